From an optimization exercise on the open Yosys and OpenROAD flow, aimed at a short achievable clock period and few clock cycles; shortcuts taken in it are not production practice.
At most, simulation tests tie the RTL to the original design; equivalence was not proved.
Runs are listed by start time; runs that overlapped did not see each other's results, and the first one shown may already differ from the original design.
Not every run is shown, and edits may drop behaviour that the tests do not exercise.
Function not checked in runs 4, 6, 7, 10 to 16, 20 and 21: the RTL went through the layout flow alone.
No driver is modelled on the clock port, so clocking that relies on it looks cheaper here than on a real chip.
Power and IR drop assume default switching activity.

File: design/flow/run.sh
#!/bin/bash
# synth_recipe.tcl (not shown) runs the flow's synth.tcl, then flattens the netlist and writes it again
# the make line also repeats each setting of config.mk as NAME=value (left out here)
make -C /OpenROAD-flow-scripts/flow DESIGN_CONFIG=/design/flow/config.mk WORK_HOME=/design/flow/orfs CLKGATE_MAP_FILE= SYNTH_SCRIPT=/design/flow/synth_recipe.tcl finish
File: design/flow/config.mk
export PLATFORM = sky130hd
export DESIGN_NAME = jericalla_evolucion
export DESIGN_NICKNAME = jericalla_evolucion
export VERILOG_FILES = /design/flow/design.v
export SDC_FILE = /design/flow/constraint.sdc
export NUM_CORES = 4
export LEC_CHECK = 0
export CAP_MARGIN = 20
export CORE_MARGIN = 2
export CORE_UTILIZATION = 40
export SLEW_MARGIN = 20
File: design/flow/constraint.sdc
create_clock -name core_clock -period 10.0 [get_ports {clk}]
set_input_delay 2.0000 -clock core_clock [delete_from_list [all_inputs] [get_ports {clk}]]
set_output_delay 2.0000 -clock core_clock [all_outputs]
set_load 0.01 [all_outputs]
File: design/flow/design.v
module contador_de_programa(
    input  wire       clk,
    input  wire       reset,
    input  wire [6:0] cantidad_instrucciones,
    output reg  [1:0] fase,
    output reg  [6:0] o_contador,
    output reg        done
);
wire [6:0] siguiente = o_contador + 7'd1;
always @(posedge clk) begin
    if (reset) begin
        fase       <= 2'd0;
        o_contador <= 7'd0;
        done       <= (cantidad_instrucciones == 7'd0);
    end else if (!done) begin
        if (fase == 2'd2) begin
            fase       <= 2'd0;
            o_contador <= siguiente;
            if (siguiente == cantidad_instrucciones)
                done <= 1'b1;
        end else begin
            fase <= fase + 2'd1;
        end
    end
end
endmodule
module unidad_control
(
    input  [3:0] instruction,
    output reg       write_enable_RB,
    output reg       read_ram,
    output reg       write_ram,
    output reg [3:0] alu_opcode,
    output reg       valido
);
always @* begin
    write_enable_RB = 1'b0;
    read_ram        = 1'b0;
    write_ram       = 1'b0;
    alu_opcode      = 4'b0000;
    valido          = 1'b1;
    case (instruction)
        4'b0000: begin write_enable_RB = 1'b1; alu_opcode = 4'b0000; end  
        4'b0001: begin write_enable_RB = 1'b1; alu_opcode = 4'b0001; end  
        4'b0010: begin write_enable_RB = 1'b1; alu_opcode = 4'b0010; end  
        4'b0011: begin write_enable_RB = 1'b1; alu_opcode = 4'b0110; end  
        4'b0100: begin write_enable_RB = 1'b1; alu_opcode = 4'b0111; end  
        4'b0101: begin write_enable_RB = 1'b1; alu_opcode = 4'b1100; end  
        4'b0110: write_ram = 1'b1;                                         
        4'b0111: read_ram  = 1'b1;                                         
        default: valido = 1'b0;                                            
    endcase
end
endmodule
module alu(
    input  [3:0]      op,
    input  [31:0]     din1_alu,
    input  [31:0]     din2_alu,
    output reg [31:0] result_alu
);
always @* begin
    case (op)
        4'b0000: result_alu = din1_alu & din2_alu;
        4'b0001: result_alu = din1_alu | din2_alu;
        4'b0010: result_alu = din1_alu + din2_alu;
        4'b0110: result_alu = din1_alu - din2_alu;
        4'b0111: result_alu = (din1_alu < din2_alu) ? 32'd1 : 32'd0;
        4'b1100: result_alu = ~(din1_alu | din2_alu);
        default: result_alu = 32'd0;
    endcase
end
endmodule
module banco_de_registros(
    input  wire        clk,
    input  wire        reset,
    input  wire [4:0]  read_address_1,
    input  wire [4:0]  read_address_2,
    input  wire [4:0]  write_address,
    input  wire [31:0] data_write,
    input  wire        write_enable,
    output wire [31:0] data_register_1,
    output wire [31:0] data_register_2
);
reg [31:0] mem [0:31];
function [31:0] valor_inicial(input [4:0] r);
    case (r)
        5'd0:  valor_inicial = 32'h000000DE;
        5'd1:  valor_inicial = 32'h0000006F;
        5'd2:  valor_inicial = 32'h00000064;
        5'd3:  valor_inicial = 32'h000000C8;
        5'd7:  valor_inicial = 32'h00000014;
        5'd8:  valor_inicial = 32'h00000015;
        5'd9:  valor_inicial = 32'h00000016;
        5'd10: valor_inicial = 32'h00000052;
        5'd11: valor_inicial = 32'h0000001B;
        5'd12: valor_inicial = 32'h7FFFFFF3;
        5'd16: valor_inicial = 32'h00000017;
        5'd17: valor_inicial = 32'h00000018;
        5'd18: valor_inicial = 32'h00000019;
        default: valor_inicial = 32'h00000000;
    endcase
endfunction
integer i;
always @(posedge clk) begin
    if (reset) begin
        for (i = 0; i < 32; i = i + 1)
            mem[i] <= valor_inicial(i[4:0]);
    end else if (write_enable) begin
        mem[write_address] <= data_write;
    end
end
assign data_register_1 = mem[read_address_1];
assign data_register_2 = mem[read_address_2];
endmodule
module ram(
    input  wire        clk,
    input  wire [31:0] address,
    input  wire [31:0] din,
    input  wire        write_enable,
    output wire [31:0] dout
);
reg [31:0] mem [0:31];
always @(posedge clk) begin
    if (write_enable)
        mem[address[4:0]] <= din;
end
assign dout = mem[address[4:0]];
endmodule
module jericalla_evolucion(
    input  wire        clk,
    input  wire        reset,
    input  wire [6:0]  cantidad_instrucciones,
    output wire [6:0]  imem_addr,
    input  wire [18:0] imem_data,
    output reg  [31:0] data_out,
    output reg         zf,
    output reg         valid,
    output wire        done
);
wire [1:0] fase;
wire [6:0] pc;
contador_de_programa contador_de_programa_inst(
    .clk(clk),
    .reset(reset),
    .cantidad_instrucciones(cantidad_instrucciones),
    .fase(fase),
    .o_contador(pc),
    .done(done)
);
assign imem_addr = pc;
wire       cu_we_rb, cu_read_ram, cu_write_ram, cu_valido;
wire [3:0] cu_alu_opcode;
unidad_control unidad_control_inst(
    .instruction(imem_data[18:15]),
    .write_enable_RB(cu_we_rb),
    .read_ram(cu_read_ram),
    .write_ram(cu_write_ram),
    .alu_opcode(cu_alu_opcode),
    .valido(cu_valido)
);
wire [31:0] rb_dr1, rb_dr2;
reg  [31:0] resultado;
reg        b1_we_rb, b1_read_ram, b1_write_ram, b1_valido;
reg [3:0]  b1_alu_opcode;
reg [4:0]  b1_rd;
reg [31:0] b1_dr1, b1_dr2;
reg        b2_we_rb, b2_valido;
reg [4:0]  b2_rd;
wire activo = !done;
banco_de_registros banco_de_registros_inst(
    .clk(clk),
    .reset(reset),
    .read_address_1(imem_data[9:5]),
    .read_address_2(imem_data[4:0]),
    .write_address(b2_rd),
    .data_write(resultado),
    .write_enable(activo && fase == 2'd2 && b2_we_rb),
    .data_register_1(rb_dr1),
    .data_register_2(rb_dr2)
);
wire [31:0] alu_result;
alu alu_inst(
    .op(b1_alu_opcode),
    .din1_alu(b1_dr1),
    .din2_alu(b1_dr2),
    .result_alu(alu_result)
);
wire [31:0] ram_dout;
ram ram_inst(
    .clk(clk),
    .address(b1_dr1),
    .din(b1_dr2),
    .write_enable(activo && fase == 2'd1 && b1_write_ram),
    .dout(ram_dout)
);
always @(posedge clk) begin
    if (reset) begin
        b1_we_rb  <= 1'b0;
        b1_read_ram <= 1'b0;
        b1_write_ram <= 1'b0;
        b1_valido <= 1'b0;
        b2_we_rb  <= 1'b0;
        b2_valido <= 1'b0;
        valid     <= 1'b0;
        zf        <= 1'b0;
    end else begin
        valid <= 1'b0;
        if (activo) begin
            case (fase)
                2'd0: begin
                    b1_we_rb      <= cu_we_rb;
                    b1_read_ram   <= cu_read_ram;
                    b1_write_ram  <= cu_write_ram;
                    b1_valido     <= cu_valido;
                    b1_alu_opcode <= cu_alu_opcode;
                    b1_rd         <= imem_data[14:10];
                    b1_dr1        <= rb_dr1;
                    b1_dr2        <= rb_dr2;
                end
                2'd1: begin
                    b2_we_rb  <= b1_we_rb;
                    b2_valido <= b1_valido;
                    b2_rd     <= b1_rd;
                    if (b1_read_ram)
                        resultado <= ram_dout;
                    else if (b1_write_ram)
                        resultado <= b1_dr2;
                    else
                        resultado <= alu_result;
                end
                default: begin
                    valid    <= b2_valido;
                    data_out <= resultado;
                    if (b2_we_rb)
                        zf <= (resultado == 32'd0);
                end
            endcase
        end
    end
end
endmodule
==> results_dict.tcl, run 1 <==
set metrics [dict create \
    status "timing/DRC/antenna clean" \
    synth_cell_types 86 \
    synth-main-ff-cell "edfxtp_1" \
    final_layout_size_suffix_gt1_frac 0.2677 \
    via_per_inst 6.115 \
    via_count 58960 \
    avgSynthCellArea_um2 17.19 \
    cts_root_buf "clkbuf_16" \
    gp_congestion 0.8550 \
    max_slew_margin 0.2122 \
    num_rows 187 \
    cp_max_fo 63 \
    overflow 0 \
    worstSetupPathType "input port to register" \
    drt_iter0_drc 7319 \
    fin_cells 9642 \
    yosys.area.top_type "edfxtp_1" \
    die_area_um2 263700 \
    slew_viol_final 0 \
    post-route-min-period_ns 5.481 \
    grt_usage 0.2440 \
    dr.pass1.iters 5 \
    crit_path_start_kind "input port" \
    grt_pass1_wl_um 456100 \
    setup_viol 0 \
    cts_resized 0 \
    vdd_drop_max_v 0.0001939 \
    wire_per_inst_um 33.65 \
    cts.htree.levels 4 \
    top_level_ports 70 \
    cts_tree "yes" \
    leakage_nw 38.22 \
    clk_latency_ns 0.91 \
    cts.path.max_buffers 3 \
    ys_seq_area_frac 0.6367 \
    worstPathArrival_ns 5.95 \
    postRouteAntennaNets 0 \
    hold_viol_final 0 \
    portBuffers 69 \
    cp-end-kind "register" \
    die_h_um 513.6 \
    antenna_found_initial 26 \
    grt_pass1_vias 60360 \
    finalCritPeriodShare 0.5481 \
    r2r_setup_slack_ns 5.09 \
    dp_hpwl_um 189500 \
    clkSlewWorstSetupHoldPaths_ns 0.06 \
    syn_nets 6177 \
    synthesis.area_um2 103900 \
    worstMarginPinSlew_ns 1.182 \
    start_util 0.4010 \
    synthCells 6042 \
    setup-tns-final_ns 0 \
    drc 0 \
    power_density_nw_per_um2 183.5 \
    cts_setup_buffers 0 \
    core_area_um2 259000 \
    cts_buffers 229 \
    syn_to_final_growth_pct 12.08 \
    clock.fmax_mhz 182.5 \
    async_flop_share 0 \
    worstPathRequired_ns 10.47 \
    synth-edff-count 2190 \
    finClkSkew_ns 0.06382 \
    cts_num_sinks 2208 \
    grt_setup_unrepaired "no" \
    synth.area.top_cells "edfxtp_1 63%, mux4_2 20%, and2_1 5.3%, clkbuf_1 1.4%, ha_1 1.3%" \
    ys_ff_latch 2208 \
    cap_violations 0 \
    hp-class "register to register" \
    ys_warn_count 6 \
    yosysMostFrequentCell "edfxtp_1" \
    synth_top_cell_area_share 0.6332 \
    die_w_um 513.6 \
    dp.cells 9207 \
    yosys-top-cells-count "2190 x edfxtp_1, 906 x mux4_2, 874 x and2_1, 386 x clkbuf_1, 202 x nor2_1" \
    holdBufCountCts 0 \
    wirelength_um 324400 \
    grt_max_degree 129 \
    fillers 22070 \
    fin_nets 6177 \
]
==> cells by family after synthesis <==
group                    share of synthesized area
adder cells (fa/ha/maj)                    0.01303
flip-flops                                  0.6367
AND/OR/NAND/NOR                            0.08597
buffers and inverters                      0.02446
XOR/XNOR                                  0.002614
AO/OA/AOI/OAI                              0.03164
multiplexers                                0.2056
==> area by class of cell <==
type                            instances  area, um^2  share of cell area
Sequential cell                      2208       66130              0.5681
Clock buffer                          279        5918             0.05084
Multi-Input combinational cell       3214       35740              0.3070
Inverter                               97       364.1            0.003128
Timing Repair Buffer                  292        2507             0.02154
Clock inverter                        141        1475             0.01267
Antenna cell                            9       22.52           0.0001935
Tap cell                             3402        4257             0.03657
==> metal layers <==
metal,vias up,wire length [um],track usage
met3,632,25840,0.04158
met5,-,12,0
met2,2776,162600,0.4180
li1,24060,-,-
met1,31490,123000,0.3113
met4,2,12950,0.08973
==> cells in the final DEF, fill, tap and decap left out, drive strengths merged, types with 111 or more instances in the layout <==
master / netlist / layout
edfxtp: 2190 / 2190
mux4: 906 / 906
and2: 874 / 874
clkbuf: 386 / 279
buf: 137 / 234
nor2: 203 / 203
nand2: 176 / 176
a21oi: 162 / 162
nor3: 111 / 111
==> per-stage QoR <==
step                power (W)  hold WS, ns    util  instance area [um^2]  setup WS, ns
finish                0.02136       0.4197  0.4494                116400         4.519
detailed placement    0.01304       0.4135  0.4204                108900         3.628
floorplan             0.01219       0.4003       -                103900         4.046
global placement      0.01301       0.4117  0.4203                108900         3.711
CTS                   0.02146       0.4248  0.4489                116300         4.543
global route          0.02195       0.4355  0.4494                116400         4.577
==> critical path, stage by stage <==
cell,delay [ns]
buf_2,0.10
buf_4,0.20
nand3b_1,0.61
or3_4,0.96
nor2_4,0.96
or2_2,1.01
==> registers in the layout, summed over array words and instances (netlist names), 2 cells and up <==
| name | cells |
|---|---|
| ram_inst.mem | 1024 |
| b1_dr1 | 32 |
| contador_de_programa_inst.fase | 2 |
| b1_dr2 | 32 |
| b1_rd | 5 |
| banco_de_registros_inst.mem | 1024 |
| b2_rd | 5 |
| resultado | 32 |
| contador_de_programa_inst.o_contador | 7 |
| data_out | 32 |
| b1_alu_opcode | 4 |
==> report_power, final <==
group          switching [W]  internal, W  total [W]  leakage [nW]
registers           0.000130       0.0104     0.0106          21.0
clock network        0.00377      0.00472    0.00850          3.58
logic                0.00142     0.000886    0.00230          13.6
==> final timing paths <==
path	from	to	depth (start not counted)
worst max-delay path	reset	banco_de_registros_inst.mem[28][8]$_SDFFCE_PN0P_	6
worst min-delay path	b1_rd[3]$_DFFE_PP_	b2_rd[3]$_DFFE_PP_	0
worst max register to register	contador_de_programa_inst.done$_DFF_P_	banco_de_registros_inst.mem[28][8]$_SDFFCE_PN0P_	6
worst min register to register	b1_rd[3]$_DFFE_PP_	b2_rd[3]$_DFFE_PP_	0
Testbench counts, summed over its fixed seeds: cycles 15,903.
==> inputs of run 2 (changes only) <==
==> design/flow/design.v (replaced) <==
module contador_de_programa(
    input  wire       clk,
    input  wire       reset,
    input  wire [6:0] cantidad_instrucciones,
    output reg  [6:0] o_contador,    
    output reg  [6:0] n_r,           
    output reg        f_valido,      
    output reg        f_ultimo       
);
reg  [6:0] pc;
wire       activo    = (pc != n_r);
wire [6:0] siguiente = pc + 7'd1;
always @(posedge clk) begin
    if (reset) begin
        pc         <= 7'd0;
        o_contador <= 7'd0;
        n_r        <= cantidad_instrucciones;
    end else if (activo) begin
        pc         <= siguiente;
        o_contador <= siguiente;
    end
end
always @(posedge clk) begin
    f_valido <= activo;
    f_ultimo <= (siguiente == n_r);
end
endmodule
module unidad_control
(
    input  [3:0] instruction,
    output       op_and,
    output       op_or,
    output       op_add,
    output       op_sub,
    output       op_slt,
    output       op_nor,
    output       op_sw,
    output       op_lw,
    output       write_enable_RB,
    output       valido
);
assign op_and = (instruction == 4'd0);
assign op_or  = (instruction == 4'd1);
assign op_add = (instruction == 4'd2);
assign op_sub = (instruction == 4'd3);
assign op_slt = (instruction == 4'd4);
assign op_nor = (instruction == 4'd5);
assign op_sw  = (instruction == 4'd6);
assign op_lw  = (instruction == 4'd7);
assign write_enable_RB = (instruction <= 4'd5);
assign valido = !instruction[3];
endmodule
module alu(
    input         op_and,
    input         op_or,
    input         op_add,
    input         op_sub,
    input         op_slt,
    input         op_nor,
    input  [31:0] din1_alu,
    input  [31:0] din2_alu,
    output [31:0] result_alu,
    output        zero_alu
);
wire [31:0] a = din1_alu;
wire [31:0] b = din2_alu;
wire [31:0] r_and = a & b;
wire [31:0] r_or  = a | b;
wire [31:0] r_add = a + b;
wire [31:0] r_sub = a - b;
wire        lt    = (a < b);
assign result_alu = ({32{op_and}} & r_and)
                  | ({32{op_or}}  & r_or)
                  | ({32{op_nor}} & ~r_or)
                  | ({32{op_add}} & r_add)
                  | ({32{op_sub}} & r_sub)
                  | {31'd0, op_slt & lt};
wire [31:0] t = a ^ b;
wire        z_add = (t == {r_or[30:0], 1'b0});
assign zero_alu = (op_and & ~|r_and)
                | (op_or  & ~|r_or)
                | (op_nor & &r_or)
                | (op_add & z_add)
                | (op_sub & (a == b))
                | (op_slt & ~lt);
endmodule
module banco_de_registros(
    input  wire        clk,
    input  wire        reset,
    input  wire [4:0]  read_address_1,
    input  wire [4:0]  read_address_2,
    input  wire [4:0]  write_address,
    input  wire [31:0] data_write,
    input  wire        write_enable,
    output wire [31:0] data_register_1,
    output wire [31:0] data_register_2
);
reg [31:0] mem [0:31];
function [31:0] valor_inicial(input [4:0] r);
    case (r)
        5'd0:  valor_inicial = 32'h000000DE;
        5'd1:  valor_inicial = 32'h0000006F;
        5'd2:  valor_inicial = 32'h00000064;
        5'd3:  valor_inicial = 32'h000000C8;
        5'd7:  valor_inicial = 32'h00000014;
        5'd8:  valor_inicial = 32'h00000015;
        5'd9:  valor_inicial = 32'h00000016;
        5'd10: valor_inicial = 32'h00000052;
        5'd11: valor_inicial = 32'h0000001B;
        5'd12: valor_inicial = 32'h7FFFFFF3;
        5'd16: valor_inicial = 32'h00000017;
        5'd17: valor_inicial = 32'h00000018;
        5'd18: valor_inicial = 32'h00000019;
        default: valor_inicial = 32'h00000000;
    endcase
endfunction
integer i;
always @(posedge clk) begin
    if (reset) begin
        for (i = 0; i < 32; i = i + 1)
            mem[i] <= valor_inicial(i[4:0]);
    end else if (write_enable) begin
        mem[write_address] <= data_write;
    end
end
assign data_register_1 = mem[read_address_1];
assign data_register_2 = mem[read_address_2];
endmodule
module ram(
    input  wire        clk,
    input  wire [4:0]  address,
    input  wire [31:0] din,
    input  wire        write_enable,
    output wire [31:0] dout
);
reg [31:0] mem [0:31];
always @(posedge clk) begin
    if (write_enable)
        mem[address] <= din;
end
assign dout = mem[address];
endmodule
module jericalla_evolucion(
    input  wire        clk,
    input  wire        reset,
    input  wire [6:0]  cantidad_instrucciones,
    output wire [6:0]  imem_addr,
    input  wire [18:0] imem_data,
    output reg  [31:0] data_out,
    output reg         zf,
    output reg         valid,
    output reg         done
);
reg rst_r;
always @(posedge clk) rst_r <= reset;
wire [6:0] n_r;
wire       f_v, f_last;
contador_de_programa contador_de_programa_inst(
    .clk(clk),
    .reset(reset),
    .cantidad_instrucciones(cantidad_instrucciones),
    .o_contador(imem_addr),
    .n_r(n_r),
    .f_valido(f_v),
    .f_ultimo(f_last)
);
reg [18:0] ir;
always @(posedge clk) ir <= imem_data;
wire d_and, d_or, d_add, d_sub, d_slt, d_nor, d_sw, d_lw, d_we, d_res;
unidad_control unidad_control_inst(
    .instruction(ir[18:15]),
    .op_and(d_and), .op_or(d_or), .op_add(d_add), .op_sub(d_sub),
    .op_slt(d_slt), .op_nor(d_nor), .op_sw(d_sw), .op_lw(d_lw),
    .write_enable_RB(d_we),
    .valido(d_res)
);
wire [4:0] rs1 = ir[9:5];
wire [4:0] rs2 = ir[4:0];
reg        x_v, x_last, x_res, x_we;
reg        x_and, x_or, x_add, x_sub, x_slt, x_nor, x_sw, x_lw;
reg [4:0]  x_rd;
reg [31:0] x_a, x_b;
reg        w_we;
reg [4:0]  w_rd;
reg [31:0] w_val;
wire [31:0] rf_a, rf_b, alu_result;
wire        alu_zero;
banco_de_registros banco_de_registros_inst(
    .clk(clk),
    .reset(rst_r),
    .read_address_1(rs1),
    .read_address_2(rs2),
    .write_address(w_rd),
    .data_write(w_val),
    .write_enable(w_we),
    .data_register_1(rf_a),
    .data_register_2(rf_b)
);
wire fe_a = x_v && x_we && (x_rd == rs1);
wire fw_a = w_we && (w_rd == rs1);
wire fe_b = x_v && x_we && (x_rd == rs2);
wire fw_b = w_we && (w_rd == rs2);
wire [31:0] d_a = fe_a ? alu_result : fw_a ? w_val : rf_a;
wire [31:0] d_b = fe_b ? alu_result : fw_b ? w_val : rf_b;
always @(posedge clk) begin
    x_v    <= !rst_r && f_v;
    x_last <= f_last;
    x_res  <= d_res;
    x_we   <= d_we;
    x_and  <= d_and;
    x_or   <= d_or;
    x_add  <= d_add;
    x_sub  <= d_sub;
    x_slt  <= d_slt;
    x_nor  <= d_nor;
    x_sw   <= d_sw;
    x_lw   <= d_lw;
    x_rd   <= ir[14:10];
    x_a    <= d_a;
    x_b    <= d_b;
end
alu alu_inst(
    .op_and(x_and), .op_or(x_or), .op_add(x_add), .op_sub(x_sub),
    .op_slt(x_slt), .op_nor(x_nor),
    .din1_alu(x_a),
    .din2_alu(x_b),
    .result_alu(alu_result),
    .zero_alu(alu_zero)
);
wire [31:0] ram_dout;
ram ram_inst(
    .clk(clk),
    .address(x_a[4:0]),
    .din(x_b),
    .write_enable(!rst_r && x_v && x_sw),
    .dout(ram_dout)
);
always @(posedge clk) begin
    data_out <= x_lw ? ram_dout : x_sw ? x_b : alu_result;
    w_val    <= alu_result;
    w_rd     <= x_rd;
    if (rst_r) begin
        valid <= 1'b0;
        zf    <= 1'b0;
        done  <= (n_r == 7'd0);
        w_we  <= 1'b0;
    end else begin
        valid <= x_v && x_res;
        if (x_v && x_we)
            zf <= alu_zero;
        if (x_v && x_last)
            done <= 1'b1;
        w_we  <= x_v && x_we;
    end
end
endmodule
==> results_dict.tcl, run 2 <==
set metrics [dict create \
    fillers 22670 \
    grt_busiest_layer "met2" \
    max_slew_margin 0.2738 \
    die_area_um2 267500 \
    seq_area_um2 65460 \
    multi_input_area_um2 37780 \
    slew_viol_final 0 \
    yosysMostFrequentCell "edfxtp_1" \
    grt_max_degree 138 \
    leakage_nw 39.32 \
    portBuffers 69 \
    crit_path_start_kind "register" \
    synth_top_family_by_area "multiplexers" \
    use_met2 0.4253 \
    die_h_um 517.2 \
    layout_common_cells "2056 x edfxtp_1, 959 x and2_1, 897 x mux4_2, 226 x clkbuf_16, 219 x nand2_1" \
    reg.largest.list "banco_de_registros_inst.mem (1024), ram_inst.mem (1024)" \
    synth_top_cell_area_share 0.5860 \
    syn_to_final_growth_pct 11.70 \
    via_count 61910 \
    num_rows 188 \
    async_flop_share 0 \
    core_area_um2 262300 \
    ys_seq_area_frac 0.6206 \
    start_util 0.4017 \
    worstPathArrival_ns 5.68 \
    fin_nets 6508 \
    top_level_ports 70 \
    setup_viol 0 \
    dr.pass1.iters 6 \
    hold_path.startpoint "ir[10]$_DFF_P_" \
    cts.htree.levels 4 \
    worstSetupPathType "register to register" \
    synthCells 6402 \
    dp_hpwl_um 197000 \
    cts_resized 0 \
    p_total_w 0.02287 \
    final_layout_size_suffix_gt1_frac 0.2476 \
    overflow 0 \
    clock.fmax_mhz 201.3 \
    use_met3 0.04416 \
    worstMarginPinSlew_ns 1.089 \
    hold_viol_final 0 \
    wirelength_um 341900 \
    wire_per_inst_um 33.92 \
    antenna_found_initial 30 \
    yosys.area_share.simple 0.08969 \
    clk_latency_ns 0.91 \
    fin_util 0.4487 \
    synth-edff-count 2056 \
    synth-main-ff-cell "edfxtp_1" \
    cap_violations 0 \
    post-route-min-period_ns 4.967 \
    cts_num_sinks 2238 \
    synth_compound_area_frac 0.04007 \
    mostFrequentLayoutCell "edfxtp_1" \
    grt_usage 0.2558 \
    vdd_drop_max_v 0.0002097 \
    setup-tns-final_ns 0 \
    finalCritPeriodShare 0.4967 \
    grtUsageMet1 0.3368 \
    timing.rr.start "x_a[4]$_DFF_P_" \
    yosys.area.top_type "edfxtp_1" \
    postRouteAntennaNets 0 \
    drt_iter0_drc 8393 \
    gp_congestion 0.9270 \
    status "timing/DRC/antenna clean" \
    cts.path.max_buffers 3 \
    drc 0 \
    worstPathRequired_ns 10.71 \
    yosys-top-cells-count "2056 x edfxtp_1, 959 x and2_1, 897 x mux4_2, 393 x clkbuf_1, 220 x nand2_1" \
    power_density_nw_per_um2 194.3 \
    grt_pass1_wl_um 481300 \
    cts_tree "yes" \
    startpoint "x_a[4]$_DFF_P_" \
    cts_buffers 224 \
    synth_xor_area_frac 0.007150 \
    cp-end-kind "register" \
    hp-class "register to register" \
    synth.area.top_cells "edfxtp_1 59%, mux4_2 19%, and2_1 5.7%, dfxtp_1 3.5%, ha_1 1.4%" \
    avgSynthCellArea_um2 16.46 \
    synth.mux.area_fraction 0.2019 \
    finClkSkew_ns 0.04884 \
    synthesis.area_um2 105400 \
    clkSlewWorstSetupHoldPaths_ns 0.06 \
    cts_setup_buffers 0 \
    synthAdderAreaFrac 0.01463 \
    cp_max_fo 18 \
    grt_setup_unrepaired "no" \
    die_w_um 517.2 \
    grt_pass1_vias 62430 \
    holdBufCountCts 0 \
    syn_nets 6552 \
    cts_root_buf "clkbuf_16" \
    ys_warn_count 4 \
    synth_cell_types 95 \
    ys_ff_latch 2238 \
    via_per_inst 6.143 \
]
==> run 2: cell types whose count changed in the layout (fill, tap and decap cells not counted), moves of 45 or more <==
cell      before   now
mux2_2        66    10
and2_1       874   959
mux2i_1       21    96
a22oi_1       42    90
dfxtp_1       16   145
nor3_1       106    30
a21oi_1      161    83
nand2_1      174   219
o21ai_0       41   162
edfxtp_1    2190  2056
==> run 2: area by class of cell <==
type                            instances  share of cell area
Antenna cell                           13           0.0002764
Clock buffer                          303             0.05164
Clock inverter                        115            0.009091
Inverter                              137            0.004370
Multi-Input combinational cell       3485              0.3210
Sequential cell                      2238              0.5563
Tap cell                             3515             0.03737
Timing Repair Buffer                  272             0.01993
==> run 2: cells by family (layout without fill, tap and decap cells) <==
logic type	after synthesis	in the layout
buffers and inverters	679	827
muxes	1003	1003
xor gates and xnor gates	86	86
AOI/OAI and AO/OA	601	601
DFF	2238	2238
other	0	13
adders and majority gates	122	122
and+or+nand+nor	1673	1673
==> run 2: where the power goes <==
part           switching (W)  internal [W]  leakage [nW]  total [W]
Combinational        0.00216       0.00131          14.6    0.00347
Clock                0.00371       0.00460          3.47    0.00831
Sequential          0.000466        0.0106          21.2     0.0111
Total                0.00633        0.0165          39.3     0.0229
==> run 2: worst paths after layout <==
kind                           to  slack (ns)  cells after the start
setup / recovery  x_a[24]$_DFF_P_        5.03                     12
hold / removal    x_rd[0]$_DFF_P_        0.33                      0
setup reg to reg  x_a[24]$_DFF_P_        5.03                     12
hold reg to reg   x_rd[0]$_DFF_P_        0.33                      0
==> run 2: through the flow <==
| step | cells | cell area, um^2 | hold slack (ns) | setup WS, ns |
|---|---|---|---|---|
| final | 10080 | 117700 | 0.3294 | 5.033 |
| after global routing | 10070 | 117700 | 0.3401 | 4.575 |
| after CTS | 10060 | 117600 | 0.3311 | 4.976 |
| after detailed placement | 9645 | 110400 | 0.3132 | 4.987 |
| after global placement | 9643 | 110400 | 0.3116 | 5.155 |
| after floorplan | 6402 | 105400 | 0.3096 | 5.886 |
==> run 2: critical path, stage by stage (launching register included) <==
cell,delay (ns)
dfxtp_1,0.81
clkinv_1,0.47
ha_1,0.64
nor2_2,0.14
a2111oi_2,0.44
o21ai_2,0.17
a31oi_2,0.33
o21ai_0,0.20
nor2_1,0.19
o21ai_0,0.13
xnor2_1,0.17
a221oi_1,0.87
o21ai_0,0.24
==> run 2: per-layer routing <==
layer | share of wire | routed length (um)
met1 | 0.38 | 131200
met2 | 0.49 | 167400
met3 | 0.087 | 29770
met4 | 0.040 | 13520
met5 | 0.000038 | 13
Testbench counts for the RTL of run 2, summed over its fixed seeds: cycles 5,397.
==> inputs of run 3 (changes only) <==
==> design/flow/flow/run.sh (new file) <==
#!/bin/bash
# Standard ORFS layout (standard.sh, standard synthesis unchanged),
# with repair_timing aiming for a setup slack margin, so that the resizer
# works on paths well below the 10 ns clock. The SDC is not changed.
set -euo pipefail
MARGIN=${MARGIN:-7}
bash standard.sh SETUP_SLACK_MARGIN=$MARGIN finish > standard_make.log 2>&1
==> design/flow/standard.sh (new file) <==
#!/bin/bash
# synth_recipe.tcl (not shown) runs the flow's synth.tcl, then flattens the netlist and writes it again
# the make line also repeats each setting of config.mk as NAME=value (left out here)
make -C /OpenROAD-flow-scripts/flow DESIGN_CONFIG=/design/flow/config.mk WORK_HOME=/design/flow/orfs CLKGATE_MAP_FILE= SYNTH_SCRIPT=/design/flow/synth_recipe.tcl "${@:-finish}"
removed: design/flow/run.sh
==> results_dict.tcl, run 3 <==
set metrics [dict create \
    status "timing/DRC/antenna clean" \
    dp.cells 9611 \
    wirelength_um 373300 \
    grt_setup_unrepaired "yes" \
    worstPathArrival_ns 1.45 \
    worstMarginPinSlew_ns 1.242 \
    worst_path_max_delay_cell "dfxtp_4" \
    ys_warn_count 4 \
    die_area_um2 267500 \
    fin_nets 6820 \
    drt_iter0_drc 9408 \
    synth-main-ff-cell "edfxtp_1" \
    cp_slowest_stage_delay_ns 0.44 \
    async_flop_share 0 \
    cts_tree "yes" \
    antenna_found_initial 32 \
    portBuffers 69 \
    core_area_um2 262300 \
    synth_top_cell_area_share 0.5860 \
    slew_viol_final 0 \
    layout_common_cells "2056 x edfxtp_1, 956 x and2_1, 897 x mux4_2, 274 x buf_4, 243 x clkbuf_16" \
    vdd_drop_max_v 0.0001963 \
    crit_family "flip-flops" \
    grt_pass1_wl_um 516600 \
    grt_max_degree 72 \
    finClkSkew_ns 0.07039 \
    overflow 0 \
    clock.fmax_mhz 290.1 \
    post-route-min-period_ns 3.447 \
    holdBufCountCts 0 \
    synthCells 6402 \
    clkSlewWorstSetupHoldPaths_ns 0.06 \
    power_density_nw_per_um2 194.9 \
    cp-end-kind "output pin" \
    dp_hpwl_um 195600 \
    seq_area_um2 65710 \
    postRouteAntennaNets 0 \
    dr.pass1.iters 6 \
    grt_usage 0.2771 \
    cts_num_sinks 2238 \
    via_per_inst 6.278 \
    top_level_ports 70 \
    final_layout_size_suffix_gt1_frac 0.3441 \
    syn_nets 6552 \
    yosysMostFrequentCell "edfxtp_1" \
    start_util 0.4017 \
    syn_to_final_growth_pct 18.59 \
    via_count 65290 \
    gp_congestion 0.9059 \
    cap_violations 0 \
    path_cells "buf_6" \
    synth-edff-count 2056 \
    ys_ff_latch 2238 \
    hp-class "register to register" \
    fillers 21950 \
    yosys.area.top_type "edfxtp_1" \
    cts.htree.levels 4 \
    cts.path.max_buffers 3 \
    grt_pass1_vias 65040 \
    cts_buffers 232 \
    die_h_um 517.2 \
    setup_viol 0 \
    synth.area.top_cells "edfxtp_1 59%, mux4_2 19%, and2_1 5.7%, dfxtp_1 3.5%, ha_1 1.4%" \
    crit_buf_inv 1 \
    crit_path_start_kind "register" \
    worstSetupPathType "register to output pin" \
    leakage_nw 42.19 \
    die_w_um 517.2 \
    reg.largest.list "banco_de_registros_inst.mem (1024), ram_inst.mem (1024)" \
    yosys-top-cells-count "2056 x edfxtp_1, 959 x and2_1, 897 x mux4_2, 393 x clkbuf_1, 220 x nand2_1" \
    finalCritPeriodShare 0.3447 \
    max_slew_margin 0.1712 \
    drc 0 \
    multi_input_area_um2 40060 \
    ys_seq_area_frac 0.6206 \
    avgSynthCellArea_um2 16.46 \
    cp_max_fo 1 \
    synthesis.area_um2 105400 \
    setup-tns-final_ns 0 \
    fin_cells 10400 \
    synth_cell_types 95 \
    mostFrequentLayoutCell "edfxtp_1" \
    hold_viol_final 0 \
    num_rows 188 \
    wire_per_inst_um 35.89 \
    worstPathRequired_ns 8.00 \
    clk_latency_ns 0.90 \
    cts_root_buf "clkbuf_16" \
]
## run 3: cell counts after synthesis
Identical to the previous run, type by type.
## run 3: final cells by class
class / count / share of cell area
timing repair buffer: 562 / 0.05361
timing repair inverter: 1 / 0.00007010
clock buffer: 286 / 0.04907
sequential: 2238 / 0.5259
tap: 3515 / 0.03520
antenna: 12 / 0.0002404
multi-input combinational: 3498 / 0.3206
clock inverter: 151 / 0.01060
inverter: 137 / 0.004647
## run 3: logic make-up (layout without fill, tap and decap cells)
family          count (synthesis)  in the layout  synth area share
flops                        2238           2238            0.6206
simple gates                 1673           1686           0.08969
mux                          1003           1003            0.2019
buf+inv                       679           1137           0.02589
compound gates                601            601           0.04007
fa+ha+maj                     122            122           0.01463
xor+xnor                       86             86          0.007150
other cells                     0             12                 0
## run 3: worst reg2reg max path: stages (launching register included)
cell       delay [ns]
dfxtp_4          0.35
buf_12           0.13
buf_8            0.13
fa_2             0.41
o21bai_4         0.17
a2111oi_4        0.11
o21ai_4          0.26
a31oi_4          0.19
o211ai_4         0.28
a41oi_2          0.18
xnor2_2          0.17
a221oi_2         0.36
inv_2            0.10
o21ai_4          0.29
nand2_1          0.10
## run 3: timing repair
item | in CTS | in global routing
pin swaps | 115 | 131
setup buffers | 232 | 60
gates resized for setup | 760 | 283
setup endpoints to repair | 1600 | 538
gates cloned | 38 | 10
## run 3: through the flow
stage	power, W	hold WS (ns)	instance area, um^2	utilization	setup slack (ns)
floorplan	0.01334	0.3096	105700	-	6.821
global placement	0.01473	0.3139	110300	0.4207	4.998
detailed placement	0.01476	0.3138	110300	0.4207	4.967
CTS	0.02404	0.3282	123200	0.4696	6.485
global route	0.02501	0.3355	124900	0.4763	6.495
finish	0.02436	0.3258	124900	0.4764	6.553
## run 3: path summary, 6_finish.rpt
check	start	to	slack, ns	depth (start not counted)
max	data_out[20]$_DFF_P_	data_out[20]	6.55	1
min	contador_de_programa_inst.f_ultimo$_DFF_P_	x_last$_DFF_P_	0.33	0
max reg2reg	x_b[1]$_DFF_P_	data_out[28]$_DFF_P_	6.66	14
min reg2reg	contador_de_programa_inst.f_ultimo$_DFF_P_	x_last$_DFF_P_	0.33	0
## run 3: report_power, final
part	total, W	internal [W]	leakage (nW)	switching [W]
Clock	0.00863	0.00482	3.66	0.00381
Sequential	0.0111	0.0106	21.3	0.000464
Combinational	0.00462	0.00194	17.3	0.00269
## run 3: metal layers
layer | up-vias | track usage | wire length, um
li1 | 25760 | - | -
met1 | 34360 | 0.3697 | 140600
met2 | 4247 | 0.4389 | 174100
met3 | 925 | 0.05810 | 39490
met4 | 6 | 0.1206 | 19000
met5 | - | 0 | 41
==> inputs of run 4 (changes only) <==
--- a/design/flow/design.v
+++ b/design/flow/design.v
@@ -3,13 +3,14 @@
     input  wire       reset,
     input  wire [6:0] cantidad_instrucciones,
     output reg  [6:0] o_contador,    
-    output reg  [6:0] n_r,           
-    output reg        f_valido,      
-    output reg        f_ultimo       
+    output wire       activo,        
+    output wire       ultimo         
 );
 reg  [6:0] pc;
-wire       activo    = (pc != n_r);
+reg  [6:0] n_r;                      
 wire [6:0] siguiente = pc + 7'd1;
+assign activo = (pc != n_r);
+assign ultimo = (siguiente == n_r);
 always @(posedge clk) begin
     if (reset) begin
         pc         <= 7'd0;
@@ -19,10 +20,6 @@
         pc         <= siguiente;
         o_contador <= siguiente;
     end
-end
-always @(posedge clk) begin
-    f_valido <= activo;
-    f_ultimo <= (siguiente == n_r);
 end
 endmodule
 module unidad_control
@@ -151,31 +148,25 @@
     output reg         valid,
     output reg         done
 );
-reg rst_r;
-always @(posedge clk) rst_r <= reset;
-wire [6:0] n_r;
-wire       f_v, f_last;
+wire f_v, f_last;
 contador_de_programa contador_de_programa_inst(
     .clk(clk),
     .reset(reset),
     .cantidad_instrucciones(cantidad_instrucciones),
     .o_contador(imem_addr),
-    .n_r(n_r),
-    .f_valido(f_v),
-    .f_ultimo(f_last)
-);
-reg [18:0] ir;
-always @(posedge clk) ir <= imem_data;
-wire d_and, d_or, d_add, d_sub, d_slt, d_nor, d_sw, d_lw, d_we, d_res;
+    .activo(f_v),
+    .ultimo(f_last)
+);
+wire f_and, f_or, f_add, f_sub, f_slt, f_nor, f_sw, f_lw, f_we, f_res;
 unidad_control unidad_control_inst(
-    .instruction(ir[18:15]),
-    .op_and(d_and), .op_or(d_or), .op_add(d_add), .op_sub(d_sub),
-    .op_slt(d_slt), .op_nor(d_nor), .op_sw(d_sw), .op_lw(d_lw),
-    .write_enable_RB(d_we),
-    .valido(d_res)
-);
-wire [4:0] rs1 = ir[9:5];
-wire [4:0] rs2 = ir[4:0];
+    .instruction(imem_data[18:15]),
+    .op_and(f_and), .op_or(f_or), .op_add(f_add), .op_sub(f_sub),
+    .op_slt(f_slt), .op_nor(f_nor), .op_sw(f_sw), .op_lw(f_lw),
+    .write_enable_RB(f_we),
+    .valido(f_res)
+);
+wire [4:0] rs1 = imem_data[9:5];
+wire [4:0] rs2 = imem_data[4:0];
 reg        x_v, x_last, x_res, x_we;
 reg        x_and, x_or, x_add, x_sub, x_slt, x_nor, x_sw, x_lw;
 reg [4:0]  x_rd;
@@ -187,7 +178,7 @@
 wire        alu_zero;
 banco_de_registros banco_de_registros_inst(
     .clk(clk),
-    .reset(rst_r),
+    .reset(reset),
     .read_address_1(rs1),
     .read_address_2(rs2),
     .write_address(w_rd),
@@ -200,24 +191,24 @@
 wire fw_a = w_we && (w_rd == rs1);
 wire fe_b = x_v && x_we && (x_rd == rs2);
 wire fw_b = w_we && (w_rd == rs2);
-wire [31:0] d_a = fe_a ? alu_result : fw_a ? w_val : rf_a;
-wire [31:0] d_b = fe_b ? alu_result : fw_b ? w_val : rf_b;
-always @(posedge clk) begin
-    x_v    <= !rst_r && f_v;
+wire [31:0] f_a = fe_a ? alu_result : fw_a ? w_val : rf_a;
+wire [31:0] f_b = fe_b ? alu_result : fw_b ? w_val : rf_b;
+always @(posedge clk) begin
+    x_v    <= !reset && f_v;
     x_last <= f_last;
-    x_res  <= d_res;
-    x_we   <= d_we;
-    x_and  <= d_and;
-    x_or   <= d_or;
-    x_add  <= d_add;
-    x_sub  <= d_sub;
-    x_slt  <= d_slt;
-    x_nor  <= d_nor;
-    x_sw   <= d_sw;
-    x_lw   <= d_lw;
-    x_rd   <= ir[14:10];
-    x_a    <= d_a;
-    x_b    <= d_b;
+    x_res  <= f_res;
+    x_we   <= f_we;
+    x_and  <= f_and;
+    x_or   <= f_or;
+    x_add  <= f_add;
+    x_sub  <= f_sub;
+    x_slt  <= f_slt;
+    x_nor  <= f_nor;
+    x_sw   <= f_sw;
+    x_lw   <= f_lw;
+    x_rd   <= imem_data[14:10];
+    x_a    <= f_a;
+    x_b    <= f_b;
 end
 alu alu_inst(
     .op_and(x_and), .op_or(x_or), .op_add(x_add), .op_sub(x_sub),
@@ -232,17 +223,17 @@
     .clk(clk),
     .address(x_a[4:0]),
     .din(x_b),
-    .write_enable(!rst_r && x_v && x_sw),
+    .write_enable(!reset && x_v && x_sw),
     .dout(ram_dout)
 );
 always @(posedge clk) begin
     data_out <= x_lw ? ram_dout : x_sw ? x_b : alu_result;
     w_val    <= alu_result;
     w_rd     <= x_rd;
-    if (rst_r) begin
+    if (reset) begin
         valid <= 1'b0;
         zf    <= 1'b0;
-        done  <= (n_r == 7'd0);
+        done  <= (cantidad_instrucciones == 7'd0);
         w_we  <= 1'b0;
     end else begin
         valid <= x_v && x_res;
==> results_dict.tcl, run 4 <==
set metrics [dict create \
    cap_violations 0 \
    die_w_um 515.2 \
    cp-end-kind "register" \
    crit_path_start_kind "input port" \
    fin_cells 10620 \
    gp_congestion 0.9194 \
    hp-class "register to register" \
    cts_num_sinks 2216 \
    portBuffers 69 \
    switchingPower_w 0.007028 \
    setup_viol 0 \
    die_area_um2 265400 \
    layout_common_cells "2056 x edfxtp_1, 903 x and2_1, 896 x mux4_2, 282 x buf_4, 276 x clkbuf_16" \
    die_h_um 515.2 \
    drc 0 \
    fillers 20660 \
    cp_max_fo 6 \
    avgSynthCellArea_um2 16.49 \
    start_util 0.4025 \
    max_slew_margin 0.1857 \
    reg.largest.list "banco_de_registros_inst.mem (1024), ram_inst.mem (1024)" \
    final_layout_size_suffix_gt1_frac 0.3832 \
    leakage_nw 45.74 \
    synth.area.top_cells "edfxtp_1 59%, mux4_2 19%, and2_1 5.8%, dfxtp_1 3.1%, clkbuf_1 1.5%" \
    synth_xor_area_frac 0.006871 \
    finClkSkew_ns 0.05275 \
    finalCritPeriodShare 0.3642 \
    cts_root_buf "clkbuf_16" \
    clkSlewWorstSetupHoldPaths_ns 0.07 \
    synth_top_cell_area_share 0.5907 \
    yosys.area_share.simple 0.09044 \
    grt_pass1_vias 66660 \
    synth_cell_types 82 \
    fin_ws_ns 6.358 \
    ys_ff_latch 2216 \
    clock.fmax_mhz 274.6 \
    switching_share 0.2872 \
    yosys.area.top_type "edfxtp_1" \
    worstPathArrival_ns 4.41 \
    grt_max_degree 65 \
    p_seq_frac 0.452 \
    comb_power_share 0.192 \
    drt_iter0_drc 9985 \
    yosys-top-cells-count "2056 x edfxtp_1, 964 x and2_1, 896 x mux4_2, 426 x clkbuf_1, 201 x nand2_1" \
    postRouteAntennaNets 0 \
    top_level_ports 70 \
    synthesis.area_um2 104500 \
    dr.pass1.iters 6 \
    mostFrequentLayoutCell "edfxtp_1" \
    clk_latency_ns 0.92 \
    synth_top_family_by_area "multiplexers" \
    synth-edff-count 2056 \
    synth_compound_area_frac 0.04020 \
    wirelength_um 408700 \
    hold_viol_final 0 \
    overflow 0 \
    holdBufCountCts 0 \
    holdWs_ns 0.4214 \
    grt_pass1_wl_um 535800 \
    status "timing/DRC/antenna clean" \
    synth-main-ff-cell "edfxtp_1" \
    p_total_w 0.02447 \
    antenna_found_initial 27 \
    yosysMostFrequentCell "edfxtp_1" \
    power_density_nw_per_um2 185.1 \
    wire_per_inst_um 38.50 \
    slew_viol_final 0 \
    worstSetupPathType "input port to register" \
    dp_slack_ns 4.449 \
    core_area_um2 259700 \
    cts.path.max_buffers 3 \
    internal_power_w 0.01744 \
    async_flop_share 0 \
    fin_nets 7129 \
    vdd_drop_max_v 0.0001755 \
    grt_usage 0.2908 \
    ys_warn_count 4 \
    syn_to_final_growth_pct 26.48 \
    post-route-min-period_ns 3.642 \
    worstPathRequired_ns 10.77 \
    ys_seq_area_frac 0.6213 \
    dp_hpwl_um 186900 \
    worstMarginPinSlew_ns 1.220 \
    grt_setup_unrepaired "yes" \
    num_rows 187 \
    synthAdderAreaFrac 0.01475 \
    via_count 68570 \
    setup-tns-final_ns 0 \
    syn_nets 6488 \
    cts_buffers 233 \
    dp.cells 9416 \
    synthCells 6338 \
    via_per_inst 6.460 \
    cts.htree.levels 4 \
    cts_tree "yes" \
    synth.mux.area_fraction 0.2018 \
    pwr-share-clk 0.356 \
]
[run 4: critical path, cell delays in order]
cell and delay (ns):
buf_16 0.16, buf_16 0.18, buf_4 0.14, buf_16 0.12
mux4_2 0.50, mux4_2 0.54, mux2i_2 0.21, nand2_1 0.13
o211ai_1 0.26, o21ai_1 0.12
[run 4: metrics by stage]
step           instance area [um^2]  utilization
2_1_floorplan                106700            -
3_3_place_gp                 109500       0.4216
3_5_place_dp                 109500       0.4217
4_1_cts                      128000       0.4929
5_1_grt                      132200       0.5089
6_report                     132200       0.5090
[run 4: final timing paths]
check / from / to / slack [ns] / depth (start not counted)
max: imem_data[5] / x_a[8]$_DFF_P_ / 6.36 / 10
min: x_rd[4]$_DFF_P_ / w_rd[4]$_DFF_P_ / 0.42 / 0
max reg2reg: x_a[3]$_DFF_P_ / data_out[25]$_DFF_P_ / 6.57 / 13
min reg2reg: x_rd[4]$_DFF_P_ / w_rd[4]$_DFF_P_ / 0.42 / 0
[run 4: area by class of cell]
| class | count | area, um^2 | area share |
|---|---|---|---|
| multi-input cells | 3480 | 40150 | 0.3037 |
| repair buffers | 920 | 14410 | 0.1090 |
| inverters | 128 | 503.0 | 0.003805 |
| well taps | 3402 | 4257 | 0.03220 |
| diodes | 23 | 57.56 | 0.0004354 |
| clock inverters | 145 | 1368 | 0.01034 |
| clock buffers | 301 | 6287 | 0.04756 |
| flip-flops and latches | 2216 | 65180 | 0.4930 |
[run 4: logic make-up after synthesis]
group	Yosys count
adders and majority gates	122
buffers and inverters	674
and+or+nand+nor	1656
AOI/OAI and AO/OA	602
DFF	2216
xor gates and xnor gates	82
muxes	986
[run 4: power by group through the flow]
stage	Combinational (W)	Clock (W)	Sequential (W)
floorplan	0.00228	0	0.0110
global placement	0.00319	0	0.0113
detailed placement	0.00320	0	0.0113
CTS	0.00437	0.00876	0.0110
global route	0.00485	0.00910	0.0111
finish	0.00470	0.00871	0.0111
[run 4: per-layer routing]
layer	GRT usage	vias to the layer above	part of all wire
met4	0.1687	14	0.082
met3	0.06978	1382	0.11
met1	0.3618	35800	0.35
met2	0.4640	4922	0.46
li1	-	26450	-
met5	0	-	0.00021
[run 4: timing repair]
action,4_1_cts,5_1_grt
pin swaps,161,134
setup buffers,374,163
setup endpoints to repair,3162,1717
gates resized for setup,997,349
cloned,142,51
==> inputs of run 5 (changes only) <==
==> design/flow/design.v: back to that of run 2 <==
--- a/design/flow/config.mk
+++ b/design/flow/config.mk
@@ -7,5 +7,6 @@
 export LEC_CHECK = 0
 export CAP_MARGIN = 20
 export CORE_MARGIN = 2
-export CORE_UTILIZATION = 40
+export CORE_UTILIZATION = 65
+export PLACE_DENSITY = 0.75
 export SLEW_MARGIN = 20
==> results_dict.tcl, run 5 <==
set metrics [dict create \
    finalCritPeriodShare 0.3452 \
    fin_nets 6735 \
    switchingPower_w 0.006736 \
    cp.depth 1 \
    synth.mux.area_fraction 0.2019 \
    grt_usage 0.4408 \
    cp_slowest_stage_delay_ns 0.38 \
    syn_nets 6552 \
    slew_viol_final 0 \
    synth_cell_types 95 \
    holdWs_ns 0.3286 \
    yosys.area.top_type "edfxtp_1" \
    worst_path_max_delay_cell "dfxtp_4" \
    cts.path.max_buffers 3 \
    synth-edff-count 2056 \
    die_h_um 406.6 \
    hp-class "register to register" \
    post-route-min-period_ns 3.452 \
    clkSlewWorstSetupHoldPaths_ns 0.08 \
    synthAdderAreaFrac 0.01463 \
    pwr-share-clk 0.346 \
    dr.pass1.iters 6 \
    die_w_um 406.6 \
    die_area_um2 165300 \
    synthesis.area_um2 105400 \
    wirelength_um 361900 \
    crit_path_start_kind "register" \
    clock.fmax_mhz 289.7 \
    dp_hpwl_um 179000 \
    comb_power_share 0.184 \
    grt_setup_unrepaired "yes" \
    hold_viol_final 0 \
    cts.htree.levels 4 \
    worstPathRequired_ns 8.00 \
    fillers 9314 \
    core_area_um2 160800 \
    avgSynthCellArea_um2 16.46 \
    synth_xor_area_frac 0.007150 \
    num_rows 147 \
    cp_max_fo 1 \
    synth_top_cell_area_share 0.5860 \
    p_seq_frac 0.470 \
    final_layout_size_suffix_gt1_frac 0.3267 \
    top_level_ports 70 \
    fin_cells 8949 \
    worstPathArrival_ns 1.45 \
    yosys-top-cells-count "2056 x edfxtp_1, 959 x and2_1, 897 x mux4_2, 393 x clkbuf_1, 220 x nand2_1" \
    mostFrequentLayoutCell "edfxtp_1" \
    crit_path_end "data_out[22]" \
    ys_ff_latch 2238 \
    synth_top_family_by_area "multiplexers" \
    dp_slack_ns 5.101 \
    timing.rr.start "x_b[7]$_DFF_P_" \
    status "timing/DRC/antenna clean" \
    setup-tns-final_ns 0 \
    via_per_inst 7.496 \
    postRouteAntennaNets 0 \
    ys_warn_count 4 \
    max_slew_margin 0.1311 \
    cp-end-kind "output pin" \
    syn_to_final_growth_pct 14.99 \
    grt_max_degree 131 \
    gp_congestion 0.9781 \
    switching_share 0.2839 \
    async_flop_share 0 \
    portBuffers 69 \
    wire_per_inst_um 40.44 \
    setup_viol 0 \
    worstSetupPathType "register to output pin" \
    reg.largest.list "banco_de_registros_inst.mem (1024), ram_inst.mem (1024)" \
    cts_num_sinks 2238 \
    synth.area.top_cells "edfxtp_1 59%, mux4_2 19%, and2_1 5.7%, dfxtp_1 3.5%, ha_1 1.4%" \
    path_cells "buf_8" \
    leakage_nw 41.34 \
    synth_compound_area_frac 0.04007 \
    final_area_um2 121100 \
    crit_family "flip-flops" \
    finClkSkew_ns 0.04955 \
    place_area_um2 108600 \
    dp.cells 8242 \
    yosys.area_share.simple 0.08969 \
    grt_pass1_vias 66320 \
    start_util 0.6554 \
    clk_latency_ns 0.94 \
    cts_tree "yes" \
    worstMarginPinSlew_ns 1.299 \
    power_density_nw_per_um2 195.8 \
    drc 0 \
    grt_pass1_wl_um 498200 \
    cap_violations 0 \
    r2r_setup_slack_ns 6.58 \
    layout_common_cells "2056 x edfxtp_1, 956 x and2_1, 897 x mux4_2, 260 x buf_4, 225 x clkbuf_16" \
    startpoint "data_out[22]$_DFF_P_" \
    fin_ws_ns 6.549 \
    internal_power_w 0.01699 \
    ys_seq_area_frac 0.6206 \
    reg2reg_to "data_out[26]$_DFF_P_" \
    synthCells 6402 \
    cts_root_buf "clkbuf_16" \
    cts_buffers 217 \
    via_count 67080 \
    overflow 0 \
    worstRegToRegCells 16 \
    synth-main-ff-cell "edfxtp_1" \
    vdd_drop_max_v 0.0002135 \
    yosysMostFrequentCell "edfxtp_1" \
    antenna_found_initial 18 \
    drt_iter0_drc 11840 \
    crit_buf_inv 1 \
]
[run 5: per-layer routing]
metal,track usage,vias up,part of all wire
met5,0,-,0.00015
met4,0.2851,8,0.081
met3,0.1226,1522,0.14
met2,0.6776,6236,0.46
met1,0.5577,33770,0.32
li1,-,25550,-
[run 5: layout make-up]
class | instances | area (um^2) | share of cell area
Timing Repair inverter | 2 | 13.76 | 0.0001136
Clock buffer | 286 | 5883 | 0.04856
Multi-Input combinational cell | 3495 | 39530 | 0.3263
Sequential cell | 2238 | 65680 | 0.5422
Timing Repair Buffer | 494 | 5599 | 0.04622
Antenna cell | 16 | 40.04 | 0.0003305
Inverter | 137 | 584.3 | 0.004823
Tap cell | 2160 | 2703 | 0.02231
Clock inverter | 121 | 1110 | 0.009161
[run 5: repair_timing]
item | 4_1_cts | 5_1_grt
hold buffers | 0 | 0
pin swaps | 94 | 98
resized for setup | 691 | 190
buffers inserted | 199 | 47
gates cloned | 31 | 6
setup endpoints to repair | 1700 | 726
[run 5: how the worst min path moves through the flow]
stage	cells past startpoint	to	start
final	0	x_rd[1]$_DFF_P_	ir[11]$_DFF_P_
after global routing	0	x_last$_DFF_P_	contador_de_programa_inst.f_ultimo$_DFF_P_
after CTS	0	x_rd[1]$_DFF_P_	ir[11]$_DFF_P_
after detailed placement	0	x_rd[1]$_DFF_P_	ir[11]$_DFF_P_
after global placement	0	x_last$_DFF_P_	contador_de_programa_inst.f_ultimo$_DFF_P_
after floorplan	0	x_last$_DFF_P_	contador_de_programa_inst.f_ultimo$_DFF_P_
[run 5: power groups by stage]
stage          clock network [W]  logic, W  registers [W]
2_1_floorplan                  0   0.00228         0.0111
3_3_place_gp                   0   0.00312         0.0115
3_5_place_dp                   0   0.00312         0.0115
4_1_cts                  0.00816   0.00400         0.0111
5_1_grt                  0.00851   0.00450         0.0112
6_report                 0.00820   0.00437         0.0111
[run 5: cell families (layout without fill, tap and decap cells)]
family                     count (synthesis)  in the layout
AOI/OAI and AO/OA                        601            601
xor gates and xnor gates                  86             86
adders and majority gates                122            122
buffers and inverters                    679           1040
DFF                                     2238           2238
muxes                                   1003           1003
other                                      0             16
and+or+nand+nor                         1673           1683
[run 5: per-stage QoR]
step	util	power, W
detailed placement	0.6753	0.01461
global route	0.7534	0.02419
global placement	0.6753	0.01457
CTS	0.7457	0.02329
finish	0.7536	0.02372
floorplan	-	0.01334
Testbench counts for the RTL of run 5, summed over its fixed seeds: cycles 5,397.
==> inputs of run 6 (changes only) <==
--- a/design/flow/design.v
+++ b/design/flow/design.v
@@ -3,13 +3,14 @@
     input  wire       reset,
     input  wire [6:0] cantidad_instrucciones,
     output reg  [6:0] o_contador,    
-    output reg  [6:0] n_r,           
-    output reg        f_valido,      
-    output reg        f_ultimo       
+    output wire       activo,        
+    output wire       ultimo         
 );
 reg  [6:0] pc;
-wire       activo    = (pc != n_r);
+reg  [6:0] n_r;                      
 wire [6:0] siguiente = pc + 7'd1;
+assign activo = (pc != n_r);
+assign ultimo = (siguiente == n_r);
 always @(posedge clk) begin
     if (reset) begin
         pc         <= 7'd0;
@@ -19,10 +20,6 @@
         pc         <= siguiente;
         o_contador <= siguiente;
     end
-end
-always @(posedge clk) begin
-    f_valido <= activo;
-    f_ultimo <= (siguiente == n_r);
 end
 endmodule
 module unidad_control
@@ -123,8 +120,20 @@
         mem[write_address] <= data_write;
     end
 end
-assign data_register_1 = mem[read_address_1];
-assign data_register_2 = mem[read_address_2];
+wire [31:0] sel_1 = 32'd1 << read_address_1;
+wire [31:0] sel_2 = 32'd1 << read_address_2;
+reg [31:0] rd_1, rd_2;
+integer k;
+always @* begin
+    rd_1 = 32'd0;
+    rd_2 = 32'd0;
+    for (k = 0; k < 32; k = k + 1) begin
+        rd_1 = rd_1 | ({32{sel_1[k]}} & mem[k]);
+        rd_2 = rd_2 | ({32{sel_2[k]}} & mem[k]);
+    end
+end
+assign data_register_1 = rd_1;
+assign data_register_2 = rd_2;
 endmodule
 module ram(
     input  wire        clk,
@@ -151,31 +160,25 @@
     output reg         valid,
     output reg         done
 );
-reg rst_r;
-always @(posedge clk) rst_r <= reset;
-wire [6:0] n_r;
-wire       f_v, f_last;
+wire f_v, f_last;
 contador_de_programa contador_de_programa_inst(
     .clk(clk),
     .reset(reset),
     .cantidad_instrucciones(cantidad_instrucciones),
     .o_contador(imem_addr),
-    .n_r(n_r),
-    .f_valido(f_v),
-    .f_ultimo(f_last)
-);
-reg [18:0] ir;
-always @(posedge clk) ir <= imem_data;
-wire d_and, d_or, d_add, d_sub, d_slt, d_nor, d_sw, d_lw, d_we, d_res;
+    .activo(f_v),
+    .ultimo(f_last)
+);
+wire f_and, f_or, f_add, f_sub, f_slt, f_nor, f_sw, f_lw, f_we, f_res;
 unidad_control unidad_control_inst(
-    .instruction(ir[18:15]),
-    .op_and(d_and), .op_or(d_or), .op_add(d_add), .op_sub(d_sub),
-    .op_slt(d_slt), .op_nor(d_nor), .op_sw(d_sw), .op_lw(d_lw),
-    .write_enable_RB(d_we),
-    .valido(d_res)
-);
-wire [4:0] rs1 = ir[9:5];
-wire [4:0] rs2 = ir[4:0];
+    .instruction(imem_data[18:15]),
+    .op_and(f_and), .op_or(f_or), .op_add(f_add), .op_sub(f_sub),
+    .op_slt(f_slt), .op_nor(f_nor), .op_sw(f_sw), .op_lw(f_lw),
+    .write_enable_RB(f_we),
+    .valido(f_res)
+);
+wire [4:0] rs1 = imem_data[9:5];
+wire [4:0] rs2 = imem_data[4:0];
 reg        x_v, x_last, x_res, x_we;
 reg        x_and, x_or, x_add, x_sub, x_slt, x_nor, x_sw, x_lw;
 reg [4:0]  x_rd;
@@ -187,7 +190,7 @@
 wire        alu_zero;
 banco_de_registros banco_de_registros_inst(
     .clk(clk),
-    .reset(rst_r),
+    .reset(reset),
     .read_address_1(rs1),
     .read_address_2(rs2),
     .write_address(w_rd),
@@ -200,24 +203,28 @@
 wire fw_a = w_we && (w_rd == rs1);
 wire fe_b = x_v && x_we && (x_rd == rs2);
 wire fw_b = w_we && (w_rd == rs2);
-wire [31:0] d_a = fe_a ? alu_result : fw_a ? w_val : rf_a;
-wire [31:0] d_b = fe_b ? alu_result : fw_b ? w_val : rf_b;
-always @(posedge clk) begin
-    x_v    <= !rst_r && f_v;
+wire [31:0] f_a = ({32{fe_a}} & alu_result)
+                | ({32{!fe_a && fw_a}} & w_val)
+                | ({32{!fe_a && !fw_a}} & rf_a);
+wire [31:0] f_b = ({32{fe_b}} & alu_result)
+                | ({32{!fe_b && fw_b}} & w_val)
+                | ({32{!fe_b && !fw_b}} & rf_b);
+always @(posedge clk) begin
+    x_v    <= !reset && f_v;
     x_last <= f_last;
-    x_res  <= d_res;
-    x_we   <= d_we;
-    x_and  <= d_and;
-    x_or   <= d_or;
-    x_add  <= d_add;
-    x_sub  <= d_sub;
-    x_slt  <= d_slt;
-    x_nor  <= d_nor;
-    x_sw   <= d_sw;
-    x_lw   <= d_lw;
-    x_rd   <= ir[14:10];
-    x_a    <= d_a;
-    x_b    <= d_b;
+    x_res  <= f_res;
+    x_we   <= f_we;
+    x_and  <= f_and;
+    x_or   <= f_or;
+    x_add  <= f_add;
+    x_sub  <= f_sub;
+    x_slt  <= f_slt;
+    x_nor  <= f_nor;
+    x_sw   <= f_sw;
+    x_lw   <= f_lw;
+    x_rd   <= imem_data[14:10];
+    x_a    <= f_a;
+    x_b    <= f_b;
 end
 alu alu_inst(
     .op_and(x_and), .op_or(x_or), .op_add(x_add), .op_sub(x_sub),
@@ -232,17 +239,17 @@
     .clk(clk),
     .address(x_a[4:0]),
     .din(x_b),
-    .write_enable(!rst_r && x_v && x_sw),
+    .write_enable(!reset && x_v && x_sw),
     .dout(ram_dout)
 );
 always @(posedge clk) begin
-    data_out <= x_lw ? ram_dout : x_sw ? x_b : alu_result;
+    data_out <= ({32{x_lw}} & ram_dout) | ({32{x_sw}} & x_b) | alu_result;
     w_val    <= alu_result;
     w_rd     <= x_rd;
-    if (rst_r) begin
+    if (reset) begin
         valid <= 1'b0;
         zf    <= 1'b0;
-        done  <= (n_r == 7'd0);
+        done  <= (cantidad_instrucciones == 7'd0);
         w_we  <= 1'b0;
     end else begin
         valid <= x_v && x_res;
--- a/design/flow/config.mk
+++ b/design/flow/config.mk
@@ -8,5 +8,7 @@
 export CAP_MARGIN = 20
 export CORE_MARGIN = 2
 export CORE_UTILIZATION = 65
+export CTS_CLUSTER_DIAMETER = 150
+export CTS_CLUSTER_SIZE = 24
 export PLACE_DENSITY = 0.75
 export SLEW_MARGIN = 20
==> results_dict.tcl, run 6 <==
set metrics [dict create \
    die_w_um 395.3 \
    avgSynthCellArea_um2 14.33 \
    cts.htree.levels 3 \
    grt_pass1_vias 88120 \
    overflow 140 \
    run.stop_error "[ERROR GRT-0116] Global routing finished with congestion. Check the congestion regions in the DRC Viewer." \
    num_rows 143 \
    start_util 0.6546 \
    place_area_um2 104100 \
    dp_hpwl_um 237400 \
    cts.path.max_buffers 3 \
    die_h_um 395.3 \
    cts_num_sinks 2216 \
    status "aborted with a tool error" \
    yosys-top-cells-count "2056 x edfxtp_1, 955 x and2_1, 663 x a22oi_1, 469 x clkbuf_1, 271 x a221oi_1" \
    ys_ff_latch 2216 \
    yosys.area.top_type "edfxtp_1" \
    synthCells 6948 \
    syn_nets 7075 \
    synth-edff-count 2056 \
    ys_seq_area_frac 0.6524 \
    async_flop_share 0 \
    synth.area.top_cells "edfxtp_1 62%, and2_1 6.0%, mux4_2 5.8%, a22oi_1 5.0%, dfxtp_1 3.2%" \
    synthesis.area_um2 99550 \
    grt_usage 0.7661 \
    synth_cell_types 95 \
    cts_buffers 102 \
    stop_stage "global routing (5_1_grt)" \
    yosysMostFrequentCell "edfxtp_1" \
    holdBufCountCts 0 \
    grt_max_degree 117 \
    grt_pass1_wl_um 801200 \
    gp_congestion 1.076 \
    synth_top_cell_area_share 0.6202 \
    cts_root_buf "clkbuf_16" \
    synth-main-ff-cell "edfxtp_1" \
    ys_warn_count 4 \
    top_level_ports 70 \
    portBuffers 69 \
]
-- run 6: cell types whose count changed after synthesis, moves of 49 or more --
cell      before  now
nand2_1      220  144
a221oi_1      25  271
mux4_2       897  256
o21ai_0      162   82
a22oi_1       90  663
nor3_1        34   87
nand4_1       42  222
a22o_1        11  251
mux2i_1       96   12
nor2_1       171  220
clkbuf_1     393  469
-- run 6: kinds of logic after synthesis --
group / synth area share
simple gates: 0.1127
flops: 0.6524
compound gates: 0.1245
fa+ha+maj: 0.01259
mux: 0.06097
buf+inv: 0.02866
xor+xnor: 0.008182
-- run 6: worst max path at each step --
stage               slack (ns)             endpoint
floorplan                 6.34      x_b[11]$_DFF_P_
global placement          4.20      x_a[19]$_DFF_P_
detailed placement        4.19      x_b[10]$_DFF_P_
CTS                       6.62  data_out[0]$_DFF_P_
-- run 6: routing by layer --
metal	overflow	global-route usage
met4	49	0.6936
met3	12	0.6614
met5	1	0.4791
met1	23	0.7890
met2	55	0.8836
-- run 6: through the flow --
step | hold slack (ns) | worst slack (ns) | instances
floorplan | 0.3734 | 6.338 | 6948
global placement | 0.4381 | 4.203 | 8659
detailed placement | 0.4175 | 4.187 | 8660
CTS | 0.4265 | 6.618 | 9612
-- run 6: timing repair --
item	CTS
buffers inserted	659
gates resized for setup	1367
cloned	102
setup endpoints to repair	3133
pin swaps	313
-- run 6: power groups by stage --
stage | Combinational, W | Clock, W | Sequential, W
after detailed placement | 0.00287 | 0 | 0.0113
after CTS | 0.00403 | 0.00492 | 0.0110
after floorplan | 0.00193 | 0 | 0.0110
after global placement | 0.00284 | 0 | 0.0113
==> inputs of run 7 (changes only) <==
--- a/design/flow/config.mk
+++ b/design/flow/config.mk
@@ -7,8 +7,8 @@
 export LEC_CHECK = 0
 export CAP_MARGIN = 20
 export CORE_MARGIN = 2
-export CORE_UTILIZATION = 65
+export CORE_UTILIZATION = 45
 export CTS_CLUSTER_DIAMETER = 150
 export CTS_CLUSTER_SIZE = 24
-export PLACE_DENSITY = 0.75
+export PLACE_DENSITY = 0.65
 export SLEW_MARGIN = 20
==> results_dict.tcl, run 7 <==
set metrics [dict create \
    status "aborted with a tool error" \
    stop_stage "global routing (5_1_grt)" \
    run.stop_error "[ERROR GRT-0232] Routing congestion too high. Check the congestion heatmap in the GUI." \
    die_w_um 474.3 \
    synth.area.top_cells "edfxtp_1 62%, and2_1 6.0%, mux4_2 5.8%, a22oi_1 5.0%, dfxtp_1 3.2%" \
    synth_cell_types 95 \
    gp_congestion 1.026 \
    top_level_ports 70 \
    synth_top_cell_area_share 0.6202 \
    portBuffers 69 \
    die_h_um 474.3 \
    yosysMostFrequentCell "edfxtp_1" \
    cts_buffers 103 \
    ys_ff_latch 2216 \
    cts_num_sinks 2216 \
    yosys.area.top_type "edfxtp_1" \
    grt_max_degree 62 \
    avgSynthCellArea_um2 14.33 \
    ys_seq_area_frac 0.6524 \
    cts.path.max_buffers 3 \
    yosys-top-cells-count "2056 x edfxtp_1, 955 x and2_1, 663 x a22oi_1, 469 x clkbuf_1, 271 x a221oi_1" \
    cts.htree.levels 3 \
    dp_slack_ns 4.179 \
    num_rows 172 \
    grt_usage 0.5906 \
    cts_root_buf "clkbuf_16" \
    overflow 228 \
    dp_hpwl_um 242400 \
    synth-edff-count 2056 \
    synthCells 6948 \
    synth-main-ff-cell "edfxtp_1" \
    async_flop_share 0 \
    start_util 0.4530 \
    ys_warn_count 4 \
    synthesis.area_um2 99550 \
    syn_nets 7075 \
]
==> run 7: metal layers <==
| metal | GRT overflow | GRT usage |
|---|---|---|
| met1 | 30 | 0.6207 |
| met2 | 103 | 0.6905 |
| met3 | 20 | 0.5016 |
| met4 | 70 | 0.4977 |
| met5 | 5 | 0.3558 |
==> run 7: worst min path at each step <==
| stage | start | end | slack [ns] |
|---|---|---|---|
| after global placement | x_rd[3]$_DFF_P_ | w_rd[3]$_DFF_P_ | 0.39 |
| after floorplan | x_rd[1]$_DFF_P_ | w_rd[1]$_DFF_P_ | 0.37 |
| after detailed placement | x_rd[2]$_DFF_P_ | w_rd[2]$_DFF_P_ | 0.39 |
| after CTS | x_rd[2]$_DFF_P_ | w_rd[2]$_DFF_P_ | 0.40 |
==> run 7: power groups by stage <==
stage	combinational [W]	clock (W)	sequential (W)
floorplan	0.00193	0	0.0110
global placement	0.00304	0	0.0113
detailed placement	0.00307	0	0.0113
CTS	0.00437	0.00507	0.0110
==> run 7: kinds of logic after synthesis <==
| logic type | share of synthesized area |
|---|---|
| flops | 0.6524 |
| compound gates | 0.1245 |
| buf+inv | 0.02866 |
| xor+xnor | 0.008182 |
| fa+ha+maj | 0.01259 |
| simple gates | 0.1127 |
| mux | 0.06097 |
==> run 7: timing repair <==
item	4_1_cts
pin swaps	413
cloned	165
endpoints found under the setup margin	3203
hold buffers	0
setup buffers	744
gates resized for setup	1664
==> run 7: stage by stage <==
step / area, um^2 / hold slack [ns] / cells / total power, W
2_1_floorplan: 102600 / 0.3734 / 6948 / 0.01290
4_1_cts: 126800 / 0.3956 / 10730 / 0.02044
3_5_place_dp: 105500 / 0.3908 / 9624 / 0.01434
3_3_place_gp: 105500 / 0.3864 / 9622 / 0.01431
==> inputs of run 8 (changes only) <==
--- a/design/flow/design.v
+++ b/design/flow/design.v
@@ -3,14 +3,13 @@
     input  wire       reset,
     input  wire [6:0] cantidad_instrucciones,
     output reg  [6:0] o_contador,    
-    output wire       activo,        
-    output wire       ultimo         
+    output reg  [6:0] n_r,           
+    output reg        f_valido,      
+    output reg        f_ultimo       
 );
 reg  [6:0] pc;
-reg  [6:0] n_r;                      
+wire       activo    = (pc != n_r);
 wire [6:0] siguiente = pc + 7'd1;
-assign activo = (pc != n_r);
-assign ultimo = (siguiente == n_r);
 always @(posedge clk) begin
     if (reset) begin
         pc         <= 7'd0;
@@ -20,6 +19,10 @@
         pc         <= siguiente;
         o_contador <= siguiente;
     end
+end
+always @(posedge clk) begin
+    f_valido <= activo;
+    f_ultimo <= (siguiente == n_r);
 end
 endmodule
 module unidad_control
@@ -47,6 +50,31 @@
 assign write_enable_RB = (instruction <= 4'd5);
 assign valido = !instruction[3];
 endmodule
+module ks_add(input [31:0] a, input [31:0] b, input cin, output [31:0] s, output cout);
+wire [31:0] p0 = a ^ b;
+wire [31:0] g0 = a & b;
+wire [31:0] G [0:5];
+wire [31:0] P [0:5];
+assign G[0] = {g0[31:1], g0[0] | (p0[0] & cin)};
+assign P[0] = p0;
+genvar l, i;
+generate
+  for (l = 0; l < 5; l = l + 1) begin : lv
+    for (i = 0; i < 32; i = i + 1) begin : bt
+      if (i >= (1 << l)) begin : c
+        assign G[l+1][i] = G[l][i] | (P[l][i] & G[l][i - (1 << l)]);
+        assign P[l+1][i] = P[l][i] & P[l][i - (1 << l)];
+      end else begin : n
+        assign G[l+1][i] = G[l][i];
+        assign P[l+1][i] = P[l][i];
+      end
+    end
+  end
+endgenerate
+wire [31:0] c = {G[5][30:0], cin};
+assign s = p0 ^ c;
+assign cout = G[5][31];
+endmodule
 module alu(
     input         op_and,
     input         op_or,
@@ -63,9 +91,11 @@
 wire [31:0] b = din2_alu;
 wire [31:0] r_and = a & b;
 wire [31:0] r_or  = a | b;
-wire [31:0] r_add = a + b;
-wire [31:0] r_sub = a - b;
-wire        lt    = (a < b);
+wire [31:0] r_add, r_sub;
+wire        c_add, c_sub;
+ks_add u_add(.a(a), .b(b),  .cin(1'b0), .s(r_add), .cout(c_add));
+ks_add u_sub(.a(a), .b(~b), .cin(1'b1), .s(r_sub), .cout(c_sub));
+wire lt = ~c_sub;
 assign result_alu = ({32{op_and}} & r_and)
                   | ({32{op_or}}  & r_or)
                   | ({32{op_nor}} & ~r_or)
@@ -120,20 +150,8 @@
         mem[write_address] <= data_write;
     end
 end
-wire [31:0] sel_1 = 32'd1 << read_address_1;
-wire [31:0] sel_2 = 32'd1 << read_address_2;
-reg [31:0] rd_1, rd_2;
-integer k;
-always @* begin
-    rd_1 = 32'd0;
-    rd_2 = 32'd0;
-    for (k = 0; k < 32; k = k + 1) begin
-        rd_1 = rd_1 | ({32{sel_1[k]}} & mem[k]);
-        rd_2 = rd_2 | ({32{sel_2[k]}} & mem[k]);
-    end
-end
-assign data_register_1 = rd_1;
-assign data_register_2 = rd_2;
+assign data_register_1 = mem[read_address_1];
+assign data_register_2 = mem[read_address_2];
 endmodule
 module ram(
     input  wire        clk,
@@ -160,25 +178,31 @@
     output reg         valid,
     output reg         done
 );
-wire f_v, f_last;
+reg rst_r;
+always @(posedge clk) rst_r <= reset;
+wire [6:0] n_r;
+wire       f_v, f_last;
 contador_de_programa contador_de_programa_inst(
     .clk(clk),
     .reset(reset),
     .cantidad_instrucciones(cantidad_instrucciones),
     .o_contador(imem_addr),
-    .activo(f_v),
-    .ultimo(f_last)
-);
-wire f_and, f_or, f_add, f_sub, f_slt, f_nor, f_sw, f_lw, f_we, f_res;
+    .n_r(n_r),
+    .f_valido(f_v),
+    .f_ultimo(f_last)
+);
+reg [18:0] ir;
+always @(posedge clk) ir <= imem_data;
+wire d_and, d_or, d_add, d_sub, d_slt, d_nor, d_sw, d_lw, d_we, d_res;
 unidad_control unidad_control_inst(
-    .instruction(imem_data[18:15]),
-    .op_and(f_and), .op_or(f_or), .op_add(f_add), .op_sub(f_sub),
-    .op_slt(f_slt), .op_nor(f_nor), .op_sw(f_sw), .op_lw(f_lw),
-    .write_enable_RB(f_we),
-    .valido(f_res)
-);
-wire [4:0] rs1 = imem_data[9:5];
-wire [4:0] rs2 = imem_data[4:0];
+    .instruction(ir[18:15]),
+    .op_and(d_and), .op_or(d_or), .op_add(d_add), .op_sub(d_sub),
+    .op_slt(d_slt), .op_nor(d_nor), .op_sw(d_sw), .op_lw(d_lw),
+    .write_enable_RB(d_we),
+    .valido(d_res)
+);
+wire [4:0] rs1 = ir[9:5];
+wire [4:0] rs2 = ir[4:0];
 reg        x_v, x_last, x_res, x_we;
 reg        x_and, x_or, x_add, x_sub, x_slt, x_nor, x_sw, x_lw;
 reg [4:0]  x_rd;
@@ -190,7 +214,7 @@
 wire        alu_zero;
 banco_de_registros banco_de_registros_inst(
     .clk(clk),
-    .reset(reset),
+    .reset(rst_r),
     .read_address_1(rs1),
     .read_address_2(rs2),
     .write_address(w_rd),
@@ -203,28 +227,24 @@
 wire fw_a = w_we && (w_rd == rs1);
 wire fe_b = x_v && x_we && (x_rd == rs2);
 wire fw_b = w_we && (w_rd == rs2);
-wire [31:0] f_a = ({32{fe_a}} & alu_result)
-                | ({32{!fe_a && fw_a}} & w_val)
-                | ({32{!fe_a && !fw_a}} & rf_a);
-wire [31:0] f_b = ({32{fe_b}} & alu_result)
-                | ({32{!fe_b && fw_b}} & w_val)
-                | ({32{!fe_b && !fw_b}} & rf_b);
-always @(posedge clk) begin
-    x_v    <= !reset && f_v;
+wire [31:0] d_a = fe_a ? alu_result : fw_a ? w_val : rf_a;
+wire [31:0] d_b = fe_b ? alu_result : fw_b ? w_val : rf_b;
+always @(posedge clk) begin
+    x_v    <= !rst_r && f_v;
     x_last <= f_last;
-    x_res  <= f_res;
-    x_we   <= f_we;
-    x_and  <= f_and;
-    x_or   <= f_or;
-    x_add  <= f_add;
-    x_sub  <= f_sub;
-    x_slt  <= f_slt;
-    x_nor  <= f_nor;
-    x_sw   <= f_sw;
-    x_lw   <= f_lw;
-    x_rd   <= imem_data[14:10];
-    x_a    <= f_a;
-    x_b    <= f_b;
+    x_res  <= d_res;
+    x_we   <= d_we;
+    x_and  <= d_and;
+    x_or   <= d_or;
+    x_add  <= d_add;
+    x_sub  <= d_sub;
+    x_slt  <= d_slt;
+    x_nor  <= d_nor;
+    x_sw   <= d_sw;
+    x_lw   <= d_lw;
+    x_rd   <= ir[14:10];
+    x_a    <= d_a;
+    x_b    <= d_b;
 end
 alu alu_inst(
     .op_and(x_and), .op_or(x_or), .op_add(x_add), .op_sub(x_sub),
@@ -239,17 +259,17 @@
     .clk(clk),
     .address(x_a[4:0]),
     .din(x_b),
-    .write_enable(!reset && x_v && x_sw),
+    .write_enable(!rst_r && x_v && x_sw),
     .dout(ram_dout)
 );
 always @(posedge clk) begin
-    data_out <= ({32{x_lw}} & ram_dout) | ({32{x_sw}} & x_b) | alu_result;
+    data_out <= x_lw ? ram_dout : x_sw ? x_b : alu_result;
     w_val    <= alu_result;
     w_rd     <= x_rd;
-    if (reset) begin
+    if (rst_r) begin
         valid <= 1'b0;
         zf    <= 1'b0;
-        done  <= (cantidad_instrucciones == 7'd0);
+        done  <= (n_r == 7'd0);
         w_we  <= 1'b0;
     end else begin
         valid <= x_v && x_res;
==> design/flow/flow/run.sh (replaced) <==
#!/bin/bash
# Standard ORFS layout (standard.sh, standard synthesis unchanged),
# with repair_timing aiming for a setup slack margin, so that the resizer
# works on paths well below the 10 ns clock (the SDC is not changed), and a
# placement step before CTS that moves each output port's flip-flop next to
# its output buffer (flow/move_out.tcl).
set -euo pipefail
MARGIN=${MARGIN:-7}
HERE=$(pwd)
bash standard.sh SETUP_SLACK_MARGIN=$MARGIN PRE_CTS_TCL=$HERE/flow/move_out.tcl finish > standard_make.log 2>&1
==> design/flow/flow/move_out.tcl (new file) <==
# Move each flip-flop that drives an output port's buffer next to that
# buffer (which sits at the port), then legalize. Shortens the wire between
# the flip-flop and the output buffer; the clock tree is built afterwards.
set block [ord::get_db_block]
set moved 0
foreach bterm [$block getBTerms] {
  if {[$bterm getIoType] != "OUTPUT"} { continue }
  set net [$bterm getNet]
  if {$net == "NULL"} { continue }
  set buf ""
  foreach it [$net getITerms] {
    if {[$it isOutputSignal]} { set buf [$it getInst] }
  }
  if {$buf == ""} { continue }
  set innet ""
  foreach it [$buf getITerms] {
    if {[$it isInputSignal]} { set innet [$it getNet] }
  }
  if {$innet == "" || $innet == "NULL"} { continue }
  set drv ""
  foreach it [$innet getITerms] {
    if {[$it isOutputSignal]} { set drv [$it getInst] }
  }
  if {$drv == ""} { continue }
  set mname [[$drv getMaster] getName]
  if {![string match "*df*" $mname]} { continue }
  lassign [$buf getLocation] x y
  $drv setLocation $x $y
  incr moved
}
puts "move_out: moved $moved flip-flops next to their output buffers"
detailed_placement
--- a/design/flow/config.mk
+++ b/design/flow/config.mk
@@ -7,8 +7,8 @@
 export LEC_CHECK = 0
 export CAP_MARGIN = 20
 export CORE_MARGIN = 2
-export CORE_UTILIZATION = 45
+export CORE_UTILIZATION = 65
 export CTS_CLUSTER_DIAMETER = 150
 export CTS_CLUSTER_SIZE = 24
-export PLACE_DENSITY = 0.65
+export PLACE_DENSITY = 0.75
 export SLEW_MARGIN = 20
==> results_dict.tcl, run 8 <==
set metrics [dict create \
    switchingPower_w 0.006119 \
    gp_congestion 0.9910 \
    synth_top_family_by_area "multiplexers" \
    holdBufCountCts 0 \
    synth.mux.area_fraction 0.2008 \
    reg.largest.list "banco_de_registros_inst.mem (1024), ram_inst.mem (1024)" \
    worstPathRequired_ns 10.58 \
    post-route-min-period_ns 3.399 \
    die_area_um2 165200 \
    yosysMostFrequentCell "edfxtp_1" \
    pwr-share-clk 0.240 \
    cts_num_sinks 2238 \
    hp-class "register to register" \
    synth_xor_area_frac 0.007321 \
    num_rows 147 \
    hold_depth 0 \
    cts_buffers 103 \
    ys_ff_latch 2238 \
    overflow 0 \
    avgSynthCellArea_um2 16.51 \
    synth_cell_types 90 \
    dr.pass1.iters 15 \
    cap_violations 0 \
    internal_power_w 0.01461 \
    synth_compound_area_frac 0.04183 \
    setup-tns-final_ns 0 \
    cp_slowest_stage_delay_ns 0.70 \
    vdd_drop_max_v 0.0002255 \
    yosys.area.top_type "edfxtp_1" \
    switching_share 0.2951 \
    fin_nets 6632 \
    die_w_um 406.5 \
    leakage_nw 39.85 \
    wire_per_inst_um 39.26 \
    p_seq_frac 0.535 \
    cp_max_fo 13 \
    seq_area_um2 65670 \
    power_density_nw_per_um2 175.6 \
    yosys.area_share.simple 0.08911 \
    synth-main-ff-cell "edfxtp_1" \
    start_util 0.6549 \
    yosys-top-cells-count "2056 x edfxtp_1, 959 x and2_1, 897 x mux4_2, 403 x clkbuf_1, 185 x nand2_1" \
    finClkSkew_ns 0.05270 \
    crit_path_start_kind "register" \
    wirelength_um 343000 \
    status "timing/DRC/antenna clean" \
    synthesis.area_um2 105300 \
    multi_input_area_um2 39770 \
    worstSetupPathType "register to register" \
    via_per_inst 7.432 \
    path_cells "buf_4 -> nand2_2 -> nor2_4 -> buf_16 -> a22oi_1 -> nand3_1 -> a221oi_2 -> o21bai_1 -> o41ai_4" \
    synthCells 6375 \
    clk_latency_ns 0.79 \
    cts_tree "yes" \
    grt_pass1_vias 64050 \
    die_h_um 406.5 \
    setup_viol 0 \
    core_area_um2 160800 \
    holdWs_ns 0.3394 \
    dp_hpwl_um 185400 \
    postRouteAntennaNets 0 \
    syn_nets 6524 \
    layout_common_cells "2056 x edfxtp_1, 958 x and2_1, 897 x mux4_2, 294 x buf_4, 172 x nand2_1" \
    clkSlewWorstSetupHoldPaths_ns 0.10 \
    comb_power_share 0.225 \
    synth.area.top_cells "edfxtp_1 59%, mux4_2 19%, and2_1 5.7%, dfxtp_1 3.5%, clkbuf_1 1.4%" \
    place_area_um2 108500 \
    cp-end-kind "register" \
    ys_seq_area_frac 0.6210 \
    final_layout_size_suffix_gt1_frac 0.3156 \
    slew_viol_final 0 \
    grt_max_degree 74 \
    fillers 9603 \
    worstMarginPinSlew_ns 1.125 \
    drt_iter0_drc 10800 \
    grt_pass1_wl_um 475400 \
    top_level_ports 70 \
    hold_viol_final 0 \
    ys_warn_count 5 \
    via_count 64930 \
    finalCritPeriodShare 0.3399 \
    synth-edff-count 2056 \
    max_slew_margin 0.2488 \
    clock.fmax_mhz 294.2 \
    final_area_um2 118000 \
    mostFrequentLayoutCell "edfxtp_1" \
    portBuffers 69 \
    worstPathArrival_ns 3.98 \
    drc 0 \
    worst_path_max_delay_cell "a221oi_2" \
    grt_usage 0.4164 \
    syn_to_final_growth_pct 12.12 \
    worstRegToRegCells 9 \
    synth_top_cell_area_share 0.5864 \
    synthAdderAreaFrac 0.01445 \
    antenna_found_initial 7 \
    async_flop_share 0 \
    grt_setup_unrepaired "yes" \
]
run 8: cell count changes after synthesis, moves of 66 or more:
cell	delta
a221oi_1	-236
a22o_1	-235
a22oi_1	-578
clkbuf_1	-66
mux2i_1	+74
mux4_2	+641
nand4_1	-189
run 8: final cells by class:
type,instances,area share
repair inverters,1,0.0001378
diodes,5,0.0001060
well taps,2160,0.02290
inverters,129,0.004738
repair buffers,545,0.05273
flip-flops and latches,2238,0.5564
multi-input cells,3465,0.3370
clock buffers,186,0.02465
clock inverters,8,0.001420
run 8: worst paths after layout:
kind / startpoint / end / slack, ns
setup / recovery: x_a[4]$_DFF_P_ / data_out[31]$_DFF_P_ / 6.60
hold / removal: ir[14]$_DFF_P_ / x_rd[4]$_DFF_P_ / 0.34
setup reg to reg: x_a[4]$_DFF_P_ / data_out[31]$_DFF_P_ / 6.60
hold reg to reg: ir[14]$_DFF_P_ / x_rd[4]$_DFF_P_ / 0.34
run 8: power groups by stage:
stage	Sequential (W)	Combinational [W]	Clock, W
3_5_place_dp	0.0115	0.00321	0
6_report	0.0111	0.00467	0.00497
4_1_cts	0.0111	0.00427	0.00496
3_3_place_gp	0.0115	0.00320	0
5_1_grt	0.0111	0.00481	0.00524
2_1_floorplan	0.0111	0.00230	0
run 8: critical path: cells and delay by family, from the launching register on:
family	cells	cell delay, ns
flops	1	0.37
compound gates	4	1.48
buf+inv	2	0.43
simple gates	3	0.90
run 8: through the flow:
| step | instances | power [W] | utilization | setup slack (ns) |
|---|---|---|---|---|
| after floorplan | 6375 | 0.01336 | - | 6.947 |
| after global placement | 8232 | 0.01467 | 0.6750 | 5.311 |
| after detailed placement | 8233 | 0.01472 | 0.6752 | 5.282 |
| after CTS | 8665 | 0.02030 | 0.7243 | 6.665 |
| after global routing | 8732 | 0.02118 | 0.7342 | 6.660 |
| final | 8737 | 0.02073 | 0.7343 | 6.601 |
run 8: timing repair:
item	in CTS	in global routing
endpoints found under the setup margin	1287	345
pin swaps	93	95
gates cloned	25	11
resized for setup	704	208
setup buffers	213	56
run 8: kinds of logic (layout without fill, tap and decap cells):
group | Yosys count | after routing
AO/OA/AOI/OAI | 628 | 628
XOR/XNOR | 88 | 88
adder cells (fa/ha/maj) | 121 | 121
buffers and inverters | 674 | 869
flip-flops | 2238 | 2238
multiplexers | 990 | 990
other | 0 | 5
AND/OR/NAND/NOR | 1636 | 1638
run 8: metal layers:
layer | wire length [um] | GRT usage | up-vias
met5 | 10 | 0 | -
met4 | 19170 | 0.2001 | 2
met3 | 45330 | 0.08995 | 994
met2 | 164100 | 0.6628 | 5265
met1 | 114300 | 0.5550 | 33440
li1 | - | - | 25240
Testbench counts for the RTL of run 8, summed over its fixed seeds: cycles 5,397.
==> inputs of run 9 (changes only) <==
==> design/flow/flow/run.sh (replaced) <==
#!/bin/bash
# Standard ORFS layout (standard.sh, standard synthesis unchanged),
# with repair_timing aiming for a setup slack margin, so that the resizer
# works on paths well below the 10 ns clock. The SDC is not changed.
set -euo pipefail
MARGIN=${MARGIN:-7}
bash standard.sh SETUP_SLACK_MARGIN=$MARGIN finish > standard_make.log 2>&1
removed: design/flow/flow/move_out.tcl
==> results_dict.tcl, run 9 <==
set metrics [dict create \
    hold_viol_final 0 \
    worstPathArrival_ns 1.35 \
    reg.largest.list "banco_de_registros_inst.mem (1024), ram_inst.mem (1024)" \
    core_area_um2 160800 \
    internal_power_w 0.01452 \
    worst_path_max_delay_cell "dfxtp_4" \
    comb_power_share 0.218 \
    cts.htree.levels 3 \
    crit_family "flip-flops" \
    crit_buf_inv 1 \
    dp_slack_ns 5.282 \
    fin_nets 6623 \
    die_area_um2 165200 \
    grt_max_degree 75 \
    top_level_ports 70 \
    slew_viol_final 0 \
    vdd_drop_max_v 0.0001506 \
    cts_num_sinks 2238 \
    cp_max_fo 1 \
    drt_iter0_drc 10620 \
    start_util 0.6549 \
    worstPathRequired_ns 8.00 \
    layout_common_cells "2056 x edfxtp_1, 958 x and2_1, 897 x mux4_2, 305 x buf_4, 176 x nand2_1" \
    place_area_um2 108500 \
    die_h_um 406.5 \
    worstMarginPinSlew_ns 1.158 \
    crit_path_start_kind "register" \
    post-route-min-period_ns 3.353 \
    grt_pass1_wl_um 472100 \
    cts_root_buf "clkbuf_16" \
    cts_tree "yes" \
    switching_share 0.2926 \
    grt_usage 0.4128 \
    synth-edff-count 2056 \
    worstRegToRegCells 14 \
    antenna_found_initial 9 \
    synthesis.area_um2 105300 \
    setup_viol 0 \
    die_w_um 406.5 \
    gp_congestion 0.9910 \
    dp_hpwl_um 185400 \
    async_flop_share 0 \
    final_layout_size_suffix_gt1_frac 0.3061 \
    grt_setup_unrepaired "yes" \
    overflow 0 \
    grt_pass1_vias 63480 \
    clk_latency_ns 0.78 \
    status "timing/DRC/antenna clean" \
    cp_slowest_stage_delay_ns 0.46 \
    cts.path.max_buffers 3 \
    synth-main-ff-cell "edfxtp_1" \
    clock.fmax_mhz 298.2 \
    wirelength_um 340000 \
    via_count 64630 \
    num_rows 147 \
    switchingPower_w 0.006006 \
    syn_nets 6524 \
    wire_per_inst_um 38.97 \
    yosys.area.top_type "edfxtp_1" \
    synth_cell_types 90 \
    syn_to_final_growth_pct 11.42 \
    finalCritPeriodShare 0.3353 \
    leakage_nw 39.61 \
    synth.area.top_cells "edfxtp_1 59%, mux4_2 19%, and2_1 5.7%, dfxtp_1 3.5%, clkbuf_1 1.4%" \
    path_cells "buf_6" \
    clkSlewWorstSetupHoldPaths_ns 0.10 \
    portBuffers 69 \
    setup-tns-final_ns 0 \
    yosysMostFrequentCell "edfxtp_1" \
    cap_violations 0 \
    yosys-top-cells-count "2056 x edfxtp_1, 959 x and2_1, 897 x mux4_2, 403 x clkbuf_1, 185 x nand2_1" \
    fillers 9754 \
    multi_input_area_um2 39390 \
    hp-class "register to register" \
    seq_area_um2 65700 \
    p_seq_frac 0.543 \
    finClkSkew_ns 0.03914 \
    synth_top_cell_area_share 0.5864 \
    mostFrequentLayoutCell "edfxtp_1" \
    holdBufCountCts 0 \
    cp.depth 1 \
    ys_ff_latch 2238 \
    cp-end-kind "output pin" \
    ys_warn_count 5 \
    final_area_um2 117300 \
    fin_ws_ns 6.647 \
    ys_seq_area_frac 0.6210 \
    pwr-share-clk 0.239 \
    drc 0 \
    avgSynthCellArea_um2 16.51 \
    hold_depth 0 \
    dr.pass1.iters 6 \
    synthCells 6375 \
    postRouteAntennaNets 0 \
    cts_buffers 103 \
    max_slew_margin 0.2267 \
    power_density_nw_per_um2 175.0 \
    worstSetupPathType "register to output pin" \
    p_total_w 0.02053 \
    via_per_inst 7.407 \
]
[run 9: cell counts after synthesis]
No cell type changed its count.
[run 9: layout make-up]
| cell class | count | share of cell area |
|---|---|---|
| Antenna cell | 5 | 0.0001067 |
| Clock buffer | 182 | 0.02450 |
| Clock inverter | 10 | 0.001035 |
| Inverter | 129 | 0.004587 |
| Multi-Input combinational cell | 3466 | 0.3358 |
| Sequential cell | 2238 | 0.5601 |
| Tap cell | 2160 | 0.02304 |
| Timing Repair Buffer | 535 | 0.05069 |
| Timing Repair inverter | 1 | 0.0001387 |
[run 9: power by group through the flow]
stage	sequential, W	combinational [W]	clock, W
after floorplan	0.0111	0.00230	0
after global placement	0.0115	0.00320	0
after detailed placement	0.0115	0.00321	0
after CTS	0.0111	0.00406	0.00489
after global routing	0.0112	0.00462	0.00518
final	0.0111	0.00448	0.00491
[run 9: path summary, 6_finish.rpt]
kind	from	slack, ns	endpoint
min reg2reg	ir[10]$_DFF_P_	0.34	x_rd[0]$_DFF_P_
max	data_out[7]$_DFF_P_	6.65	data_out[7]
min	ir[10]$_DFF_P_	0.34	x_rd[0]$_DFF_P_
max reg2reg	x_a[2]$_DFF_P_	6.90	x_b[25]$_DFF_P_
[run 9: logic make-up after synthesis]
group           count (synthesis)  synth area share
simple gates                 1636           0.08911
xor+xnor                       88          0.007321
mux                           990            0.2008
flops                        2238            0.6210
fa+ha+maj                     121           0.01445
compound gates                628           0.04183
buf+inv                       674           0.02544
[run 9: layer usage]
layer / vias up / GRT usage / wire [um]
met2: 5043 / 0.6568 / 161600
met3: 999 / 0.08642 / 43810
met1: 33360 / 0.5527 / 114800
met5: - / 0 / 22
li1: 25230 / - / -
met4: 4 / 0.1975 / 19750
[run 9: repair_timing]
item / 4_1_cts / 5_1_grt
setup buffers: 166 / 96
gates cloned: 23 / 10
gates resized for setup: 659 / 156
setup endpoints to repair: 1287 / 526
pin swaps: 65 / 81
[run 9: metrics by stage]
stage               utilization  std cells  hold WS, ns
floorplan                     -       6375       0.3096
global placement         0.6750       8232       0.3110
detailed placement       0.6752       8233       0.3121
CTS                      0.7191       8614       0.3340
global route             0.7296       8721       0.3422
finish                   0.7297       8726       0.3356
==> inputs of run 10 (changes only) <==
--- a/design/flow/design.v
+++ b/design/flow/design.v
@@ -155,17 +155,18 @@
 endmodule
 module ram(
     input  wire        clk,
-    input  wire [4:0]  address,
+    input  wire [4:0]  write_address,
     input  wire [31:0] din,
     input  wire        write_enable,
+    input  wire [4:0]  read_address,
     output wire [31:0] dout
 );
 reg [31:0] mem [0:31];
 always @(posedge clk) begin
     if (write_enable)
-        mem[address] <= din;
-end
-assign dout = mem[address];
+        mem[write_address] <= din;
+end
+assign dout = mem[read_address];
 endmodule
 module jericalla_evolucion(
     input  wire        clk,
@@ -203,10 +204,11 @@
 );
 wire [4:0] rs1 = ir[9:5];
 wire [4:0] rs2 = ir[4:0];
-reg        x_v, x_last, x_res, x_we;
+reg        x_vres, x_vwe, x_vsw, x_fin;   
 reg        x_and, x_or, x_add, x_sub, x_slt, x_nor, x_sw, x_lw;
 reg [4:0]  x_rd;
 reg [31:0] x_a, x_b;
+reg [31:0] x_m;                          
 reg        w_we;
 reg [4:0]  w_rd;
 reg [31:0] w_val;
@@ -223,17 +225,28 @@
     .data_register_1(rf_a),
     .data_register_2(rf_b)
 );
-wire fe_a = x_v && x_we && (x_rd == rs1);
+wire fe_a = x_vwe && (x_rd == rs1);
 wire fw_a = w_we && (w_rd == rs1);
-wire fe_b = x_v && x_we && (x_rd == rs2);
+wire fe_b = x_vwe && (x_rd == rs2);
 wire fw_b = w_we && (w_rd == rs2);
 wire [31:0] d_a = fe_a ? alu_result : fw_a ? w_val : rf_a;
 wire [31:0] d_b = fe_b ? alu_result : fw_b ? w_val : rf_b;
-always @(posedge clk) begin
-    x_v    <= !rst_r && f_v;
-    x_last <= f_last;
-    x_res  <= d_res;
-    x_we   <= d_we;
+wire [31:0] ram_dout;
+ram ram_inst(
+    .clk(clk),
+    .write_address(x_a[4:0]),
+    .din(x_b),
+    .write_enable(x_vsw),
+    .read_address(d_a[4:0]),
+    .dout(ram_dout)
+);
+wire fm = x_vsw && (x_a[4:0] == d_a[4:0]);
+wire d_go = !rst_r && f_v;
+always @(posedge clk) begin
+    x_vres <= d_go && d_res;
+    x_vwe  <= d_go && d_we;
+    x_vsw  <= d_go && d_sw;
+    x_fin  <= d_go && f_last;
     x_and  <= d_and;
     x_or   <= d_or;
     x_add  <= d_add;
@@ -245,6 +258,7 @@
     x_rd   <= ir[14:10];
     x_a    <= d_a;
     x_b    <= d_b;
+    x_m    <= fm ? x_b : ram_dout;
 end
 alu alu_inst(
     .op_and(x_and), .op_or(x_or), .op_add(x_add), .op_sub(x_sub),
@@ -254,16 +268,8 @@
     .result_alu(alu_result),
     .zero_alu(alu_zero)
 );
-wire [31:0] ram_dout;
-ram ram_inst(
-    .clk(clk),
-    .address(x_a[4:0]),
-    .din(x_b),
-    .write_enable(!rst_r && x_v && x_sw),
-    .dout(ram_dout)
-);
-always @(posedge clk) begin
-    data_out <= x_lw ? ram_dout : x_sw ? x_b : alu_result;
+always @(posedge clk) begin
+    data_out <= x_lw ? x_m : x_sw ? x_b : alu_result;
     w_val    <= alu_result;
     w_rd     <= x_rd;
     if (rst_r) begin
@@ -272,12 +278,12 @@
         done  <= (n_r == 7'd0);
         w_we  <= 1'b0;
     end else begin
-        valid <= x_v && x_res;
-        if (x_v && x_we)
+        valid <= x_vres;
+        if (x_vwe)
             zf <= alu_zero;
-        if (x_v && x_last)
+        if (x_fin)
             done <= 1'b1;
-        w_we  <= x_v && x_we;
-    end
-end
-endmodule
+        w_we  <= x_vwe;
+    end
+end
+endmodule
==> results_dict.tcl, run 10 <==
set metrics [dict create \
    status "timing/DRC/antenna clean" \
    gp_congestion 1.020 \
    grt_max_degree 69 \
    postRouteAntennaNets 0 \
    crit_path_end "done" \
    synth.mux.area_fraction 0.2035 \
    wirelength_um 348500 \
    crit_family "flip-flops" \
    grt_pass1_vias 63870 \
    fin_nets 6563 \
    finClkSkew_ns 0.03625 \
    die_h_um 406.3 \
    start_util 0.6552 \
    worstSetupPathType "register to output pin" \
    finalCritPeriodShare 0.3374 \
    die_area_um2 165100 \
    grt_usage 0.4236 \
    cts_num_sinks 2238 \
    worstPathRequired_ns 8.00 \
    synthesis.area_um2 105200 \
    cts.htree.levels 3 \
    vdd_drop_max_v 0.0001845 \
    ys_warn_count 5 \
    synth_compound_area_frac 0.03925 \
    yosysMostFrequentCell "edfxtp_1" \
    num_rows 147 \
    fillers 9609 \
    reg2reg_to "x_b[2]$_DFF_P_" \
    worstRegToRegCells 8 \
    portBuffers 69 \
    cts.path.max_buffers 3 \
    core_area_um2 160600 \
    synth_top_cell_area_share 0.5869 \
    path_cells "buf_2" \
    cts_root_buf "clkbuf_16" \
    clock.fmax_mhz 296.4 \
    layout_common_cells "2056 x edfxtp_1, 953 x and2_1, 897 x mux4_2, 257 x buf_4, 160 x nand2_1" \
    setup_viol 0 \
    reg.largest.list "banco_de_registros_inst.mem (1024), ram_inst.mem (1024)" \
    syn_to_final_growth_pct 10.96 \
    top_level_ports 70 \
    via_count 65770 \
    hold_viol_final 0 \
    synth-main-ff-cell "edfxtp_1" \
    slew_viol_final 0 \
    die_w_um 406.3 \
    multi_input_area_um2 39330 \
    post-route-min-period_ns 3.374 \
    seq_area_um2 65690 \
    holdWs_ns 0.3404 \
    synthAdderAreaFrac 0.01446 \
    antenna_found_initial 25 \
    synth_top_family_by_area "multiplexers" \
    synth-edff-count 2056 \
    dp_hpwl_um 178000 \
    cp_max_fo 1 \
    synth_xor_area_frac 0.007493 \
    yosys-top-cells-count "2056 x edfxtp_1, 953 x and2_1, 897 x mux4_2, 401 x clkbuf_1, 211 x nor2_1" \
    crit_buf_inv 1 \
    dp_slack_ns 5.701 \
    synthCells 6362 \
    cp.depth 1 \
    yosys.area_share.simple 0.08872 \
    fin_util 0.7270 \
    yosys.area.top_type "edfxtp_1" \
    worstMarginPinSlew_ns 1.135 \
    timing.rr.start "ir[0]$_DFF_P_" \
    fin_ws_ns 6.626 \
    cts_tree "yes" \
    async_flop_share 0 \
    synth_cell_types 92 \
    holdBufCountCts 0 \
    synth.area.top_cells "edfxtp_1 59%, mux4_2 19%, and2_1 5.7%, dfxtp_1 3.5%, clkbuf_1 1.4%" \
    avgSynthCellArea_um2 16.54 \
    crit_path_start_kind "register" \
    cp-end-kind "output pin" \
    syn_nets 6511 \
    cap_violations 0 \
    grt_pass1_wl_um 481200 \
    startpoint "done$_SDFFCE_PN1P_" \
    drc 0 \
    dr.pass1.iters 8 \
    cp_slowest_stage_delay_ns 0.41 \
    worstPathArrival_ns 1.37 \
    hp-class "register to register" \
    clkSlewWorstSetupHoldPaths_ns 0.10 \
    ys_seq_area_frac 0.6215 \
    final_layout_size_suffix_gt1_frac 0.2952 \
    ys_ff_latch 2238 \
    clk_latency_ns 0.82 \
    via_per_inst 7.580 \
    power_density_nw_per_um2 173.7 \
    leakage_nw 39.05 \
    r2r_setup_slack_ns 6.90 \
    max_slew_margin 0.2420 \
    overflow 0 \
    grt_setup_unrepaired "yes" \
    worst_path_max_delay_cell "edfxtp_1" \
    wire_per_inst_um 40.17 \
    drt_iter0_drc 11850 \
    setup-tns-final_ns 0 \
    mostFrequentLayoutCell "edfxtp_1" \
    cts_buffers 103 \
]
-- run 10: metal layers --
metal / GRT usage / wire length [um]
met1: 0.5556 / 111000
met4: 0.2382 / 25510
met3: 0.1140 / 51920
met2: 0.6496 / 160000
met5: 0 / 105
-- run 10: worst min path at each step --
stage                         from              end  slack [ns]  cells past startpoint
finish              ir[11]$_DFF_P_  x_rd[1]$_DFF_P_        0.34                      0
global route        ir[10]$_DFF_P_  x_rd[0]$_DFF_P_        0.34                      0
CTS                 ir[10]$_DFF_P_  x_rd[0]$_DFF_P_        0.34                      0
detailed placement  ir[12]$_DFF_P_  x_rd[2]$_DFF_P_        0.32                      0
global placement    ir[10]$_DFF_P_  x_rd[0]$_DFF_P_        0.31                      0
floorplan           ir[10]$_DFF_P_  x_rd[0]$_DFF_P_        0.31                      0
-- run 10: area by class of cell --
cell class / instances / area share
Tap cell: 2160 / 0.02315
Multi-Input combinational cell: 3476 / 0.3369
Sequential cell: 2238 / 0.5628
Clock inverter: 8 / 0.001393
Timing Repair Buffer: 474 / 0.04627
Antenna cell: 14 / 0.0003001
Clock buffer: 186 / 0.02475
Inverter: 120 / 0.004395
Timing Repair inverter: 1 / 0.00004288
-- run 10: cell families after synthesis --
| family | after synthesis |
|---|---|
| DFF | 2238 |
| adders and majority gates | 121 |
| xor gates and xnor gates | 90 |
| and+or+nand+nor | 1642 |
| buffers and inverters | 659 |
| muxes | 1017 |
| AOI/OAI and AO/OA | 595 |
-- run 10: timing repair --
action	in CTS	in global routing
pin swaps	55	76
cloned	27	9
setup buffers	157	70
endpoints found under the setup margin	943	384
resized for setup	592	171
-- run 10: where the power goes --
group / switching, W / total [W] / internal (W)
Sequential: 0.000545 / 0.0112 / 0.0106
Combinational: 0.00237 / 0.00411 / 0.00174
Clock: 0.00299 / 0.00499 / 0.00200
-- run 10: metrics by stage --
stage,power [W],area [um^2],std cells
3_5_place_dp,0.01454,108400,8206
5_1_grt,0.02070,116700,8664
6_report,0.02028,116700,8677
4_1_cts,0.01979,115100,8584
2_1_floorplan,0.01331,105400,6362
3_3_place_gp,0.01450,108400,8206
==> inputs of run 11 (changes only) <==
==> design/flow/flow/run.sh (replaced) <==
#!/bin/bash
# Standard ORFS layout (standard.sh, standard synthesis unchanged),
# with repair_timing aiming for a setup slack margin, so that the resizer
# works on paths well below the 10 ns clock (the SDC is not changed), and a
# placement step before CTS that moves each output port's flip-flop next to
# its output buffer (flow/move_out.tcl).
set -euo pipefail
MARGIN=${MARGIN:-7}
HERE=$(pwd)
bash standard.sh SETUP_SLACK_MARGIN=$MARGIN PRE_CTS_TCL=$HERE/flow/move_out.tcl finish > standard_make.log 2>&1
==> design/flow/flow/move_out.tcl (new file) <==
# Move each flip-flop that drives an output port's buffer next to that
# buffer (which sits at the port), then legalize. Shortens the wire between
# the flip-flop and the output buffer; the clock tree is built afterwards.
set block [ord::get_db_block]
set moved 0
foreach bterm [$block getBTerms] {
  if {[$bterm getIoType] != "OUTPUT"} { continue }
  set net [$bterm getNet]
  if {$net == "NULL"} { continue }
  set buf ""
  foreach it [$net getITerms] {
    if {[$it isOutputSignal]} { set buf [$it getInst] }
  }
  if {$buf == ""} { continue }
  set innet ""
  foreach it [$buf getITerms] {
    if {[$it isInputSignal]} { set innet [$it getNet] }
  }
  if {$innet == "" || $innet == "NULL"} { continue }
  set drv ""
  foreach it [$innet getITerms] {
    if {[$it isOutputSignal]} { set drv [$it getInst] }
  }
  if {$drv == ""} { continue }
  set mname [[$drv getMaster] getName]
  if {![string match "*df*" $mname]} { continue }
  lassign [$buf getLocation] x y
  $drv setLocation $x $y
  incr moved
}
puts "move_out: moved $moved flip-flops next to their output buffers"
detailed_placement
==> results_dict.tcl, run 11 <==
set metrics [dict create \
    holdBufCountCts 0 \
    worstRegToRegCells 12 \
    grt_pass1_wl_um 487100 \
    synth.area.top_cells "edfxtp_1 59%, mux4_2 19%, and2_1 5.7%, dfxtp_1 3.5%, clkbuf_1 1.4%" \
    synth-edff-count 2056 \
    worst_path_max_delay_cell "edfxtp_1" \
    syn_nets 6511 \
    crit_family "flip-flops" \
    num_rows 147 \
    mostFrequentLayoutCell "edfxtp_1" \
    crit_buf_inv 1 \
    fin_cells 8681 \
    post-route-min-period_ns 3.329 \
    hold_viol_final 0 \
    crit_path_start_kind "register" \
    finalCritPeriodShare 0.3329 \
    final_layout_size_suffix_gt1_frac 0.3029 \
    gp_congestion 1.020 \
    ys_seq_area_frac 0.6215 \
    place_area_um2 108400 \
    grt_pass1_vias 64440 \
    synthesis.area_um2 105200 \
    synth_top_cell_area_share 0.5869 \
    worstMarginPinSlew_ns 1.181 \
    r2r_setup_slack_ns 6.80 \
    grt_setup_unrepaired "yes" \
    final_area_um2 117100 \
    setup_viol 0 \
    worstPathArrival_ns 1.33 \
    vdd_drop_max_v 0.0001558 \
    cp_slowest_stage_delay_ns 0.38 \
    ys_ff_latch 2238 \
    avgSynthCellArea_um2 16.54 \
    antenna_found_initial 26 \
    die_w_um 406.3 \
    max_slew_margin 0.2117 \
    holdWs_ns 0.3385 \
    synthCells 6362 \
    p_total_w 0.02034 \
    ys_warn_count 5 \
    grt_usage 0.4289 \
    yosys.area.top_type "edfxtp_1" \
    cts_num_sinks 2238 \
    syn_to_final_growth_pct 11.28 \
    portBuffers 69 \
    drt_iter0_drc 12330 \
    core_area_um2 160600 \
    yosys-top-cells-count "2056 x edfxtp_1, 953 x and2_1, 897 x mux4_2, 401 x clkbuf_1, 211 x nor2_1" \
    top_level_ports 70 \
    overflow 0 \
    hp-class "register to register" \
    power_density_nw_per_um2 173.7 \
    layout_common_cells "2056 x edfxtp_1, 953 x and2_1, 897 x mux4_2, 263 x buf_4, 156 x nand2_1" \
    finClkSkew_ns 0.03785 \
    hold_depth 0 \
    worstPathRequired_ns 8.00 \
    start_util 0.6552 \
    clkSlewWorstSetupHoldPaths_ns 0.09 \
    cts_buffers 103 \
    leakage_nw 39.17 \
    fin_nets 6575 \
    wire_per_inst_um 40.69 \
    dr.pass1.iters 7 \
    status "timing/DRC/antenna clean" \
    dp_hpwl_um 178000 \
    postRouteAntennaNets 0 \
    hold_end "x_rd[1]$_DFF_P_" \
    clock.fmax_mhz 300.4 \
    cp-end-kind "output pin" \
    reg2reg_to "data_out[28]$_DFF_P_" \
    die_h_um 406.3 \
    cap_violations 0 \
    timing.rr.start "x_a[11]$_DFF_P_" \
    synth-main-ff-cell "edfxtp_1" \
    grt_max_degree 69 \
    die_area_um2 165100 \
    drc 0 \
    dp.cells 8206 \
    slew_viol_final 0 \
    async_flop_share 0 \
    via_per_inst 7.635 \
    worstSetupPathType "register to output pin" \
    wirelength_um 353200 \
    clk_latency_ns 0.81 \
    startpoint "done$_SDFFCE_PN1P_" \
    yosysMostFrequentCell "edfxtp_1" \
    path_cells "buf_2" \
    setup-tns-final_ns 0 \
    cts_tree "yes" \
    hold_path.startpoint "ir[11]$_DFF_P_" \
    cp_max_fo 1 \
    reg.largest.list "banco_de_registros_inst.mem (1024), ram_inst.mem (1024)" \
    synth_cell_types 92 \
    via_count 66280 \
]
[run 11: cell types whose count changed in the layout (fill, tap and decap cells not counted), sizes merged]
| cell | delta |
|---|---|
| clkbuf | -12 |
| clkinv | +3 |
| inv | -4 |
| clkinvlp | +1 |
| buf | +10 |
| diode | +6 |
[run 11: kinds of logic (layout without fill, tap and decap cells)]
group / after synthesis / count (layout) / synth area share
compound gates: 595 / 595 / 0.03925
xor+xnor: 90 / 90 / 0.007493
fa+ha+maj: 121 / 121 / 0.01446
buf+inv: 659 / 787 / 0.02506
flops: 2238 / 2238 / 0.6215
mux: 1017 / 1017 / 0.2035
other cells: 0 / 20 / 0
simple gates: 1642 / 1653 / 0.08872
[run 11: metal layers]
layer	wire length (um)	GRT usage	vias to the layer above
met1	109700	0.5536	33230
met4	27750	0.2541	20
met5	146	0	-
met2	161500	0.6580	6418
met3	54080	0.1196	1566
li1	-	-	25050
[run 11: metrics by stage]
step | setup slack (ns) | util
after floorplan | 6.884 | -
after global placement | 5.692 | 0.6749
after detailed placement | 5.701 | 0.6749
after CTS | 6.638 | 0.7188
after global routing | 6.637 | 0.7287
final | 6.671 | 0.7290
[run 11: layout make-up]
class                      instances  area, um^2
multi-input combinational       3476       39550
tap                             2160        2703
antenna                           20       50.05
timing repair inverter             1       5.005
clock buffer                     172        2836
timing repair buffer             486        5567
clock inverter                     8       171.4
sequential                      2238       65660
inverter                         120       511.7
fill                            9517       43510
[run 11: worst max-delay path by stage]
stage / cells past startpoint / to
floorplan: 16 / x_a[30]$_DFF_P_
global placement: 8 / x_b[4]$_DFF_P_
detailed placement: 10 / data_out[28]$_DFF_P_
CTS: 1 / done
global route: 1 / done
finish: 1 / done
[run 11: report_power, final]
group	switching [W]	total, W	internal [W]	leakage (nW)
Combinational	0.00248	0.00427	0.00178	16.5
Sequential	0.000503	0.0111	0.0106	21.3
Clock	0.00297	0.00495	0.00198	1.42
[run 11: repair_timing]
item                       in CTS  in global routing
gates cloned                   26                 10
setup buffers                 177                 61
setup endpoints to repair     933                473
pin swaps                      66                 89
resized for setup             621                195
==> inputs of run 12 (changes only) <==
--- a/design/flow/design.v
+++ b/design/flow/design.v
@@ -272,18 +272,9 @@
     data_out <= x_lw ? x_m : x_sw ? x_b : alu_result;
     w_val    <= alu_result;
     w_rd     <= x_rd;
-    if (rst_r) begin
-        valid <= 1'b0;
-        zf    <= 1'b0;
-        done  <= (n_r == 7'd0);
-        w_we  <= 1'b0;
-    end else begin
-        valid <= x_vres;
-        if (x_vwe)
-            zf <= alu_zero;
-        if (x_fin)
-            done <= 1'b1;
-        w_we  <= x_vwe;
-    end
-end
-endmodule
+    valid <= !rst_r && x_vres;
+    zf    <= !rst_r && ((x_vwe && alu_zero) || (!x_vwe && zf));
+    done  <= rst_r ? (n_r == 7'd0) : (done || x_fin);
+    w_we  <= !rst_r && x_vwe;
+end
+endmodule
==> design/flow/flow/run.sh (replaced) <==
#!/bin/bash
# Standard ORFS layout (standard.sh, standard synthesis unchanged),
# with repair_timing aiming for a setup slack margin, so that the resizer
# works on paths well below the 10 ns clock. The SDC is not changed.
set -euo pipefail
MARGIN=${MARGIN:-7}
bash standard.sh SETUP_SLACK_MARGIN=$MARGIN finish > standard_make.log 2>&1
removed: design/flow/flow/move_out.tcl
==> results_dict.tcl, run 12 <==
set metrics [dict create \
    route.met3.wl_um 45640 \
    hold_end "x_rd[2]$_DFF_P_" \
    grt_pass1_vias 64030 \
    p_seq_frac 0.531 \
    power_density_nw_per_um2 176.6 \
    status "timing/DRC/antenna clean" \
    switching_share 0.2979 \
    max_slew_margin 0.1912 \
    cp-end-kind "output pin" \
    dr.pass1.iters 8 \
    crit_buf_inv 1 \
    r2r_setup_slack_ns 6.66 \
    hold_viol_final 0 \
    antenna_found_initial 15 \
    synth-edff-count 2055 \
    setup_viol 0 \
    path_cells "buf_6" \
    cap_violations 0 \
    timing.rr.start "x_a[3]$_DFF_P_" \
    worstMarginPinSlew_ns 1.211 \
    pwr-share-clk 0.239 \
    worstRegToRegCells 13 \
    mostFrequentLayoutCell "edfxtp_1" \
    layout_common_cells "2055 x edfxtp_1, 958 x and2_1, 898 x mux4_2, 308 x buf_4, 170 x nor2_1" \
    num_rows 147 \
    dp_hpwl_um 195100 \
    top_level_ports 70 \
    grt_max_degree 67 \
    cts_num_sinks 2238 \
    wirelength_um 354400 \
    drc 0 \
    fin_cells 8711 \
    avgSynthCellArea_um2 16.48 \
    async_flop_share 0 \
    overflow 0 \
    holdBufCountCts 0 \
    ys_ff_latch 2238 \
    comb_power_share 0.230 \
    die_h_um 405.8 \
    wire_per_inst_um 40.68 \
    start_util 0.6542 \
    hold_depth 0 \
    switchingPower_w 0.006153 \
    route.met2.wl_um 164300 \
    via_count 65080 \
    gp_congestion 1.027 \
    crit_path_start_kind "register" \
    clock.fmax_mhz 297.3 \
    reg.largest.list "banco_de_registros_inst.mem (1024), ram_inst.mem (1024)" \
    drt_iter0_drc 11150 \
    slew_viol_final 0 \
    hold_path.startpoint "ir[12]$_DFF_P_" \
    ys_warn_count 5 \
    syn_nets 6498 \
    post-route-min-period_ns 3.364 \
    postRouteAntennaNets 0 \
    finalCritPeriodShare 0.3364 \
    synthesis.area_um2 104900 \
    syn_to_final_growth_pct 11.47 \
    portBuffers 69 \
    internal_power_w 0.01450 \
    yosysMostFrequentCell "edfxtp_1" \
    ys_seq_area_frac 0.6230 \
    yosys.area.top_type "edfxtp_1" \
    synth_top_cell_area_share 0.5881 \
    die_area_um2 164700 \
    reg2reg_to "data_out[31]$_DFF_P_" \
    final_layout_size_suffix_gt1_frac 0.3069 \
    clkSlewWorstSetupHoldPaths_ns 0.10 \
    via_per_inst 7.471 \
    seq_area_um2 65670 \
    cp_max_fo 1 \
    worstSetupPathType "register to output pin" \
    worstPathRequired_ns 8.00 \
    cts_root_buf "clkbuf_16" \
    synthCells 6366 \
    grt_pass1_wl_um 489100 \
    setup-tns-final_ns 0 \
    grt_setup_unrepaired "yes" \
    worstPathArrival_ns 1.36 \
    cts_buffers 103 \
    core_area_um2 160400 \
    grt_usage 0.4332 \
    highest_layer "met5" \
    leakage_nw 39.19 \
    cp_slowest_stage_delay_ns 0.45 \
    holdWs_ns 0.3380 \
    die_w_um 405.8 \
    wl_met1_um 113900 \
    cts_tree "yes" \
    hp-class "register to register" \
    cts.path.max_buffers 3 \
    finClkSkew_ns 0.03793 \
    synth.area.top_cells "edfxtp_1 59%, mux4_2 19%, and2_1 5.7%, dfxtp_1 3.5%, clkbuf_1 1.5%" \
    synth_cell_types 84 \
    clk_latency_ns 0.82 \
    fillers 9804 \
    dp.cells 8258 \
    crit_family "flip-flops" \
    vdd_drop_max_v 0.0001662 \
    cts.htree.levels 3 \
    fin_nets 6599 \
    multi_input_area_um2 39210 \
    synth-main-ff-cell "edfxtp_1" \
    worst_path_max_delay_cell "dfxtp_4" \
    yosys-top-cells-count "2055 x edfxtp_1, 960 x and2_1, 898 x mux4_2, 433 x clkbuf_1, 243 x nor2_1" \
]
## run 12: cell count changes after synthesis, moves of 17 or more
cell      delta
clkbuf_1    +32
buf_1       +64
ha_1        -17
buf_2       -95
a21oi_1     +30
nor2_1      +32
nand2_1     -29
a21o_1      -18
## run 12: worst max-delay path by stage
stage               cells after the start                  from              endpoint  slack, ns
floorplan                              16        x_a[1]$_DFF_P_  data_out[31]$_DFF_P_       6.41
detailed placement                     11       x_b[21]$_DFF_P_        x_a[0]$_DFF_P_       5.04
global route                           15        x_b[4]$_DFF_P_  data_out[31]$_DFF_P_       6.59
global placement                       11       x_b[22]$_DFF_P_        x_b[0]$_DFF_P_       5.12
CTS                                     1  data_out[21]$_DFF_P_          data_out[21]       6.61
finish                                  1  data_out[19]$_DFF_P_          data_out[19]       6.64
## run 12: kinds of logic after synthesis
group / after synthesis / synth area share
multiplexers: 1024 / 0.2049
XOR/XNOR: 85 / 0.007095
adder cells (fa/ha/maj): 104 / 0.01247
AO/OA/AOI/OAI: 579 / 0.03754
AND/OR/NAND/NOR: 1679 / 0.09114
flip-flops: 2238 / 0.6230
buffers and inverters: 657 / 0.02382
## run 12: area by class of cell
class                      count  share of cell area
tap                         2160             0.02311
antenna                        2          0.00004279
inverter                     119            0.004204
timing repair buffer         534             0.05017
multi-input combinational   3471              0.3352
clock inverter                 8            0.001369
clock buffer                 179             0.02447
sequential                  2238              0.5615
## run 12: power groups by stage
stage / clock, W / sequential (W) / combinational (W)
6_report: 0.00494 / 0.0110 / 0.00475
5_1_grt: 0.00522 / 0.0110 / 0.00485
4_1_cts: 0.00492 / 0.0109 / 0.00439
3_5_place_dp: 0 / 0.0113 / 0.00354
3_3_place_gp: 0 / 0.0113 / 0.00352
2_1_floorplan: 0 / 0.0111 / 0.00229
## run 12: per-stage QoR
| stage | utilization | cell area (um^2) | total power, W | worst slack [ns] |
|---|---|---|---|---|
| detailed placement | 0.6769 | 108600 | 0.01486 | 5.040 |
| global route | 0.7293 | 117000 | 0.02104 | 6.591 |
| floorplan | - | 105400 | 0.01335 | 6.411 |
| finish | 0.7293 | 117000 | 0.02065 | 6.636 |
| CTS | 0.7214 | 115700 | 0.02026 | 6.611 |
| global placement | 0.6769 | 108600 | 0.01481 | 5.123 |
## run 12: metal layers
| metal | up-vias | track usage |
|---|---|---|
| met2 | 5431 | 0.6730 |
| met1 | 33230 | 0.5543 |
| met4 | 6 | 0.2857 |
| li1 | 25150 | - |
| met5 | - | 0 |
| met3 | 1268 | 0.09978 |
## run 12: timing repair
action,CTS,global route
resized for setup,702,152
cloned,12,9
pin swaps,66,63
endpoints found under the setup margin,1369,345
setup buffers,195,48
==> inputs of run 13 (changes only) <==
==> design/flow/flow/run.sh (replaced) <==
#!/bin/bash
# Standard ORFS layout (standard.sh, standard synthesis unchanged),
# with repair_timing aiming for a setup slack margin, so that the resizer
# works on paths well below the 10 ns clock (the SDC is not changed), and a
# placement step before CTS that moves each output port's flip-flop next to
# its output buffer (flow/move_out.tcl).
set -euo pipefail
MARGIN=${MARGIN:-7}
HERE=$(pwd)
bash standard.sh SETUP_SLACK_MARGIN=$MARGIN PRE_CTS_TCL=$HERE/flow/move_out.tcl finish > standard_make.log 2>&1
==> design/flow/flow/move_out.tcl (new file) <==
# Move each flip-flop that drives an output port's buffer next to that
# buffer (which sits at the port), then legalize. Shortens the wire between
# the flip-flop and the output buffer; the clock tree is built afterwards.
set block [ord::get_db_block]
set moved 0
foreach bterm [$block getBTerms] {
  if {[$bterm getIoType] != "OUTPUT"} { continue }
  set net [$bterm getNet]
  if {$net == "NULL"} { continue }
  set buf ""
  foreach it [$net getITerms] {
    if {[$it isOutputSignal]} { set buf [$it getInst] }
  }
  if {$buf == ""} { continue }
  set innet ""
  foreach it [$buf getITerms] {
    if {[$it isInputSignal]} { set innet [$it getNet] }
  }
  if {$innet == "" || $innet == "NULL"} { continue }
  set drv ""
  foreach it [$innet getITerms] {
    if {[$it isOutputSignal]} { set drv [$it getInst] }
  }
  if {$drv == ""} { continue }
  set mname [[$drv getMaster] getName]
  if {![string match "*df*" $mname]} { continue }
  lassign [$buf getLocation] x y
  $drv setLocation $x $y
  incr moved
}
puts "move_out: moved $moved flip-flops next to their output buffers"
detailed_placement
==> results_dict.tcl, run 13 <==
set metrics [dict create \
    status "timing/DRC/antenna clean" \
    dr.pass1.iters 7 \
    yosysMostFrequentCell "edfxtp_1" \
    portBuffers 69 \
    cp_common_cell "buf_4" \
    power_density_nw_per_um2 176.9 \
    yosys.area.top_type "edfxtp_1" \
    cp_slowest_stage_delay_ns 0.57 \
    max_slew_margin 0.3441 \
    cap_violations 0 \
    synth_top_cell_area_share 0.5881 \
    cp_max_fo 5 \
    leakage_nw 39.31 \
    die_w_um 405.8 \
    reg.largest.list "banco_de_registros_inst.mem (1024), ram_inst.mem (1024)" \
    crit_path_start_kind "register" \
    postRouteAntennaNets 0 \
    grt_pass1_wl_um 491500 \
    core_area_um2 160400 \
    hold_viol_final 0 \
    dp_hpwl_um 195100 \
    worst_path_max_delay_cell "o41ai_4" \
    grt_max_degree 66 \
    multi_input_area_um2 39340 \
    synth-main-ff-cell "edfxtp_1" \
    synthCells 6366 \
    synth_cell_types 84 \
    fin_util 0.7304 \
    die_area_um2 164700 \
    top_level_ports 70 \
    gp_congestion 1.027 \
    worstSetupPathType "register to register" \
    avgSynthCellArea_um2 16.48 \
    place_area_um2 108600 \
    syn_nets 6498 \
    fin_nets 6602 \
    seq_area_um2 65620 \
    setup_viol 0 \
    p_total_w 0.02072 \
    wire_per_inst_um 40.83 \
    final_area_um2 117100 \
    post-route-min-period_ns 3.664 \
    drt_iter0_drc 11110 \
    mostFrequentLayoutCell "edfxtp_1" \
    grt_pass1_vias 64090 \
    finalCritPeriodShare 0.3664 \
    synth-edff-count 2055 \
    overflow 0 \
    drc 0 \
    ys_warn_count 5 \
    clk_latency_ns 0.80 \
    finClkSkew_ns 0.04991 \
    synthesis.area_um2 104900 \
    ys_ff_latch 2238 \
    setup-tns-final_ns 0 \
    grt_setup_unrepaired "yes" \
    yosys-top-cells-count "2055 x edfxtp_1, 960 x and2_1, 898 x mux4_2, 433 x clkbuf_1, 243 x nor2_1" \
    worstPathRequired_ns 10.61 \
    synth.area.top_cells "edfxtp_1 59%, mux4_2 19%, and2_1 5.7%, dfxtp_1 3.5%, clkbuf_1 1.5%" \
    cts_num_sinks 2238 \
    worstMarginPinSlew_ns 0.9838 \
    grt_usage 0.4352 \
    clock.fmax_mhz 272.9 \
    holdWs_ns 0.3363 \
    via_count 65200 \
    via_per_inst 7.472 \
    cts_tree "yes" \
    cp-end-kind "register" \
    ys_seq_area_frac 0.6230 \
    layout_common_cells "2055 x edfxtp_1, 959 x and2_1, 898 x mux4_2, 318 x buf_4, 168 x nor2_1" \
    path_cells "inv_4 -> ha_4 -> buf_4 -> nor3b_2 -> o31ai_4 -> a2111oi_4 -> o41ai_4 -> a31oi_4 -> nor4_2 -> a2111oi_2 -> buf_4 -> and3_4 -> a311oi_4" \
    clkSlewWorstSetupHoldPaths_ns 0.10 \
    antenna_found_initial 10 \
    final_layout_size_suffix_gt1_frac 0.3063 \
    num_rows 147 \
    worstPathArrival_ns 4.27 \
    async_flop_share 0 \
    fillers 9773 \
    slew_viol_final 0 \
    vdd_drop_max_v 0.0001873 \
    syn_to_final_growth_pct 11.64 \
    hp-class "register to register" \
    cts_buffers 103 \
    die_h_um 405.8 \
    holdBufCountCts 0 \
    wirelength_um 356400 \
    start_util 0.6542 \
]
==> run 13: area by class of cell <==
class | instances | share of cell area
antenna | 7 | 0.0001495
timing repair buffer | 537 | 0.05068
clock inverter | 9 | 0.001196
clock buffer | 186 | 0.02466
inverter | 119 | 0.004219
multi-input combinational | 3471 | 0.3358
tap | 2160 | 0.02307
sequential | 2238 | 0.5602
==> run 13: cells by family (layout without fill, tap and decap cells) <==
| logic type | count (synthesis) | after routing | share of synthesized area |
|---|---|---|---|
| AO/OA/AOI/OAI | 579 | 579 | 0.03754 |
| XOR/XNOR | 85 | 85 | 0.007095 |
| adder cells (fa/ha/maj) | 104 | 104 | 0.01247 |
| buffers and inverters | 657 | 851 | 0.02382 |
| flip-flops | 2238 | 2238 | 0.6230 |
| multiplexers | 1024 | 1024 | 0.2049 |
| other | 0 | 7 | 0 |
| AND/OR/NAND/NOR | 1679 | 1679 | 0.09114 |
==> run 13: final timing paths <==
kind,from,to,cells past startpoint,slack [ns]
max,x_b[4]$_DFF_P_,data_out[31]$_DFF_P_,13,6.34
min,ir[11]$_DFF_P_,x_rd[1]$_DFF_P_,0,0.34
max reg2reg,x_b[4]$_DFF_P_,data_out[31]$_DFF_P_,13,6.34
min reg2reg,ir[11]$_DFF_P_,x_rd[1]$_DFF_P_,0,0.34
==> run 13: timing repair <==
action / 4_1_cts / 5_1_grt
pin swaps: 76 / 53
endpoints found under the hold margin: 0 / 0
setup endpoints to repair: 1319 / 498
gates resized for setup: 700 / 122
buffers inserted: 199 / 43
cloned: 19 / 6
==> run 13: where the power goes <==
| part | leakage [nW] | internal, W | switching (W) |
|---|---|---|---|
| registers | 21.3 | 0.0106 | 0.000286 |
| logic | 16.6 | 0.00192 | 0.00294 |
| clock network | 1.43 | 0.00202 | 0.00294 |
| total | 39.3 | 0.0146 | 0.00617 |
==> run 13: stage by stage <==
step           instances  setup slack [ns]
6_report            8727             6.336
3_5_place_dp        8258             5.040
4_1_cts             8671             6.355
3_3_place_gp        8258             5.123
2_1_floorplan       6366             6.411
5_1_grt             8721             6.381
==> run 13: worst max-delay path, delay by kind of cell (launching register included) <==
family	cells	cell delay, ns
buffers and inverters	3	0.34
flip-flops	1	0.42
AND/OR/NAND/NOR	3	0.60
AO/OA/AOI/OAI	6	1.81
adder cells (fa/ha/maj)	1	0.31
==> run 13: routing by layer <==
layer | vias up | wire length (um) | share of wire | GRT usage
met4 | 8 | 31660 | 0.089 | 0.2983
met1 | 33390 | 115000 | 0.32 | 0.5576
met5 | - | 47 | 0.00013 | 0
li1 | 25190 | - | - | -
met2 | 5407 | 164100 | 0.46 | 0.6707
met3 | 1209 | 45560 | 0.13 | 0.09982
==> inputs of run 14 (changes only) <==
--- a/design/flow/design.v
+++ b/design/flow/design.v
@@ -84,24 +84,23 @@
     input         op_nor,
     input  [31:0] din1_alu,
     input  [31:0] din2_alu,
-    output [31:0] result_alu,
+    output [31:0] r_add,
+    output [31:0] r_sub,
+    output [31:0] r_logic,
+    output        lt,
     output        zero_alu
 );
 wire [31:0] a = din1_alu;
 wire [31:0] b = din2_alu;
 wire [31:0] r_and = a & b;
 wire [31:0] r_or  = a | b;
-wire [31:0] r_add, r_sub;
 wire        c_add, c_sub;
 ks_add u_add(.a(a), .b(b),  .cin(1'b0), .s(r_add), .cout(c_add));
 ks_add u_sub(.a(a), .b(~b), .cin(1'b1), .s(r_sub), .cout(c_sub));
-wire lt = ~c_sub;
-assign result_alu = ({32{op_and}} & r_and)
-                  | ({32{op_or}}  & r_or)
-                  | ({32{op_nor}} & ~r_or)
-                  | ({32{op_add}} & r_add)
-                  | ({32{op_sub}} & r_sub)
-                  | {31'd0, op_slt & lt};
+assign lt = ~c_sub;
+assign r_logic = ({32{op_and}} & r_and)
+               | ({32{op_or}}  & r_or)
+               | ({32{op_nor}} & ~r_or);
 wire [31:0] t = a ^ b;
 wire        z_add = (t == {r_or[30:0], 1'b0});
 assign zero_alu = (op_and & ~|r_and)
@@ -204,16 +203,18 @@
 );
 wire [4:0] rs1 = ir[9:5];
 wire [4:0] rs2 = ir[4:0];
-reg        x_vres, x_vwe, x_vsw, x_fin;   
-reg        x_and, x_or, x_add, x_sub, x_slt, x_nor, x_sw, x_lw;
+reg        x_vres, x_vwe, x_vsw;         
+reg        x_and, x_or, x_add, x_sub, x_slt, x_nor, x_lg, x_sw, x_lw;
 reg [4:0]  x_rd;
 reg [31:0] x_a, x_b;
+reg [31:0] x_bs;                         
 reg [31:0] x_m;                          
 reg        w_we;
 reg [4:0]  w_rd;
 reg [31:0] w_val;
-wire [31:0] rf_a, rf_b, alu_result;
-wire        alu_zero;
+wire [31:0] rf_a, rf_b;
+wire [31:0] r_add, r_sub, r_logic;
+wire        r_lt, alu_zero;
 banco_de_registros banco_de_registros_inst(
     .clk(clk),
     .reset(rst_r),
@@ -226,55 +227,79 @@
     .data_register_2(rf_b)
 );
 wire fe_a = x_vwe && (x_rd == rs1);
-wire fw_a = w_we && (w_rd == rs1);
+wire fw_a = !fe_a && w_we && (w_rd == rs1);
+wire fr_a = !fe_a && !fw_a;
 wire fe_b = x_vwe && (x_rd == rs2);
-wire fw_b = w_we && (w_rd == rs2);
-wire [31:0] d_a = fe_a ? alu_result : fw_a ? w_val : rf_a;
-wire [31:0] d_b = fe_b ? alu_result : fw_b ? w_val : rf_b;
+wire fw_b = !fe_b && w_we && (w_rd == rs2);
+wire fr_b = !fe_b && !fw_b;
+wire [31:0] d_a = ({32{fe_a && x_add}} & r_add)
+                | ({32{fe_a && x_sub}} & r_sub)
+                | ({32{fe_a && x_lg}}  & r_logic)
+                | {31'd0, fe_a && x_slt && r_lt}
+                | ({32{fw_a}} & w_val)
+                | ({32{fr_a}} & rf_a);
+wire [31:0] d_b = ({32{fe_b && x_add}} & r_add)
+                | ({32{fe_b && x_sub}} & r_sub)
+                | ({32{fe_b && x_lg}}  & r_logic)
+                | {31'd0, fe_b && x_slt && r_lt}
+                | ({32{fw_b}} & w_val)
+                | ({32{fr_b}} & rf_b);
 wire [31:0] ram_dout;
 ram ram_inst(
     .clk(clk),
     .write_address(x_a[4:0]),
-    .din(x_b),
+    .din(x_bs),
     .write_enable(x_vsw),
     .read_address(d_a[4:0]),
     .dout(ram_dout)
 );
 wire fm = x_vsw && (x_a[4:0] == d_a[4:0]);
 wire d_go = !rst_r && f_v;
+reg done_pre;
+always @(posedge clk)
+    done_pre <= rst_r ? (n_r == 7'd0) : (done_pre || (f_v && f_last));
 always @(posedge clk) begin
     x_vres <= d_go && d_res;
     x_vwe  <= d_go && d_we;
     x_vsw  <= d_go && d_sw;
-    x_fin  <= d_go && f_last;
     x_and  <= d_and;
     x_or   <= d_or;
     x_add  <= d_add;
     x_sub  <= d_sub;
     x_slt  <= d_slt;
     x_nor  <= d_nor;
+    x_lg   <= d_and || d_or || d_nor;
     x_sw   <= d_sw;
     x_lw   <= d_lw;
     x_rd   <= ir[14:10];
     x_a    <= d_a;
     x_b    <= d_b;
-    x_m    <= fm ? x_b : ram_dout;
+    if (d_sw)
+        x_bs <= d_b;
+    x_m    <= fm ? x_bs : ram_dout;
 end
 alu alu_inst(
     .op_and(x_and), .op_or(x_or), .op_add(x_add), .op_sub(x_sub),
     .op_slt(x_slt), .op_nor(x_nor),
     .din1_alu(x_a),
     .din2_alu(x_b),
-    .result_alu(alu_result),
+    .r_add(r_add),
+    .r_sub(r_sub),
+    .r_logic(r_logic),
+    .lt(r_lt),
     .zero_alu(alu_zero)
 );
-always @(posedge clk) begin
-    data_out <= x_lw ? x_m : x_sw ? x_b : alu_result;
+wire [31:0] alu_result = ({32{x_add}} & r_add)
+                       | ({32{x_sub}} & r_sub)
+                       | ({32{x_lg}}  & r_logic)
+                       | {31'd0, x_slt && r_lt};
+always @(posedge clk) begin
+    data_out <= ({32{x_lw}} & x_m) | ({32{x_sw}} & x_bs) | alu_result;
     w_val    <= alu_result;
     w_rd     <= x_rd;
-    valid <= !rst_r && x_vres;
-    zf    <= !rst_r && ((x_vwe && alu_zero) || (!x_vwe && zf));
-    done  <= rst_r ? (n_r == 7'd0) : (done || x_fin);
-    w_we  <= !rst_r && x_vwe;
-end
-endmodule
+    valid    <= !rst_r && x_vres;
+    zf       <= !rst_r && ((x_vwe && alu_zero) || (!x_vwe && zf));
+    done     <= rst_r ? (n_r == 7'd0) : done_pre;
+    w_we     <= !rst_r && x_vwe;
+end
+endmodule
==> design/flow/flow/run.sh (replaced) <==
#!/bin/bash
# Standard ORFS layout (standard.sh, standard synthesis unchanged),
# with repair_timing aiming for a setup slack margin, so that the resizer
# works on paths well below the 10 ns clock. The SDC is not changed.
set -euo pipefail
MARGIN=${MARGIN:-7}
bash standard.sh SETUP_SLACK_MARGIN=$MARGIN finish > standard_make.log 2>&1
removed: design/flow/flow/move_out.tcl
==> results_dict.tcl, run 14 <==
set metrics [dict create \
    grt_setup_unrepaired "yes" \
    max_slew_margin 0.1872 \
    clk_latency_ns 0.81 \
    cts_num_sinks 2271 \
    cts_root_buf "clkbuf_16" \
    die_area_um2 166700 \
    top_level_ports 70 \
    yosys-top-cells-count "2087 x edfxtp_1, 963 x and2_1, 896 x mux4_2, 410 x clkbuf_1, 203 x nor2_1" \
    synth-main-ff-cell "edfxtp_1" \
    cts_tree "yes" \
    final_area_um2 119600 \
    grt_max_degree 77 \
    synth_top_cell_area_share 0.5900 \
    timing.rr.start "x_a[3]$_DFF_P_" \
    ys_warn_count 5 \
    core_area_um2 162600 \
    cts_buffers 104 \
    vdd_drop_max_v 0.0001639 \
    leakage_nw 40.03 \
    antenna_found_initial 28 \
    post-route-min-period_ns 3.384 \
    start_util 0.6533 \
    cts.path.max_buffers 3 \
    ys_seq_area_frac 0.6247 \
    pwr-share-clk 0.231 \
    fin_nets 6691 \
    syn_nets 6560 \
    async_flop_share 0 \
    cp-end-kind "register" \
    drt_iter0_drc 12820 \
    finClkSkew_ns 0.03220 \
    reg2reg_to "x_bs[25]$_DFFE_PP_" \
    hp-class "register to register" \
    synth_cell_types 88 \
    portBuffers 69 \
    r2r_setup_slack_ns 6.62 \
    mostFrequentLayoutCell "edfxtp_1" \
    hold_path.startpoint "ir[13]$_DFF_P_" \
    worstRegToRegCells 12 \
    clkSlewWorstSetupHoldPaths_ns 0.11 \
    avgSynthCellArea_um2 16.51 \
    setup-tns-final_ns 0 \
    ys_ff_latch 2271 \
    cap_violations 0 \
    fin_util 0.7355 \
    synth.area.top_cells "edfxtp_1 59%, mux4_2 19%, and2_1 5.7%, dfxtp_1 3.5%, clkbuf_1 1.4%" \
    grt_pass1_wl_um 492700 \
    seq_area_um2 66530 \
    place_area_um2 110000 \
    cts.htree.levels 3 \
    num_rows 148 \
    final_layout_size_suffix_gt1_frac 0.3104 \
    fillers 9721 \
    gp_congestion 1.019 \
    yosysMostFrequentCell "edfxtp_1" \
    switching_share 0.3090 \
    syn_to_final_growth_pct 12.58 \
    p_total_w 0.02183 \
    via_per_inst 7.654 \
    cp_max_fo 5 \
    dp_hpwl_um 196200 \
    wire_per_inst_um 40.65 \
    multi_input_area_um2 40330 \
    reg.largest.list "banco_de_registros_inst.mem (1024), ram_inst.mem (1024)" \
    setup_viol 0 \
    switchingPower_w 0.006746 \
    postRouteAntennaNets 0 \
    crit_path_start_kind "register" \
    hold_depth 0 \
    synthesis.area_um2 106200 \
    status "timing/DRC/antenna clean" \
    power_density_nw_per_um2 182.6 \
    grt_usage 0.4254 \
    p_seq_frac 0.509 \
    wirelength_um 359200 \
    worstSetupPathType "register to register" \
    comb_power_share 0.260 \
    yosys.area.top_type "edfxtp_1" \
    worstMarginPinSlew_ns 1.219 \
    clock.fmax_mhz 295.5 \
    synthCells 6432 \
    dr.pass1.iters 7 \
    die_w_um 408.2 \
    internal_power_w 0.01509 \
    overflow 0 \
    drc 0 \
    via_count 67640 \
    slew_viol_final 0 \
    synth-edff-count 2087 \
    die_h_um 408.2 \
    worstPathRequired_ns 10.53 \
    worstPathArrival_ns 3.91 \
    grt_pass1_vias 65340 \
    hold_viol_final 0 \
    finalCritPeriodShare 0.3384 \
    hold_end "x_rd[3]$_DFF_P_" \
    layout_common_cells "2087 x edfxtp_1, 961 x and2_1, 896 x mux4_2, 338 x buf_4, 142 x a22oi_1" \
]
==> run 14: cell count changes in the layout (fill, tap and decap cells not counted), moves of 20 or more <==
cell	before	now
nor2_1	168	116
nor2_4	57	78
or2_2	25	4
a21oi_1	139	91
buf_4	318	338
o21ai_4	5	37
dfxtp_4	52	27
a221o_1	16	53
edfxtp_1	2055	2087
nand3_1	17	41
mux2i_1	99	48
a22oi_1	103	142
==> run 14: cells by family after synthesis <==
family | after synthesis | synth area share
simple gates | 1663 | 0.08928
fa+ha+maj | 100 | 0.01185
mux | 981 | 0.1980
flops | 2271 | 0.6247
xor+xnor | 104 | 0.008575
buf+inv | 669 | 0.02457
compound gates | 644 | 0.04299
==> run 14: per-layer routing <==
layer	track usage	share of wire	vias up
met4	0.2114	0.064	20
met1	0.5932	0.33	34400
met5	0	0.00046	-
met3	0.1297	0.16	1244
li1	-	-	25620
met2	0.6186	0.44	6352
==> run 14: worst max-delay path by stage <==
stage	end	start	cells past startpoint	slack [ns]
2_1_floorplan	banco_de_registros_inst.mem[20][0]$_SDFFCE_PN0P_	w_rd[0]$_DFF_P_	4	6.17
3_3_place_gp	x_bs[18]$_DFFE_PP_	x_a[3]$_DFF_P_	11	5.16
3_5_place_dp	x_a[22]$_DFF_P_	ir[5]$_DFF_P_	11	5.35
4_1_cts	zf	zf$_DFF_P_	1	6.65
5_1_grt	x_bs[29]$_DFFE_PP_	x_a[3]$_DFF_P_	12	6.67
6_report	x_bs[25]$_DFFE_PP_	x_a[3]$_DFF_P_	12	6.62
==> run 14: critical path: stages, from the launching register on <==
cell and delay [ns]:
dfxtp_4 0.49, clkinvlp_4 0.18, ha_4 0.27, a211o_1 0.28, a21oi_2 0.20, o221a_4 0.28
o21ai_4 0.07, a2111o_2 0.53, a41oi_2 0.23, xnor2_1 0.11, a21oi_2 0.16, buf_6 0.15
o221ai_2 0.12
==> run 14: metrics by stage <==
stage,hold slack [ns],std cells,setup slack [ns]
floorplan,0.3096,6432,6.172
detailed placement,0.3165,8302,5.351
CTS,0.3389,8722,6.649
global route,0.3518,8828,6.667
finish,0.3378,8837,6.616
global placement,0.3113,8301,5.160
==> run 14: layout make-up <==
type | instances | area share
Multi-Input combinational cell | 3492 | 0.3372
Clock buffer | 187 | 0.02437
Antenna cell | 10 | 0.0002093
Tap cell | 2175 | 0.02276
Inverter | 123 | 0.004311
Clock inverter | 8 | 0.001444
Sequential cell | 2271 | 0.5564
Timing Repair Buffer | 571 | 0.05330
==> run 14: power groups by stage <==
stage                     logic (W)  registers [W]  clock network [W]
after global placement      0.00415         0.0113                  0
after CTS                   0.00507         0.0111            0.00502
after global routing        0.00582         0.0112            0.00532
final                       0.00567         0.0111            0.00504
after floorplan             0.00289         0.0110                  0
after detailed placement    0.00417         0.0113                  0
==> run 14: timing repair <==
action,in CTS,in global routing
gates resized for setup,630,212
gates cloned,30,19
setup buffers,195,74
endpoints found under the hold margin,0,0
pin swaps,105,85
setup endpoints to repair,1456,434
hold buffers,0,0
==> inputs of run 15 (changes only) <==
==> design/flow/flow/run.sh (replaced) <==
#!/bin/bash
# Standard ORFS layout (standard.sh, standard synthesis unchanged),
# with repair_timing aiming for a setup slack margin, so that the resizer
# works on paths well below the 10 ns clock (the SDC is not changed), and a
# placement step before CTS that moves each output port's flip-flop next to
# its output buffer (flow/move_out.tcl).
set -euo pipefail
MARGIN=${MARGIN:-7}
HERE=$(pwd)
bash standard.sh SETUP_SLACK_MARGIN=$MARGIN PRE_CTS_TCL=$HERE/flow/move_out.tcl finish > standard_make.log 2>&1
==> design/flow/flow/move_out.tcl (new file) <==
# Move each flip-flop that drives an output port's buffer next to that
# buffer (which sits at the port), then legalize. Shortens the wire between
# the flip-flop and the output buffer; the clock tree is built afterwards.
set block [ord::get_db_block]
set moved 0
foreach bterm [$block getBTerms] {
  if {[$bterm getIoType] != "OUTPUT"} { continue }
  set net [$bterm getNet]
  if {$net == "NULL"} { continue }
  set buf ""
  foreach it [$net getITerms] {
    if {[$it isOutputSignal]} { set buf [$it getInst] }
  }
  if {$buf == ""} { continue }
  set innet ""
  foreach it [$buf getITerms] {
    if {[$it isInputSignal]} { set innet [$it getNet] }
  }
  if {$innet == "" || $innet == "NULL"} { continue }
  set drv ""
  foreach it [$innet getITerms] {
    if {[$it isOutputSignal]} { set drv [$it getInst] }
  }
  if {$drv == ""} { continue }
  set mname [[$drv getMaster] getName]
  if {![string match "*df*" $mname]} { continue }
  lassign [$buf getLocation] x y
  $drv setLocation $x $y
  incr moved
}
puts "move_out: moved $moved flip-flops next to their output buffers"
detailed_placement
==> results_dict.tcl, run 15 <==
set metrics [dict create \
    status "timing/DRC/antenna clean" \
    grt_pass1_wl_um 494100 \
    portBuffers 69 \
    die_w_um 408.2 \
    yosys-top-cells-count "2087 x edfxtp_1, 963 x and2_1, 896 x mux4_2, 410 x clkbuf_1, 203 x nor2_1" \
    layout_common_cells "2087 x edfxtp_1, 960 x and2_1, 896 x mux4_2, 385 x buf_4, 142 x a22oi_1" \
    holdBufCountCts 0 \
    grt_pass1_vias 65570 \
    syn_to_final_growth_pct 13.90 \
    leakage_nw 40.64 \
    drt_iter0_drc 13130 \
    setup-tns-final_ns 0 \
    clkSlewWorstSetupHoldPaths_ns 0.10 \
    synthesis.area_um2 106200 \
    clk_latency_ns 0.81 \
    worstPathArrival_ns 3.97 \
    cts_num_sinks 2271 \
    synth-main-ff-cell "edfxtp_1" \
    hold_depth 0 \
    crit_buf_inv 2 \
    crit_path_start_kind "register" \
    async_flop_share 0 \
    antenna_found_initial 24 \
    grt_usage 0.4269 \
    finalCritPeriodShare 0.3450 \
    vdd_drop_max_v 0.0001856 \
    crit_family "compound AO/OA/AOI/OAI gates" \
    post-route-min-period_ns 3.450 \
    ys_ff_latch 2271 \
    worstRegToRegCells 12 \
    cp_max_fo 5 \
    reg.largest.list "banco_de_registros_inst.mem (1024), ram_inst.mem (1024)" \
    via_per_inst 7.643 \
    cts_buffers 104 \
    synth.area.top_cells "edfxtp_1 59%, mux4_2 19%, and2_1 5.7%, dfxtp_1 3.5%, clkbuf_1 1.4%" \
    ys_seq_area_frac 0.6247 \
    holdWs_ns 0.3367 \
    power_density_nw_per_um2 182.5 \
    path_cells "clkinvlp_4 -> ha_4 -> a211o_1 -> a21oi_2 -> o221a_4 -> o21ai_4 -> a2111o_2 -> a41oi_2 -> xnor2_1 -> a21oi_2 -> buf_6 -> o221ai_2" \
    slew_viol_final 0 \
    mostFrequentLayoutCell "edfxtp_1" \
    postRouteAntennaNets 0 \
    gp_congestion 1.019 \
    cp-end-kind "register" \
    fin_nets 6779 \
    grt_setup_unrepaired "yes" \
    worstSetupPathType "register to register" \
    ys_warn_count 5 \
    core_area_um2 162600 \
    wire_per_inst_um 40.43 \
    hp-class "register to register" \
    max_slew_margin 0.1846 \
    start_util 0.6533 \
    overflow 0 \
    setup_viol 0 \
    wirelength_um 361200 \
    synth-edff-count 2087 \
    cp_common_cell "a21oi_2" \
    grt_max_degree 77 \
    cp.depth 12 \
    finClkSkew_ns 0.07826 \
    p_total_w 0.02208 \
    drc 0 \
    worst_path_max_delay_cell "a2111o_2" \
    hold_viol_final 0 \
    clock.fmax_mhz 289.8 \
    die_h_um 408.2 \
    dp_hpwl_um 196200 \
    dr.pass1.iters 9 \
    fin_cells 8934 \
    die_area_um2 166700 \
    via_count 68280 \
    worstMarginPinSlew_ns 1.221 \
    syn_nets 6560 \
    yosysMostFrequentCell "edfxtp_1" \
    worstPathRequired_ns 10.52 \
    cts_tree "yes" \
    dp.cells 8302 \
    final_layout_size_suffix_gt1_frac 0.3237 \
    yosys.area.top_type "edfxtp_1" \
    top_level_ports 70 \
    synth_cell_types 88 \
    synth_top_cell_area_share 0.5900 \
    cp_slowest_stage_delay_ns 0.53 \
    num_rows 148 \
    avgSynthCellArea_um2 16.51 \
    synthCells 6432 \
    cap_violations 0 \
]
## run 15: cell count changes in the layout (fill, tap and decap cells not counted), sizes merged
| cell | before | now |
|---|---|---|
| buf | 520 | 606 |
| clkbuf | 201 | 208 |
| diode | 10 | 16 |
| inv | 120 | 116 |
| clkinv | 6 | 8 |
| clkinvlp | 4 | 6 |
| bufbuf | 10 | 9 |
| bufinv | 1 | 0 |
## run 15: cell type report
cell class | count | area (um^2)
fill | 9583 | 41600
antenna | 16 | 40.04
clock inverter | 7 | 188.9
multi-input combinational | 3492 | 40560
tap | 2175 | 2721
inverter | 123 | 520.5
timing repair buffer | 659 | 7467
sequential | 2271 | 66540
clock buffer | 191 | 2950
## run 15: power by group
group          internal [W]  switching [W]
registers            0.0106       0.000478
logic               0.00258        0.00335
clock network       0.00204        0.00299
total                0.0153        0.00682
## run 15: path summary, 6_finish.rpt
check,startpoint,to,slack [ns]
worst min register to register,ir[13]$_DFF_P_,x_rd[3]$_DFF_P_,0.34
worst max register to register,x_a[3]$_DFF_P_,x_bs[25]$_DFFE_PP_,6.55
worst max-delay path,x_a[3]$_DFF_P_,x_bs[25]$_DFFE_PP_,6.55
worst min-delay path,ir[13]$_DFF_P_,x_rd[3]$_DFF_P_,0.34
## run 15: metal layers
layer  vias up  track usage  part of all wire
met5         -            0           0.00017
li1      25810            -                 -
met2      6601       0.6199              0.44
met3      1287       0.1252              0.16
met4         2       0.2154             0.064
met1     34580       0.5984              0.33
## run 15: per-stage QoR
| stage | worst slack (ns) | utilization | cell area, um^2 |
|---|---|---|---|
| floorplan | 6.172 | - | 106600 |
| global placement | 5.160 | 0.6767 | 110000 |
| detailed placement | 5.351 | 0.6768 | 110000 |
| CTS | 6.681 | 0.7250 | 117900 |
| global route | 6.632 | 0.7440 | 121000 |
| finish | 6.550 | 0.7441 | 121000 |
## run 15: cells by family after synthesis
group | count (synthesis) | synth area share
adders and majority gates | 100 | 0.01185
buffers and inverters | 669 | 0.02457
DFF | 2271 | 0.6247
and+or+nand+nor | 1663 | 0.08928
xor gates and xnor gates | 104 | 0.008575
AOI/OAI and AO/OA | 644 | 0.04299
muxes | 981 | 0.1980
## run 15: timing repair
item,in CTS,in global routing
pin swaps,101,79
resized for setup,661,279
buffers inserted,204,152
endpoints found under the hold margin,0,0
setup endpoints to repair,1472,398
gates cloned,33,17
==> inputs of run 16 (changes only) <==
--- a/design/flow/design.v
+++ b/design/flow/design.v
@@ -274,8 +274,7 @@
     x_rd   <= ir[14:10];
     x_a    <= d_a;
     x_b    <= d_b;
-    if (d_sw)
-        x_bs <= d_b;
+    x_bs   <= {32{d_sw}} & d_b;
     x_m    <= fm ? x_bs : ram_dout;
 end
 alu alu_inst(
==> design/flow/flow/run.sh (replaced) <==
#!/bin/bash
# Standard ORFS layout (standard.sh, standard synthesis unchanged),
# with repair_timing aiming for a setup slack margin, so that the resizer
# works on paths well below the 10 ns clock. The SDC is not changed.
set -euo pipefail
MARGIN=${MARGIN:-7}
bash standard.sh SETUP_SLACK_MARGIN=$MARGIN finish > standard_make.log 2>&1
removed: design/flow/flow/move_out.tcl
==> results_dict.tcl, run 16 <==
set metrics [dict create \
    portBuffers 69 \
    ys_seq_area_frac 0.6233 \
    grt_max_degree 71 \
    finalCritPeriodShare 0.3335 \
    crit_buf_inv 1 \
    layout_common_cells "2055 x edfxtp_1, 920 x and2_1, 894 x mux4_2, 364 x buf_4, 138 x a22oi_1" \
    ys_ff_latch 2271 \
    grt_pass1_wl_um 484700 \
    top_level_ports 70 \
    yosys.area.top_type "edfxtp_1" \
    gp_congestion 0.9707 \
    worst_path_max_delay_cell "dfxtp_4" \
    dr.pass1.iters 8 \
    worstPathRequired_ns 8.00 \
    place_area_um2 109600 \
    syn_nets 6534 \
    syn_to_final_growth_pct 12.18 \
    cts.htree.levels 3 \
    cts_root_buf "clkbuf_16" \
    start_util 0.6524 \
    hp-class "register to register" \
    slew_viol_final 0 \
    max_slew_margin 0.2364 \
    async_flop_share 0 \
    worstPathArrival_ns 1.34 \
    setup-tns-final_ns 0 \
    dp_hpwl_um 191800 \
    worstMarginPinSlew_ns 1.144 \
    setup_viol 0 \
    via_per_inst 7.614 \
    mostFrequentLayoutCell "edfxtp_1" \
    vdd_drop_max_v 0.0001804 \
    clk_latency_ns 0.82 \
    crit_path_start_kind "register" \
    grt_setup_unrepaired "yes" \
    final_layout_size_suffix_gt1_frac 0.3117 \
    power_density_nw_per_um2 171.4 \
    clock.fmax_mhz 299.8 \
    cts.path.max_buffers 3 \
    post-route-min-period_ns 3.335 \
    wirelength_um 350300 \
    synth-edff-count 2055 \
    grt_usage 0.4175 \
    drt_iter0_drc 12210 \
    synthesis.area_um2 105900 \
    drc 0 \
    yosysMostFrequentCell "edfxtp_1" \
    avgSynthCellArea_um2 16.54 \
    final_area_um2 118900 \
    wire_per_inst_um 39.76 \
    hold_viol_final 0 \
    cp_max_fo 2 \
    cp_slowest_stage_delay_ns 0.42 \
    worstSetupPathType "register to output pin" \
    die_w_um 407.7 \
    synth_top_cell_area_share 0.5825 \
    cts_tree "yes" \
    grtUsageMet1 0.5897 \
    holdWs_ns 0.3422 \
    use_met3 0.1222 \
    overflow 0 \
    fin_nets 6666 \
    die_h_um 407.7 \
    cp-end-kind "output pin" \
    path_cells "buf_6" \
    postRouteAntennaNets 0 \
    num_rows 148 \
    cts_num_sinks 2271 \
    core_area_um2 162400 \
    leakage_nw 40.64 \
    clkSlewWorstSetupHoldPaths_ns 0.10 \
    status "timing/DRC/antenna clean" \
    synth.area.top_cells "edfxtp_1 58%, mux4_2 19%, and2_1 5.4%, dfxtp_1 4.1%, clkbuf_1 1.4%" \
    ys_warn_count 5 \
    cts_buffers 104 \
    grt_pass1_vias 64730 \
    finClkSkew_ns 0.05041 \
    synthCells 6405 \
    reg.largest.list "banco_de_registros_inst.mem (1024), ram_inst.mem (1024)" \
    use_met2 0.6051 \
    synth-main-ff-cell "edfxtp_1" \
    antenna_found_initial 10 \
    die_area_um2 166200 \
    yosys-top-cells-count "2055 x edfxtp_1, 921 x and2_1, 894 x mux4_2, 399 x clkbuf_1, 216 x dfxtp_1" \
    grt_busiest_layer "met2" \
    via_count 67080 \
    crit_family "flip-flops" \
    cap_violations 0 \
    p_total_w 0.02038 \
    synth_cell_types 89 \
]
==> run 16: cell count changes in the layout (fill, tap and decap cells not counted), moves of 25 or more <==
cell      previous run  this run
mux2i_4             26         1
mux2i_1             42        81
o211ai_1             7        35
nor3_1              19        85
edfxtp_1          2087      2055
buf_6              111        81
and2_1             960       920
==> run 16: stage by stage <==
stage                       util  setup slack (ns)  instances
after floorplan                -             6.137       6405
after global placement    0.6742             4.795       8275
after detailed placement  0.6746             4.812       8279
after CTS                 0.7175             6.518       8661
after global routing      0.7317             6.650       8801
final                     0.7318             6.665       8811
==> run 16: cell type report <==
class / count / area, um^2
clock inverter: 8 / 183.9
antenna: 10 / 25.02
timing repair buffer: 575 / 6339
clock buffer: 187 / 2914
sequential: 2271 / 66260
inverter: 131 / 569.3
tap: 2175 / 2721
fill: 9810 / 43550
multi-input combinational: 3454 / 39840
==> run 16: repair_timing <==
item | in CTS | in global routing
setup endpoints to repair | 2043 | 343
buffers inserted | 166 | 125
gates resized for setup | 596 | 249
pin swaps | 91 | 105
cloned | 21 | 15
hold buffers | 0 | 0
==> run 16: worst register-to-register path: stages, from the launching register on <==
cell and delay [ns]:
dfxtp_4 0.41, inv_8 0.04, ha_4 0.16, fa_2 0.38, nor2_4 0.14, o221ai_4 0.14
a211oi_4 0.32, buf_4 0.17, o21bai_4 0.11, a2111oi_4 0.55, nor3b_2 0.09, nand3b_4 0.19
a21o_4 0.22, a221o_1 0.28
==> run 16: cells by family after synthesis <==
| group | Yosys count | synth area share |
|---|---|---|
| buffers and inverters | 681 | 0.02573 |
| adders and majority gates | 101 | 0.01207 |
| DFF | 2271 | 0.6233 |
| xor gates and xnor gates | 89 | 0.007358 |
| and+or+nand+nor | 1620 | 0.08726 |
| muxes | 992 | 0.1994 |
| AOI/OAI and AO/OA | 651 | 0.04493 |
==> run 16: layer usage <==
metal | wire length, um | vias up
met1 | 117900 | 34160
met3 | 56360 | 1109
met2 | 154400 | 6248
met4 | 21580 | 8
met5 | 90 | -
li1 | - | 25560
==> run 16: power by group <==
| part | leakage, nW | switching, W | internal (W) | total [W] |
|---|---|---|---|---|
| clock network | 1.45 | 0.00301 | 0.00202 | 0.00502 |
| registers | 22.5 | 0.000415 | 0.0106 | 0.0110 |
| logic | 16.7 | 0.00248 | 0.00190 | 0.00438 |
| total | 40.6 | 0.00590 | 0.0145 | 0.0204 |
==> run 16: worst paths after layout <==
path	start	end	slack, ns	depth (start not counted)
hold / removal	ir[13]$_DFF_P_	x_rd[3]$_DFF_P_	0.34	0
setup / recovery	zf$_DFF_P_	zf	6.66	1
hold reg to reg	ir[13]$_DFF_P_	x_rd[3]$_DFF_P_	0.34	0
setup reg to reg	x_a[0]$_DFF_P_	data_out[28]$_DFF_P_	6.68	13
==> inputs of run 17 (changes only) <==
==> design/flow/design.v: back to that of run 8 <==
==> design/flow/flow/run.sh (replaced) <==
#!/bin/bash
# Standard ORFS layout (standard.sh, standard synthesis unchanged),
# with repair_timing aiming for a setup slack margin, so that the resizer
# works on paths well below the 10 ns clock. The SDC is not changed.
set -euo pipefail
MARGIN=${MARGIN:-6.8}
bash standard.sh SETUP_SLACK_MARGIN=$MARGIN finish > standard_make.log 2>&1
==> results_dict.tcl, run 17 <==
set metrics [dict create \
    synth_cell_types 90 \
    fin_nets 6524 \
    worstMarginPinSlew_ns 1.092 \
    synth.area.top_cells "edfxtp_1 59%, mux4_2 19%, and2_1 5.7%, dfxtp_1 3.5%, clkbuf_1 1.4%" \
    synth_top_cell_area_share 0.5864 \
    ys_ff_latch 2238 \
    die_area_um2 165200 \
    worstSetupPathType "register to output pin" \
    cp_max_fo 1 \
    clk_latency_ns 0.81 \
    clock.fmax_mhz 296.1 \
    start_util 0.6549 \
    synth_compound_area_frac 0.04183 \
    synth.mux.area_fraction 0.2008 \
    worstRegToRegCells 6 \
    synth-edff-count 2056 \
    via_per_inst 7.417 \
    cts_num_sinks 2238 \
    ys_warn_count 5 \
    num_rows 147 \
    worstPathArrival_ns 1.38 \
    grt_setup_unrepaired "yes" \
    cts_tree "yes" \
    drt_iter0_drc 9964 \
    wire_per_inst_um 38.26 \
    syn_nets 6524 \
    hold_depth 0 \
    r2r_setup_slack_ns 6.72 \
    postRouteAntennaNets 0 \
    dr.pass1.iters 8 \
    clkSlewWorstSetupHoldPaths_ns 0.12 \
    yosys.area_share.simple 0.08911 \
    final_layout_size_suffix_gt1_frac 0.2770 \
    post-route-min-period_ns 3.377 \
    cts_root_buf "clkbuf_16" \
    hold_viol_final 0 \
    async_flop_share 0 \
    grt_pass1_wl_um 459800 \
    dp_hpwl_um 183200 \
    finClkSkew_ns 0.04644 \
    cts.path.max_buffers 3 \
    drc 0 \
    portBuffers 69 \
    cp.depth 1 \
    slew_viol_final 0 \
    yosys.area.top_type "edfxtp_1" \
    vdd_drop_max_v 0.0001471 \
    setup_viol 0 \
    p_total_w 0.02025 \
    leakage_nw 38.89 \
    power_density_nw_per_um2 175.4 \
    synth-main-ff-cell "edfxtp_1" \
    crit_family "flip-flops" \
    synthesis.area_um2 105300 \
    path_cells "buf_6" \
    grt_max_degree 117 \
    cts_buffers 103 \
    die_h_um 406.5 \
    worstPathRequired_ns 8.00 \
    avgSynthCellArea_um2 16.51 \
    via_count 63930 \
    worst_path_max_delay_cell "dfxtp_4" \
    cap_violations 0 \
    mostFrequentLayoutCell "edfxtp_1" \
    ys_seq_area_frac 0.6210 \
    synthAdderAreaFrac 0.01445 \
    gp_congestion 1.033 \
    cp_slowest_stage_delay_ns 0.44 \
    wirelength_um 329800 \
    cts.htree.levels 3 \
    setup-tns-final_ns 0 \
    max_slew_margin 0.2721 \
    overflow 0 \
    synthCells 6375 \
    hp-class "register to register" \
    core_area_um2 160800 \
    fillers 9924 \
    synth_xor_area_frac 0.007321 \
    yosysMostFrequentCell "edfxtp_1" \
    die_w_um 406.5 \
    synth_top_family_by_area "multiplexers" \
    cp-end-kind "output pin" \
    layout_common_cells "2056 x edfxtp_1, 959 x and2_1, 897 x mux4_2, 257 x buf_4, 179 x nand2_1" \
    antenna_found_initial 10 \
    grt_pass1_vias 62900 \
    grt_usage 0.3990 \
    finalCritPeriodShare 0.3377 \
    reg.largest.list "banco_de_registros_inst.mem (1024), ram_inst.mem (1024)" \
    syn_to_final_growth_pct 9.677 \
    status "timing/DRC/antenna clean" \
    yosys-top-cells-count "2056 x edfxtp_1, 959 x and2_1, 897 x mux4_2, 403 x clkbuf_1, 185 x nand2_1" \
    crit_path_start_kind "register" \
    crit_buf_inv 1 \
    top_level_ports 70 \
]
[run 17: timing repair]
item	CTS	global route
setup endpoints to repair	1303	407
cloned	13	15
gates resized for setup	536	124
setup buffers	70	81
pin swaps	35	41
hold buffers	0	0
[run 17: path summary, 6_finish.rpt]
kind                   startpoint               to
max          data_out[18]$_DFF_P_     data_out[18]
min reg2reg        ir[12]$_DFF_P_  x_rd[2]$_DFF_P_
min                ir[12]$_DFF_P_  x_rd[2]$_DFF_P_
max reg2reg         ir[9]$_DFF_P_  x_a[12]$_DFF_P_
[run 17: stage by stage]
step / instance area (um^2) / hold WS (ns) / setup WS [ns] / utilization / std cells
floorplan: 105300 / 0.3096 / 6.801 / - / 6375
global placement: 108600 / 0.3116 / 5.017 / 0.6754 / 8250
detailed placement: 108600 / 0.3121 / 5.182 / 0.6756 / 8251
CTS: 114000 / 0.3338 / 6.588 / 0.7090 / 8519
global route: 115500 / 0.3344 / 6.617 / 0.7183 / 8616
finish: 115500 / 0.3340 / 6.623 / 0.7183 / 8619
[run 17: cell families (layout without fill, tap and decap cells)]
kind of cell    after synthesis  in the layout
flops                      2238           2238
simple gates               1636           1637
mux                         990            990
buf+inv                     674            753
compound gates              628            628
fa+ha+maj                   121            121
xor+xnor                     88             88
other cells                   0              4
[run 17: metal layers]
layer  global-route usage  share of wire
met5                    0       0.000039
met4               0.1968          0.063
met3              0.08171           0.12
met2               0.6435           0.48
met1               0.5249           0.33
[run 17: power by group]
group	internal [W]	switching (W)	leakage [nW]
Clock	0.00199	0.00295	1.43
Combinational	0.00176	0.00239	16.2
Sequential	0.0106	0.000538	21.3
[run 17: layout make-up]
cell class                 count  area, um^2  area share
sequential                  2238       65650      0.5685
multi-input combinational   3464       38790      0.3360
tap                         2160        2703     0.02341
clock inverter                 8       160.2    0.001387
clock buffer                 177        2855     0.02473
timing repair buffer         439        4800     0.04157
inverter                     129       501.7    0.004345
antenna                        4       10.01  0.00008669
Testbench counts for the RTL of run 17, summed over its fixed seeds: cycles 5,397.
==> inputs of run 18 (changes only) <==
==> design/flow/flow/run.sh (replaced) <==
#!/bin/bash
# Standard ORFS layout (standard.sh, standard synthesis unchanged),
# with repair_timing aiming for a setup slack margin, so that the resizer
# works on paths well below the 10 ns clock. The SDC is not changed.
set -euo pipefail
MARGIN=${MARGIN:-7.3}
bash standard.sh SETUP_SLACK_MARGIN=$MARGIN finish > standard_make.log 2>&1
==> results_dict.tcl, run 18 <==
set metrics [dict create \
    grt_setup_unrepaired "yes" \
    synthesis.area_um2 105300 \
    finalCritPeriodShare 0.3369 \
    num_rows 147 \
    setup-tns-final_ns 0 \
    worst_path_max_delay_cell "dfxtp_4" \
    worstMarginPinSlew_ns 1.135 \
    crit_buf_inv 1 \
    clock.fmax_mhz 296.9 \
    synth_top_cell_area_share 0.5864 \
    die_area_um2 165200 \
    leakage_nw 41.13 \
    cts_tree "yes" \
    top_level_ports 70 \
    die_w_um 406.5 \
    yosys.area.top_type "edfxtp_1" \
    cp_max_fo 1 \
    fillers 9256 \
    wire_per_inst_um 40.25 \
    clkSlewWorstSetupHoldPaths_ns 0.11 \
    final_layout_size_suffix_gt1_frac 0.3395 \
    worstPathArrival_ns 1.37 \
    status "timing/DRC/antenna clean" \
    synth-edff-count 2056 \
    hp-class "register to register" \
    core_area_um2 160800 \
    dr.pass1.iters 9 \
    start_util 0.6549 \
    setup_viol 0 \
    grt_pass1_wl_um 489100 \
    crit_family "flip-flops" \
    ys_warn_count 5 \
    cts_buffers 103 \
    mostFrequentLayoutCell "edfxtp_1" \
    grt_max_degree 68 \
    portBuffers 69 \
    cts_root_buf "clkbuf_16" \
    cp_slowest_stage_delay_ns 0.44 \
    vdd_drop_max_v 0.0001853 \
    avgSynthCellArea_um2 16.51 \
    crit_path_start_kind "register" \
    grt_usage 0.4299 \
    cp-end-kind "output pin" \
    gp_congestion 1.013 \
    cts.htree.levels 3 \
    overflow 0 \
    synth_cell_types 90 \
    cap_violations 0 \
    finClkSkew_ns 0.03035 \
    ys_seq_area_frac 0.6210 \
    synthCells 6375 \
    dp_hpwl_um 180700 \
    holdBufCountCts 0 \
    yosys-top-cells-count "2056 x edfxtp_1, 959 x and2_1, 897 x mux4_2, 403 x clkbuf_1, 185 x nand2_1" \
    holdWs_ns 0.3356 \
    power_density_nw_per_um2 174.4 \
    hold_viol_final 0 \
    synth.area.top_cells "edfxtp_1 59%, mux4_2 19%, and2_1 5.7%, dfxtp_1 3.5%, clkbuf_1 1.4%" \
    post-route-min-period_ns 3.369 \
    seq_area_um2 65710 \
    fin_nets 6781 \
    cts_num_sinks 2238 \
    antenna_found_initial 5 \
    postRouteAntennaNets 0 \
    worstPathRequired_ns 8.00 \
    max_slew_margin 0.2436 \
    synth-main-ff-cell "edfxtp_1" \
    worstSetupPathType "register to output pin" \
    drt_iter0_drc 11590 \
    slew_viol_final 0 \
    grt_pass1_vias 65180 \
    clk_latency_ns 0.82 \
    async_flop_share 0 \
    multi_input_area_um2 40190 \
    ys_ff_latch 2238 \
    reg.largest.list "banco_de_registros_inst.mem (1024), ram_inst.mem (1024)" \
    fin_util 0.7524 \
    via_count 67150 \
    via_per_inst 7.556 \
    syn_nets 6524 \
    wirelength_um 357700 \
    die_h_um 406.5 \
    syn_to_final_growth_pct 14.88 \
    drc 0 \
    layout_common_cells "2056 x edfxtp_1, 957 x and2_1, 897 x mux4_2, 320 x buf_4, 178 x nand2_1" \
    cts.path.max_buffers 3 \
    path_cells "buf_6" \
    yosysMostFrequentCell "edfxtp_1" \
]
[run 18: stage by stage]
stage               cell area (um^2)  total power [W]  std cells  setup WS (ns)
floorplan                     105700          0.01339       6375          6.974
global placement              108600          0.01466       8218          5.555
detailed placement            108600          0.01470       8218          5.515
CTS                           118700          0.02047       8765          6.624
global route                  120900          0.02148       8879          6.613
finish                        120900          0.02109       8887          6.631
[run 18: cell families after synthesis]
kind of cell / count (synthesis) / share of synthesized area
AOI/OAI and AO/OA: 628 / 0.04183
xor gates and xnor gates: 88 / 0.007321
adders and majority gates: 121 / 0.01445
buffers and inverters: 674 / 0.02544
DFF: 2238 / 0.6210
muxes: 990 / 0.2008
and+or+nand+nor: 1636 / 0.08911
[run 18: routing by layer]
layer	global-route usage	wire, um	vias to the layer above
met2	0.6685	166400	6036
met3	0.1125	49370	1408
met5	0	64	-
met1	0.5559	114800	34100
li1	-	-	25600
met4	0.2481	27060	6
[run 18: final timing paths]
check | cells past startpoint | from | end | slack [ns]
max reg2reg | 12 | x_b[1]$_DFF_P_ | data_out[22]$_DFF_P_ | 6.91
min reg2reg | 0 | contador_de_programa_inst.f_ultimo$_DFF_P_ | x_last$_DFF_P_ | 0.34
max | 1 | data_out[26]$_DFF_P_ | data_out[26] | 6.63
min | 0 | contador_de_programa_inst.f_ultimo$_DFF_P_ | x_last$_DFF_P_ | 0.34
[run 18: timing repair]
item / 4_1_cts / 5_1_grt
buffers inserted: 294 / 98
gates cloned: 61 / 16
resized for setup: 902 / 257
pin swaps: 113 / 143
setup endpoints to repair: 2245 / 703
[run 18: area by class of cell]
class,instances,area share
Tap cell,2160,0.02235
Clock buffer,184,0.02382
Sequential cell,2238,0.5433
Inverter,129,0.004624
Timing Repair inverter,1,0.0001345
Multi-Input combinational cell,3471,0.3323
Clock inverter,8,0.001386
Antenna cell,8,0.0001655
Timing Repair Buffer,688,0.07188
[run 18: worst reg2reg max path: stages, from the launching register on]
cell      delay (ns)
dfxtp_4         0.47
inv_2           0.09
ha_4            0.27
a211oi_4        0.36
o21ai_4         0.15
and4_4          0.21
o31a_1          0.33
a21o_1          0.24
buf_6           0.13
a211oi_4        0.24
mux2i_1         0.12
a21oi_2         0.23
a21oi_1         0.10
[run 18: power breakdown]
group          internal, W  leakage, nW  switching [W]
clock              0.00200         1.44        0.00299
combinational      0.00215         18.4        0.00281
sequential          0.0106         21.3       0.000505
==> inputs of run 19 (changes only) <==
==> design/flow/flow/run.sh (replaced) <==
#!/bin/bash
# Standard ORFS layout (standard.sh, standard synthesis unchanged),
# with repair_timing aiming for a setup slack margin, so that the resizer
# works on paths well below the 10 ns clock (the SDC is not changed), and a
# placement step before CTS that moves each output port's flip-flop halfway towards
# its output buffer (flow/move_out.tcl).
set -euo pipefail
MARGIN=${MARGIN:-7}
HERE=$(pwd)
bash standard.sh SETUP_SLACK_MARGIN=$MARGIN PRE_CTS_TCL=$HERE/flow/move_out.tcl finish > standard_make.log 2>&1
==> design/flow/flow/move_out.tcl (new file) <==
# Move each flip-flop that drives an output port's buffer halfway towards
# that buffer (which sits at the port), then legalize. Shortens the wire between
# the flip-flop and the output buffer; the clock tree is built afterwards.
set block [ord::get_db_block]
set moved 0
foreach bterm [$block getBTerms] {
  if {[$bterm getIoType] != "OUTPUT"} { continue }
  set net [$bterm getNet]
  if {$net == "NULL"} { continue }
  set buf ""
  foreach it [$net getITerms] {
    if {[$it isOutputSignal]} { set buf [$it getInst] }
  }
  if {$buf == ""} { continue }
  set innet ""
  foreach it [$buf getITerms] {
    if {[$it isInputSignal]} { set innet [$it getNet] }
  }
  if {$innet == "" || $innet == "NULL"} { continue }
  set drv ""
  foreach it [$innet getITerms] {
    if {[$it isOutputSignal]} { set drv [$it getInst] }
  }
  if {$drv == ""} { continue }
  set mname [[$drv getMaster] getName]
  if {![string match "*df*" $mname]} { continue }
  lassign [$buf getLocation] bx by
  lassign [$drv getLocation] fx fy
  $drv setLocation [expr {($bx + $fx) / 2}] [expr {($by + $fy) / 2}]
  incr moved
}
puts "move_out: moved $moved flip-flops towards their output buffers"
detailed_placement
==> results_dict.tcl, run 19 <==
set metrics [dict create \
    status "timing/DRC/antenna clean" \
    holdBufCountCts 0 \
    async_flop_share 0 \
    worstPathRequired_ns 8.00 \
    setup_viol 0 \
    internal_power_w 0.01462 \
    ys_seq_area_frac 0.6210 \
    die_h_um 406.5 \
    slew_viol_final 0 \
    wire_per_inst_um 39.24 \
    top_level_ports 70 \
    wirelength_um 343100 \
    avgSynthCellArea_um2 16.51 \
    synth_cell_types 90 \
    crit_buf_inv 1 \
    fin_nets 6641 \
    fin_cells 8744 \
    worst_path_max_delay_cell "edfxtp_1" \
    layout_common_cells "2056 x edfxtp_1, 958 x and2_1, 897 x mux4_2, 302 x buf_4, 172 x nand2_1" \
    hold_viol_final 0 \
    setup-tns-final_ns 0 \
    drt_iter0_drc 10380 \
    cts_buffers 103 \
    switching_share 0.2940 \
    overflow 0 \
    gp_congestion 0.9910 \
    yosysMostFrequentCell "edfxtp_1" \
    worstPathArrival_ns 1.31 \
    via_count 64940 \
    crit_path_start_kind "register" \
    via_per_inst 7.427 \
    grt_max_degree 74 \
    grt_busiest_layer "met2" \
    clk_latency_ns 0.79 \
    synth-edff-count 2056 \
    post-route-min-period_ns 3.305 \
    worstMarginPinSlew_ns 1.097 \
    dr.pass1.iters 9 \
    finClkSkew_ns 0.04770 \
    num_rows 147 \
    reg.largest.list "banco_de_registros_inst.mem (1024), ram_inst.mem (1024)" \
    synthesis.area_um2 105300 \
    cp_slowest_stage_delay_ns 0.38 \
    yosys.area.top_type "edfxtp_1" \
    dp_hpwl_um 185400 \
    cap_violations 0 \
    clkSlewWorstSetupHoldPaths_ns 0.09 \
    cp-end-kind "output pin" \
    use_met3 0.09104 \
    syn_nets 6524 \
    core_area_um2 160800 \
    crit_family "flip-flops" \
    antenna_found_initial 9 \
    syn_to_final_growth_pct 12.15 \
    synth-main-ff-cell "edfxtp_1" \
    switchingPower_w 0.006087 \
    pwr-share-clk 0.239 \
    die_area_um2 165200 \
    start_util 0.6549 \
    grt_usage 0.4172 \
    grt_pass1_wl_um 476200 \
    dp.cells 8233 \
    synthCells 6375 \
    ys_warn_count 5 \
    final_layout_size_suffix_gt1_frac 0.3137 \
    p_seq_frac 0.537 \
    portBuffers 69 \
    cts_tree "yes" \
    worstSetupPathType "register to output pin" \
    comb_power_share 0.224 \
    power_density_nw_per_um2 175.4 \
    synth_top_cell_area_share 0.5864 \
    drc 0 \
    mostFrequentLayoutCell "edfxtp_1" \
    synth.area.top_cells "edfxtp_1 59%, mux4_2 19%, and2_1 5.7%, dfxtp_1 3.5%, clkbuf_1 1.4%" \
    postRouteAntennaNets 0 \
    use_met2 0.6649 \
    hp-class "register to register" \
    grtUsageMet1 0.5515 \
    ys_ff_latch 2238 \
    yosys-top-cells-count "2056 x edfxtp_1, 959 x and2_1, 897 x mux4_2, 403 x clkbuf_1, 185 x nand2_1" \
    cp_max_fo 1 \
    leakage_nw 39.87 \
    path_cells "buf_2" \
    grt_pass1_vias 64160 \
    finalCritPeriodShare 0.3305 \
    max_slew_margin 0.2680 \
    die_w_um 406.5 \
    grt_setup_unrepaired "yes" \
    clock.fmax_mhz 302.6 \
    vdd_drop_max_v 0.0001744 \
    cts_num_sinks 2238 \
]
run 19: cell counts after synthesis:
No cell type changed its count.
run 19: worst paths after layout:
path | from | endpoint | slack (ns) | depth (start not counted)
setup / recovery | done$_SDFFCE_PN1P_ | done | 6.69 | 1
setup reg to reg | x_a[8]$_DFF_P_ | data_out[0]$_DFF_P_ | 6.82 | 12
hold / removal | ir[10]$_DFF_P_ | x_rd[0]$_DFF_P_ | 0.33 | 0
hold reg to reg | ir[10]$_DFF_P_ | x_rd[0]$_DFF_P_ | 0.33 | 0
run 19: final cells by class:
class | count | area, um^2
diodes | 2 | 5.005
clock inverters | 9 | 163.9
repair inverters | 1 | 16.27
clock buffers | 186 | 2910
multi-input cells | 3466 | 39700
flip-flops and latches | 2238 | 65700
well taps | 2160 | 2703
inverters | 129 | 540.5
repair buffers | 553 | 6339
fillers | 9669 | 42680
run 19: logic make-up after synthesis:
kind of cell | share of synthesized area
flops | 0.6210
simple gates | 0.08911
mux | 0.2008
buf+inv | 0.02544
compound gates | 0.04183
fa+ha+maj | 0.01445
xor+xnor | 0.007321
run 19: repair_timing:
action	in CTS	in global routing
cloned	31	7
setup buffers	200	76
pin swaps	90	111
endpoints found under the setup margin	1285	443
gates resized for setup	726	170
run 19: power by group through the flow:
stage / clock [W] / combinational, W / sequential [W]
2_1_floorplan: 0 / 0.00230 / 0.0111
3_3_place_gp: 0 / 0.00320 / 0.0115
3_5_place_dp: 0 / 0.00321 / 0.0115
4_1_cts: 0.00495 / 0.00424 / 0.0111
5_1_grt: 0.00523 / 0.00477 / 0.0112
6_report: 0.00496 / 0.00463 / 0.0111
run 19: metrics by stage:
| stage | setup WS [ns] | util | hold WS, ns | area, um^2 | power, W |
|---|---|---|---|---|---|
| 6_report | 6.695 | 0.7345 | 0.3349 | 118100 | 0.02071 |
| 3_3_place_gp | 5.311 | 0.6750 | 0.3110 | 108500 | 0.01467 |
| 4_1_cts | 6.659 | 0.7249 | 0.3345 | 116500 | 0.02029 |
| 2_1_floorplan | 6.947 | - | 0.3096 | 105500 | 0.01336 |
| 5_1_grt | 6.644 | 0.7345 | 0.3417 | 118100 | 0.02116 |
| 3_5_place_dp | 5.282 | 0.6752 | 0.3121 | 108500 | 0.01472 |
run 19: routing by layer:
layer	up-vias	wire, um
li1	25260	-
met1	33430	114600
met4	4	21040
met3	1092	44050
met5	-	27
met2	5150	163300
==> inputs of run 20 (changes only) <==
==> design/flow/design.v: back to that of run 16 <==
==> results_dict.tcl, run 20 <==
set metrics [dict create \
    gp_congestion 0.9707 \
    leakage_nw 40.54 \
    holdBufCountCts 0 \
    grt_pass1_vias 64970 \
    grt_max_degree 71 \
    cts_num_sinks 2271 \
    worstSetupPathType "register to output pin" \
    antenna_found_initial 18 \
    top_level_ports 70 \
    power_density_nw_per_um2 171.7 \
    async_flop_share 0 \
    worstPathRequired_ns 8.00 \
    die_h_um 407.7 \
    r2r_setup_slack_ns 6.75 \
    hp-class "register to register" \
    crit_buf_inv 1 \
    drt_iter0_drc 12290 \
    vdd_drop_max_v 0.0002206 \
    clock.fmax_mhz 303.8 \
    dp_slack_ns 4.812 \
    hold_end "x_rd[3]$_DFF_P_" \
    cp_max_fo 1 \
    start_util 0.6524 \
    syn_nets 6534 \
    final_layout_size_suffix_gt1_frac 0.3096 \
    cp_slowest_stage_delay_ns 0.38 \
    avgSynthCellArea_um2 16.54 \
    die_w_um 407.7 \
    mostFrequentLayoutCell "edfxtp_1" \
    cp.depth 1 \
    synthesis.area_um2 105900 \
    grtUsageMet1 0.5926 \
    ys_warn_count 5 \
    worst_path_max_delay_cell "dfxtp_4" \
    clkSlewWorstSetupHoldPaths_ns 0.09 \
    cp-end-kind "output pin" \
    overflow 0 \
    finalCritPeriodShare 0.3292 \
    path_cells "buf_6" \
    p_total_w 0.02038 \
    yosys-top-cells-count "2055 x edfxtp_1, 921 x and2_1, 894 x mux4_2, 399 x clkbuf_1, 216 x dfxtp_1" \
    dp_hpwl_um 191800 \
    use_met2 0.6020 \
    die_area_um2 166200 \
    yosys.area.top_type "edfxtp_1" \
    place_area_um2 109600 \
    final_area_um2 118700 \
    worstRegToRegCells 14 \
    synth.area.top_cells "edfxtp_1 58%, mux4_2 19%, and2_1 5.4%, dfxtp_1 4.1%, clkbuf_1 1.4%" \
    crit_path_start_kind "register" \
    slew_viol_final 0 \
    synthCells 6405 \
    setup_viol 0 \
    setup-tns-final_ns 0 \
    post-route-min-period_ns 3.292 \
    worstMarginPinSlew_ns 1.135 \
    holdWs_ns 0.3426 \
    hold_path.startpoint "ir[13]$_DFF_P_" \
    core_area_um2 162400 \
    num_rows 148 \
    use_met3 0.1141 \
    finClkSkew_ns 0.06196 \
    dr.pass1.iters 6 \
    ys_seq_area_frac 0.6233 \
    ys_ff_latch 2271 \
    drc 0 \
    status "timing/DRC/antenna clean" \
    wirelength_um 351300 \
    cts_buffers 104 \
    grt_pass1_wl_um 486000 \
    synth-edff-count 2055 \
    via_per_inst 7.605 \
    cts_tree "yes" \
    fin_ws_ns 6.708 \
    max_slew_margin 0.2422 \
    layout_common_cells "2055 x edfxtp_1, 920 x and2_1, 894 x mux4_2, 347 x buf_4, 139 x a22oi_1" \
    synth_cell_types 89 \
    reg.largest.list "banco_de_registros_inst.mem (1024), ram_inst.mem (1024)" \
    fin_nets 6651 \
    grt_usage 0.4187 \
    timing.rr.start "x_a[0]$_DFF_P_" \
    portBuffers 69 \
    synth_top_cell_area_share 0.5825 \
    via_count 66880 \
    wire_per_inst_um 39.95 \
    worstPathArrival_ns 1.29 \
    hold_viol_final 0 \
    hold_depth 0 \
    grt_busiest_layer "met2" \
    reg2reg_to "data_out[28]$_DFF_P_" \
    clk_latency_ns 0.81 \
    syn_to_final_growth_pct 12.03 \
    yosysMostFrequentCell "edfxtp_1" \
    grt_setup_unrepaired "yes" \
    synth-main-ff-cell "edfxtp_1" \
    fillers 9805 \
    postRouteAntennaNets 0 \
    cap_violations 0 \
    crit_family "flip-flops" \
]
==> run 20: worst max path at each step <==
stage / start / end / slack (ns)
finish: data_out[19]$_DFF_P_ / data_out[19] / 6.71
floorplan: w_rd[0]$_DFF_P_ / banco_de_registros_inst.mem[5][0]$_SDFFCE_PN0P_ / 6.14
global placement: x_a[0]$_DFF_P_ / data_out[5]$_DFF_P_ / 4.80
CTS: data_out[19]$_DFF_P_ / data_out[19] / 6.67
detailed placement: x_a[0]$_DFF_P_ / data_out[5]$_DFF_P_ / 4.81
global route: x_a[0]$_DFF_P_ / data_out[28]$_DFF_P_ / 6.67
==> run 20: layout make-up <==
class	count	area, um^2	area share
antenna	7	17.52	0.0001476
clock buffer	187	2914	0.02455
clock inverter	8	217.7	0.001834
inverter	131	561.8	0.004733
multi-input combinational	3454	39890	0.3361
sequential	2271	66230	0.5580
tap	2175	2721	0.02293
timing repair buffer	560	6135	0.05169
==> run 20: where the power goes <==
| group | switching, W | total [W] | internal, W |
|---|---|---|---|
| combinational | 0.00250 | 0.00439 | 0.00189 |
| sequential | 0.000403 | 0.0110 | 0.0106 |
| clock | 0.00299 | 0.00503 | 0.00204 |
==> run 20: logic make-up after synthesis <==
family	synth area share
buffers and inverters	0.02573
adders and majority gates	0.01207
DFF	0.6233
xor gates and xnor gates	0.007358
muxes	0.1994
AOI/OAI and AO/OA	0.04493
and+or+nand+nor	0.08726
==> run 20: through the flow <==
stage | instances | util
2_1_floorplan | 6405 | -
3_3_place_gp | 8275 | 0.6742
3_5_place_dp | 8279 | 0.6746
4_1_cts | 8666 | 0.7184
5_1_grt | 8791 | 0.7308
6_report | 8793 | 0.7308
==> run 20: worst reg2reg max path, stage by stage, from the launching register on <==
cell	delay [ns]
dfxtp_4	0.42
inv_8	0.04
ha_4	0.16
fa_2	0.37
nor2_4	0.14
o221ai_4	0.14
a211oi_4	0.32
buf_4	0.18
o21bai_4	0.11
a2111oi_4	0.30
buf_4	0.19
nor3b_2	0.05
nand3b_4	0.19
a21o_4	0.23
a221o_1	0.28
==> run 20: what timing repair did <==
item,in CTS,in global routing
setup endpoints to repair,1981,398
cloned,21,15
buffers inserted,171,104
resized for setup,605,221
pin swaps,96,106
==> run 20: routing by layer <==
layer | vias up | share of wire
met5 | - | 0.00016
met4 | 8 | 0.065
met3 | 1126 | 0.16
met2 | 6187 | 0.44
met1 | 34040 | 0.34
li1 | 25520 | -
==> inputs of run 21 (changes only) <==
--- a/design/flow/design.v
+++ b/design/flow/design.v
@@ -84,23 +84,24 @@
     input         op_nor,
     input  [31:0] din1_alu,
     input  [31:0] din2_alu,
-    output [31:0] r_add,
-    output [31:0] r_sub,
-    output [31:0] r_logic,
-    output        lt,
+    output [31:0] result_alu,
     output        zero_alu
 );
 wire [31:0] a = din1_alu;
 wire [31:0] b = din2_alu;
 wire [31:0] r_and = a & b;
 wire [31:0] r_or  = a | b;
+wire [31:0] r_add, r_sub;
 wire        c_add, c_sub;
 ks_add u_add(.a(a), .b(b),  .cin(1'b0), .s(r_add), .cout(c_add));
 ks_add u_sub(.a(a), .b(~b), .cin(1'b1), .s(r_sub), .cout(c_sub));
-assign lt = ~c_sub;
-assign r_logic = ({32{op_and}} & r_and)
-               | ({32{op_or}}  & r_or)
-               | ({32{op_nor}} & ~r_or);
+wire lt = ~c_sub;
+assign result_alu = ({32{op_and}} & r_and)
+                  | ({32{op_or}}  & r_or)
+                  | ({32{op_nor}} & ~r_or)
+                  | ({32{op_add}} & r_add)
+                  | ({32{op_sub}} & r_sub)
+                  | {31'd0, op_slt & lt};
 wire [31:0] t = a ^ b;
 wire        z_add = (t == {r_or[30:0], 1'b0});
 assign zero_alu = (op_and & ~|r_and)
@@ -154,18 +155,17 @@
 endmodule
 module ram(
     input  wire        clk,
-    input  wire [4:0]  write_address,
+    input  wire [4:0]  address,
     input  wire [31:0] din,
     input  wire        write_enable,
-    input  wire [4:0]  read_address,
     output wire [31:0] dout
 );
 reg [31:0] mem [0:31];
 always @(posedge clk) begin
     if (write_enable)
-        mem[write_address] <= din;
-end
-assign dout = mem[read_address];
+        mem[address] <= din;
+end
+assign dout = mem[address];
 endmodule
 module jericalla_evolucion(
     input  wire        clk,
@@ -203,18 +203,15 @@
 );
 wire [4:0] rs1 = ir[9:5];
 wire [4:0] rs2 = ir[4:0];
-reg        x_vres, x_vwe, x_vsw;         
-reg        x_and, x_or, x_add, x_sub, x_slt, x_nor, x_lg, x_sw, x_lw;
+reg        x_v, x_last, x_res, x_we;
+reg        x_and, x_or, x_add, x_sub, x_slt, x_nor, x_sw, x_lw;
 reg [4:0]  x_rd;
 reg [31:0] x_a, x_b;
-reg [31:0] x_bs;                         
-reg [31:0] x_m;                          
 reg        w_we;
 reg [4:0]  w_rd;
 reg [31:0] w_val;
-wire [31:0] rf_a, rf_b;
-wire [31:0] r_add, r_sub, r_logic;
-wire        r_lt, alu_zero;
+wire [31:0] rf_a, rf_b, alu_result;
+wire        alu_zero;
 banco_de_registros banco_de_registros_inst(
     .clk(clk),
     .reset(rst_r),
@@ -226,79 +223,63 @@
     .data_register_1(rf_a),
     .data_register_2(rf_b)
 );
-wire fe_a = x_vwe && (x_rd == rs1);
-wire fw_a = !fe_a && w_we && (w_rd == rs1);
-wire fr_a = !fe_a && !fw_a;
-wire fe_b = x_vwe && (x_rd == rs2);
-wire fw_b = !fe_b && w_we && (w_rd == rs2);
-wire fr_b = !fe_b && !fw_b;
-wire [31:0] d_a = ({32{fe_a && x_add}} & r_add)
-                | ({32{fe_a && x_sub}} & r_sub)
-                | ({32{fe_a && x_lg}}  & r_logic)
-                | {31'd0, fe_a && x_slt && r_lt}
-                | ({32{fw_a}} & w_val)
-                | ({32{fr_a}} & rf_a);
-wire [31:0] d_b = ({32{fe_b && x_add}} & r_add)
-                | ({32{fe_b && x_sub}} & r_sub)
-                | ({32{fe_b && x_lg}}  & r_logic)
-                | {31'd0, fe_b && x_slt && r_lt}
-                | ({32{fw_b}} & w_val)
-                | ({32{fr_b}} & rf_b);
-wire [31:0] ram_dout;
-ram ram_inst(
-    .clk(clk),
-    .write_address(x_a[4:0]),
-    .din(x_bs),
-    .write_enable(x_vsw),
-    .read_address(d_a[4:0]),
-    .dout(ram_dout)
-);
-wire fm = x_vsw && (x_a[4:0] == d_a[4:0]);
-wire d_go = !rst_r && f_v;
-reg done_pre;
-always @(posedge clk)
-    done_pre <= rst_r ? (n_r == 7'd0) : (done_pre || (f_v && f_last));
-always @(posedge clk) begin
-    x_vres <= d_go && d_res;
-    x_vwe  <= d_go && d_we;
-    x_vsw  <= d_go && d_sw;
+wire fe_a = x_v && x_we && (x_rd == rs1);
+wire fw_a = w_we && (w_rd == rs1);
+wire fe_b = x_v && x_we && (x_rd == rs2);
+wire fw_b = w_we && (w_rd == rs2);
+wire [31:0] d_a = fe_a ? alu_result : fw_a ? w_val : rf_a;
+wire [31:0] d_b = fe_b ? alu_result : fw_b ? w_val : rf_b;
+always @(posedge clk) begin
+    x_v    <= !rst_r && f_v;
+    x_last <= f_last;
+    x_res  <= d_res;
+    x_we   <= d_we;
     x_and  <= d_and;
     x_or   <= d_or;
     x_add  <= d_add;
     x_sub  <= d_sub;
     x_slt  <= d_slt;
     x_nor  <= d_nor;
-    x_lg   <= d_and || d_or || d_nor;
     x_sw   <= d_sw;
     x_lw   <= d_lw;
     x_rd   <= ir[14:10];
     x_a    <= d_a;
     x_b    <= d_b;
-    x_bs   <= {32{d_sw}} & d_b;
-    x_m    <= fm ? x_bs : ram_dout;
 end
 alu alu_inst(
     .op_and(x_and), .op_or(x_or), .op_add(x_add), .op_sub(x_sub),
     .op_slt(x_slt), .op_nor(x_nor),
     .din1_alu(x_a),
     .din2_alu(x_b),
-    .r_add(r_add),
-    .r_sub(r_sub),
-    .r_logic(r_logic),
-    .lt(r_lt),
+    .result_alu(alu_result),
     .zero_alu(alu_zero)
 );
-wire [31:0] alu_result = ({32{x_add}} & r_add)
-                       | ({32{x_sub}} & r_sub)
-                       | ({32{x_lg}}  & r_logic)
-                       | {31'd0, x_slt && r_lt};
-always @(posedge clk) begin
-    data_out <= ({32{x_lw}} & x_m) | ({32{x_sw}} & x_bs) | alu_result;
+wire [31:0] ram_dout;
+ram ram_inst(
+    .clk(clk),
+    .address(x_a[4:0]),
+    .din(x_b),
+    .write_enable(!rst_r && x_v && x_sw),
+    .dout(ram_dout)
+);
+reg done_pre;
+always @(posedge clk)
+    done_pre <= rst_r ? (n_r == 7'd0) : (done_pre || (f_v && f_last));
+always @(posedge clk) begin
+    data_out <= x_lw ? ram_dout : x_sw ? x_b : alu_result;
     w_val    <= alu_result;
     w_rd     <= x_rd;
-    valid    <= !rst_r && x_vres;
-    zf       <= !rst_r && ((x_vwe && alu_zero) || (!x_vwe && zf));
-    done     <= rst_r ? (n_r == 7'd0) : done_pre;
-    w_we     <= !rst_r && x_vwe;
-end
-endmodule
+    if (rst_r) begin
+        valid <= 1'b0;
+        zf    <= 1'b0;
+        done  <= (n_r == 7'd0);
+        w_we  <= 1'b0;
+    end else begin
+        valid <= x_v && x_res;
+        if (x_v && x_we)
+            zf <= alu_zero;
+        done  <= done_pre;
+        w_we  <= x_v && x_we;
+    end
+end
+endmodule
==> results_dict.tcl, run 21 <==
set metrics [dict create \
    layout_common_cells "2055 x edfxtp_1, 960 x and2_1, 897 x mux4_2, 259 x buf_4, 234 x nand2_1" \
    grt_max_degree 75 \
    yosys-top-cells-count "2055 x edfxtp_1, 960 x and2_1, 897 x mux4_2, 390 x clkbuf_1, 243 x nand2_1" \
    fin_ws_ns 6.665 \
    via_per_inst 7.283 \
    grt_busiest_layer "met2" \
    crit_family "compound AO/OA/AOI/OAI gates" \
    use_met2 0.6350 \
    grt_pass1_vias 62620 \
    post-route-min-period_ns 3.335 \
    finalCritPeriodShare 0.3335 \
    synth-edff-count 2055 \
    setup_viol 0 \
    ys_warn_count 5 \
    dp.cells 8266 \
    holdBufCountCts 0 \
    cts_tree "yes" \
    grtUsageMet1 0.5347 \
    worst_path_max_delay_cell "o211ai_1" \
    cp_max_fo 5 \
    grt_pass1_wl_um 457900 \
    cp-end-kind "register" \
    avgSynthCellArea_um2 16.40 \
    synthesis.area_um2 105300 \
    synth_top_cell_area_share 0.5859 \
    wire_per_inst_um 37.35 \
    die_w_um 406.5 \
    clock.fmax_mhz 299.9 \
    reg.largest.list "banco_de_registros_inst.mem (1024), ram_inst.mem (1024)" \
    overflow 0 \
    worstMarginPinSlew_ns 1.249 \
    cap_violations 0 \
    synthCells 6422 \
    grt_setup_unrepaired "yes" \
    path_cells "clkinvlp_4 -> ha_4 -> buf_12 -> nor2_4 -> o311ai_4 -> a31oi_4 -> a2111oi_4 -> o211ai_1 -> nand2_2 -> a41o_1 -> o211ai_1 -> buf_4 -> a31oi_4" \
    use_met3 0.08928 \
    syn_nets 6571 \
    clk_latency_ns 0.78 \
    clkSlewWorstSetupHoldPaths_ns 0.10 \
    top_level_ports 70 \
    start_util 0.6552 \
    ys_ff_latch 2238 \
    p_total_w 0.02013 \
    cts_buffers 103 \
    yosys.area.top_type "edfxtp_1" \
    async_flop_share 0 \
    portBuffers 69 \
    dp_slack_ns 5.235 \
    worstPathRequired_ns 10.60 \
    max_slew_margin 0.1675 \
    die_area_um2 165300 \
    cp_slowest_stage_delay_ns 0.40 \
    leakage_nw 38.86 \
    hold_viol_final 0 \
    grt_usage 0.3976 \
    gp_congestion 0.9411 \
    fin_nets 6593 \
    synth_cell_types 96 \
    num_rows 147 \
    wirelength_um 324900 \
    yosysMostFrequentCell "edfxtp_1" \
    fin_util 0.7235 \
    final_layout_size_suffix_gt1_frac 0.2973 \
    mostFrequentLayoutCell "edfxtp_1" \
    worstPathArrival_ns 3.94 \
    status "timing/DRC/antenna clean" \
    hp-class "register to register" \
    die_h_um 406.5 \
    via_count 63360 \
    slew_viol_final 0 \
    postRouteAntennaNets 0 \
    ys_seq_area_frac 0.6207 \
    synth-main-ff-cell "edfxtp_1" \
    antenna_found_initial 10 \
    crit_buf_inv 3 \
    dp_hpwl_um 178700 \
    core_area_um2 160800 \
    power_density_nw_per_um2 173.1 \
    crit_path_start_kind "register" \
    vdd_drop_max_v 0.0001555 \
    cts_num_sinks 2238 \
    drt_iter0_drc 9946 \
    setup-tns-final_ns 0 \
    drc 0 \
    worstSetupPathType "register to register" \
    dr.pass1.iters 8 \
    syn_to_final_growth_pct 10.44 \
    finClkSkew_ns 0.04404 \
    fin_cells 8700 \
    synth.area.top_cells "edfxtp_1 59%, mux4_2 19%, and2_1 5.7%, dfxtp_1 3.5%, ha_1 1.4%" \
]
[run 21: worst paths after layout]
path | endpoint | from | slack (ns) | cells past startpoint
setup / recovery | data_out[31]$_DFF_P_ | x_a[4]$_DFF_P_ | 6.67 | 13
hold / removal | x_rd[2]$_DFF_P_ | ir[12]$_DFF_P_ | 0.38 | 0
setup reg to reg | data_out[31]$_DFF_P_ | x_a[4]$_DFF_P_ | 6.67 | 13
hold reg to reg | x_rd[2]$_DFF_P_ | ir[12]$_DFF_P_ | 0.38 | 0
[run 21: what timing repair did]
| item | CTS | global route |
|---|---|---|
| pin swaps | 89 | 48 |
| gates cloned | 7 | 3 |
| endpoints found under the setup margin | 1364 | 359 |
| gates resized for setup | 624 | 134 |
| setup buffers | 186 | 37 |
[run 21: power by group]
part	total, W	switching, W	internal [W]
combinational	0.00415	0.00239	0.00176
sequential	0.0111	0.000502	0.0106
clock	0.00488	0.00289	0.00199
[run 21: worst register-to-register path, cell delays in order, from the launching register on]
cell        delay [ns]
dfxtp_4           0.39
clkinvlp_4        0.11
ha_4              0.26
buf_12            0.13
nor2_4            0.18
o311ai_4          0.15
a31oi_4           0.32
a2111oi_4         0.16
o211ai_1          0.40
nand2_2           0.22
a41o_1            0.31
o211ai_1          0.22
buf_4             0.21
a31oi_4           0.11
[run 21: metal layers]
metal	part of all wire	wire length (um)
met5	0.00018	57
met1	0.34	111700
met4	0.051	16610
met2	0.48	155500
met3	0.13	41050
[run 21: cell type report]
type	instances	area (um^2)
Sequential cell	2238	65650
Fill cell	9972	44440
Multi-Input combinational cell	3517	39560
Timing Repair Buffer	460	4866
Clock buffer	185	2885
Tap cell	2160	2703
Inverter	124	510.5
Clock inverter	9	116.4
Antenna cell	7	17.52
[run 21: cell families (layout without fill, tap and decap cells)]
logic type / after synthesis / after routing / synth area share
compound gates: 601 / 601 / 0.03810
xor+xnor: 94 / 94 / 0.007817
fa+ha+maj: 121 / 121 / 0.01445
buf+inv: 667 / 778 / 0.02571
flops: 2238 / 2238 / 0.6207
mux: 1002 / 1002 / 0.2020
other cells: 0 / 7 / 0
simple gates: 1699 / 1699 / 0.09125
[run 21: stage by stage]
stage	cell area (um^2)	hold WS, ns
CTS	115400	0.3812
floorplan	105800	0.3096
finish	116300	0.3805
detailed placement	108500	0.3706
global route	116300	0.3851
global placement	108500	0.3757

[port drivers added, routing unchanged]
How much do the figures lean on ideal ports? The routed layouts below were timed once more, with nothing changed but the port constraints. Step 1 assumes that a clkbuf_16 drives the clock port and a buf_2 every other input. Step 2 adds t to the input delays and takes it off the output delays; t is the mean of the earliest and latest rising clock arrival at the registers after step 1. Input paths then give back, and output paths get back, about the clock's delay inside the block. Slacks: no drivers / after step 1 / after step 2; pairs: no drivers / after step 1.
run	t (ns)	setup slack, ns	worst setup path at the end	slew at the worst register clock pin (ns)	pins driven straight from the clock port
run 1	0.988	4.519 / 4.601 / 3.613	input to register	0.07 / 0.07	1
run 2	0.978	5.033 / 5.033 / 5.033	register to register	0.07 / 0.07	1
run 3	0.966	6.553 / 6.452 / 6.663	register to register	0.08 / 0.08	1
run 4	0.993	6.358 / 6.157 / 5.164	input to register	0.07 / 0.07	1
run 5	1.003	6.548 / 6.458 / 6.578	register to register	0.08 / 0.08	1
run 8	0.861	6.601 / 6.601 / 6.601	register to register	0.11 / 0.11	1
run 9	0.852	6.647 / 6.557 / 6.744	input to register	0.11 / 0.11	1
run 10	0.895	6.626 / 6.532 / 6.765	input to register	0.12 / 0.12	1
run 11	0.881	6.671 / 6.577 / 6.759	input to register	0.12 / 0.12	1
run 12	0.893	6.636 / 6.541 / 6.657	register to register	0.12 / 0.12	1
run 13	0.869	6.336 / 6.336 / 6.336	register to register	0.11 / 0.11	1
run 14	0.891	6.616 / 6.575 / 6.616	register to register	0.12 / 0.12	1
run 15	0.869	6.550 / 6.550 / 6.550	register to register	0.12 / 0.12	1
run 16	0.875	6.665 / 6.580 / 6.678	register to register	0.11 / 0.11	1
run 17	0.870	6.623 / 6.536 / 6.720	register to register	0.12 / 0.12	1
run 18	0.891	6.631 / 6.538 / 6.742	input to register	0.12 / 0.12	1
run 19	0.857	6.695 / 6.604 / 6.755	input to register	0.11 / 0.11	1
run 20	0.867	6.708 / 6.618 / 6.731	input to register	0.11 / 0.11	1
run 21	0.851	6.665 / 6.657 / 6.665	register to register	0.11 / 0.11	1
After both steps every run listed still meets setup and hold. For run 4, which loses most, drivers alone change the setup slack by -0.201 ns; drivers and shift together by -1.194 ns.
